This design comes from an exercise in tuning for small area on the open sky130 flow, not from production work. In this exercise RTL edits were held to simulation tests only and were not proved equivalent to the original. Runs are listed by start time; runs that overlapped did not see each other's results, and the first one shown may already differ from the original design. Some runs may be left out. An edit can pass the tests and still lose a function that they never use. Power is estimated from default activity; no workload was simulated.

`flow/config.mk`:
```
export PLATFORM = sky130hd
export DESIGN_NAME = CPU
export DESIGN_NICKNAME = CPU
export VERILOG_FILES = /design/flow/design.v
export SDC_FILE = /design/flow/constraint.sdc
export NUM_CORES = 4
export LEC_CHECK = 0
export CAP_MARGIN = 20
export CORE_MARGIN = 2
export CORE_UTILIZATION = 40
export SLEW_MARGIN = 20
```
`flow/constraint.sdc`:
```
create_clock -name core_clock -period 15.0 [get_ports {clk}]
set_input_delay 3.0000 -clock core_clock [delete_from_list [all_inputs] [get_ports {clk}]]
set_output_delay 3.0000 -clock core_clock [all_outputs]
set_load 0.01 [all_outputs]
```
`flow/design.v`:
```
module ALU (
    input [31:0] A,          
    input [31:0] B,          
    input [3:0] ALUControl,  
    output reg [31:0] Result,   
    output reg Zero          
);
    always @ (A, B, ALUControl) begin
        case (ALUControl)
            4'b0000: Result = A + B;           
            4'b0001: Result = A - B;           
            4'b0010: Result = A & B;           
            4'b0011: Result = A | B;           
            4'b0100: Result = A ^ B;           
            4'b0101: Result = ~(A | B);        
            default: Result = 32'b0;           
        endcase
        Zero = (Result == 32'b0);   
    end
endmodule
module RegisterFile (
    input clk,                
    input reset,              
    input [3:0] readReg1,     
    input [3:0] readReg2,     
    input [3:0] writeReg,     
    input [31:0] writeData,   
    input writeEnable,        
    output [31:0] readData1,  
    output [31:0] readData2   
);
    reg [31:0] registers [0:15];
    integer i;
    always @ (posedge clk or posedge reset) begin
        if (reset) begin
            for (i = 0; i < 16; i = i + 1)
                registers[i] = 32'b0;
        end else if (writeEnable) begin
            registers[writeReg] = writeData;   
        end
    end
    assign readData1 = registers[readReg1];
    assign readData2 = registers[readReg2];
endmodule
module CPU (
    input clk,               
    input reset,             
    input [3:0] ALUControl,  
    input [3:0] readReg1,    
    input [3:0] readReg2,    
    input [3:0] writeReg,    
    input [31:0] writeData,  
    input writeEnable,       
    output [31:0] ALUResult,  
    output Zero              
);
    wire [31:0] readData1;
    wire [31:0] readData2;
    RegisterFile regFile (
        .clk(clk),
        .reset(reset),
        .readReg1(readReg1),
        .readReg2(readReg2),
        .writeReg(writeReg),
        .writeData(writeData),
        .writeEnable(writeEnable),
        .readData1(readData1),
        .readData2(readData2)
    );
    ALU alu (
        .A(readData1),
        .B(readData2),
        .ALUControl(ALUControl),
        .Result(ALUResult),
        .Zero(Zero)
    );
endmodule
```
`flow/run.sh`:
```
#!/bin/bash
# synth_recipe.tcl (not shown) runs the flow's synth.tcl, then flattens the netlist and writes it again
# the make line also repeats each setting of config.mk as NAME=value (left out here)
make -C /OpenROAD-flow-scripts/flow DESIGN_CONFIG=/design/flow/config.mk WORK_HOME=/design/flow/orfs CLKGATE_MAP_FILE= SYNTH_SCRIPT=/design/flow/synth_recipe.tcl finish
```
==> key figures, run 1 <==
Clocking
  • Max Root-Sink Buffers: 3
  • Clock transition at path regs: about 0.050 ns
  • Root Driver: clkbuf_16
  • TritonCTS Buffers: between 50 and 60
  • CTS tree: done
  • Cts repair resizes: 0
  • Latest clock arrival within the worst-skew pair: a little over 0.6 ns
  • Clock sink count: between 500 and 600
  • Post-CTS Setup Repair Bufs: 0
  • Post-CTS Hold Fix Bufs: 0
  • H-tree levels: 2

Synth
  • Number of flops mapped to enable cells by yosys: 0
  • Synthesized Nets: around 3000
  • Largest area contributor in the synthesized netlist: dfrtp_1
  • Synth async-reset ratio: 1.00
  • Top-area cell type share of the netlist area: 0.411
  • Post-Syn Area: between 0.03 and 0.04 mm2
  • Synth cell types: just over 80
  • Yosys warning count: 3
  • Post-synthesis register bit count: between 500 and 600
  • Syn Area/Cell: approximately 11 um2
  • Synth area leaders: dfrtp_1 41%, mux2_2 19%, a22oi_1 5.2%
  • Seq/Total Area, Yosys: 0.411
  • Post-Syn Instances: 2935
  • Synth Flop Type: dfrtp_1

Pwr
  • Worst IR drop on VDD: between 0.07 and 0.08 mV
  • Leakage: 14.6 nW
  • PD cells: around 140 mW/mm2

Critical path
  • Critical Path Slowest Stage Cell: clkdlybuf4s50_1
  • Worst path top cell family by delay: simple AND/OR/NAND/NOR gates
  • Crit path DAT: around 11 ns
  • Worst EP required: 12.00 ns
  • Kind of critical path: input pin to output port
  • Max FO, Critical Path: 35
  • CP dominant cell by count: buf_4
  • CP Launch Type: input pin
  • Worst stage delay on the critical path: 0.59 ns
  • Worst setup EP type: output port
  • WP buf/inv: 4

Floorplanning
  • Core ar.: 0.0773 mm2
  • Die X: 283 um
  • I/O pins: between 80 and 90
  • Die span in y: between 200 and 300 um
  • Die Area: 0.0802 mm2
  • Initial Util: 0.403
  • Row cnt: 102

Final layout
  • Design area: 0.0352 mm2
  • Final net count: between 3000 and 4000
  • Area delta synth->final: 13.0%
  • Largest register FFs: ~500
  • Layout cell share with drive strength beyond 1: 0.276
  • Fill cells: a little over 7000
  • Fin cells: approximately 4000

STA
  • Tcrit/Tclk final: 0.950
  • Setup WS post-layout: 0.756 ns
  • Slew headroom: 0.133
  • Fin. max-slew vios: 0
  • RSZ-0062 raised after global routing: false
  • Maximum clock rate: 0.0702 GHz
  • Tmin final: between 10 and 15 ns
  • Slew @ Worst Pin: about 1.3 ns
  • Clk_skew: 0 ns
  • Hold_ws: between 0.5 and 0.6 ns
  • Sum Neg Setup Slack: 0 ns
  • Final setup vio count: 0
  • Hold Vio Cnt, Final: 0

Min path
  • HP Class: register to register

Outcome
  • Outcome: timing/DRC/antenna clean

Global route
  • Gr usage total: 0.319
  • Initial antenna violation count: 4
  • Largest net degree at the start of global routing: 170
  • Vias in the first global route: ~27000
  • GR Overflow Total: 0
  • First-pass GRT wire length: 191000 um

Detailed routing
  • DRC viols: 0
  • Antenna Violating Nets Remaining: 0
  • Total routed wirelength: about 130000 um
  • Wire per inst: approximately 33 um
  • DR vias: ~28000
  • Initial DRC Count: approximately 4500
  • Vias/cell: 6.95
  • DR pass1 iterations: 7

Placed design
  • DP Area: 0.0335 mm2
  • Dpl cells: between 3000 and 4000
  • RD Place Congestion: ~1
  • Pre-CTS setup slack: a little under 0.9 ns
  • Dpl hpwl: between 80000 and 90000 um
  • I/O Buffers: 83

Job
  • Max Cap Viol: 0
[synth_stat cells, drive strengths merged, types with 62 or more instances]
cell,number
mux2,539
dfrtp,512
a22oi,216
clkbuf,210
a21oi,129
nand2,98
ha,96
nor2,95
o21ai,92
inv,86
mux2i,67
nand3,67
a22o,62
[logic make-up after synthesis]
logic type      count (synthesis)  share of synthesized area
simple gates                  493                     0.0827
buf+inv                       349                     0.0426
xor+xnor                       46                     0.0129
mux                           608                      0.218
flops                         512                      0.411
fa+ha+maj                      97                     0.0392
compound gates                830                      0.194
[layer usage]
layer	up-vias	share of wire	GRT usage	wire length, um
met5	-	0.00022	0	29
met4	4	0.060	0.160	7880
li1	11200	-	-	-
met1	14000	0.39	0.420	51600
met2	2153	0.42	0.460	54900
met3	589	0.13	0.115	17500
[where the power goes]
part	switching (W)	total (W)	internal [W]
clock	0.000573	0.00132	0.000747
sequential	0.000369	0.00207	0.00170
combinational	0.000758	0.00140	0.000640
[layout make-up]
cell class | count | area (um2) | area share
inverter | 87 | 330 | 0.00938
clock inverter | 21 | 199 | 0.00565
sequential | 512 | 12800 | 0.364
timing repair buffer | 204 | 1800 | 0.0512
multi-input combinational | 2074 | 17300 | 0.490
tap | 1040 | 1300 | 0.0370
antenna | 3 | 7.51 | 0.000213
clock buffer | 72 | 1500 | 0.0425
[cell usage in the layout, fill, tap and decap left out, types with 11 or more instances in the layout]
cell / n
clkbuf_16: 53
a22o_1: 62
nand2b_1: 25
dfrtp_1: 512
nand4_1: 53
nor3_1: 21
inv_1: 85
a21o_1: 19
mux2i_1: 67
buf_4: 118
a22oi_1: 216
or3_1: 14
nand2_1: 97
a32o_1: 11
and3_1: 15
xnor2_1: 45
a21oi_1: 129
nand3b_1: 12
ha_1: 96
clkinv_2: 11
o211ai_1: 16
clkdlybuf4s50_1: 78
mux2_2: 539
a32oi_1: 18
o21ai_0: 92
o22a_1: 35
a31oi_1: 25
o22ai_1: 21
nand3_1: 67
nor2_1: 75
nor2_4: 18
a221oi_1: 60
nor2b_1: 13
[path summary, 6_finish.rpt]
path,endpoint,slack (ns),cells after the start,startpoint
min reg2reg,regFile.registers[9][30]$_DFFE_PP0P_,0.54,1,regFile.registers[9][30]$_DFFE_PP0P_
max in group asynchronous,regFile.registers[3][22]$_DFFE_PP0P_,9.18,5,reset
min in group asynchronous,regFile.registers[4][2]$_DFFE_PP0P_,2.86,2,reset
max,Zero,0.76,25,readReg2[1]
max reg2reg,regFile.registers[3][25]$_DFFE_PP0P_,14.09,1,regFile.registers[3][25]$_DFFE_PP0P_
min,regFile.registers[9][30]$_DFFE_PP0P_,0.54,1,regFile.registers[9][30]$_DFFE_PP0P_
[per-stage QoR]
stage                     total power, W  utilization
after global routing             0.00499        0.455
final                            0.00479        0.455
after global placement           0.00339        0.433
after floorplan                  0.00288            -
after detailed placement         0.00342        0.433
after CTS                        0.00474        0.455
==> inputs of run 2 (changes only) <==
==> flow/design.v (replaced) <==
module ALU (
    input [31:0] Ax,
    input [31:0] B,
    input [3:0] ALUControl,
    output [31:0] Result,
    output Zero
);
    wire add = (ALUControl == 4'd0);
    wire sub = (ALUControl == 4'd1);
    wire opand = (ALUControl == 4'd2);
    wire opor  = (ALUControl == 4'd3);
    wire opxor = (ALUControl == 4'd4);
    wire opnor = (ALUControl == 4'd5);
    wire f00 = sub | opnor;
    wire f01 = add | opxor | opor;
    wire f10 = add | opxor | opor;
    wire f11 = sub | opand | opor;
    wire m   = add | sub;
    wire [32:0] cx;    
    wire [31:0] p;
    assign cx[0] = sub;
    genvar i;
    generate
        for (i = 0; i < 32; i = i + 1) begin : bt
            if (i % 2 == 0) begin : ev
                wire k;   
                hc_mux4 pm (.A0(f10), .A1(f00), .A2(f11), .A3(f01), .S0(Ax[i]), .S1(B[i]), .X(p[i]));
                hc_nor2 kg (.A(Ax[i]), .B(~m), .Y(k));
                hc_mux2i cm (.A0(k), .A1(cx[i]), .S(p[i]), .Y(cx[i+1]));
                hc_xor2 sx (.A(p[i]), .B(cx[i]), .X(Result[i]));
            end else begin : od
                wire kn;  
                hc_mux4 pm (.A0(f00), .A1(f10), .A2(f01), .A3(f11), .S0(Ax[i]), .S1(B[i]), .X(p[i]));
                hc_nand2 kg (.A(Ax[i]), .B(m), .Y(kn));
                hc_mux2i cm (.A0(kn), .A1(cx[i]), .S(p[i]), .Y(cx[i+1]));
                hc_xnor2 sx (.A(p[i]), .B(cx[i]), .Y(Result[i]));
            end
        end
    endgenerate
    wire [7:0] z4;
    wire [1:0] z16n;
    generate
        for (i = 0; i < 8; i = i + 1) begin : zq
            hc_nor4 z (.A(Result[4*i]), .B(Result[4*i+1]), .C(Result[4*i+2]), .D(Result[4*i+3]), .Y(z4[i]));
        end
    endgenerate
    hc_nand4 zh0 (.A(z4[0]), .B(z4[1]), .C(z4[2]), .D(z4[3]), .Y(z16n[0]));
    hc_nand4 zh1 (.A(z4[4]), .B(z4[5]), .C(z4[6]), .D(z4[7]), .Y(z16n[1]));
    hc_nor2  zf  (.A(z16n[0]), .B(z16n[1]), .Y(Zero));
endmodule
module RegisterFile (
    input clk,
    input reset,
    input [3:0] readReg1,
    input [3:0] readReg2,
    input [3:0] writeReg,
    input [31:0] writeData,
    input writeEnable,
    output [31:0] readData1x,
    output [31:0] readData2
);
    reg  [15:0] valid;
    wire [15:0] we;      
    wire [15:0] hold;    
    wire [511:0] regs;
    genvar g, b;
    generate
        for (g = 0; g < 16; g = g + 1) begin : row
            reg  [31:0] q;
            wire [31:0] d;
            assign we[g]   = writeEnable & (writeReg == g);
            assign hold[g] = valid[g] & ~we[g];
            for (b = 0; b < 32; b = b + 1) begin : bt
                hc_a22o upd (.A1(q[b]), .A2(hold[g]), .B1(writeData[b]), .B2(we[g]), .X(d[b]));
            end
            always @(posedge clk)
                q <= d;
            assign regs[32*g +: 32] = q;
        end
    endgenerate
    always @(posedge clk or posedge reset) begin
        if (reset)
            valid <= 16'b0;
        else
            valid <= valid | we;
    end
    wire [15:0] sel1 = valid & (16'b1 << readReg1);
    wire [15:0] sel2 = valid & (16'b1 << readReg2);
    generate
        for (b = 0; b < 32; b = b + 1) begin : rbit
            wire [15:0] col;   
            for (g = 0; g < 16; g = g + 1) begin : c
                assign col[g] = regs[32*g + b];
            end
            RegRead #(.INV(b % 2 == 0)) rd1 (.sel(sel1), .d(col), .y(readData1x[b]));
            RegRead #(.INV(0))          rd2 (.sel(sel2), .d(col), .y(readData2[b]));
        end
    endgenerate
endmodule
module RegRead #(parameter INV = 0) (
    input [15:0] sel,
    input [15:0] d,
    output y
);
    genvar i;
    wire [4:0] t;
    generate
        for (i = 0; i < 5; i = i + 1) begin : grp
            hc_a222oi g (.A1(sel[3*i]), .A2(d[3*i]), .B1(sel[3*i+1]), .B2(d[3*i+1]),
                         .C1(sel[3*i+2]), .C2(d[3*i+2]), .Y(t[i]));
        end
        if (INV) begin : inv
            wire u0, u1;
            hc_nand3 n0 (.A(t[0]), .B(t[1]), .C(t[2]), .Y(u0));
            hc_nand2 n1 (.A(t[3]), .B(t[4]), .Y(u1));
            hc_a211oi o (.A1(sel[15]), .A2(d[15]), .B1(u0), .C1(u1), .Y(y));
        end else begin : tru
            wire v0, t5;
            hc_and3  a0 (.A(t[0]), .B(t[1]), .C(t[2]), .X(v0));
            hc_nand2 n5 (.A(sel[15]), .B(d[15]), .Y(t5));
            hc_nand4 o  (.A(v0), .B(t[3]), .C(t[4]), .D(t5), .Y(y));
        end
    endgenerate
endmodule
module CPU (
    input clk,
    input reset,
    input [3:0] ALUControl,
    input [3:0] readReg1,
    input [3:0] readReg2,
    input [3:0] writeReg,
    input [31:0] writeData,
    input writeEnable,
    output [31:0] ALUResult,
    output Zero
);
    wire [31:0] readData1x;   
    wire [31:0] readData2;    
    RegisterFile regFile (
        .clk(clk),
        .reset(reset),
        .readReg1(readReg1),
        .readReg2(readReg2),
        .writeReg(writeReg),
        .writeData(writeData),
        .writeEnable(writeEnable),
        .readData1x(readData1x),
        .readData2(readData2)
    );
    ALU alu (
        .Ax(readData1x),
        .B(readData2),
        .ALUControl(ALUControl),
        .Result(ALUResult),
        .Zero(Zero)
    );
endmodule
module hc_a22o (input A1, input A2, input B1, input B2, output X);
    assign X = (A1 & A2) | (B1 & B2);
endmodule
module hc_a222oi (input A1, input A2, input B1, input B2, input C1, input C2, output Y);
    assign Y = ~((A1 & A2) | (B1 & B2) | (C1 & C2));
endmodule
module hc_a211oi (input A1, input A2, input B1, input C1, output Y);
    assign Y = ~((A1 & A2) | B1 | C1);
endmodule
module hc_and3 (input A, input B, input C, output X);
    assign X = A & B & C;
endmodule
module hc_nand2 (input A, input B, output Y);
    assign Y = ~(A & B);
endmodule
module hc_nand3 (input A, input B, input C, output Y);
    assign Y = ~(A & B & C);
endmodule
module hc_nand4 (input A, input B, input C, input D, output Y);
    assign Y = ~(A & B & C & D);
endmodule
module hc_nor2 (input A, input B, output Y);
    assign Y = ~(A | B);
endmodule
module hc_nor4 (input A, input B, input C, input D, output Y);
    assign Y = ~(A | B | C | D);
endmodule
module hc_xor2 (input A, input B, output X);
    assign X = A ^ B;
endmodule
module hc_xnor2 (input A, input B, output Y);
    assign Y = ~(A ^ B);
endmodule
module hc_mux2i (input A0, input A1, input S, output Y);
    assign Y = ~(S ? A1 : A0);
endmodule
module hc_mux4 (input A0, input A1, input A2, input A3, input S0, input S1, output X);
    assign X = S1 ? (S0 ? A3 : A2) : (S0 ? A1 : A0);
endmodule
==> flow/flow/run.sh (new file) <==
#!/bin/bash
# Layout flow: ORFS's synthesis with one added step, then the standard ORFS
# flow from floorplan to finish.
#
# The added step maps the design's hc_* gate modules (plain-logic modules in
# the RTL) straight to the library gates of the same function (flow/cellmap.v)
# before Yosys flattens the design, so ABC only maps the remaining logic.
# Registers are inferred and mapped exactly as in the standard synthesis.
# Each tool's output goes to a log file of its own in this folder.
set -euo pipefail
W=$PWD
mkdir -p $W/mysynth

# standard synthesis, for reference (register names and cells)
make -C $FLOW_HOME DESIGN_CONFIG=$FLOW_CONFIG WORK_HOME=$W/orfs_std CLKGATE_MAP_FILE= \
  SYNTH_SCRIPT=$W/synth_recipe.tcl synth > $W/std_synth.log 2>&1 || true

# ORFS synth.tcl with the cell-mapping step after the first hierarchy command
sed "/^hierarchy -check -top/a techmap -map $W/flow/cellmap.v" \
  $FLOW_HOME/scripts/synth.tcl > $W/mysynth/synth.tcl
grep -q "cellmap.v" $W/mysynth/synth.tcl
sed "s#source \$::env(SCRIPTS_DIR)/synth.tcl#source $W/mysynth/synth.tcl#" \
  $W/synth_recipe.tcl > $W/mysynth/synth_recipe.tcl
grep -q "mysynth/synth.tcl" $W/mysynth/synth_recipe.tcl

make -C $FLOW_HOME DESIGN_CONFIG=$FLOW_CONFIG WORK_HOME=$W/orfs CLKGATE_MAP_FILE= \
  SYNTH_SCRIPT=$W/mysynth/synth_recipe.tcl synth > $W/my_synth.log 2>&1

# compare the registers with the standard synthesis
python3 $W/flow/regs.py $W/orfs_std/results/$FLOW_PLATFORM/CPU/base/1_2_yosys.v \
  $W/orfs/results/$FLOW_PLATFORM/CPU/base/1_2_yosys.v > $W/regs_compare.log 2>&1 || true
[ -n "${FT_SYNTH_ONLY:-}" ] && exit 0

make -C $FLOW_HOME DESIGN_CONFIG=$FLOW_CONFIG WORK_HOME=$W/orfs CLKGATE_MAP_FILE= \
  SYNTH_SCRIPT=$W/mysynth/synth_recipe.tcl \
  BUFFER_PORTS_ARGS="-buffer_cell sky130_fd_sc_hd__buf_1" finish > $W/orfs_flow.log 2>&1

: # left out here: write the final layout as DEF
  $FLOW_OUT/final.def > $W/mysynth/write_def.tcl
openroad -no_init -exit $W/mysynth/write_def.tcl > $W/write_def.log 2>&1
==> flow/flow/cellmap.v (new file) <==
// Maps the design's hc_* gate modules to the library gates of the same function.
module hc_a22o (input A1, input A2, input B1, input B2, output X);
    sky130_fd_sc_hd__a22o_1 _TECHMAP_REPLACE_ (.A1(A1), .A2(A2), .B1(B1), .B2(B2), .X(X));
endmodule

module hc_a222oi (input A1, input A2, input B1, input B2, input C1, input C2, output Y);
    sky130_fd_sc_hd__a222oi_1 _TECHMAP_REPLACE_ (.A1(A1), .A2(A2), .B1(B1), .B2(B2), .C1(C1), .C2(C2), .Y(Y));
endmodule

module hc_a211oi (input A1, input A2, input B1, input C1, output Y);
    sky130_fd_sc_hd__a211oi_1 _TECHMAP_REPLACE_ (.A1(A1), .A2(A2), .B1(B1), .C1(C1), .Y(Y));
endmodule

module hc_and3 (input A, input B, input C, output X);
    sky130_fd_sc_hd__and3_1 _TECHMAP_REPLACE_ (.A(A), .B(B), .C(C), .X(X));
endmodule

module hc_nand2 (input A, input B, output Y);
    sky130_fd_sc_hd__nand2_1 _TECHMAP_REPLACE_ (.A(A), .B(B), .Y(Y));
endmodule

module hc_nand3 (input A, input B, input C, output Y);
    sky130_fd_sc_hd__nand3_1 _TECHMAP_REPLACE_ (.A(A), .B(B), .C(C), .Y(Y));
endmodule

module hc_nand4 (input A, input B, input C, input D, output Y);
    sky130_fd_sc_hd__nand4_1 _TECHMAP_REPLACE_ (.A(A), .B(B), .C(C), .D(D), .Y(Y));
endmodule

module hc_nor2 (input A, input B, output Y);
    sky130_fd_sc_hd__nor2_1 _TECHMAP_REPLACE_ (.A(A), .B(B), .Y(Y));
endmodule

module hc_nor4 (input A, input B, input C, input D, output Y);
    sky130_fd_sc_hd__nor4_1 _TECHMAP_REPLACE_ (.A(A), .B(B), .C(C), .D(D), .Y(Y));
endmodule

module hc_xor2 (input A, input B, output X);
    sky130_fd_sc_hd__xor2_1 _TECHMAP_REPLACE_ (.A(A), .B(B), .X(X));
endmodule

module hc_xnor2 (input A, input B, output Y);
    sky130_fd_sc_hd__xnor2_1 _TECHMAP_REPLACE_ (.A(A), .B(B), .Y(Y));
endmodule

module hc_mux2i (input A0, input A1, input S, output Y);
    sky130_fd_sc_hd__mux2i_1 _TECHMAP_REPLACE_ (.A0(A0), .A1(A1), .S(S), .Y(Y));
endmodule

module hc_mux4 (input A0, input A1, input A2, input A3, input S0, input S1, output X);
    sky130_fd_sc_hd__mux4_2 _TECHMAP_REPLACE_ (.A0(A0), .A1(A1), .A2(A2), .A3(A3), .S0(S0), .S1(S1), .X(X));
endmodule
==> flow/flow/regs.py (new file) <==
# regs.py STD.v MINE.v: compare flip-flop instances (name -> cell) of two netlists.
import re, sys
def regs(path):
    r = {}
    for m in re.finditer(r'^\s*(sky130_fd_sc_hd__(?:df|edf|sdf|dl)\w*)\s+(\S+)\s*\(', open(path).read(), re.M):
        r[m.group(2)] = re.sub(r'_\d+$', '', m.group(1))
    return r
a, b = regs(sys.argv[1]), regs(sys.argv[2])
print("standard:", len(a), "mine:", len(b))
bad = 0
for k in sorted(set(a) | set(b)):
    if a.get(k) != b.get(k):
        bad += 1
        if bad <= 20: print("DIFF", k, a.get(k), b.get(k))
print("differences:", bad)
sys.exit(1 if bad else 0)
==> flow/standard.sh (new file) <==
#!/bin/bash
# synth_recipe.tcl (not shown) runs the flow's synth.tcl, then flattens the netlist and writes it again
# the make line also repeats each setting of config.mk as NAME=value (left out here)
make -C /OpenROAD-flow-scripts/flow DESIGN_CONFIG=/design/flow/config.mk WORK_HOME=/design/flow/orfs CLKGATE_MAP_FILE= SYNTH_SCRIPT=/design/flow/synth_recipe.tcl "${@:-finish}"
--- a/flow/config.mk
+++ b/flow/config.mk
@@ -8,4 +8,5 @@
 export CAP_MARGIN = 20
 export CORE_MARGIN = 2
-export CORE_UTILIZATION = 40
+export CORE_UTILIZATION = 70
+export CTS_BUF_LIST = sky130_fd_sc_hd__clkbuf_4 sky130_fd_sc_hd__clkbuf_8
 export SLEW_MARGIN = 20
removed: flow/run.sh
==> key figures, run 2 <==
Critical path
  • Worst EP required: between 10 and 15 ns
  • Crit path DAT: 12.42 ns
  • Kind of critical path: input pin to output port
  • CP Launch Type: input pin
  • CP endpoint: Zero
  • R2R depth: 3
  • Worst setup EP type: output port
  • R2R Path Start: regFile.valid[1]$_DFF_PP0_
  • RR Endpoint: regFile.row[1].q[19]$_DFF_P_
  • Worst stage delay on the critical path: 0.53 ns
  • Max FO, Critical Path: 16
  • CP dominant cell by count: mux2i_1
  • Critical Path Slowest Stage Cell: mux4_2
  • Crit path from: readReg1[0]
  • Flop-to-flop setup slack: roughly 13 ns

Detailed routing
  • DRC viols: 0
  • Total routed wirelength: about 100000 um
  • Initial DRC Count: slightly below 9000
  • Wire per inst: 40.5 um
  • DR pass1 iterations: 30
  • DR vias: about 25000
  • Vias/cell: roughly 9.6
  • Antenna Violating Nets Remaining: 0

Final layout
  • Design area: between 0.02 and 0.03 mm2
  • Most frequent cells in the layout: 512 x a22o_1, 512 x dfxtp_1, 320 x a222oi_1, 143 x buf_4, 111 x clkbuf_8
  • Largest register FFs: a little over 500
  • Layout cell share with drive strength beyond 1: 0.179
  • Fin cells: 2588
  • Area delta synth->final: 19.8%
  • Final net count: between 2000 and 2500

Clocking
  • TritonCTS Buffers: 83
  • Clock transition at path regs: 0.06 ns
  • Post-CTS Hold Fix Bufs: 0
  • CTS tree: done
  • Latest clock arrival within the worst-skew pair: around 0.7 ns
  • Max Root-Sink Buffers: 3
  • Clock sink count: between 500 and 600
  • Root Driver: clkbuf_8
  • H-tree levels: 3

Global route
  • Vias in the first global route: 23700
  • First-pass GRT wire length: between 100000 and 150000 um
  • GR Overflow Total: 0
  • Initial antenna violation count: 5
  • Largest net degree at the start of global routing: 34
  • Gr usage total: 0.592

Synth
  • Post-synthesis register bit count: about 530
  • Post-Syn Instances: 1814
  • Synthesized Nets: around 1900
  • Synth async-reset ratio: 0.0303
  • Synth area leaders: dfxtp_1 47%, a22o_1 21%, a222oi_1 15%
  • Top-area cell type share of the netlist area: 0.474
  • Seq/Total Area, Yosys: 0.492
  • Commonest cells post-synth: 512 x a22o_1, 512 x dfxtp_1, 320 x a222oi_1, 83 x nand2_1, 72 x and3_1
  • Post-Syn Area: ~0.022 mm2
  • Syn Area/Cell: around 12 um2
  • Synth cell types: 33
  • Synth Flop Type: dfxtp_1
  • Largest area contributor in the synthesized netlist: dfxtp_1
  • Yosys warning count: 1
  • Number of flops mapped to enable cells by yosys: 0

Pwr
  • Leakage: 9.59 nW
  • Worst IR drop on VDD: 0.144 mV
  • PD cells: about 130 mW/mm2

Placed design
  • Dpl hpwl: around 57000 um
  • Pre-CTS setup slack: -0.519 ns
  • I/O Buffers: 83
  • RD Place Congestion: ~1.1
  • Dpl cells: roughly 2400
  • DP Area: approximately 0.023 mm2

STA
  • RSZ-0062 raised after global routing: true
  • Slew headroom: 0.109
  • Sum Neg Setup Slack: -0.421 ns
  • Tcrit/Tclk final: 1.03
  • Fin. max-slew vios: 0
  • Slew @ Worst Pin: ~1.3 ns
  • Tmin final: about 15 ns
  • Hold Vio Cnt, Final: 0
  • Maximum clock rate: about 0.065 GHz
  • Setup WS post-layout: -0.421 ns
  • Clk_skew: approximately 0.023 ns
  • Final setup vio count: 1

Floorplanning
  • Die Area: 0.0323 mm2
  • Row cnt: 64
  • Die X: approximately 180 um
  • I/O pins: 84
  • Die span in y: between 150 and 200 um
  • Core ar.: 0.0305 mm2
  • Initial Util: 0.709

Min path
  • HP Class: register to register
  • Cell count of the worst hold path: 1

Outcome
  • SO Viols: negative setup slack
  • Outcome: finished with violations

Job
  • Max Cap Viol: 0
run 2: cell count changes after synthesis, moves of 216 or more:
cell      previous run  this run
a222oi_1             6       320
mux2_2             539         0
dfrtp_1            512        16
a22o_1              62       512
a22oi_1            216         0
dfxtp_1              0       512
run 2: layout make-up:
type,count,area (um2)
fill,1581,4590
inverter,2,7.51
antenna,3,7.51
sequential,528,10700
tap,396,495
clock buffer,131,1680
clock inverter,14,138
multi-input combinational,1275,11200
timing repair buffer,239,1710
run 2: per-stage QoR:
stage	utilization	power, W	hold slack (ns)
floorplan	-	0.00184	0.472
global route	0.849	0.00351	0.519
detailed placement	0.768	0.00207	0.487
finish	0.849	0.00348	0.511
global placement	0.767	0.00205	0.483
CTS	0.833	0.00336	0.507
run 2: where the power goes:
group	internal, W	total [W]	switching (W)
Sequential	0.00151	0.00162	0.000108
Combinational	0.000156	0.000509	0.000352
Clock	0.000744	0.00135	0.000605
Total	0.00241	0.00348	0.00107
run 2: logic make-up after synthesis:
logic type | count (synthesis) | share of synthesized area
buf+inv | 11 | 0.00237
compound gates | 881 | 0.372
xor+xnor | 32 | 0.0130
simple gates | 299 | 0.0722
flops | 528 | 0.492
mux | 63 | 0.0477
run 2: timing repair:
item,4_1_cts,5_1_grt
buffers inserted,21,16
endpoints found under the setup margin,1,3
hold endpoints to repair,0,0
pin swaps,4,14
gates resized for setup,2,51
run 2: worst min path at each step:
stage | start | endpoint
detailed placement | regFile.row[12].q[24]$_DFF_P_ | regFile.row[12].q[24]$_DFF_P_
CTS | regFile.row[14].q[4]$_DFF_P_ | regFile.row[14].q[4]$_DFF_P_
floorplan | regFile.valid[5]$_DFF_PP0_ | regFile.valid[5]$_DFF_PP0_
global placement | regFile.row[12].q[31]$_DFF_P_ | regFile.row[12].q[31]$_DFF_P_
finish | regFile.row[15].q[5]$_DFF_P_ | regFile.row[15].q[5]$_DFF_P_
global route | regFile.row[8].q[8]$_DFF_P_ | regFile.row[8].q[8]$_DFF_P_
run 2: routing by layer:
| metal | up-vias | part of all wire | track usage |
|---|---|---|---|
| met5 | - | 0.00021 | 0.00741 |
| met4 | 4 | 0.12 | 0.461 |
| met3 | 1196 | 0.19 | 0.300 |
| met2 | 3501 | 0.38 | 0.800 |
| met1 | 11200 | 0.31 | 0.708 |
| li1 | 8898 | - | - |
run 2: worst max-delay path: cells and delay by family:
family	cells	cell delay, ns
xor gates and xnor gates	1	0.09
and+or+nand+nor	6	1.45
muxes	29	5.81
AOI/OAI and AO/OA	2	0.72
buffers and inverters	8	1.33
==> inputs of run 3 (changes only) <==
--- a/flow/design.v
+++ b/flow/design.v
@@ -17,32 +17,177 @@
     wire f11 = sub | opand | opor;
     wire m   = add | sub;
-    wire [32:0] cx;    
-    wire [31:0] p;
+    wire mn  = ~m;
+    wire [31:0] p;      
+    wire [31:0] kx;     
+    wire [32:0] cx;     
     assign cx[0] = sub;
-    genvar i;
-    generate
-        for (i = 0; i < 32; i = i + 1) begin : bt
-            if (i % 2 == 0) begin : ev
-                wire k;   
-                hc_mux4 pm (.A0(f10), .A1(f00), .A2(f11), .A3(f01), .S0(Ax[i]), .S1(B[i]), .X(p[i]));
-                hc_nor2 kg (.A(Ax[i]), .B(~m), .Y(k));
-                hc_mux2i cm (.A0(k), .A1(cx[i]), .S(p[i]), .Y(cx[i+1]));
-                hc_xor2 sx (.A(p[i]), .B(cx[i]), .X(Result[i]));
-            end else begin : od
-                wire kn;  
-                hc_mux4 pm (.A0(f00), .A1(f10), .A2(f01), .A3(f11), .S0(Ax[i]), .S1(B[i]), .X(p[i]));
-                hc_nand2 kg (.A(Ax[i]), .B(m), .Y(kn));
-                hc_mux2i cm (.A0(kn), .A1(cx[i]), .S(p[i]), .Y(cx[i+1]));
-                hc_xnor2 sx (.A(p[i]), .B(cx[i]), .Y(Result[i]));
-            end
-        end
-    endgenerate
+    hc_mux4 pm0 (.A0(f10), .A1(f00), .A2(f11), .A3(f01), .S0(Ax[0]), .S1(B[0]), .X(p[0]));
+    hc_nor2 kg0 (.A(Ax[0]), .B(mn), .Y(kx[0]));    
+    hc_mux4 pm1 (.A0(f00), .A1(f10), .A2(f01), .A3(f11), .S0(Ax[1]), .S1(B[1]), .X(p[1]));
+    hc_nand2 kg1 (.A(Ax[1]), .B(m), .Y(kx[1]));    
+    hc_mux4 pm2 (.A0(f10), .A1(f00), .A2(f11), .A3(f01), .S0(Ax[2]), .S1(B[2]), .X(p[2]));
+    hc_nor2 kg2 (.A(Ax[2]), .B(mn), .Y(kx[2]));    
+    hc_mux4 pm3 (.A0(f00), .A1(f10), .A2(f01), .A3(f11), .S0(Ax[3]), .S1(B[3]), .X(p[3]));
+    hc_nand2 kg3 (.A(Ax[3]), .B(m), .Y(kx[3]));    
+    hc_mux4 pm4 (.A0(f10), .A1(f00), .A2(f11), .A3(f01), .S0(Ax[4]), .S1(B[4]), .X(p[4]));
+    hc_nor2 kg4 (.A(Ax[4]), .B(mn), .Y(kx[4]));    
+    hc_mux4 pm5 (.A0(f10), .A1(f00), .A2(f11), .A3(f01), .S0(Ax[5]), .S1(B[5]), .X(p[5]));
+    hc_nor2 kg5 (.A(Ax[5]), .B(mn), .Y(kx[5]));    
+    hc_mux4 pm6 (.A0(f00), .A1(f10), .A2(f01), .A3(f11), .S0(Ax[6]), .S1(B[6]), .X(p[6]));
+    hc_nand2 kg6 (.A(Ax[6]), .B(m), .Y(kx[6]));    
+    hc_mux4 pm7 (.A0(f00), .A1(f10), .A2(f01), .A3(f11), .S0(Ax[7]), .S1(B[7]), .X(p[7]));
+    hc_nand2 kg7 (.A(Ax[7]), .B(m), .Y(kx[7]));    
+    hc_mux4 pm8 (.A0(f10), .A1(f00), .A2(f11), .A3(f01), .S0(Ax[8]), .S1(B[8]), .X(p[8]));
+    hc_nor2 kg8 (.A(Ax[8]), .B(mn), .Y(kx[8]));    
+    hc_mux4 pm9 (.A0(f10), .A1(f00), .A2(f11), .A3(f01), .S0(Ax[9]), .S1(B[9]), .X(p[9]));
+    hc_nor2 kg9 (.A(Ax[9]), .B(mn), .Y(kx[9]));    
+    hc_mux4 pm10 (.A0(f00), .A1(f10), .A2(f01), .A3(f11), .S0(Ax[10]), .S1(B[10]), .X(p[10]));
+    hc_nand2 kg10 (.A(Ax[10]), .B(m), .Y(kx[10]));    
+    hc_mux4 pm11 (.A0(f00), .A1(f10), .A2(f01), .A3(f11), .S0(Ax[11]), .S1(B[11]), .X(p[11]));
+    hc_nand2 kg11 (.A(Ax[11]), .B(m), .Y(kx[11]));    
+    hc_mux4 pm12 (.A0(f10), .A1(f00), .A2(f11), .A3(f01), .S0(Ax[12]), .S1(B[12]), .X(p[12]));
+    hc_nor2 kg12 (.A(Ax[12]), .B(mn), .Y(kx[12]));    
+    hc_mux4 pm13 (.A0(f10), .A1(f00), .A2(f11), .A3(f01), .S0(Ax[13]), .S1(B[13]), .X(p[13]));
+    hc_nor2 kg13 (.A(Ax[13]), .B(mn), .Y(kx[13]));    
+    hc_mux4 pm14 (.A0(f00), .A1(f10), .A2(f01), .A3(f11), .S0(Ax[14]), .S1(B[14]), .X(p[14]));
+    hc_nand2 kg14 (.A(Ax[14]), .B(m), .Y(kx[14]));    
+    hc_mux4 pm15 (.A0(f00), .A1(f10), .A2(f01), .A3(f11), .S0(Ax[15]), .S1(B[15]), .X(p[15]));
+    hc_nand2 kg15 (.A(Ax[15]), .B(m), .Y(kx[15]));    
+    hc_mux4 pm16 (.A0(f10), .A1(f00), .A2(f11), .A3(f01), .S0(Ax[16]), .S1(B[16]), .X(p[16]));
+    hc_nor2 kg16 (.A(Ax[16]), .B(mn), .Y(kx[16]));    
+    hc_mux4 pm17 (.A0(f10), .A1(f00), .A2(f11), .A3(f01), .S0(Ax[17]), .S1(B[17]), .X(p[17]));
+    hc_nor2 kg17 (.A(Ax[17]), .B(mn), .Y(kx[17]));    
+    hc_mux4 pm18 (.A0(f00), .A1(f10), .A2(f01), .A3(f11), .S0(Ax[18]), .S1(B[18]), .X(p[18]));
+    hc_nand2 kg18 (.A(Ax[18]), .B(m), .Y(kx[18]));    
+    hc_mux4 pm19 (.A0(f00), .A1(f10), .A2(f01), .A3(f11), .S0(Ax[19]), .S1(B[19]), .X(p[19]));
+    hc_nand2 kg19 (.A(Ax[19]), .B(m), .Y(kx[19]));    
+    hc_mux4 pm20 (.A0(f10), .A1(f00), .A2(f11), .A3(f01), .S0(Ax[20]), .S1(B[20]), .X(p[20]));
+    hc_nor2 kg20 (.A(Ax[20]), .B(mn), .Y(kx[20]));    
+    hc_mux4 pm21 (.A0(f10), .A1(f00), .A2(f11), .A3(f01), .S0(Ax[21]), .S1(B[21]), .X(p[21]));
+    hc_nor2 kg21 (.A(Ax[21]), .B(mn), .Y(kx[21]));    
+    hc_mux4 pm22 (.A0(f00), .A1(f10), .A2(f01), .A3(f11), .S0(Ax[22]), .S1(B[22]), .X(p[22]));
+    hc_nand2 kg22 (.A(Ax[22]), .B(m), .Y(kx[22]));    
+    hc_mux4 pm23 (.A0(f00), .A1(f10), .A2(f01), .A3(f11), .S0(Ax[23]), .S1(B[23]), .X(p[23]));
+    hc_nand2 kg23 (.A(Ax[23]), .B(m), .Y(kx[23]));    
+    hc_mux4 pm24 (.A0(f10), .A1(f00), .A2(f11), .A3(f01), .S0(Ax[24]), .S1(B[24]), .X(p[24]));
+    hc_nor2 kg24 (.A(Ax[24]), .B(mn), .Y(kx[24]));    
+    hc_mux4 pm25 (.A0(f00), .A1(f10), .A2(f01), .A3(f11), .S0(Ax[25]), .S1(B[25]), .X(p[25]));
+    hc_nand2 kg25 (.A(Ax[25]), .B(m), .Y(kx[25]));    
+    hc_mux4 pm26 (.A0(f10), .A1(f00), .A2(f11), .A3(f01), .S0(Ax[26]), .S1(B[26]), .X(p[26]));
+    hc_nor2 kg26 (.A(Ax[26]), .B(mn), .Y(kx[26]));    
+    hc_mux4 pm27 (.A0(f00), .A1(f10), .A2(f01), .A3(f11), .S0(Ax[27]), .S1(B[27]), .X(p[27]));
+    hc_nand2 kg27 (.A(Ax[27]), .B(m), .Y(kx[27]));    
+    hc_mux4 pm28 (.A0(f10), .A1(f00), .A2(f11), .A3(f01), .S0(Ax[28]), .S1(B[28]), .X(p[28]));
+    hc_nor2 kg28 (.A(Ax[28]), .B(mn), .Y(kx[28]));    
+    hc_mux4 pm29 (.A0(f00), .A1(f10), .A2(f01), .A3(f11), .S0(Ax[29]), .S1(B[29]), .X(p[29]));
+    hc_nand2 kg29 (.A(Ax[29]), .B(m), .Y(kx[29]));    
+    hc_mux4 pm30 (.A0(f10), .A1(f00), .A2(f11), .A3(f01), .S0(Ax[30]), .S1(B[30]), .X(p[30]));
+    hc_nor2 kg30 (.A(Ax[30]), .B(mn), .Y(kx[30]));    
+    hc_mux4 pm31 (.A0(f10), .A1(f00), .A2(f11), .A3(f01), .S0(Ax[31]), .S1(B[31]), .X(p[31]));
+    assign kx[31] = 1'b0;   
+    hc_mux2i cm0 (.A0(kx[0]), .A1(cx[0]), .S(p[0]), .Y(cx[1]));
+    hc_mux2i cm1 (.A0(kx[1]), .A1(cx[1]), .S(p[1]), .Y(cx[2]));
+    hc_mux2i cm2 (.A0(kx[2]), .A1(cx[2]), .S(p[2]), .Y(cx[3]));
+    hc_mux2i cm3 (.A0(kx[3]), .A1(cx[3]), .S(p[3]), .Y(cx[4]));
+    hc_mux2i cm4 (.A0(kx[4]), .A1(cx[4]), .S(p[4]), .Y(cx[5]));
+    wire g2_4, ppn_4;
+    hc_mux2 gm4 (.A0(kx[5]), .A1(kx[4]), .S(p[5]), .X(g2_4));
+    hc_nand2 pp4 (.A(p[4]), .B(p[5]), .Y(ppn_4));
+    hc_mux2i sm4 (.A0(cx[4]), .A1(g2_4), .S(ppn_4), .Y(cx[6]));
+    hc_mux2i cm6 (.A0(kx[6]), .A1(cx[6]), .S(p[6]), .Y(cx[7]));
+    wire g2_6, ppn_6;
+    hc_mux2 gm6 (.A0(kx[7]), .A1(kx[6]), .S(p[7]), .X(g2_6));
+    hc_nand2 pp6 (.A(p[6]), .B(p[7]), .Y(ppn_6));
+    hc_mux2i sm6 (.A0(cx[6]), .A1(g2_6), .S(ppn_6), .Y(cx[8]));
+    hc_mux2i cm8 (.A0(kx[8]), .A1(cx[8]), .S(p[8]), .Y(cx[9]));
+    wire g2_8, ppn_8;
+    hc_mux2 gm8 (.A0(kx[9]), .A1(kx[8]), .S(p[9]), .X(g2_8));
+    hc_nand2 pp8 (.A(p[8]), .B(p[9]), .Y(ppn_8));
+    hc_mux2i sm8 (.A0(cx[8]), .A1(g2_8), .S(ppn_8), .Y(cx[10]));
+    hc_mux2i cm10 (.A0(kx[10]), .A1(cx[10]), .S(p[10]), .Y(cx[11]));
+    wire g2_10, ppn_10;
+    hc_mux2 gm10 (.A0(kx[11]), .A1(kx[10]), .S(p[11]), .X(g2_10));
+    hc_nand2 pp10 (.A(p[10]), .B(p[11]), .Y(ppn_10));
+    hc_mux2i sm10 (.A0(cx[10]), .A1(g2_10), .S(ppn_10), .Y(cx[12]));
+    hc_mux2i cm12 (.A0(kx[12]), .A1(cx[12]), .S(p[12]), .Y(cx[13]));
+    wire g2_12, ppn_12;
+    hc_mux2 gm12 (.A0(kx[13]), .A1(kx[12]), .S(p[13]), .X(g2_12));
+    hc_nand2 pp12 (.A(p[12]), .B(p[13]), .Y(ppn_12));
+    hc_mux2i sm12 (.A0(cx[12]), .A1(g2_12), .S(ppn_12), .Y(cx[14]));
+    hc_mux2i cm14 (.A0(kx[14]), .A1(cx[14]), .S(p[14]), .Y(cx[15]));
+    wire g2_14, ppn_14;
+    hc_mux2 gm14 (.A0(kx[15]), .A1(kx[14]), .S(p[15]), .X(g2_14));
+    hc_nand2 pp14 (.A(p[14]), .B(p[15]), .Y(ppn_14));
+    hc_mux2i sm14 (.A0(cx[14]), .A1(g2_14), .S(ppn_14), .Y(cx[16]));
+    hc_mux2i cm16 (.A0(kx[16]), .A1(cx[16]), .S(p[16]), .Y(cx[17]));
+    wire g2_16, ppn_16;
+    hc_mux2 gm16 (.A0(kx[17]), .A1(kx[16]), .S(p[17]), .X(g2_16));
+    hc_nand2 pp16 (.A(p[16]), .B(p[17]), .Y(ppn_16));
+    hc_mux2i sm16 (.A0(cx[16]), .A1(g2_16), .S(ppn_16), .Y(cx[18]));
+    hc_mux2i cm18 (.A0(kx[18]), .A1(cx[18]), .S(p[18]), .Y(cx[19]));
+    wire g2_18, ppn_18;
+    hc_mux2 gm18 (.A0(kx[19]), .A1(kx[18]), .S(p[19]), .X(g2_18));
+    hc_nand2 pp18 (.A(p[18]), .B(p[19]), .Y(ppn_18));
+    hc_mux2i sm18 (.A0(cx[18]), .A1(g2_18), .S(ppn_18), .Y(cx[20]));
+    hc_mux2i cm20 (.A0(kx[20]), .A1(cx[20]), .S(p[20]), .Y(cx[21]));
+    wire g2_20, ppn_20;
+    hc_mux2 gm20 (.A0(kx[21]), .A1(kx[20]), .S(p[21]), .X(g2_20));
+    hc_nand2 pp20 (.A(p[20]), .B(p[21]), .Y(ppn_20));
+    hc_mux2i sm20 (.A0(cx[20]), .A1(g2_20), .S(ppn_20), .Y(cx[22]));
+    hc_mux2i cm22 (.A0(kx[22]), .A1(cx[22]), .S(p[22]), .Y(cx[23]));
+    wire g2_22, ppn_22;
+    hc_mux2 gm22 (.A0(kx[23]), .A1(kx[22]), .S(p[23]), .X(g2_22));
+    hc_nand2 pp22 (.A(p[22]), .B(p[23]), .Y(ppn_22));
+    hc_mux2i sm22 (.A0(cx[22]), .A1(g2_22), .S(ppn_22), .Y(cx[24]));
+    hc_mux2i cm24 (.A0(kx[24]), .A1(cx[24]), .S(p[24]), .Y(cx[25]));
+    hc_mux2i cm25 (.A0(kx[25]), .A1(cx[25]), .S(p[25]), .Y(cx[26]));
+    hc_mux2i cm26 (.A0(kx[26]), .A1(cx[26]), .S(p[26]), .Y(cx[27]));
+    hc_mux2i cm27 (.A0(kx[27]), .A1(cx[27]), .S(p[27]), .Y(cx[28]));
+    hc_mux2i cm28 (.A0(kx[28]), .A1(cx[28]), .S(p[28]), .Y(cx[29]));
+    hc_mux2i cm29 (.A0(kx[29]), .A1(cx[29]), .S(p[29]), .Y(cx[30]));
+    hc_mux2i cm30 (.A0(kx[30]), .A1(cx[30]), .S(p[30]), .Y(cx[31]));
+    assign cx[32] = 1'b0;   
+    hc_xor2 sx0 (.A(p[0]), .B(cx[0]), .X(Result[0]));
+    hc_xnor2 sx1 (.A(p[1]), .B(cx[1]), .Y(Result[1]));
+    hc_xor2 sx2 (.A(p[2]), .B(cx[2]), .X(Result[2]));
+    hc_xnor2 sx3 (.A(p[3]), .B(cx[3]), .Y(Result[3]));
+    hc_xor2 sx4 (.A(p[4]), .B(cx[4]), .X(Result[4]));
+    hc_xnor2 sx5 (.A(p[5]), .B(cx[5]), .Y(Result[5]));
+    hc_xnor2 sx6 (.A(p[6]), .B(cx[6]), .Y(Result[6]));
+    hc_xor2 sx7 (.A(p[7]), .B(cx[7]), .X(Result[7]));
+    hc_xor2 sx8 (.A(p[8]), .B(cx[8]), .X(Result[8]));
+    hc_xnor2 sx9 (.A(p[9]), .B(cx[9]), .Y(Result[9]));
+    hc_xnor2 sx10 (.A(p[10]), .B(cx[10]), .Y(Result[10]));
+    hc_xor2 sx11 (.A(p[11]), .B(cx[11]), .X(Result[11]));
+    hc_xor2 sx12 (.A(p[12]), .B(cx[12]), .X(Result[12]));
+    hc_xnor2 sx13 (.A(p[13]), .B(cx[13]), .Y(Result[13]));
+    hc_xnor2 sx14 (.A(p[14]), .B(cx[14]), .Y(Result[14]));
+    hc_xor2 sx15 (.A(p[15]), .B(cx[15]), .X(Result[15]));
+    hc_xor2 sx16 (.A(p[16]), .B(cx[16]), .X(Result[16]));
+    hc_xnor2 sx17 (.A(p[17]), .B(cx[17]), .Y(Result[17]));
+    hc_xnor2 sx18 (.A(p[18]), .B(cx[18]), .Y(Result[18]));
+    hc_xor2 sx19 (.A(p[19]), .B(cx[19]), .X(Result[19]));
+    hc_xor2 sx20 (.A(p[20]), .B(cx[20]), .X(Result[20]));
+    hc_xnor2 sx21 (.A(p[21]), .B(cx[21]), .Y(Result[21]));
+    hc_xnor2 sx22 (.A(p[22]), .B(cx[22]), .Y(Result[22]));
+    hc_xor2 sx23 (.A(p[23]), .B(cx[23]), .X(Result[23]));
+    hc_xor2 sx24 (.A(p[24]), .B(cx[24]), .X(Result[24]));
+    hc_xnor2 sx25 (.A(p[25]), .B(cx[25]), .Y(Result[25]));
+    hc_xor2 sx26 (.A(p[26]), .B(cx[26]), .X(Result[26]));
+    hc_xnor2 sx27 (.A(p[27]), .B(cx[27]), .Y(Result[27]));
+    hc_xor2 sx28 (.A(p[28]), .B(cx[28]), .X(Result[28]));
+    hc_xnor2 sx29 (.A(p[29]), .B(cx[29]), .Y(Result[29]));
+    hc_xor2 sx30 (.A(p[30]), .B(cx[30]), .X(Result[30]));
+    hc_xnor2 sx31 (.A(p[31]), .B(cx[31]), .Y(Result[31]));
     wire [7:0] z4;
     wire [1:0] z16n;
-    generate
-        for (i = 0; i < 8; i = i + 1) begin : zq
-            hc_nor4 z (.A(Result[4*i]), .B(Result[4*i+1]), .C(Result[4*i+2]), .D(Result[4*i+3]), .Y(z4[i]));
-        end
-    endgenerate
+    hc_nor4 zq0 (.A(Result[0]), .B(Result[1]), .C(Result[2]), .D(Result[3]), .Y(z4[0]));
+    hc_nor4 zq1 (.A(Result[4]), .B(Result[5]), .C(Result[6]), .D(Result[7]), .Y(z4[1]));
+    hc_nor4 zq2 (.A(Result[8]), .B(Result[9]), .C(Result[10]), .D(Result[11]), .Y(z4[2]));
+    hc_nor4 zq3 (.A(Result[12]), .B(Result[13]), .C(Result[14]), .D(Result[15]), .Y(z4[3]));
+    hc_nor4 zq4 (.A(Result[16]), .B(Result[17]), .C(Result[18]), .D(Result[19]), .Y(z4[4]));
+    hc_nor4 zq5 (.A(Result[20]), .B(Result[21]), .C(Result[22]), .D(Result[23]), .Y(z4[5]));
+    hc_nor4 zq6 (.A(Result[24]), .B(Result[25]), .C(Result[26]), .D(Result[27]), .Y(z4[6]));
+    hc_nor4 zq7 (.A(Result[28]), .B(Result[29]), .C(Result[30]), .D(Result[31]), .Y(z4[7]));
     hc_nand4 zh0 (.A(z4[0]), .B(z4[1]), .C(z4[2]), .D(z4[3]), .Y(z16n[0]));
     hc_nand4 zh1 (.A(z4[4]), .B(z4[5]), .C(z4[6]), .D(z4[7]), .Y(z16n[1]));
@@ -85,4 +230,5 @@
             valid <= valid | we;
     end
+    localparam [31:0] AINV = 32'hd5333335;
     wire [15:0] sel1 = valid & (16'b1 << readReg1);
     wire [15:0] sel2 = valid & (16'b1 << readReg2);
@@ -93,5 +239,5 @@
                 assign col[g] = regs[32*g + b];
             end
-            RegRead #(.INV(b % 2 == 0)) rd1 (.sel(sel1), .d(col), .y(readData1x[b]));
+            RegRead #(.INV(AINV[b])) rd1 (.sel(sel1), .d(col), .y(readData1x[b]));
             RegRead #(.INV(0))          rd2 (.sel(sel2), .d(col), .y(readData2[b]));
         end
@@ -192,4 +338,7 @@
     assign Y = ~(S ? A1 : A0);
 endmodule
+module hc_mux2 (input A0, input A1, input S, output X);
+    assign X = S ? A1 : A0;
+endmodule
 module hc_mux4 (input A0, input A1, input A2, input A3, input S0, input S1, output X);
     assign X = S1 ? (S0 ? A3 : A2) : (S0 ? A1 : A0);
--- a/flow/flow/run.sh
+++ b/flow/flow/run.sh
@@ -11,4 +11,8 @@
 W=$PWD
 mkdir -p $W/mysynth
+
+# clock tree: 8x clock buffers in clusters of at most 16 flip-flops, no dummy loads
+CTS_ARGS="-sink_clustering_enable -repair_clock_nets -buf_list sky130_fd_sc_hd__clkbuf_8"
+CTS_ARGS="$CTS_ARGS -sink_clustering_size 16 -sink_clustering_max_diameter 50 -dont_use_dummy_load"
 
 # standard synthesis, for reference (register names and cells)
@@ -34,5 +38,7 @@
 make -C $FLOW_HOME DESIGN_CONFIG=$FLOW_CONFIG WORK_HOME=$W/orfs CLKGATE_MAP_FILE= \
   SYNTH_SCRIPT=$W/mysynth/synth_recipe.tcl \
-  BUFFER_PORTS_ARGS="-buffer_cell sky130_fd_sc_hd__buf_1" finish > $W/orfs_flow.log 2>&1
+  BUFFER_PORTS_ARGS="-buffer_cell sky130_fd_sc_hd__buf_1" \
+  CTS_ARGS="$CTS_ARGS" ${FT_TARGET:-finish} > $W/orfs_flow.log 2>&1
+[ -n "${FT_TARGET:-}" ] && exit 0
 
 : # left out here: write the final layout as DEF
--- a/flow/flow/cellmap.v
+++ b/flow/flow/cellmap.v
@@ -51,2 +51,6 @@
     sky130_fd_sc_hd__mux4_2 _TECHMAP_REPLACE_ (.A0(A0), .A1(A1), .A2(A2), .A3(A3), .S0(S0), .S1(S1), .X(X));
 endmodule
+
+module hc_mux2 (input A0, input A1, input S, output X);
+    sky130_fd_sc_hd__mux2_1 _TECHMAP_REPLACE_ (.A0(A0), .A1(A1), .S(S), .X(X));
+endmodule
--- a/flow/config.mk
+++ b/flow/config.mk
@@ -9,4 +9,3 @@
 export CORE_MARGIN = 2
 export CORE_UTILIZATION = 70
-export CTS_BUF_LIST = sky130_fd_sc_hd__clkbuf_4 sky130_fd_sc_hd__clkbuf_8
 export SLEW_MARGIN = 20
==> key figures, run 3 <==
Final layout
  • Layout cell share with drive strength beyond 1: 0.0957
  • Final net count: 2060
  • Area delta synth->final: 9.44%
  • Fin cells: 2408
  • Largest register FFs: 512
  • Design area: 0.0238 mm2
  • Most frequent cells in the layout: 512 x a22o_1, 512 x dfxtp_1, 320 x a222oi_1, 93 x nand2_1, 83 x buf_1

Global route
  • First-pass GRT wire length: ~130000 um
  • Vias in the first global route: between 20000 and 25000
  • GR Overflow Total: 0
  • Largest net degree at the start of global routing: 37
  • Initial antenna violation count: 6
  • Gr usage total: 0.543

Detailed routing
  • DRC viols: 0
  • Initial DRC Count: around 6500
  • DR pass1 iterations: 17
  • Total routed wirelength: 93100 um
  • DR vias: between 20000 and 25000
  • Vias/cell: approximately 9.4
  • Wire per inst: 38.6 um
  • Antenna Violating Nets Remaining: 0

Pwr
  • Total power: between 0.002 and 0.003 W
  • Worst IR drop on VDD: about 0.10 mV
  • Leakage: ~8.5 nW
  • PD cells: between 100 and 150 mW/mm2

Critical path
  • Kind of critical path: input pin to output port
  • Crit path DAT: 11.63 ns
  • CP Launch Type: input pin
  • CP dominant cell by count: mux2i_1
  • Worst EP required: about 12 ns
  • Max FO, Critical Path: 17
  • Critical Path Slowest Stage Cell: mux4_2
  • Worst stage delay on the critical path: roughly 0.60 ns
  • Worst setup EP type: output port

Clocking
  • Post-CTS Hold Fix Bufs: 0
  • Clock sink count: 528
  • Latest clock arrival within the worst-skew pair: 0.62 ns
  • TritonCTS Buffers: 44
  • H-tree levels: 2
  • CTS tree: done
  • Max Root-Sink Buffers: 3
  • Clock transition at path regs: 0.10 ns
  • Root Driver: clkbuf_8

Synth
  • Synth Flop Type: dfxtp_1
  • Synth cell types: 34
  • Synth async-reset ratio: 0.0303
  • Seq/Total Area, Yosys: 0.489
  • Number of flops mapped to enable cells by yosys: 0
  • Synth area leaders: dfxtp_1 47%, a22o_1 21%, a222oi_1 15%
  • Yosys warning count: 1
  • Commonest cells post-synth: 512 x a22o_1, 512 x dfxtp_1, 320 x a222oi_1, 93 x nand2_1, 71 x and3_1
  • Post-Syn Instances: roughly 1800
  • Top-area cell type share of the netlist area: 0.471
  • Synthesized Nets: ~1900
  • Largest area contributor in the synthesized netlist: dfxtp_1
  • Post-Syn Area: ~0.022 mm2
  • Post-synthesis register bit count: between 500 and 600
  • Syn Area/Cell: between 10 and 15 um2

Floorplanning
  • Die span in y: about 180 um
  • Initial Util: 0.712
  • Row cnt: 64
  • I/O pins: 84
  • Die X: around 180 um
  • Die Area: about 0.033 mm2
  • Core ar.: around 0.03 mm2

Placed design
  • I/O Buffers: 83
  • Dpl cells: 2356
  • Dpl hpwl: approximately 52000 um
  • DP Area: roughly 0.023 mm2
  • RD Place Congestion: 0.970

STA
  • Fin. max-slew vios: 0
  • Maximum clock rate: around 0.068 GHz
  • Final setup vio count: 0
  • Slew headroom: 0.105
  • Tmin final: around 15 ns
  • Hold Vio Cnt, Final: 0
  • Clk_skew: just over 0.06 ns
  • Hold_ws: roughly 0.52 ns
  • Tcrit/Tclk final: 0.976
  • Slew @ Worst Pin: approximately 1.3 ns

Outcome
  • Outcome: timing/DRC/antenna clean

Job
  • Max Cap Viol: 0

Min path
  • HP Class: register to register
run 3: kinds of logic (layout without fill, tap and decap cells):
| kind of cell | Yosys count | after routing | share of synthesized area |
|---|---|---|---|
| other cells | 0 | 5 | 0 |
| simple gates | 308 | 308 | 0.0731 |
| buf+inv | 11 | 184 | 0.00236 |
| xor+xnor | 32 | 32 | 0.0129 |
| flops | 528 | 528 | 0.489 |
| mux | 73 | 73 | 0.0525 |
| compound gates | 882 | 882 | 0.370 |
run 3: layer usage:
layer / share of wire / GRT usage / vias to the layer above
met5: 0.00061 / 0.00889 / -
met4: 0.090 / 0.364 / 4
met3: 0.19 / 0.235 / 764
met2: 0.40 / 0.771 / 2709
met1: 0.32 / 0.667 / 10400
li1: - / - / 8626
run 3: per-stage QoR:
stage	TNS [ns]	utilization	setup WS (ns)
CTS	0	0.776	0.227
global route	-0.00179	0.779	-0.00179
detailed placement	0	0.756	0.268
finish	0	0.779	0.367
global placement	0	0.756	0.833
floorplan	0	-	1.04
run 3: cell type report:
cell class | count | area [um2]
fill | 2031 | 6760
multi-input combinational | 1295 | 11300
timing repair buffer | 138 | 744
tap | 396 | 495
clock buffer | 44 | 606
sequential | 528 | 10700
antenna | 5 | 12.5
inverter | 2 | 7.51
run 3: worst paths after layout:
kind                                                from                       endpoint  slack, ns  cells past startpoint
setup / recovery                             readReg1[0]                           Zero       0.37                     34
min in group asynchronous                          reset    regFile.valid[14]$_DFF_PP0_       2.51                      2
hold / removal             regFile.row[15].q[18]$_DFF_P_  regFile.row[15].q[18]$_DFF_P_       0.52                      1
max in group asynchronous                          reset     regFile.valid[0]$_DFF_PP0_      12.04                      2
setup reg to reg             regFile.valid[12]$_DFF_PP0_   regFile.row[12].q[2]$_DFF_P_      13.09                      2
hold reg to reg            regFile.row[15].q[18]$_DFF_P_  regFile.row[15].q[18]$_DFF_P_       0.52                      1
run 3: power breakdown:
part,switching (W),leakage [nW],internal [W]
registers,0.0000988,4.33,0.00151
logic,0.000324,3.81,0.000140
clock network,0.000455,0.316,0.000263
run 3: timing repair:
item	CTS	global route
resized for setup	0	6
buffers inserted	0	2
setup endpoints to repair	0	1
run 3: critical path, delay by kind of cell:
kind	cells	cell delay, ns
compound gates	2	0.62
xor+xnor	1	0.12
buf+inv	3	0.46
mux	22	5.76
simple gates	6	1.68
==> inputs of run 4 (changes only) <==
--- a/flow/design.v
+++ b/flow/design.v
@@ -209,4 +209,8 @@
     wire [15:0] hold;    
     wire [511:0] regs;
+    wire [3:0] wlo = {4{writeEnable}} & (4'b1 << writeReg[1:0]);
+    wire [3:0] whi = 4'b1 << writeReg[3:2];
+    wire [15:0] sel1 = valid & (16'b1 << readReg1);
+    wire [15:0] sel2 = valid & (16'b1 << readReg2);
     genvar g, b;
     generate
@@ -214,6 +218,6 @@
             reg  [31:0] q;
             wire [31:0] d;
-            assign we[g]   = writeEnable & (writeReg == g);
-            assign hold[g] = valid[g] & ~we[g];
+            hc_and2_4  wdec (.A(wlo[g % 4]), .B(whi[g / 4]), .X(we[g]));
+            hc_and2b_4 hdec (.A_N(we[g]), .B(valid[g]), .X(hold[g]));
             for (b = 0; b < 32; b = b + 1) begin : bt
                 hc_a22o upd (.A1(q[b]), .A2(hold[g]), .B1(writeData[b]), .B2(we[g]), .X(d[b]));
@@ -231,6 +235,4 @@
     end
     localparam [31:0] AINV = 32'hd5333335;
-    wire [15:0] sel1 = valid & (16'b1 << readReg1);
-    wire [15:0] sel2 = valid & (16'b1 << readReg2);
     generate
         for (b = 0; b < 32; b = b + 1) begin : rbit
@@ -311,4 +313,13 @@
     assign Y = ~((A1 & A2) | B1 | C1);
 endmodule
+module hc_and2_4 (input A, input B, output X);
+    assign X = A & B;
+endmodule
+module hc_and2b_4 (input A_N, input B, output X);
+    assign X = ~A_N & B;
+endmodule
+module hc_and3_4 (input A, input B, input C, output X);
+    assign X = A & B & C;
+endmodule
 module hc_and3 (input A, input B, input C, output X);
     assign X = A & B & C;
--- a/flow/flow/cellmap.v
+++ b/flow/flow/cellmap.v
@@ -55,2 +55,14 @@
     sky130_fd_sc_hd__mux2_1 _TECHMAP_REPLACE_ (.A0(A0), .A1(A1), .S(S), .X(X));
 endmodule
+
+module hc_and2_4 (input A, input B, output X);
+    sky130_fd_sc_hd__and2_4 _TECHMAP_REPLACE_ (.A(A), .B(B), .X(X));
+endmodule
+
+module hc_and2b_4 (input A_N, input B, output X);
+    sky130_fd_sc_hd__and2b_4 _TECHMAP_REPLACE_ (.A_N(A_N), .B(B), .X(X));
+endmodule
+
+module hc_and3_4 (input A, input B, input C, output X);
+    sky130_fd_sc_hd__and3_4 _TECHMAP_REPLACE_ (.A(A), .B(B), .C(C), .X(X));
+endmodule
--- a/flow/config.mk
+++ b/flow/config.mk
@@ -9,3 +9,4 @@
 export CORE_MARGIN = 2
 export CORE_UTILIZATION = 70
+export SETUP_SLACK_MARGIN = 0.4
 export SLEW_MARGIN = 20
==> key figures, run 4 <==
Synth
  • Seq/Total Area, Yosys: 0.487
  • Synth Flop Type: dfxtp_1
  • Synthesized Nets: roughly 1900
  • Synth area leaders: dfxtp_1 47%, a22o_1 21%, a222oi_1 15%
  • Yosys warning count: 1
  • Post-synthesis register bit count: ~530
  • Synth cell types: 33
  • Post-Syn Instances: between 1500 and 2000
  • Commonest cells post-synth: 512 x a22o_1, 512 x dfxtp_1, 320 x a222oi_1, 92 x nand2_1, 74 x and3_1
  • Largest area contributor in the synthesized netlist: dfxtp_1
  • Number of flops mapped to enable cells by yosys: 0
  • Synth async-reset ratio: 0.0303
  • Syn Area/Cell: ~12 um2
  • Post-Syn Area: roughly 0.022 mm2
  • Top-area cell type share of the netlist area: 0.469

Placed design
  • Dpl hpwl: between 50000 and 60000 um
  • I/O Buffers: 83
  • RD Place Congestion: between 1 and 1.5

Pwr
  • Clock power share: 0.257
  • PD cells: between 100 and 150 mW/mm2
  • Worst IR drop on VDD: about 0.15 mV
  • Net Sw Frac: 0.311
  • Register share of total power: 0.578
  • Leakage: 8.52 nW
  • Total power: 0.00278 W
  • Cell-internal power: between 0.0015 and 0.002 W
  • Net switching power: about 0.00087 W
  • Comb pwr share: 0.165

Detailed routing
  • Wire per inst: 37.6 um
  • Total routed wirelength: 90100 um
  • Vias/cell: between 9 and 10
  • DR pass1 iterations: 17
  • Antenna Violating Nets Remaining: 0
  • DR vias: about 22000
  • DRC viols: 0
  • Initial DRC Count: around 6500

STA
  • Slew @ Worst Pin: between 1 and 1.5 ns
  • Clk_skew: between 0.04 and 0.05 ns
  • Tmin final: around 14 ns
  • Fin. max-slew vios: 0
  • Tcrit/Tclk final: 0.951
  • Maximum clock rate: roughly 0.070 GHz
  • Hold Vio Cnt, Final: 0
  • Sum Neg Setup Slack: 0 ns
  • RSZ-0062 raised after global routing: false
  • Slew headroom: 0.271
  • Final setup vio count: 0

Critical path
  • Critical Path Slowest Stage Cell: mux4_2
  • Worst setup EP type: output port
  • Crit path DAT: approximately 11 ns
  • Worst EP required: 12.00 ns
  • Max FO, Critical Path: 20
  • CP dominant cell by count: mux2i_1
  • Worst stage delay on the critical path: 0.55 ns
  • Kind of critical path: input pin to output port
  • CP Launch Type: input pin

Outcome
  • Outcome: timing/DRC/antenna clean

Global route
  • First-pass GRT wire length: roughly 130000 um
  • Gr usage total: 0.523
  • GR Overflow Total: 0
  • Largest net degree at the start of global routing: 53
  • Initial antenna violation count: 2
  • Vias in the first global route: roughly 21000

Floorplanning
  • I/O pins: 84
  • Die X: around 180 um
  • Die span in y: ~180 um
  • Row cnt: 64
  • Die Area: around 0.033 mm2
  • Initial Util: 0.713
  • Core ar.: 0.0307 mm2

Clocking
  • Root Driver: clkbuf_8
  • Latest clock arrival within the worst-skew pair: between 0.6 and 0.7 ns
  • Clock sink count: about 530
  • H-tree levels: 2
  • CTS tree: done
  • Clock transition at path regs: around 0.05 ns
  • TritonCTS Buffers: 44
  • Max Root-Sink Buffers: 3

Final layout
  • Most frequent cells in the layout: 512 x a22o_1, 512 x dfxtp_1, 320 x a222oi_1, 92 x nand2_1, 81 x buf_1
  • Final net count: 2053
  • Layout cell share with drive strength beyond 1: 0.102
  • Largest register FFs: 512
  • Area delta synth->final: 8.53%

Job
  • Max Cap Viol: 0

Min path
  • HP Class: register to register
## run 4: changes by cell type in the layout (fill, tap and decap cells not counted), sizes merged, moves of 2 or more
cell	before	now
and2	2	20
and2b	0	17
o21a	16	0
o21bai	16	0
or2	2	17
nor2	39	25
buf	138	127
and3	71	74
diode	5	2
and4	4	2
clkbuf	44	46
nand3	19	17
## run 4: cell families after synthesis
| family | count (synthesis) | share of synthesized area |
|---|---|---|
| AOI/OAI and AO/OA | 850 | 0.358 |
| DFF | 528 | 0.487 |
| buffers and inverters | 3 | 0.000572 |
| and+or+nand+nor | 342 | 0.0891 |
| xor gates and xnor gates | 32 | 0.0128 |
| muxes | 73 | 0.0523 |
## run 4: final timing paths
kind | depth (start not counted) | startpoint | to | slack, ns
setup / recovery | 33 | readReg1[2] | Zero | 0.73
hold / removal | 1 | regFile.row[15].q[11]$_DFF_P_ | regFile.row[15].q[11]$_DFF_P_ | 0.51
setup reg to reg | 2 | regFile.valid[5]$_DFF_PP0_ | regFile.row[5].q[13]$_DFF_P_ | 13.53
hold reg to reg | 1 | regFile.row[15].q[11]$_DFF_P_ | regFile.row[15].q[11]$_DFF_P_ | 0.51
max in group asynchronous | 2 | reset | regFile.valid[12]$_DFF_PP0_ | 12.20
min in group asynchronous | 2 | reset | regFile.valid[6]$_DFF_PP0_ | 2.42
## run 4: per-layer routing
layer | vias to the layer above | GRT usage | wire (um)
met5 | - | 0 | 12
met4 | 2 | 0.365 | 7960
met3 | 749 | 0.198 | 16700
met2 | 2726 | 0.736 | 36000
met1 | 10400 | 0.662 | 29500
li1 | 8573 | - | -
## run 4: area by class of cell
cell class | count | area (um2)
Antenna cell | 2 | 5.00
Sequential cell | 528 | 10700
Timing Repair Buffer | 129 | 659
Inverter | 2 | 7.51
Multi-Input combinational cell | 1297 | 11300
Tap cell | 396 | 495
Clock buffer | 44 | 606
Fill cell | 2130 | 6950
## run 4: power by group through the flow
| stage | sequential, W | combinational [W] | clock, W |
|---|---|---|---|
| floorplan | 0.00160 | 0.000246 | 0 |
| CTS | 0.00160 | 0.000421 | 0.000701 |
| global route | 0.00161 | 0.000458 | 0.000746 |
| detailed placement | 0.00163 | 0.000419 | 0 |
| global placement | 0.00162 | 0.000408 | 0 |
| finish | 0.00161 | 0.000458 | 0.000716 |
## run 4: timing repair
item,in CTS,in global routing
hold endpoints to repair,0,0
hold buffers,0,0
endpoints found under the setup margin,1,2
resized for setup,2,10
buffers inserted,0,2
## run 4: worst max-delay path, delay by kind of cell
family / cells / cell delay (ns)
mux: 21 / 5.27
simple gates: 7 / 1.87
buf+inv: 3 / 0.79
xor+xnor: 1 / 0.19
compound gates: 1 / 0.12
## run 4: through the flow
step           hold WS [ns]  cells  area [um2]  utilization  setup slack [ns]
6_report              0.507   2398       23700        0.773             0.733
3_3_place_gp          0.484   2350       23000        0.751             0.634
4_1_cts               0.508   2394       23700        0.771             0.473
2_1_floorplan         0.468   1828       21900            -              1.72
3_5_place_dp          0.490   2350       23000        0.751             0.311
5_1_grt               0.524   2397       23700        0.773             0.291
==> inputs of run 5 (changes only) <==
--- a/flow/design.v
+++ b/flow/design.v
@@ -38,12 +38,12 @@
     hc_mux4 pm7 (.A0(f00), .A1(f10), .A2(f01), .A3(f11), .S0(Ax[7]), .S1(B[7]), .X(p[7]));
     hc_nand2 kg7 (.A(Ax[7]), .B(m), .Y(kx[7]));    
-    hc_mux4 pm8 (.A0(f10), .A1(f00), .A2(f11), .A3(f01), .S0(Ax[8]), .S1(B[8]), .X(p[8]));
-    hc_nor2 kg8 (.A(Ax[8]), .B(mn), .Y(kx[8]));    
-    hc_mux4 pm9 (.A0(f10), .A1(f00), .A2(f11), .A3(f01), .S0(Ax[9]), .S1(B[9]), .X(p[9]));
-    hc_nor2 kg9 (.A(Ax[9]), .B(mn), .Y(kx[9]));    
-    hc_mux4 pm10 (.A0(f00), .A1(f10), .A2(f01), .A3(f11), .S0(Ax[10]), .S1(B[10]), .X(p[10]));
-    hc_nand2 kg10 (.A(Ax[10]), .B(m), .Y(kx[10]));    
-    hc_mux4 pm11 (.A0(f00), .A1(f10), .A2(f01), .A3(f11), .S0(Ax[11]), .S1(B[11]), .X(p[11]));
-    hc_nand2 kg11 (.A(Ax[11]), .B(m), .Y(kx[11]));    
+    hc_mux4 pm8 (.A0(f00), .A1(f10), .A2(f01), .A3(f11), .S0(Ax[8]), .S1(B[8]), .X(p[8]));
+    hc_nand2 kg8 (.A(Ax[8]), .B(m), .Y(kx[8]));    
+    hc_mux4 pm9 (.A0(f00), .A1(f10), .A2(f01), .A3(f11), .S0(Ax[9]), .S1(B[9]), .X(p[9]));
+    hc_nand2 kg9 (.A(Ax[9]), .B(m), .Y(kx[9]));    
+    hc_mux4 pm10 (.A0(f10), .A1(f00), .A2(f11), .A3(f01), .S0(Ax[10]), .S1(B[10]), .X(p[10]));
+    hc_nor2 kg10 (.A(Ax[10]), .B(mn), .Y(kx[10]));    
+    hc_mux4 pm11 (.A0(f10), .A1(f00), .A2(f11), .A3(f01), .S0(Ax[11]), .S1(B[11]), .X(p[11]));
+    hc_nor2 kg11 (.A(Ax[11]), .B(mn), .Y(kx[11]));    
     hc_mux4 pm12 (.A0(f10), .A1(f00), .A2(f11), .A3(f01), .S0(Ax[12]), .S1(B[12]), .X(p[12]));
     hc_nor2 kg12 (.A(Ax[12]), .B(mn), .Y(kx[12]));    
@@ -54,12 +54,12 @@
     hc_mux4 pm15 (.A0(f00), .A1(f10), .A2(f01), .A3(f11), .S0(Ax[15]), .S1(B[15]), .X(p[15]));
     hc_nand2 kg15 (.A(Ax[15]), .B(m), .Y(kx[15]));    
-    hc_mux4 pm16 (.A0(f10), .A1(f00), .A2(f11), .A3(f01), .S0(Ax[16]), .S1(B[16]), .X(p[16]));
-    hc_nor2 kg16 (.A(Ax[16]), .B(mn), .Y(kx[16]));    
-    hc_mux4 pm17 (.A0(f10), .A1(f00), .A2(f11), .A3(f01), .S0(Ax[17]), .S1(B[17]), .X(p[17]));
-    hc_nor2 kg17 (.A(Ax[17]), .B(mn), .Y(kx[17]));    
-    hc_mux4 pm18 (.A0(f00), .A1(f10), .A2(f01), .A3(f11), .S0(Ax[18]), .S1(B[18]), .X(p[18]));
-    hc_nand2 kg18 (.A(Ax[18]), .B(m), .Y(kx[18]));    
-    hc_mux4 pm19 (.A0(f00), .A1(f10), .A2(f01), .A3(f11), .S0(Ax[19]), .S1(B[19]), .X(p[19]));
-    hc_nand2 kg19 (.A(Ax[19]), .B(m), .Y(kx[19]));    
+    hc_mux4 pm16 (.A0(f00), .A1(f10), .A2(f01), .A3(f11), .S0(Ax[16]), .S1(B[16]), .X(p[16]));
+    hc_nand2 kg16 (.A(Ax[16]), .B(m), .Y(kx[16]));    
+    hc_mux4 pm17 (.A0(f00), .A1(f10), .A2(f01), .A3(f11), .S0(Ax[17]), .S1(B[17]), .X(p[17]));
+    hc_nand2 kg17 (.A(Ax[17]), .B(m), .Y(kx[17]));    
+    hc_mux4 pm18 (.A0(f10), .A1(f00), .A2(f11), .A3(f01), .S0(Ax[18]), .S1(B[18]), .X(p[18]));
+    hc_nor2 kg18 (.A(Ax[18]), .B(mn), .Y(kx[18]));    
+    hc_mux4 pm19 (.A0(f10), .A1(f00), .A2(f11), .A3(f01), .S0(Ax[19]), .S1(B[19]), .X(p[19]));
+    hc_nor2 kg19 (.A(Ax[19]), .B(mn), .Y(kx[19]));    
     hc_mux4 pm20 (.A0(f10), .A1(f00), .A2(f11), .A3(f01), .S0(Ax[20]), .S1(B[20]), .X(p[20]));
     hc_nor2 kg20 (.A(Ax[20]), .B(mn), .Y(kx[20]));    
@@ -70,18 +70,18 @@
     hc_mux4 pm23 (.A0(f00), .A1(f10), .A2(f01), .A3(f11), .S0(Ax[23]), .S1(B[23]), .X(p[23]));
     hc_nand2 kg23 (.A(Ax[23]), .B(m), .Y(kx[23]));    
-    hc_mux4 pm24 (.A0(f10), .A1(f00), .A2(f11), .A3(f01), .S0(Ax[24]), .S1(B[24]), .X(p[24]));
-    hc_nor2 kg24 (.A(Ax[24]), .B(mn), .Y(kx[24]));    
-    hc_mux4 pm25 (.A0(f00), .A1(f10), .A2(f01), .A3(f11), .S0(Ax[25]), .S1(B[25]), .X(p[25]));
-    hc_nand2 kg25 (.A(Ax[25]), .B(m), .Y(kx[25]));    
-    hc_mux4 pm26 (.A0(f10), .A1(f00), .A2(f11), .A3(f01), .S0(Ax[26]), .S1(B[26]), .X(p[26]));
-    hc_nor2 kg26 (.A(Ax[26]), .B(mn), .Y(kx[26]));    
-    hc_mux4 pm27 (.A0(f00), .A1(f10), .A2(f01), .A3(f11), .S0(Ax[27]), .S1(B[27]), .X(p[27]));
-    hc_nand2 kg27 (.A(Ax[27]), .B(m), .Y(kx[27]));    
-    hc_mux4 pm28 (.A0(f10), .A1(f00), .A2(f11), .A3(f01), .S0(Ax[28]), .S1(B[28]), .X(p[28]));
-    hc_nor2 kg28 (.A(Ax[28]), .B(mn), .Y(kx[28]));    
-    hc_mux4 pm29 (.A0(f00), .A1(f10), .A2(f01), .A3(f11), .S0(Ax[29]), .S1(B[29]), .X(p[29]));
-    hc_nand2 kg29 (.A(Ax[29]), .B(m), .Y(kx[29]));    
-    hc_mux4 pm30 (.A0(f10), .A1(f00), .A2(f11), .A3(f01), .S0(Ax[30]), .S1(B[30]), .X(p[30]));
-    hc_nor2 kg30 (.A(Ax[30]), .B(mn), .Y(kx[30]));    
+    hc_mux4 pm24 (.A0(f00), .A1(f10), .A2(f01), .A3(f11), .S0(Ax[24]), .S1(B[24]), .X(p[24]));
+    hc_nand2 kg24 (.A(Ax[24]), .B(m), .Y(kx[24]));    
+    hc_mux4 pm25 (.A0(f10), .A1(f00), .A2(f11), .A3(f01), .S0(Ax[25]), .S1(B[25]), .X(p[25]));
+    hc_nor2 kg25 (.A(Ax[25]), .B(mn), .Y(kx[25]));    
+    hc_mux4 pm26 (.A0(f00), .A1(f10), .A2(f01), .A3(f11), .S0(Ax[26]), .S1(B[26]), .X(p[26]));
+    hc_nand2 kg26 (.A(Ax[26]), .B(m), .Y(kx[26]));    
+    hc_mux4 pm27 (.A0(f10), .A1(f00), .A2(f11), .A3(f01), .S0(Ax[27]), .S1(B[27]), .X(p[27]));
+    hc_nor2 kg27 (.A(Ax[27]), .B(mn), .Y(kx[27]));    
+    hc_mux4 pm28 (.A0(f00), .A1(f10), .A2(f01), .A3(f11), .S0(Ax[28]), .S1(B[28]), .X(p[28]));
+    hc_nand2 kg28 (.A(Ax[28]), .B(m), .Y(kx[28]));    
+    hc_mux4 pm29 (.A0(f10), .A1(f00), .A2(f11), .A3(f01), .S0(Ax[29]), .S1(B[29]), .X(p[29]));
+    hc_nor2 kg29 (.A(Ax[29]), .B(mn), .Y(kx[29]));    
+    hc_mux4 pm30 (.A0(f00), .A1(f10), .A2(f01), .A3(f11), .S0(Ax[30]), .S1(B[30]), .X(p[30]));
+    hc_nand2 kg30 (.A(Ax[30]), .B(m), .Y(kx[30]));    
     hc_mux4 pm31 (.A0(f10), .A1(f00), .A2(f11), .A3(f01), .S0(Ax[31]), .S1(B[31]), .X(p[31]));
     assign kx[31] = 1'b0;   
@@ -90,54 +90,59 @@
     hc_mux2i cm2 (.A0(kx[2]), .A1(cx[2]), .S(p[2]), .Y(cx[3]));
     hc_mux2i cm3 (.A0(kx[3]), .A1(cx[3]), .S(p[3]), .Y(cx[4]));
+    wire g2l_4, g2h_4, g4_4, ppnl_4, ppnh_4, ppn4_4;
     hc_mux2i cm4 (.A0(kx[4]), .A1(cx[4]), .S(p[4]), .Y(cx[5]));
-    wire g2_4, ppn_4;
-    hc_mux2 gm4 (.A0(kx[5]), .A1(kx[4]), .S(p[5]), .X(g2_4));
-    hc_nand2 pp4 (.A(p[4]), .B(p[5]), .Y(ppn_4));
-    hc_mux2i sm4 (.A0(cx[4]), .A1(g2_4), .S(ppn_4), .Y(cx[6]));
+    hc_mux2 gl4 (.A0(kx[5]), .A1(kx[4]), .S(p[5]), .X(g2l_4));
+    hc_nand2 pl4 (.A(p[4]), .B(p[5]), .Y(ppnl_4));
+    hc_mux2i sl4 (.A0(cx[4]), .A1(g2l_4), .S(ppnl_4), .Y(cx[6]));
     hc_mux2i cm6 (.A0(kx[6]), .A1(cx[6]), .S(p[6]), .Y(cx[7]));
-    wire g2_6, ppn_6;
-    hc_mux2 gm6 (.A0(kx[7]), .A1(kx[6]), .S(p[7]), .X(g2_6));
-    hc_nand2 pp6 (.A(p[6]), .B(p[7]), .Y(ppn_6));
-    hc_mux2i sm6 (.A0(cx[6]), .A1(g2_6), .S(ppn_6), .Y(cx[8]));
+    hc_mux2i gh4 (.A0(kx[7]), .A1(kx[6]), .S(p[7]), .Y(g2h_4));
+    hc_nand2 ph4 (.A(p[6]), .B(p[7]), .Y(ppnh_4));
+    hc_mux2 g4m4 (.A0(g2l_4), .A1(g2h_4), .S(ppnh_4), .X(g4_4));
+    hc_nand4 p44 (.A(p[4]), .B(p[5]), .C(p[6]), .D(p[7]), .Y(ppn4_4));
+    hc_mux2i sq4 (.A0(cx[4]), .A1(g4_4), .S(ppn4_4), .Y(cx[8]));
+    wire g2l_8, g2h_8, g4_8, ppnl_8, ppnh_8, ppn4_8;
     hc_mux2i cm8 (.A0(kx[8]), .A1(cx[8]), .S(p[8]), .Y(cx[9]));
-    wire g2_8, ppn_8;
-    hc_mux2 gm8 (.A0(kx[9]), .A1(kx[8]), .S(p[9]), .X(g2_8));
-    hc_nand2 pp8 (.A(p[8]), .B(p[9]), .Y(ppn_8));
-    hc_mux2i sm8 (.A0(cx[8]), .A1(g2_8), .S(ppn_8), .Y(cx[10]));
+    hc_mux2 gl8 (.A0(kx[9]), .A1(kx[8]), .S(p[9]), .X(g2l_8));
+    hc_nand2 pl8 (.A(p[8]), .B(p[9]), .Y(ppnl_8));
+    hc_mux2i sl8 (.A0(cx[8]), .A1(g2l_8), .S(ppnl_8), .Y(cx[10]));
     hc_mux2i cm10 (.A0(kx[10]), .A1(cx[10]), .S(p[10]), .Y(cx[11]));
-    wire g2_10, ppn_10;
-    hc_mux2 gm10 (.A0(kx[11]), .A1(kx[10]), .S(p[11]), .X(g2_10));
-    hc_nand2 pp10 (.A(p[10]), .B(p[11]), .Y(ppn_10));
-    hc_mux2i sm10 (.A0(cx[10]), .A1(g2_10), .S(ppn_10), .Y(cx[12]));
+    hc_mux2i gh8 (.A0(kx[11]), .A1(kx[10]), .S(p[11]), .Y(g2h_8));
+    hc_nand2 ph8 (.A(p[10]), .B(p[11]), .Y(ppnh_8));
+    hc_mux2 g4m8 (.A0(g2l_8), .A1(g2h_8), .S(ppnh_8), .X(g4_8));
+    hc_nand4 p48 (.A(p[8]), .B(p[9]), .C(p[10]), .D(p[11]), .Y(ppn4_8));
+    hc_mux2i sq8 (.A0(cx[8]), .A1(g4_8), .S(ppn4_8), .Y(cx[12]));
+    wire g2l_12, g2h_12, g4_12, ppnl_12, ppnh_12, ppn4_12;
     hc_mux2i cm12 (.A0(kx[12]), .A1(cx[12]), .S(p[12]), .Y(cx[13]));
-    wire g2_12, ppn_12;
-    hc_mux2 gm12 (.A0(kx[13]), .A1(kx[12]), .S(p[13]), .X(g2_12));
-    hc_nand2 pp12 (.A(p[12]), .B(p[13]), .Y(ppn_12));
-    hc_mux2i sm12 (.A0(cx[12]), .A1(g2_12), .S(ppn_12), .Y(cx[14]));
+    hc_mux2 gl12 (.A0(kx[13]), .A1(kx[12]), .S(p[13]), .X(g2l_12));
+    hc_nand2 pl12 (.A(p[12]), .B(p[13]), .Y(ppnl_12));
+    hc_mux2i sl12 (.A0(cx[12]), .A1(g2l_12), .S(ppnl_12), .Y(cx[14]));
     hc_mux2i cm14 (.A0(kx[14]), .A1(cx[14]), .S(p[14]), .Y(cx[15]));
-    wire g2_14, ppn_14;
-    hc_mux2 gm14 (.A0(kx[15]), .A1(kx[14]), .S(p[15]), .X(g2_14));
-    hc_nand2 pp14 (.A(p[14]), .B(p[15]), .Y(ppn_14));
-    hc_mux2i sm14 (.A0(cx[14]), .A1(g2_14), .S(ppn_14), .Y(cx[16]));
+    hc_mux2i gh12 (.A0(kx[15]), .A1(kx[14]), .S(p[15]), .Y(g2h_12));
+    hc_nand2 ph12 (.A(p[14]), .B(p[15]), .Y(ppnh_12));
+    hc_mux2 g4m12 (.A0(g2l_12), .A1(g2h_12), .S(ppnh_12), .X(g4_12));
+    hc_nand4 p412 (.A(p[12]), .B(p[13]), .C(p[14]), .D(p[15]), .Y(ppn4_12));
+    hc_mux2i sq12 (.A0(cx[12]), .A1(g4_12), .S(ppn4_12), .Y(cx[16]));
+    wire g2l_16, g2h_16, g4_16, ppnl_16, ppnh_16, ppn4_16;
     hc_mux2i cm16 (.A0(kx[16]), .A1(cx[16]), .S(p[16]), .Y(cx[17]));
-    wire g2_16, ppn_16;
-    hc_mux2 gm16 (.A0(kx[17]), .A1(kx[16]), .S(p[17]), .X(g2_16));
-    hc_nand2 pp16 (.A(p[16]), .B(p[17]), .Y(ppn_16));
-    hc_mux2i sm16 (.A0(cx[16]), .A1(g2_16), .S(ppn_16), .Y(cx[18]));
+    hc_mux2 gl16 (.A0(kx[17]), .A1(kx[16]), .S(p[17]), .X(g2l_16));
+    hc_nand2 pl16 (.A(p[16]), .B(p[17]), .Y(ppnl_16));
+    hc_mux2i sl16 (.A0(cx[16]), .A1(g2l_16), .S(ppnl_16), .Y(cx[18]));
     hc_mux2i cm18 (.A0(kx[18]), .A1(cx[18]), .S(p[18]), .Y(cx[19]));
-    wire g2_18, ppn_18;
-    hc_mux2 gm18 (.A0(kx[19]), .A1(kx[18]), .S(p[19]), .X(g2_18));
-    hc_nand2 pp18 (.A(p[18]), .B(p[19]), .Y(ppn_18));
-    hc_mux2i sm18 (.A0(cx[18]), .A1(g2_18), .S(ppn_18), .Y(cx[20]));
+    hc_mux2i gh16 (.A0(kx[19]), .A1(kx[18]), .S(p[19]), .Y(g2h_16));
+    hc_nand2 ph16 (.A(p[18]), .B(p[19]), .Y(ppnh_16));
+    hc_mux2 g4m16 (.A0(g2l_16), .A1(g2h_16), .S(ppnh_16), .X(g4_16));
+    hc_nand4 p416 (.A(p[16]), .B(p[17]), .C(p[18]), .D(p[19]), .Y(ppn4_16));
+    hc_mux2i sq16 (.A0(cx[16]), .A1(g4_16), .S(ppn4_16), .Y(cx[20]));
+    wire g2l_20, g2h_20, g4_20, ppnl_20, ppnh_20, ppn4_20;
     hc_mux2i cm20 (.A0(kx[20]), .A1(cx[20]), .S(p[20]), .Y(cx[21]));
-    wire g2_20, ppn_20;
-    hc_mux2 gm20 (.A0(kx[21]), .A1(kx[20]), .S(p[21]), .X(g2_20));
-    hc_nand2 pp20 (.A(p[20]), .B(p[21]), .Y(ppn_20));
-    hc_mux2i sm20 (.A0(cx[20]), .A1(g2_20), .S(ppn_20), .Y(cx[22]));
+    hc_mux2 gl20 (.A0(kx[21]), .A1(kx[20]), .S(p[21]), .X(g2l_20));
+    hc_nand2 pl20 (.A(p[20]), .B(p[21]), .Y(ppnl_20));
+    hc_mux2i sl20 (.A0(cx[20]), .A1(g2l_20), .S(ppnl_20), .Y(cx[22]));
     hc_mux2i cm22 (.A0(kx[22]), .A1(cx[22]), .S(p[22]), .Y(cx[23]));
-    wire g2_22, ppn_22;
-    hc_mux2 gm22 (.A0(kx[23]), .A1(kx[22]), .S(p[23]), .X(g2_22));
-    hc_nand2 pp22 (.A(p[22]), .B(p[23]), .Y(ppn_22));
-    hc_mux2i sm22 (.A0(cx[22]), .A1(g2_22), .S(ppn_22), .Y(cx[24]));
+    hc_mux2i gh20 (.A0(kx[23]), .A1(kx[22]), .S(p[23]), .Y(g2h_20));
+    hc_nand2 ph20 (.A(p[22]), .B(p[23]), .Y(ppnh_20));
+    hc_mux2 g4m20 (.A0(g2l_20), .A1(g2h_20), .S(ppnh_20), .X(g4_20));
+    hc_nand4 p420 (.A(p[20]), .B(p[21]), .C(p[22]), .D(p[23]), .Y(ppn4_20));
+    hc_mux2i sq20 (.A0(cx[20]), .A1(g4_20), .S(ppn4_20), .Y(cx[24]));
     hc_mux2i cm24 (.A0(kx[24]), .A1(cx[24]), .S(p[24]), .Y(cx[25]));
     hc_mux2i cm25 (.A0(kx[25]), .A1(cx[25]), .S(p[25]), .Y(cx[26]));
@@ -156,28 +161,28 @@
     hc_xnor2 sx6 (.A(p[6]), .B(cx[6]), .Y(Result[6]));
     hc_xor2 sx7 (.A(p[7]), .B(cx[7]), .X(Result[7]));
-    hc_xor2 sx8 (.A(p[8]), .B(cx[8]), .X(Result[8]));
-    hc_xnor2 sx9 (.A(p[9]), .B(cx[9]), .Y(Result[9]));
-    hc_xnor2 sx10 (.A(p[10]), .B(cx[10]), .Y(Result[10]));
-    hc_xor2 sx11 (.A(p[11]), .B(cx[11]), .X(Result[11]));
+    hc_xnor2 sx8 (.A(p[8]), .B(cx[8]), .Y(Result[8]));
+    hc_xor2 sx9 (.A(p[9]), .B(cx[9]), .X(Result[9]));
+    hc_xor2 sx10 (.A(p[10]), .B(cx[10]), .X(Result[10]));
+    hc_xnor2 sx11 (.A(p[11]), .B(cx[11]), .Y(Result[11]));
     hc_xor2 sx12 (.A(p[12]), .B(cx[12]), .X(Result[12]));
     hc_xnor2 sx13 (.A(p[13]), .B(cx[13]), .Y(Result[13]));
     hc_xnor2 sx14 (.A(p[14]), .B(cx[14]), .Y(Result[14]));
     hc_xor2 sx15 (.A(p[15]), .B(cx[15]), .X(Result[15]));
-    hc_xor2 sx16 (.A(p[16]), .B(cx[16]), .X(Result[16]));
-    hc_xnor2 sx17 (.A(p[17]), .B(cx[17]), .Y(Result[17]));
-    hc_xnor2 sx18 (.A(p[18]), .B(cx[18]), .Y(Result[18]));
-    hc_xor2 sx19 (.A(p[19]), .B(cx[19]), .X(Result[19]));
+    hc_xnor2 sx16 (.A(p[16]), .B(cx[16]), .Y(Result[16]));
+    hc_xor2 sx17 (.A(p[17]), .B(cx[17]), .X(Result[17]));
+    hc_xor2 sx18 (.A(p[18]), .B(cx[18]), .X(Result[18]));
+    hc_xnor2 sx19 (.A(p[19]), .B(cx[19]), .Y(Result[19]));
     hc_xor2 sx20 (.A(p[20]), .B(cx[20]), .X(Result[20]));
     hc_xnor2 sx21 (.A(p[21]), .B(cx[21]), .Y(Result[21]));
     hc_xnor2 sx22 (.A(p[22]), .B(cx[22]), .Y(Result[22]));
     hc_xor2 sx23 (.A(p[23]), .B(cx[23]), .X(Result[23]));
-    hc_xor2 sx24 (.A(p[24]), .B(cx[24]), .X(Result[24]));
-    hc_xnor2 sx25 (.A(p[25]), .B(cx[25]), .Y(Result[25]));
-    hc_xor2 sx26 (.A(p[26]), .B(cx[26]), .X(Result[26]));
-    hc_xnor2 sx27 (.A(p[27]), .B(cx[27]), .Y(Result[27]));
-    hc_xor2 sx28 (.A(p[28]), .B(cx[28]), .X(Result[28]));
-    hc_xnor2 sx29 (.A(p[29]), .B(cx[29]), .Y(Result[29]));
-    hc_xor2 sx30 (.A(p[30]), .B(cx[30]), .X(Result[30]));
-    hc_xnor2 sx31 (.A(p[31]), .B(cx[31]), .Y(Result[31]));
+    hc_xnor2 sx24 (.A(p[24]), .B(cx[24]), .Y(Result[24]));
+    hc_xor2 sx25 (.A(p[25]), .B(cx[25]), .X(Result[25]));
+    hc_xnor2 sx26 (.A(p[26]), .B(cx[26]), .Y(Result[26]));
+    hc_xor2 sx27 (.A(p[27]), .B(cx[27]), .X(Result[27]));
+    hc_xnor2 sx28 (.A(p[28]), .B(cx[28]), .Y(Result[28]));
+    hc_xor2 sx29 (.A(p[29]), .B(cx[29]), .X(Result[29]));
+    hc_xnor2 sx30 (.A(p[30]), .B(cx[30]), .Y(Result[30]));
+    hc_xor2 sx31 (.A(p[31]), .B(cx[31]), .X(Result[31]));
     wire [7:0] z4;
     wire [1:0] z16n;
@@ -189,8 +194,8 @@
     hc_nor4 zq5 (.A(Result[20]), .B(Result[21]), .C(Result[22]), .D(Result[23]), .Y(z4[5]));
     hc_nor4 zq6 (.A(Result[24]), .B(Result[25]), .C(Result[26]), .D(Result[27]), .Y(z4[6]));
-    hc_nor4 zq7 (.A(Result[28]), .B(Result[29]), .C(Result[30]), .D(Result[31]), .Y(z4[7]));
+    hc_nor3 zq7 (.A(Result[28]), .B(Result[29]), .C(Result[30]), .Y(z4[7]));
     hc_nand4 zh0 (.A(z4[0]), .B(z4[1]), .C(z4[2]), .D(z4[3]), .Y(z16n[0]));
     hc_nand4 zh1 (.A(z4[4]), .B(z4[5]), .C(z4[6]), .D(z4[7]), .Y(z16n[1]));
-    hc_nor2  zf  (.A(z16n[0]), .B(z16n[1]), .Y(Zero));
+    hc_nor3  zf  (.A(z16n[0]), .B(z16n[1]), .C(Result[31]), .Y(Zero));
 endmodule
 module RegisterFile (
@@ -234,5 +239,5 @@
             valid <= valid | we;
     end
-    localparam [31:0] AINV = 32'hd5333335;
+    localparam [31:0] AINV = 32'haa3c3c35;
     generate
         for (b = 0; b < 32; b = b + 1) begin : rbit
@@ -337,4 +342,7 @@
     assign Y = ~(A | B);
 endmodule
+module hc_nor3 (input A, input B, input C, output Y);
+    assign Y = ~(A | B | C);
+endmodule
 module hc_nor4 (input A, input B, input C, input D, output Y);
     assign Y = ~(A | B | C | D);
--- a/flow/flow/cellmap.v
+++ b/flow/flow/cellmap.v
@@ -67,2 +67,6 @@
     sky130_fd_sc_hd__and3_4 _TECHMAP_REPLACE_ (.A(A), .B(B), .C(C), .X(X));
 endmodule
+
+module hc_nor3 (input A, input B, input C, output Y);
+    sky130_fd_sc_hd__nor3_1 _TECHMAP_REPLACE_ (.A(A), .B(B), .C(C), .Y(Y));
+endmodule
--- a/flow/config.mk
+++ b/flow/config.mk
@@ -9,4 +9,4 @@
 export CORE_MARGIN = 2
 export CORE_UTILIZATION = 70
-export SETUP_SLACK_MARGIN = 0.4
+export SETUP_SLACK_MARGIN = 0.2
 export SLEW_MARGIN = 20
==> key figures, run 5 <==
Detailed routing
  • DR pass1 iterations: 17
  • Initial DRC Count: 6032
  • DR vias: around 22000
  • Wire per inst: about 38 um
  • DRC viols: 0
  • Antenna Violating Nets Remaining: 0
  • Total routed wirelength: around 91000 um
  • Vias/cell: 9.23

Final layout
  • Area delta synth->final: 8.25%
  • Design area: around 0.024 mm2
  • Most frequent cells in the layout: 512 x a22o_1, 512 x dfxtp_1, 320 x a222oi_1, 93 x nand2_1, 83 x buf_1
  • Largest register FFs: around 510
  • Fill cells: a little over 2000
  • Final net count: roughly 2100
  • Layout cell share with drive strength beyond 1: 0.0891

Placed design
  • Dpl hpwl: approximately 50000 um
  • RD Place Congestion: 1.00
  • Pre-CTS setup slack: 1.67 ns
  • DP Area: 0.0231 mm2
  • I/O Buffers: 83

Global route
  • Initial antenna violation count: 6
  • GR Overflow Total: 0
  • Largest net degree at the start of global routing: 35
  • First-pass GRT wire length: around 130000 um
  • Gr usage total: 0.536
  • Vias in the first global route: between 20000 and 25000

Outcome
  • Outcome: timing/DRC/antenna clean

Synth
  • Post-synthesis register bit count: roughly 530
  • Number of flops mapped to enable cells by yosys: 0
  • Largest area contributor in the synthesized netlist: dfxtp_1
  • Post-Syn Instances: between 1500 and 2000
  • Yosys warning count: 1
  • Post-Syn Area: approximately 0.022 mm2
  • Synth async-reset ratio: 0.0303
  • Commonest cells post-synth: 512 x a22o_1, 512 x dfxtp_1, 320 x a222oi_1, 93 x nand2_1, 75 x and3_1
  • Syn Area/Cell: 11.9 um2
  • Synth cell types: 33
  • Synth area leaders: dfxtp_1 47%, a22o_1 20%, a222oi_1 15%
  • Synth Flop Type: dfxtp_1
  • Synthesized Nets: around 1900
  • Seq/Total Area, Yosys: 0.486
  • Top-area cell type share of the netlist area: 0.467

Floorplanning
  • Die Area: around 0.033 mm2
  • Row cnt: 64
  • Initial Util: 0.713
  • Die span in y: 181 um
  • Core ar.: between 0.03 and 0.04 mm2
  • I/O pins: 84
  • Die X: approximately 180 um

STA
  • Clk_skew: between 0.04 and 0.05 ns
  • Slew @ Worst Pin: between 1 and 1.5 ns
  • Fin. max-slew vios: 0
  • Setup WS post-layout: 1.11 ns
  • Tcrit/Tclk final: 0.926
  • Slew headroom: 0.266
  • Hold Vio Cnt, Final: 0
  • RSZ-0062 raised after global routing: false
  • Tmin final: approximately 14 ns
  • Final setup vio count: 0
  • Sum Neg Setup Slack: 0 ns
  • Hold_ws: approximately 0.51 ns
  • Maximum clock rate: between 0.07 and 0.08 GHz

Pwr
  • Net Sw Frac: 0.310
  • Clock power share: 0.256
  • Cell-internal power: 0.00191 W
  • Register share of total power: 0.578
  • Worst IR drop on VDD: around 0.1 mV
  • PD cells: approximately 120 mW/mm2
  • Net switching power: between 0.0008 and 0.0009 W
  • Leakage: 8.57 nW
  • Comb pwr share: 0.166

Clocking
  • Post-CTS Hold Fix Bufs: 0
  • Clock sink count: 528
  • Clock transition at path regs: ~0.070 ns
  • Latest clock arrival within the worst-skew pair: 0.62 ns
  • H-tree levels: 2
  • Root Driver: clkbuf_8
  • Cts repair resizes: 0
  • Post-CTS Setup Repair Bufs: 0
  • Max Root-Sink Buffers: 3
  • TritonCTS Buffers: 44
  • CTS tree: done

Critical path
  • WP buf/inv: 2
  • Critical Path Slowest Stage Cell: mux4_2
  • R2R Path Start: regFile.valid[14]$_DFF_PP0_
  • Worst EP required: 12.00 ns
  • Kind of critical path: input pin to output port
  • Worst path top cell family by delay: multiplexers
  • Worst stage delay on the critical path: around 0.63 ns
  • Crit path from: readReg1[1]
  • CP dominant cell by count: mux2i_1
  • Worst setup EP type: output port
  • Max FO, Critical Path: 9
  • Crit path DAT: 10.89 ns
  • CP Launch Type: input pin

Job
  • Max Cap Viol: 0

Min path
  • HP Class: register to register
  • Min-Delay Startpoint: regFile.row[15].q[10]$_DFF_P_
==> run 5: cell types whose count changed after synthesis, sizes merged <==
cell | previous run | this run
a211oi | 17 | 16
nand2 | 92 | 93
nand4 | 49 | 55
nor2 | 25 | 23
nand3 | 17 | 16
mux2i | 31 | 36
nor4 | 8 | 7
nor3 | 2 | 4
and3 | 74 | 75
==> run 5: logic make-up (layout without fill, tap and decap cells) <==
group,Yosys count,in the layout,synth area share
and+or+nand+nor,348,348,0.0905
DFF,528,528,0.486
muxes,78,78,0.0544
other,0,2,0
xor gates and xnor gates,32,32,0.0128
AOI/OAI and AO/OA,849,849,0.356
buffers and inverters,3,175,0.000570
==> run 5: area by class of cell <==
type                            instances  area [um2]  area share
Multi-Input combinational cell       1307       11300       0.477
Sequential cell                       528       10700       0.449
Timing Repair Buffer                  129         657      0.0277
Clock buffer                           44         606      0.0255
Tap cell                              396         495      0.0209
Inverter                                2        7.51    0.000316
Antenna cell                            2        5.00    0.000211
==> run 5: power groups by stage <==
stage	clock network, W	registers [W]	logic (W)
global placement	0	0.00162	0.000413
detailed placement	0	0.00163	0.000426
global route	0.000755	0.00161	0.000460
finish	0.000711	0.00160	0.000460
floorplan	0	0.00160	0.000247
CTS	0.000701	0.00160	0.000426
==> run 5: path summary, 6_finish.rpt <==
kind                       cells past startpoint                       endpoint  slack [ns]
setup / recovery                              27                           Zero        1.11
hold / removal                                 1  regFile.row[15].q[10]$_DFF_P_        0.51
setup reg to reg                               2  regFile.row[14].q[12]$_DFF_P_       13.49
hold reg to reg                                1  regFile.row[15].q[10]$_DFF_P_        0.51
max in group asynchronous                      2    regFile.valid[13]$_DFF_PP0_       12.01
min in group asynchronous                      2     regFile.valid[3]$_DFF_PP0_        2.52
==> run 5: layer usage <==
metal / up-vias / wire length, um / global-route usage
met2: 2568 / 36000 / 0.736
met4: 6 / 7600 / 0.386
met3: 637 / 17200 / 0.244
met1: 10400 / 30300 / 0.663
li1: 8613 / - / -
met5: - / 86 / 0.0178
==> run 5: worst reg2reg max path, cell delays in order (launching register included) <==
cell,delay [ns]
dfrtp_1,0.43
and2b_4,0.69
a22o_1,0.31
==> run 5: through the flow <==
| step | power, W | util | std cells |
|---|---|---|---|
| floorplan | 0.00185 | - | 1838 |
| global placement | 0.00203 | 0.752 | 2362 |
| detailed placement | 0.00205 | 0.752 | 2362 |
| CTS | 0.00272 | 0.772 | 2406 |
| global route | 0.00283 | 0.772 | 2407 |
| finish | 0.00277 | 0.772 | 2408 |
==> inputs of run 6 (changes only) <==
--- a/flow/design.v
+++ b/flow/design.v
@@ -210,5 +210,5 @@
     output [31:0] readData2
 );
-    reg  [15:0] valid;
+    reg         clr;
     wire [15:0] we;      
     wire [15:0] hold;    
@@ -216,6 +216,6 @@
     wire [3:0] wlo = {4{writeEnable}} & (4'b1 << writeReg[1:0]);
     wire [3:0] whi = 4'b1 << writeReg[3:2];
-    wire [15:0] sel1 = valid & (16'b1 << readReg1);
-    wire [15:0] sel2 = valid & (16'b1 << readReg2);
+    wire [15:0] sel1 = {16{~clr}} & (16'b1 << readReg1);
+    wire [15:0] sel2 = {16{~clr}} & (16'b1 << readReg2);
     genvar g, b;
     generate
@@ -224,5 +224,5 @@
             wire [31:0] d;
             hc_and2_4  wdec (.A(wlo[g % 4]), .B(whi[g / 4]), .X(we[g]));
-            hc_and2b_4 hdec (.A_N(we[g]), .B(valid[g]), .X(hold[g]));
+            hc_nor2_4  hdec (.A(we[g]), .B(clr), .Y(hold[g]));
             for (b = 0; b < 32; b = b + 1) begin : bt
                 hc_a22o upd (.A1(q[b]), .A2(hold[g]), .B1(writeData[b]), .B2(we[g]), .X(d[b]));
@@ -235,7 +235,7 @@
     always @(posedge clk or posedge reset) begin
         if (reset)
-            valid <= 16'b0;
+            clr <= 1'b1;
         else
-            valid <= valid | we;
+            clr <= 1'b0;
     end
     localparam [31:0] AINV = 32'haa3c3c35;
@@ -321,10 +321,10 @@
     assign X = A & B;
 endmodule
-module hc_and2b_4 (input A_N, input B, output X);
-    assign X = ~A_N & B;
-endmodule
 module hc_and3_4 (input A, input B, input C, output X);
     assign X = A & B & C;
 endmodule
+module hc_nor2_4 (input A, input B, output Y);
+    assign Y = ~(A | B);
+endmodule
 module hc_and3 (input A, input B, input C, output X);
     assign X = A & B & C;
--- a/flow/flow/run.sh
+++ b/flow/flow/run.sh
@@ -7,4 +7,6 @@
 # before Yosys flattens the design, so ABC only maps the remaining logic.
 # Registers are inferred and mapped exactly as in the standard synthesis.
+# After global routing ORFS's power recovery (RECOVER_POWER) downsizes gates
+# off the critical paths; port buffers are the smallest buffer.
 # Each tool's output goes to a log file of its own in this folder.
 set -euo pipefail
@@ -39,5 +41,5 @@
   SYNTH_SCRIPT=$W/mysynth/synth_recipe.tcl \
   BUFFER_PORTS_ARGS="-buffer_cell sky130_fd_sc_hd__buf_1" \
-  CTS_ARGS="$CTS_ARGS" ${FT_TARGET:-finish} > $W/orfs_flow.log 2>&1
+  CTS_ARGS="$CTS_ARGS" RECOVER_POWER=100 ${FT_TARGET:-finish} > $W/orfs_flow.log 2>&1
 [ -n "${FT_TARGET:-}" ] && exit 0
 
--- a/flow/flow/cellmap.v
+++ b/flow/flow/cellmap.v
@@ -60,8 +60,4 @@
 endmodule
 
-module hc_and2b_4 (input A_N, input B, output X);
-    sky130_fd_sc_hd__and2b_4 _TECHMAP_REPLACE_ (.A_N(A_N), .B(B), .X(X));
-endmodule
-
 module hc_and3_4 (input A, input B, input C, output X);
     sky130_fd_sc_hd__and3_4 _TECHMAP_REPLACE_ (.A(A), .B(B), .C(C), .X(X));
@@ -71,2 +67,6 @@
     sky130_fd_sc_hd__nor3_1 _TECHMAP_REPLACE_ (.A(A), .B(B), .C(C), .Y(Y));
 endmodule
+
+module hc_nor2_4 (input A, input B, output Y);
+    sky130_fd_sc_hd__nor2_4 _TECHMAP_REPLACE_ (.A(A), .B(B), .Y(Y));
+endmodule
==> key figures, run 6 <==
Min path
  • HP Class: register to register
  • Cell count of the worst hold path: 1
  • Min-Delay Startpoint: regFile.row[13].q[22]$_DFF_P_
  • Hold path endpoint: regFile.row[13].q[22]$_DFF_P_

Job
  • Max Cap Viol: 33

Detailed routing
  • Wire per inst: 36.9 um
  • Initial DRC Count: 6092
  • DRC viols: 0
  • DR pass1 iterations: 17
  • DR vias: between 20000 and 25000
  • Antenna Violating Nets Remaining: 0
  • Vias/cell: between 9 and 10
  • Total routed wirelength: 87800 um

Placed design
  • Dpl hpwl: between 40000 and 50000 um
  • I/O Buffers: 83
  • RD Place Congestion: roughly 0.96
  • Dpl cells: 2324

Critical path
  • Worst stage delay on the critical path: about 0.63 ns
  • CP Launch Type: input pin
  • Worst setup EP type: output port
  • CP dominant cell by count: mux2i_1
  • Worst EP required: about 12 ns
  • Critical Path Slowest Stage Cell: mux2i_1
  • Crit path DAT: roughly 11 ns
  • Max FO, Critical Path: 22
  • RR Endpoint: regFile.row[11].q[3]$_DFF_P_
  • Flop-to-flop setup slack: between 10 and 15 ns
  • R2R Path Start: regFile.clr$_DFF_PP1_
  • Worst path top cell family by delay: multiplexers
  • R2R depth: 2
  • WP buf/inv: 2
  • Kind of critical path: input pin to output port

Final layout
  • Fill cells: between 2000 and 2500
  • Largest register FFs: 512
  • Most frequent cells in the layout: 512 x a22o_1, 512 x dfxtp_1, 320 x a222oi_1, 93 x nand2_1, 82 x buf_1
  • Fin cells: 2377
  • Final net count: roughly 2000
  • Area delta synth->final: 8.75%
  • Util after Layout: 0.767
  • Register Area: roughly 0.01 mm2
  • Layout cell share with drive strength beyond 1: 0.0824
  • Area of the multi-input gates: between 0.01 and 0.015 mm2

Synth
  • Post-Synth Adder-Cell Area: 0
  • Top-area cell type share of the netlist area: 0.479
  • Yosys warning count: 1
  • Number of flops mapped to enable cells by yosys: 0
  • Synthesized Nets: 1852
  • Post-Syn Instances: 1801
  • Post-Syn Area: approximately 0.021 mm2
  • Synth cell types: 33
  • Syn Area/Cell: between 10 and 15 um2
  • Post-synthesis register bit count: 513
  • Largest family of logic cells by synthesized area: compound AO/OA/AOI/OAI gates
  • Commonest cells post-synth: 512 x a22o_1, 512 x dfxtp_1, 320 x a222oi_1, 93 x nand2_1, 55 x nand4_1
  • Synth async-reset ratio: 0.00195
  • Synth area leaders: dfxtp_1 48%, a22o_1 21%, a222oi_1 15%
  • Compound-cell area share of the yosys netlist: 0.365
  • Largest area contributor in the synthesized netlist: dfxtp_1
  • Synth Area in Simple Gates: 0.0857
  • Synth Flop Type: dfxtp_1
  • Synth Area in XOR/XNOR: 0.0131
  • Seq/Total Area, Yosys: 0.480
  • Multiplexer share of the synthesized area: 0.0558

Clocking
  • Latest clock arrival within the worst-skew pair: between 0.6 and 0.7 ns
  • H-tree levels: 2
  • Root Driver: clkbuf_8
  • Cts repair resizes: 0
  • Max Root-Sink Buffers: 3
  • CTS tree: done
  • Post-CTS Setup Repair Bufs: 0
  • TritonCTS Buffers: 44
  • Post-CTS Hold Fix Bufs: 0
  • Clock transition at path regs: approximately 0.05 ns
  • Clock sink count: between 500 and 600

Outcome
  • Outcome: finished with violations
  • SO Viols: max-capacitance violations, max-slew violations

STA
  • Tmin final: about 14 ns
  • Slew headroom: -1.42
  • Clk_skew: 0.0396 ns
  • Sum Neg Setup Slack: 0 ns
  • Final setup vio count: 0
  • Fin. max-slew vios: 998
  • Maximum clock rate: 0.0731 GHz
  • RSZ-0062 raised after global routing: false
  • Slew @ Worst Pin: 3.63 ns
  • Tcrit/Tclk final: 0.912
  • Hold Vio Cnt, Final: 0

Pwr
  • Total power: approximately 0.0023 W
  • PD cells: about 100 mW/mm2
  • Worst IR drop on VDD: between 0.1 and 0.15 mV
  • Leakage: ~8.1 nW

Floorplanning
  • Die Area: approximately 0.032 mm2
  • Die X: 179 um
  • Core ar.: 0.0303 mm2
  • Row cnt: 64
  • I/O pins: 84
  • Initial Util: 0.705
  • Die span in y: 179 um

Global route
  • Vias in the first global route: between 20000 and 25000
  • GR Overflow Total: 0
  • First-pass GRT wire length: 126000 um
  • Largest net degree at the start of global routing: 65
  • Gr usage total: 0.529
  • Initial antenna violation count: 7
run 6: worst max-delay path by stage:
stage | start | to | cells past startpoint
3_5_place_dp | readReg1[3] | Zero | 27
4_1_cts | readReg1[3] | Zero | 27
5_1_grt | readReg1[3] | Zero | 27
2_1_floorplan | readReg1[0] | Zero | 25
3_3_place_gp | readReg1[3] | Zero | 27
6_report | readReg1[3] | Zero | 27
run 6: worst reg2reg max path: cells and delay by family, from the launching register on:
kind / cells / cell delay [ns]
and+or+nand+nor: 1 / 2.65
DFF: 1 / 0.56
AOI/OAI and AO/OA: 1 / 0.50
run 6: area by class of cell:
class                           instances  area share
Timing Repair Buffer                  133      0.0288
Antenna cell                            3    0.000322
Inverter                                2    0.000322
Tap cell                              396      0.0213
Multi-Input combinational cell       1286       0.482
Sequential cell                       513       0.441
Clock buffer                           44      0.0260
run 6: logic make-up (layout without fill, tap and decap cells):
logic type / count (synthesis) / count (layout)
xor+xnor: 32 / 32
simple gates: 326 / 326
mux: 78 / 78
compound gates: 849 / 849
buf+inv: 2 / 179
flops: 513 / 513
other cells: 1 / 4
run 6: metrics by stage:
stage,setup WS [ns],area [um2],hold WS [ns]
floorplan,2.39,21400,0.472
global placement,1.69,22800,0.484
detailed placement,1.49,22800,0.488
CTS,1.48,23400,0.509
global route,0.847,23300,0.525
finish,1.31,23300,0.513
run 6: where the power goes:
group | internal [W] | switching, W
registers | 0.00139 | 0.0000276
logic | 0.0000540 | 0.000150
clock network | 0.000262 | 0.000448
total | 0.00171 | 0.000626
run 6: metal layers:
layer  up-vias  track usage  share of wire
li1       8502            -              -
met1     10200        0.645           0.33
met2      2354        0.758           0.41
met3       628        0.239           0.18
met4         8        0.333          0.071
met5         -            0         0.0013
==> inputs of run 7 (changes only) <==
--- a/flow/design.v
+++ b/flow/design.v
@@ -216,6 +216,10 @@
     wire [3:0] wlo = {4{writeEnable}} & (4'b1 << writeReg[1:0]);
     wire [3:0] whi = 4'b1 << writeReg[3:2];
-    wire [15:0] sel1 = {16{~clr}} & (16'b1 << readReg1);
-    wire [15:0] sel2 = {16{~clr}} & (16'b1 << readReg2);
+    wire [3:0] r1lo = {4{~clr}} & (4'b1 << readReg1[1:0]);
+    wire [3:0] r1hi = 4'b1 << readReg1[3:2];
+    wire [3:0] r2lo = {4{~clr}} & (4'b1 << readReg2[1:0]);
+    wire [3:0] r2hi = 4'b1 << readReg2[3:2];
+    wire [15:0] sel1;
+    wire [15:0] sel2;
     genvar g, b;
     generate
@@ -225,4 +229,6 @@
             hc_and2_4  wdec (.A(wlo[g % 4]), .B(whi[g / 4]), .X(we[g]));
             hc_nor2_4  hdec (.A(we[g]), .B(clr), .Y(hold[g]));
+            hc_and2_4  s1dec (.A(r1lo[g % 4]), .B(r1hi[g / 4]), .X(sel1[g]));
+            hc_and2_4  s2dec (.A(r2lo[g % 4]), .B(r2hi[g / 4]), .X(sel2[g]));
             for (b = 0; b < 32; b = b + 1) begin : bt
                 hc_a22o upd (.A1(q[b]), .A2(hold[g]), .B1(writeData[b]), .B2(we[g]), .X(d[b]));
--- a/flow/flow/run.sh
+++ b/flow/flow/run.sh
@@ -7,6 +7,5 @@
 # before Yosys flattens the design, so ABC only maps the remaining logic.
 # Registers are inferred and mapped exactly as in the standard synthesis.
-# After global routing ORFS's power recovery (RECOVER_POWER) downsizes gates
-# off the critical paths; port buffers are the smallest buffer.
+# Port buffers are the smallest buffer.
 # Each tool's output goes to a log file of its own in this folder.
 set -euo pipefail
@@ -41,5 +40,5 @@
   SYNTH_SCRIPT=$W/mysynth/synth_recipe.tcl \
   BUFFER_PORTS_ARGS="-buffer_cell sky130_fd_sc_hd__buf_1" \
-  CTS_ARGS="$CTS_ARGS" RECOVER_POWER=100 ${FT_TARGET:-finish} > $W/orfs_flow.log 2>&1
+  CTS_ARGS="$CTS_ARGS" ${FT_TARGET:-finish} > $W/orfs_flow.log 2>&1
 [ -n "${FT_TARGET:-}" ] && exit 0
 
==> key figures, run 7 <==
Critical path
  • R2R depth: 3
  • Kind of critical path: input pin to output port
  • Max FO, Critical Path: 32
  • Worst EP required: 12.00 ns
  • CP Launch Type: input pin
  • Crit path DAT: between 10 and 15 ns
  • Worst setup EP type: output port

STA
  • RSZ-0062 raised after global routing: false
  • Clk_skew: 0.0310 ns
  • Sum Neg Setup Slack: 0 ns
  • Hold Vio Cnt, Final: 0
  • Tcrit/Tclk final: 0.907
  • Tmin final: roughly 14 ns
  • Slew headroom: 0.178
  • Slew @ Worst Pin: 1.23 ns
  • Fin. max-slew vios: 0
  • Maximum clock rate: approximately 0.073 GHz
  • Final setup vio count: 0

Final layout
  • Final net count: 2000
  • Area delta synth->final: 8.17%
  • Most frequent cells in the layout: 512 x a22o_1, 512 x dfxtp_1, 320 x a222oi_1, 92 x nand2_1, 83 x buf_1
  • Layout cell share with drive strength beyond 1: 0.0827
  • Largest register FFs: a little over 500

Floorplanning
  • Die span in y: roughly 180 um
  • Die Area: approximately 0.032 mm2
  • Core ar.: between 0.03 and 0.04 mm2
  • Initial Util: 0.708
  • I/O pins: 84
  • Row cnt: 64
  • Die X: about 180 um

Detailed routing
  • Vias/cell: 9.12
  • DR vias: 21400
  • Antenna Violating Nets Remaining: 0
  • Initial DRC Count: between 5000 and 6000
  • DR pass1 iterations: 15
  • Wire per inst: ~36 um
  • DRC viols: 0
  • Total routed wirelength: 83900 um

Clocking
  • Cts repair resizes: 0
  • Root Driver: clkbuf_8
  • Clock sink count: between 500 and 600
  • CTS tree: done
  • Clock transition at path regs: 0.04 ns
  • Max Root-Sink Buffers: 3
  • Latest clock arrival within the worst-skew pair: slightly above 0.6 ns
  • H-tree levels: 2
  • Post-CTS Hold Fix Bufs: 0
  • Post-CTS Setup Repair Bufs: 0
  • TritonCTS Buffers: 46

Global route
  • Largest net degree at the start of global routing: 65
  • GR Overflow Total: 0
  • Initial antenna violation count: 2
  • Vias in the first global route: approximately 21000
  • First-pass GRT wire length: roughly 120000 um
  • Gr usage total: 0.493

Synth
  • Synth area leaders: dfxtp_1 48%, a22o_1 21%, a222oi_1 15%
  • Number of flops mapped to enable cells by yosys: 0
  • Commonest cells post-synth: 512 x a22o_1, 512 x dfxtp_1, 320 x a222oi_1, 92 x nand2_1, 55 x nand4_1
  • Post-Syn Instances: 1804
  • Largest area contributor in the synthesized netlist: dfxtp_1
  • Seq/Total Area, Yosys: 0.477
  • Top-area cell type share of the netlist area: 0.476
  • Synth cell types: 30
  • Post-synthesis register bit count: ~510
  • Syn Area/Cell: between 10 and 15 um2
  • Synth async-reset ratio: 0.00195
  • Post-Syn Area: 0.0215 mm2
  • Yosys warning count: 1
  • Synth Flop Type: dfxtp_1
  • Synthesized Nets: between 1500 and 2000

Placed design
  • Dpl hpwl: about 45000 um
  • RD Place Congestion: between 0.8 and 0.9
  • I/O Buffers: 83

Pwr
  • Total power: 0.00235 W
  • Worst IR drop on VDD: between 0.09 and 0.1 mV
  • Leakage: ~8.1 nW
  • PD cells: a little over 100 mW/mm2

Min path
  • HP Class: register to register
  • Cell count of the worst hold path: 1

Job
  • Max Cap Viol: 0

Outcome
  • Outcome: timing/DRC/antenna clean
-- run 7: cell types whose count changed after synthesis, sizes merged, moves of 3 or more --
cell    delta
nand2b     -4
or3b       -4
nor2b      +4
nor3       -5
or3        -3
nor2      -21
nor3b      +4
and2      +34
-- run 7: power by group --
group / total, W / internal, W / leakage [nW] / switching [W]
registers: 0.00142 / 0.00139 / 4.15 / 0.0000288
clock network: 0.000722 / 0.000274 / 0.331 / 0.000448
logic: 0.000203 / 0.0000591 / 3.65 / 0.000144
total: 0.00235 / 0.00172 / 8.14 / 0.000621
-- run 7: path summary, 6_finish.rpt --
check	slack [ns]	start	endpoint
setup / recovery	1.39	readReg1[0]	Zero
hold / removal	0.52	regFile.row[0].q[13]$_DFF_P_	regFile.row[0].q[13]$_DFF_P_
setup reg to reg	12.76	regFile.clr$_DFF_PP1_	regFile.row[10].q[4]$_DFF_P_
hold reg to reg	0.52	regFile.row[0].q[13]$_DFF_P_	regFile.row[0].q[13]$_DFF_P_
max in group asynchronous	12.62	reset	regFile.clr$_DFF_PP1_
min in group asynchronous	2.36	reset	regFile.clr$_DFF_PP1_
-- run 7: worst max-delay path: stages --
cell and delay, ns:
buf_1 0.15, nor3_1 0.13, and2_4 0.38, a222oi_1 0.46
nand3_1 0.16, a211oi_1 0.38, mux4_2 0.60, mux2i_1 0.35
mux2i_1 0.19, mux2i_1 0.25, mux2i_1 0.19, mux2i_1 0.40
mux2i_1 0.36, mux2i_1 0.54, mux2i_1 0.31, mux2i_1 0.44
mux2i_1 0.20, mux2i_1 0.27, mux2i_1 0.16, mux2i_1 0.29
mux2i_1 0.17, mux2i_1 0.27, xnor2_1 0.14, nor3_1 0.14
nand4_1 0.11, nor3_1 0.35, buf_1 0.19
-- run 7: area by class of cell --
type,instances,area [um2]
tap,396,495
timing repair buffer,97,602
clock buffer,46,633
inverter,2,7.51
fill,2112,7120
multi-input combinational,1289,11300
antenna,1,2.50
sequential,513,10300
-- run 7: cell families (layout without fill, tap and decap cells) --
kind of cell | Yosys count | in the layout | synth area share
simple gates | 329 | 329 | 0.0916
buf+inv | 2 | 145 | 0.000349
flops | 513 | 513 | 0.477
compound gates | 849 | 849 | 0.363
xor+xnor | 32 | 32 | 0.0130
mux | 78 | 78 | 0.0554
other cells | 1 | 2 | 0.000174
-- run 7: stage by stage --
stage	hold slack, ns	std cells	instance area, um2	utilization	setup WS [ns]
floorplan	0.472	1804	21500	-	2.83
global placement	0.484	2287	22400	0.737	2.14
detailed placement	0.490	2290	22500	0.739	1.87
CTS	0.503	2336	23100	0.760	1.80
global route	0.523	2343	23300	0.766	1.07
finish	0.517	2344	23300	0.766	1.39
-- run 7: metal layers --
layer | wire (um) | global-route usage | up-vias
met5 | 0 | 0.00148 | -
met4 | 6350 | 0.326 | 0
met3 | 14000 | 0.161 | 615
met2 | 34800 | 0.725 | 2291
met1 | 28700 | 0.622 | 10000
li1 | - | - | 8433
==> inputs of run 8 (changes only) <==
--- a/flow/design.v
+++ b/flow/design.v
@@ -216,10 +216,6 @@
     wire [3:0] wlo = {4{writeEnable}} & (4'b1 << writeReg[1:0]);
     wire [3:0] whi = 4'b1 << writeReg[3:2];
-    wire [3:0] r1lo = {4{~clr}} & (4'b1 << readReg1[1:0]);
-    wire [3:0] r1hi = 4'b1 << readReg1[3:2];
-    wire [3:0] r2lo = {4{~clr}} & (4'b1 << readReg2[1:0]);
-    wire [3:0] r2hi = 4'b1 << readReg2[3:2];
-    wire [15:0] sel1;
-    wire [15:0] sel2;
+    wire [15:0] sel1 = {16{~clr}} & (16'b1 << readReg1);
+    wire [15:0] sel2 = {16{~clr}} & (16'b1 << readReg2);
     genvar g, b;
     generate
@@ -229,6 +225,4 @@
             hc_and2_4  wdec (.A(wlo[g % 4]), .B(whi[g / 4]), .X(we[g]));
             hc_nor2_4  hdec (.A(we[g]), .B(clr), .Y(hold[g]));
-            hc_and2_4  s1dec (.A(r1lo[g % 4]), .B(r1hi[g / 4]), .X(sel1[g]));
-            hc_and2_4  s2dec (.A(r2lo[g % 4]), .B(r2hi[g / 4]), .X(sel2[g]));
             for (b = 0; b < 32; b = b + 1) begin : bt
                 hc_a22o upd (.A1(q[b]), .A2(hold[g]), .B1(writeData[b]), .B2(we[g]), .X(d[b]));
==> key figures, run 8 <==
Outcome
  • Outcome: timing/DRC/antenna clean

Clocking
  • Post-CTS Setup Repair Bufs: 0
  • CTS tree: done
  • Cts repair resizes: 0
  • Max Root-Sink Buffers: 3
  • Clock sink count: between 500 and 600
  • TritonCTS Buffers: between 40 and 50
  • Root Driver: clkbuf_8
  • Post-CTS Hold Fix Bufs: 0
  • H-tree levels: 2
  • Clock transition at path regs: about 0.09 ns
  • Latest clock arrival within the worst-skew pair: between 0.6 and 0.7 ns

Final layout
  • Largest register FFs: ~510
  • Fill cells: roughly 2000
  • Layout cell share with drive strength beyond 1: 0.102
  • Util after Layout: 0.777
  • Area delta synth->final: 10.1%
  • Most frequent cells in the layout: 512 x a22o_1, 512 x dfxtp_1, 320 x a222oi_1, 93 x nand2_1, 83 x buf_1
  • Final net count: around 2000

Floorplanning
  • Die X: 179 um
  • Row cnt: 64
  • Core ar.: a little over 0.03 mm2
  • Die Area: 0.0320 mm2
  • Die span in y: roughly 180 um
  • I/O pins: 84
  • Initial Util: 0.705

Critical path
  • CP Launch Type: input pin
  • Worst stage delay on the critical path: ~0.68 ns
  • CP dominant cell by count: mux2i_1
  • Max FO, Critical Path: 22
  • Crit path DAT: roughly 11 ns
  • Critical Path Slowest Stage Cell: mux2i_1
  • Worst EP required: roughly 12 ns
  • Worst setup EP type: output port
  • Kind of critical path: input pin to output port

STA
  • Hold Vio Cnt, Final: 0
  • Clk_skew: just over 0.04 ns
  • Maximum clock rate: approximately 0.073 GHz
  • RSZ-0062 raised after global routing: false
  • Hold_ws: 0.515 ns
  • Tcrit/Tclk final: 0.913
  • Setup WS post-layout: 1.30 ns
  • Fin. max-slew vios: 0
  • Slew @ Worst Pin: between 1 and 1.5 ns
  • Tmin final: ~14 ns
  • Final setup vio count: 0
  • Sum Neg Setup Slack: 0 ns
  • Slew headroom: 0.149

Synth
  • Synth area leaders: dfxtp_1 48%, a22o_1 21%, a222oi_1 15%
  • Synthesized Nets: roughly 1900
  • Yosys warning count: 1
  • Top-area cell type share of the netlist area: 0.479
  • Commonest cells post-synth: 512 x a22o_1, 512 x dfxtp_1, 320 x a222oi_1, 93 x nand2_1, 55 x nand4_1
  • Number of flops mapped to enable cells by yosys: 0
  • Post-Syn Instances: roughly 1800
  • Seq/Total Area, Yosys: 0.480
  • Synth async-reset ratio: 0.00195
  • Syn Area/Cell: between 10 and 15 um2
  • Post-Syn Area: 0.0214 mm2
  • Synth Flop Type: dfxtp_1
  • Post-synthesis register bit count: roughly 500
  • Largest area contributor in the synthesized netlist: dfxtp_1
  • Synth cell types: 33

Global route
  • Largest net degree at the start of global routing: 65
  • GR Overflow Total: 0
  • Gr usage total: 0.529
  • First-pass GRT wire length: approximately 130000 um
  • Vias in the first global route: a little over 20000
  • Initial antenna violation count: 7

Placed design
  • Dpl hpwl: between 40000 and 50000 um
  • Pre-CTS setup slack: between 1 and 1.5 ns
  • I/O Buffers: 83
  • RD Place Congestion: 0.965

Detailed routing
  • Total routed wirelength: 88100 um
  • Top Metal Used: met5
  • Post-Route M1 WL: approximately 30000 um
  • Wire per inst: approximately 37 um
  • Vias/cell: about 9
  • DR vias: around 22000
  • Antenna Violating Nets Remaining: 0
  • Initial DRC Count: between 6000 and 7000
  • Met3 Wirelength: between 15000 and 20000 um
  • DR WL met2: between 30000 and 40000 um
  • DR pass1 iterations: 17
  • DRC viols: 0

Pwr
  • PD cells: just under 100 mW/mm2
  • Worst IR drop on VDD: around 0.098 mV
  • Leakage: about 8 nW
  • Total power: 0.00234 W

Min path
  • HP Class: register to register

Job
  • Max Cap Viol: 0
-- run 8: cell types whose count changed in the layout (fill, tap and decap cells not counted), sizes merged --
cell | previous run | this run
or3b | 0 | 4
nand3b | 1 | 3
nor2b | 6 | 2
buf | 97 | 133
nor2 | 36 | 57
nand2b | 0 | 4
and3b | 2 | 1
nand2 | 92 | 93
clkbuf | 46 | 44
and2 | 51 | 17
nor3b | 7 | 3
nor3 | 5 | 10
diode | 1 | 6
or3 | 0 | 3
-- run 8: routing by layer --
layer  vias up  track usage
met5         -            0
met3       644        0.239
met1     10200        0.645
met2      2340        0.758
met4         2        0.333
li1       8521            -
-- run 8: path summary, 6_finish.rpt --
check	startpoint	slack [ns]	end	cells after the start
worst max-delay path	readReg1[3]	1.30	Zero	27
worst min-delay path	regFile.row[15].q[1]$_DFF_P_	0.52	regFile.row[15].q[1]$_DFF_P_	1
worst max register to register	regFile.clr$_DFF_PP1_	12.74	regFile.row[9].q[19]$_DFF_P_	3
worst min register to register	regFile.row[15].q[1]$_DFF_P_	0.52	regFile.row[15].q[1]$_DFF_P_	1
max in group asynchronous	reset	12.64	regFile.clr$_DFF_PP1_	2
min in group asynchronous	reset	2.34	regFile.clr$_DFF_PP1_	2
-- run 8: per-stage QoR --
stage | cell area [um2] | instances
after floorplan | 21400 | 1801
after global placement | 22800 | 2324
after detailed placement | 22800 | 2324
after CTS | 23400 | 2368
after global routing | 23600 | 2375
final | 23600 | 2380
-- run 8: logic make-up (layout without fill, tap and decap cells) --
logic type,Yosys count,count (layout),share of synthesized area
DFF,513,513,0.480
and+or+nand+nor,326,326,0.0857
xor gates and xnor gates,32,32,0.0131
AOI/OAI and AO/OA,849,849,0.365
other,1,7,0.000175
buffers and inverters,2,179,0.000351
muxes,78,78,0.0558
-- run 8: final cells by class --
cell class / count / area (um2) / area share
flip-flops and latches: 513 / 10300 / 0.436
repair buffers: 133 / 812 / 0.0344
multi-input cells: 1286 / 11400 / 0.482
inverters: 2 / 7.51 / 0.000318
clock buffers: 44 / 606 / 0.0257
diodes: 6 / 15.0 / 0.000637
well taps: 396 / 495 / 0.0210
-- run 8: power breakdown --
group | total (W) | internal (W) | switching (W)
Clock | 0.000712 | 0.000262 | 0.000450
Combinational | 0.000210 | 0.0000583 | 0.000152
Sequential | 0.00142 | 0.00139 | 0.0000286
Total | 0.00234 | 0.00171 | 0.000630
-- run 8: critical path, delay by kind of cell --
| kind | cells | cell delay (ns) |
|---|---|---|
| and+or+nand+nor | 6 | 1.45 |
| xor gates and xnor gates | 1 | 0.16 |
| AOI/OAI and AO/OA | 2 | 0.75 |
| muxes | 16 | 4.84 |
| buffers and inverters | 2 | 0.48 |
==> inputs of run 9 (changes only) <==
--- a/flow/design.v
+++ b/flow/design.v
@@ -210,5 +210,5 @@
     output [31:0] readData2
 );
-    reg         clr;
+    reg         ready;
     wire [15:0] we;      
     wire [15:0] hold;    
@@ -216,6 +216,10 @@
     wire [3:0] wlo = {4{writeEnable}} & (4'b1 << writeReg[1:0]);
     wire [3:0] whi = 4'b1 << writeReg[3:2];
-    wire [15:0] sel1 = {16{~clr}} & (16'b1 << readReg1);
-    wire [15:0] sel2 = {16{~clr}} & (16'b1 << readReg2);
+    wire [3:0] r1lo = {4{ready}} & (4'b1 << readReg1[1:0]);
+    wire [3:0] r1hi = 4'b1 << readReg1[3:2];
+    wire [3:0] r2lo = {4{ready}} & (4'b1 << readReg2[1:0]);
+    wire [3:0] r2hi = 4'b1 << readReg2[3:2];
+    wire [15:0] sel1;
+    wire [15:0] sel2;
     genvar g, b;
     generate
@@ -224,5 +228,7 @@
             wire [31:0] d;
             hc_and2_4  wdec (.A(wlo[g % 4]), .B(whi[g / 4]), .X(we[g]));
-            hc_nor2_4  hdec (.A(we[g]), .B(clr), .Y(hold[g]));
+            hc_and2b_4 hdec (.A_N(we[g]), .B(ready), .X(hold[g]));
+            hc_and2_4  s1dec (.A(r1lo[g % 4]), .B(r1hi[g / 4]), .X(sel1[g]));
+            hc_and2_4  s2dec (.A(r2lo[g % 4]), .B(r2hi[g / 4]), .X(sel2[g]));
             for (b = 0; b < 32; b = b + 1) begin : bt
                 hc_a22o upd (.A1(q[b]), .A2(hold[g]), .B1(writeData[b]), .B2(we[g]), .X(d[b]));
@@ -235,7 +241,7 @@
     always @(posedge clk or posedge reset) begin
         if (reset)
-            clr <= 1'b1;
+            ready <= 1'b0;
         else
-            clr <= 1'b0;
+            ready <= 1'b1;
     end
     localparam [31:0] AINV = 32'haa3c3c35;
@@ -324,6 +330,6 @@
     assign X = A & B & C;
 endmodule
-module hc_nor2_4 (input A, input B, output Y);
-    assign Y = ~(A | B);
+module hc_and2b_4 (input A_N, input B, output X);
+    assign X = ~A_N & B;
 endmodule
 module hc_and3 (input A, input B, input C, output X);
--- a/flow/flow/cellmap.v
+++ b/flow/flow/cellmap.v
@@ -68,5 +68,5 @@
 endmodule
 
-module hc_nor2_4 (input A, input B, output Y);
-    sky130_fd_sc_hd__nor2_4 _TECHMAP_REPLACE_ (.A(A), .B(B), .Y(Y));
+module hc_and2b_4 (input A_N, input B, output X);
+    sky130_fd_sc_hd__and2b_4 _TECHMAP_REPLACE_ (.A_N(A_N), .B(B), .X(X));
 endmodule
==> key figures, run 9 <==
Final layout
  • Ant. Diodes: 0
  • Most frequent cells in the layout: 512 x a22o_1, 512 x dfxtp_1, 320 x a222oi_1, 94 x nand2_1, 83 x buf_1
  • Largest register FFs: approximately 500
  • Layout cell share with drive strength beyond 1: 0.0774
  • Final net count: approximately 2000
  • Area delta synth->final: 6.87%
  • Design area: roughly 0.023 mm2

Synth
  • Syn Area/Cell: 11.9 um2
  • Yosys warning count: 1
  • Top-area cell type share of the netlist area: 0.476
  • Compound-cell area share of the yosys netlist: 0.363
  • Synth Area in XOR/XNOR: 0.0130
  • Seq/Total Area, Yosys: 0.477
  • Synth Area in Simple Gates: 0.0909
  • Synthesized Nets: about 1900
  • Synth async-reset ratio: 0.00195
  • Multiplexer share of the synthesized area: 0.0554
  • Synth Flop Type: dfxtp_1
  • Synth cell types: 30
  • Commonest cells post-synth: 512 x a22o_1, 512 x dfxtp_1, 320 x a222oi_1, 94 x nand2_1, 55 x nand4_1
  • Post-Syn Area: 0.0215 mm2
  • Largest area contributor in the synthesized netlist: dfxtp_1
  • Largest family of logic cells by synthesized area: compound AO/OA/AOI/OAI gates
  • Post-Syn Instances: 1806
  • Post-Synth Adder-Cell Area: 0
  • Number of flops mapped to enable cells by yosys: 0
  • Synth area leaders: dfxtp_1 48%, a22o_1 21%, a222oi_1 15%
  • Post-synthesis register bit count: between 500 and 600

Detailed routing
  • DR pass1 iterations: 15
  • Antenna Violating Nets Remaining: 0
  • Total routed wirelength: ~84000 um
  • Vias/cell: 9.13
  • DR vias: ~21000
  • DRC viols: 0
  • Wire per inst: ~36 um
  • Initial DRC Count: between 5000 and 6000

Critical path
  • Max FO, Critical Path: 32
  • Critical Path Slowest Stage Cell: mux4_2
  • Worst stage delay on the critical path: just under 0.6 ns
  • Worst path top cell family by delay: multiplexers
  • Flop-to-flop setup slack: 12.89 ns
  • Kind of critical path: input pin to output port
  • CP dominant cell by count: mux2i_1
  • Worst setup EP type: output port
  • CP Launch Type: input pin
  • Crit path DAT: 10.53 ns
  • WP buf/inv: 2
  • Worst EP required: around 12 ns

STA
  • Slew @ Worst Pin: 1.04 ns
  • Tmin final: approximately 14 ns
  • Slew headroom: 0.305
  • Tcrit/Tclk final: 0.902
  • Sum Neg Setup Slack: 0 ns
  • Final setup vio count: 0
  • Hold_ws: roughly 0.51 ns
  • Maximum clock rate: 0.0739 GHz
  • Clk_skew: 0.0376 ns
  • Hold Vio Cnt, Final: 0
  • Fin. max-slew vios: 0
  • RSZ-0062 raised after global routing: false

Global route
  • Vias in the first global route: 20400
  • Largest net degree at the start of global routing: 63
  • Gr usage total: 0.505
  • GR Overflow Total: 0
  • First-pass GRT wire length: 122000 um
  • Initial antenna violation count: 0

Clocking
  • Clock transition at path regs: roughly 0.07 ns
  • Post-CTS Hold Fix Bufs: 0
  • Clock sink count: approximately 510
  • CTS tree: done
  • Post-CTS Setup Repair Bufs: 0
  • H-tree levels: 2
  • Latest clock arrival within the worst-skew pair: 0.60 ns
  • Root Driver: clkbuf_8
  • TritonCTS Buffers: between 40 and 50
  • Max Root-Sink Buffers: 3
  • Cts repair resizes: 0

Pwr
  • PD cells: around 100 mW/mm2
  • Total power: 0.00232 W
  • Worst IR drop on VDD: roughly 0.093 mV
  • Leakage: about 8.0 nW

Placed design
  • DP Area: around 0.022 mm2
  • I/O Buffers: 83
  • RD Place Congestion: around 0.97
  • Dpl hpwl: ~46000 um

Floorplanning
  • Die X: around 180 um
  • Die Area: around 0.032 mm2
  • Core ar.: 0.0304 mm2
  • Initial Util: 0.708
  • Row cnt: 64
  • Die span in y: between 150 and 200 um
  • I/O pins: 84

Job
  • Max Cap Viol: 0

Min path
  • HP Class: register to register

Outcome
  • Outcome: timing/DRC/antenna clean
[run 9: changes by cell type after synthesis, moves of 2 or more]
| cell | change |
|---|---|
| and2b_4 | +16 |
| and2_1 | +2 |
| or3_4 | -2 |
| nor3_1 | -7 |
| and3_1 | +2 |
| nor2_1 | -19 |
| and2_4 | +32 |
| nand2b_1 | -4 |
| nor2_4 | -16 |
| nor2b_1 | +4 |
| or3b_4 | -4 |
| nand3b_1 | -2 |
[run 9: report_power, final]
group | leakage [nW] | total [W] | switching [W] | internal, W
sequential | 4.16 | 0.00142 | 0.0000277 | 0.00139
combinational | 3.58 | 0.000196 | 0.000143 | 0.0000534
clock | 0.309 | 0.000699 | 0.000443 | 0.000257
[run 9: area by class of cell]
| type | count | area [um2] |
|---|---|---|
| multi-input combinational | 1291 | 11300 |
| sequential | 513 | 10300 |
| fill | 2144 | 7420 |
| clock buffer | 43 | 592 |
| tap | 396 | 495 |
| timing repair buffer | 90 | 364 |
| inverter | 2 | 7.51 |
[run 9: layer usage]
| metal | share of wire | vias to the layer above | track usage |
|---|---|---|---|
| met5 | 0.0012 | - | 0.0262 |
| met4 | 0.078 | 4 | 0.339 |
| met3 | 0.18 | 589 | 0.207 |
| met2 | 0.40 | 2357 | 0.710 |
| met1 | 0.34 | 9944 | 0.631 |
| li1 | - | 8414 | - |
[run 9: final timing paths]
path | from | end | cells past startpoint
max | readReg1[1] | Zero | 27
min | regFile.row[14].q[17]$_DFF_P_ | regFile.row[14].q[17]$_DFF_P_ | 1
max reg2reg | regFile.ready$_DFF_PP0_ | regFile.row[11].q[13]$_DFF_P_ | 2
min reg2reg | regFile.row[14].q[17]$_DFF_P_ | regFile.row[14].q[17]$_DFF_P_ | 1
max in group asynchronous | reset | regFile.ready$_DFF_PP0_ | 2
min in group asynchronous | reset | regFile.ready$_DFF_PP0_ | 2
[run 9: cell families (layout without fill, tap and decap cells)]
family,after synthesis,count (layout)
compound gates,849,849
buf+inv,2,135
flops,513,513
xor+xnor,32,32
simple gates,331,331
other cells,1,1
mux,78,78
[run 9: through the flow]
step | cells | setup slack [ns] | utilization
final | 2335 | 1.47 | 0.756
after global routing | 2335 | 1.13 | 0.756
after CTS | 2335 | 1.74 | 0.756
after detailed placement | 2292 | 1.77 | 0.737
after global placement | 2292 | 2.18 | 0.737
after floorplan | 1806 | 2.83 | -
[run 9: worst reg2reg max path: stages (launching register included)]
cell     delay (ns)
dfrtp_1        0.89
and2b_4        0.84
a22o_1         0.29
==> inputs of run 10 (changes only) <==
--- a/flow/design.v
+++ b/flow/design.v
@@ -38,12 +38,12 @@
     hc_mux4 pm7 (.A0(f00), .A1(f10), .A2(f01), .A3(f11), .S0(Ax[7]), .S1(B[7]), .X(p[7]));
     hc_nand2 kg7 (.A(Ax[7]), .B(m), .Y(kx[7]));    
-    hc_mux4 pm8 (.A0(f00), .A1(f10), .A2(f01), .A3(f11), .S0(Ax[8]), .S1(B[8]), .X(p[8]));
-    hc_nand2 kg8 (.A(Ax[8]), .B(m), .Y(kx[8]));    
-    hc_mux4 pm9 (.A0(f00), .A1(f10), .A2(f01), .A3(f11), .S0(Ax[9]), .S1(B[9]), .X(p[9]));
-    hc_nand2 kg9 (.A(Ax[9]), .B(m), .Y(kx[9]));    
-    hc_mux4 pm10 (.A0(f10), .A1(f00), .A2(f11), .A3(f01), .S0(Ax[10]), .S1(B[10]), .X(p[10]));
-    hc_nor2 kg10 (.A(Ax[10]), .B(mn), .Y(kx[10]));    
-    hc_mux4 pm11 (.A0(f10), .A1(f00), .A2(f11), .A3(f01), .S0(Ax[11]), .S1(B[11]), .X(p[11]));
-    hc_nor2 kg11 (.A(Ax[11]), .B(mn), .Y(kx[11]));    
+    hc_mux4 pm8 (.A0(f10), .A1(f00), .A2(f11), .A3(f01), .S0(Ax[8]), .S1(B[8]), .X(p[8]));
+    hc_nor2 kg8 (.A(Ax[8]), .B(mn), .Y(kx[8]));    
+    hc_mux4 pm9 (.A0(f10), .A1(f00), .A2(f11), .A3(f01), .S0(Ax[9]), .S1(B[9]), .X(p[9]));
+    hc_nor2 kg9 (.A(Ax[9]), .B(mn), .Y(kx[9]));    
+    hc_mux4 pm10 (.A0(f00), .A1(f10), .A2(f01), .A3(f11), .S0(Ax[10]), .S1(B[10]), .X(p[10]));
+    hc_nand2 kg10 (.A(Ax[10]), .B(m), .Y(kx[10]));    
+    hc_mux4 pm11 (.A0(f00), .A1(f10), .A2(f01), .A3(f11), .S0(Ax[11]), .S1(B[11]), .X(p[11]));
+    hc_nand2 kg11 (.A(Ax[11]), .B(m), .Y(kx[11]));    
     hc_mux4 pm12 (.A0(f10), .A1(f00), .A2(f11), .A3(f01), .S0(Ax[12]), .S1(B[12]), .X(p[12]));
     hc_nor2 kg12 (.A(Ax[12]), .B(mn), .Y(kx[12]));    
@@ -54,12 +54,12 @@
     hc_mux4 pm15 (.A0(f00), .A1(f10), .A2(f01), .A3(f11), .S0(Ax[15]), .S1(B[15]), .X(p[15]));
     hc_nand2 kg15 (.A(Ax[15]), .B(m), .Y(kx[15]));    
-    hc_mux4 pm16 (.A0(f00), .A1(f10), .A2(f01), .A3(f11), .S0(Ax[16]), .S1(B[16]), .X(p[16]));
-    hc_nand2 kg16 (.A(Ax[16]), .B(m), .Y(kx[16]));    
-    hc_mux4 pm17 (.A0(f00), .A1(f10), .A2(f01), .A3(f11), .S0(Ax[17]), .S1(B[17]), .X(p[17]));
-    hc_nand2 kg17 (.A(Ax[17]), .B(m), .Y(kx[17]));    
-    hc_mux4 pm18 (.A0(f10), .A1(f00), .A2(f11), .A3(f01), .S0(Ax[18]), .S1(B[18]), .X(p[18]));
-    hc_nor2 kg18 (.A(Ax[18]), .B(mn), .Y(kx[18]));    
-    hc_mux4 pm19 (.A0(f10), .A1(f00), .A2(f11), .A3(f01), .S0(Ax[19]), .S1(B[19]), .X(p[19]));
-    hc_nor2 kg19 (.A(Ax[19]), .B(mn), .Y(kx[19]));    
+    hc_mux4 pm16 (.A0(f10), .A1(f00), .A2(f11), .A3(f01), .S0(Ax[16]), .S1(B[16]), .X(p[16]));
+    hc_nor2 kg16 (.A(Ax[16]), .B(mn), .Y(kx[16]));    
+    hc_mux4 pm17 (.A0(f10), .A1(f00), .A2(f11), .A3(f01), .S0(Ax[17]), .S1(B[17]), .X(p[17]));
+    hc_nor2 kg17 (.A(Ax[17]), .B(mn), .Y(kx[17]));    
+    hc_mux4 pm18 (.A0(f00), .A1(f10), .A2(f01), .A3(f11), .S0(Ax[18]), .S1(B[18]), .X(p[18]));
+    hc_nand2 kg18 (.A(Ax[18]), .B(m), .Y(kx[18]));    
+    hc_mux4 pm19 (.A0(f00), .A1(f10), .A2(f01), .A3(f11), .S0(Ax[19]), .S1(B[19]), .X(p[19]));
+    hc_nand2 kg19 (.A(Ax[19]), .B(m), .Y(kx[19]));    
     hc_mux4 pm20 (.A0(f10), .A1(f00), .A2(f11), .A3(f01), .S0(Ax[20]), .S1(B[20]), .X(p[20]));
     hc_nor2 kg20 (.A(Ax[20]), .B(mn), .Y(kx[20]));    
@@ -70,18 +70,18 @@
     hc_mux4 pm23 (.A0(f00), .A1(f10), .A2(f01), .A3(f11), .S0(Ax[23]), .S1(B[23]), .X(p[23]));
     hc_nand2 kg23 (.A(Ax[23]), .B(m), .Y(kx[23]));    
-    hc_mux4 pm24 (.A0(f00), .A1(f10), .A2(f01), .A3(f11), .S0(Ax[24]), .S1(B[24]), .X(p[24]));
-    hc_nand2 kg24 (.A(Ax[24]), .B(m), .Y(kx[24]));    
-    hc_mux4 pm25 (.A0(f10), .A1(f00), .A2(f11), .A3(f01), .S0(Ax[25]), .S1(B[25]), .X(p[25]));
-    hc_nor2 kg25 (.A(Ax[25]), .B(mn), .Y(kx[25]));    
-    hc_mux4 pm26 (.A0(f00), .A1(f10), .A2(f01), .A3(f11), .S0(Ax[26]), .S1(B[26]), .X(p[26]));
-    hc_nand2 kg26 (.A(Ax[26]), .B(m), .Y(kx[26]));    
-    hc_mux4 pm27 (.A0(f10), .A1(f00), .A2(f11), .A3(f01), .S0(Ax[27]), .S1(B[27]), .X(p[27]));
-    hc_nor2 kg27 (.A(Ax[27]), .B(mn), .Y(kx[27]));    
-    hc_mux4 pm28 (.A0(f00), .A1(f10), .A2(f01), .A3(f11), .S0(Ax[28]), .S1(B[28]), .X(p[28]));
-    hc_nand2 kg28 (.A(Ax[28]), .B(m), .Y(kx[28]));    
-    hc_mux4 pm29 (.A0(f10), .A1(f00), .A2(f11), .A3(f01), .S0(Ax[29]), .S1(B[29]), .X(p[29]));
-    hc_nor2 kg29 (.A(Ax[29]), .B(mn), .Y(kx[29]));    
-    hc_mux4 pm30 (.A0(f00), .A1(f10), .A2(f01), .A3(f11), .S0(Ax[30]), .S1(B[30]), .X(p[30]));
-    hc_nand2 kg30 (.A(Ax[30]), .B(m), .Y(kx[30]));    
+    hc_mux4 pm24 (.A0(f10), .A1(f00), .A2(f11), .A3(f01), .S0(Ax[24]), .S1(B[24]), .X(p[24]));
+    hc_nor2 kg24 (.A(Ax[24]), .B(mn), .Y(kx[24]));    
+    hc_mux4 pm25 (.A0(f00), .A1(f10), .A2(f01), .A3(f11), .S0(Ax[25]), .S1(B[25]), .X(p[25]));
+    hc_nand2 kg25 (.A(Ax[25]), .B(m), .Y(kx[25]));    
+    hc_mux4 pm26 (.A0(f10), .A1(f00), .A2(f11), .A3(f01), .S0(Ax[26]), .S1(B[26]), .X(p[26]));
+    hc_nor2 kg26 (.A(Ax[26]), .B(mn), .Y(kx[26]));    
+    hc_mux4 pm27 (.A0(f00), .A1(f10), .A2(f01), .A3(f11), .S0(Ax[27]), .S1(B[27]), .X(p[27]));
+    hc_nand2 kg27 (.A(Ax[27]), .B(m), .Y(kx[27]));    
+    hc_mux4 pm28 (.A0(f10), .A1(f00), .A2(f11), .A3(f01), .S0(Ax[28]), .S1(B[28]), .X(p[28]));
+    hc_nor2 kg28 (.A(Ax[28]), .B(mn), .Y(kx[28]));    
+    hc_mux4 pm29 (.A0(f00), .A1(f10), .A2(f01), .A3(f11), .S0(Ax[29]), .S1(B[29]), .X(p[29]));
+    hc_nand2 kg29 (.A(Ax[29]), .B(m), .Y(kx[29]));    
+    hc_mux4 pm30 (.A0(f10), .A1(f00), .A2(f11), .A3(f01), .S0(Ax[30]), .S1(B[30]), .X(p[30]));
+    hc_nor2 kg30 (.A(Ax[30]), .B(mn), .Y(kx[30]));    
     hc_mux4 pm31 (.A0(f10), .A1(f00), .A2(f11), .A3(f01), .S0(Ax[31]), .S1(B[31]), .X(p[31]));
     assign kx[31] = 1'b0;   
@@ -90,59 +90,54 @@
     hc_mux2i cm2 (.A0(kx[2]), .A1(cx[2]), .S(p[2]), .Y(cx[3]));
     hc_mux2i cm3 (.A0(kx[3]), .A1(cx[3]), .S(p[3]), .Y(cx[4]));
-    wire g2l_4, g2h_4, g4_4, ppnl_4, ppnh_4, ppn4_4;
     hc_mux2i cm4 (.A0(kx[4]), .A1(cx[4]), .S(p[4]), .Y(cx[5]));
-    hc_mux2 gl4 (.A0(kx[5]), .A1(kx[4]), .S(p[5]), .X(g2l_4));
-    hc_nand2 pl4 (.A(p[4]), .B(p[5]), .Y(ppnl_4));
-    hc_mux2i sl4 (.A0(cx[4]), .A1(g2l_4), .S(ppnl_4), .Y(cx[6]));
+    wire g2_4, ppn_4;
+    hc_mux2 gm4 (.A0(kx[5]), .A1(kx[4]), .S(p[5]), .X(g2_4));
+    hc_nand2 pp4 (.A(p[4]), .B(p[5]), .Y(ppn_4));
+    hc_mux2i sm4 (.A0(cx[4]), .A1(g2_4), .S(ppn_4), .Y(cx[6]));
     hc_mux2i cm6 (.A0(kx[6]), .A1(cx[6]), .S(p[6]), .Y(cx[7]));
-    hc_mux2i gh4 (.A0(kx[7]), .A1(kx[6]), .S(p[7]), .Y(g2h_4));
-    hc_nand2 ph4 (.A(p[6]), .B(p[7]), .Y(ppnh_4));
-    hc_mux2 g4m4 (.A0(g2l_4), .A1(g2h_4), .S(ppnh_4), .X(g4_4));
-    hc_nand4 p44 (.A(p[4]), .B(p[5]), .C(p[6]), .D(p[7]), .Y(ppn4_4));
-    hc_mux2i sq4 (.A0(cx[4]), .A1(g4_4), .S(ppn4_4), .Y(cx[8]));
-    wire g2l_8, g2h_8, g4_8, ppnl_8, ppnh_8, ppn4_8;
+    wire g2_6, ppn_6;
+    hc_mux2 gm6 (.A0(kx[7]), .A1(kx[6]), .S(p[7]), .X(g2_6));
+    hc_nand2 pp6 (.A(p[6]), .B(p[7]), .Y(ppn_6));
+    hc_mux2i sm6 (.A0(cx[6]), .A1(g2_6), .S(ppn_6), .Y(cx[8]));
     hc_mux2i cm8 (.A0(kx[8]), .A1(cx[8]), .S(p[8]), .Y(cx[9]));
-    hc_mux2 gl8 (.A0(kx[9]), .A1(kx[8]), .S(p[9]), .X(g2l_8));
-    hc_nand2 pl8 (.A(p[8]), .B(p[9]), .Y(ppnl_8));
-    hc_mux2i sl8 (.A0(cx[8]), .A1(g2l_8), .S(ppnl_8), .Y(cx[10]));
+    wire g2_8, ppn_8;
+    hc_mux2 gm8 (.A0(kx[9]), .A1(kx[8]), .S(p[9]), .X(g2_8));
+    hc_nand2 pp8 (.A(p[8]), .B(p[9]), .Y(ppn_8));
+    hc_mux2i sm8 (.A0(cx[8]), .A1(g2_8), .S(ppn_8), .Y(cx[10]));
     hc_mux2i cm10 (.A0(kx[10]), .A1(cx[10]), .S(p[10]), .Y(cx[11]));
-    hc_mux2i gh8 (.A0(kx[11]), .A1(kx[10]), .S(p[11]), .Y(g2h_8));
-    hc_nand2 ph8 (.A(p[10]), .B(p[11]), .Y(ppnh_8));
-    hc_mux2 g4m8 (.A0(g2l_8), .A1(g2h_8), .S(ppnh_8), .X(g4_8));
-    hc_nand4 p48 (.A(p[8]), .B(p[9]), .C(p[10]), .D(p[11]), .Y(ppn4_8));
-    hc_mux2i sq8 (.A0(cx[8]), .A1(g4_8), .S(ppn4_8), .Y(cx[12]));
-    wire g2l_12, g2h_12, g4_12, ppnl_12, ppnh_12, ppn4_12;
+    wire g2_10, ppn_10;
+    hc_mux2 gm10 (.A0(kx[11]), .A1(kx[10]), .S(p[11]), .X(g2_10));
+    hc_nand2 pp10 (.A(p[10]), .B(p[11]), .Y(ppn_10));
+    hc_mux2i sm10 (.A0(cx[10]), .A1(g2_10), .S(ppn_10), .Y(cx[12]));
     hc_mux2i cm12 (.A0(kx[12]), .A1(cx[12]), .S(p[12]), .Y(cx[13]));
-    hc_mux2 gl12 (.A0(kx[13]), .A1(kx[12]), .S(p[13]), .X(g2l_12));
-    hc_nand2 pl12 (.A(p[12]), .B(p[13]), .Y(ppnl_12));
-    hc_mux2i sl12 (.A0(cx[12]), .A1(g2l_12), .S(ppnl_12), .Y(cx[14]));
+    wire g2_12, ppn_12;
+    hc_mux2 gm12 (.A0(kx[13]), .A1(kx[12]), .S(p[13]), .X(g2_12));
+    hc_nand2 pp12 (.A(p[12]), .B(p[13]), .Y(ppn_12));
+    hc_mux2i sm12 (.A0(cx[12]), .A1(g2_12), .S(ppn_12), .Y(cx[14]));
     hc_mux2i cm14 (.A0(kx[14]), .A1(cx[14]), .S(p[14]), .Y(cx[15]));
-    hc_mux2i gh12 (.A0(kx[15]), .A1(kx[14]), .S(p[15]), .Y(g2h_12));
-    hc_nand2 ph12 (.A(p[14]), .B(p[15]), .Y(ppnh_12));
-    hc_mux2 g4m12 (.A0(g2l_12), .A1(g2h_12), .S(ppnh_12), .X(g4_12));
-    hc_nand4 p412 (.A(p[12]), .B(p[13]), .C(p[14]), .D(p[15]), .Y(ppn4_12));
-    hc_mux2i sq12 (.A0(cx[12]), .A1(g4_12), .S(ppn4_12), .Y(cx[16]));
-    wire g2l_16, g2h_16, g4_16, ppnl_16, ppnh_16, ppn4_16;
+    wire g2_14, ppn_14;
+    hc_mux2 gm14 (.A0(kx[15]), .A1(kx[14]), .S(p[15]), .X(g2_14));
+    hc_nand2 pp14 (.A(p[14]), .B(p[15]), .Y(ppn_14));
+    hc_mux2i sm14 (.A0(cx[14]), .A1(g2_14), .S(ppn_14), .Y(cx[16]));
     hc_mux2i cm16 (.A0(kx[16]), .A1(cx[16]), .S(p[16]), .Y(cx[17]));
-    hc_mux2 gl16 (.A0(kx[17]), .A1(kx[16]), .S(p[17]), .X(g2l_16));
-    hc_nand2 pl16 (.A(p[16]), .B(p[17]), .Y(ppnl_16));
-    hc_mux2i sl16 (.A0(cx[16]), .A1(g2l_16), .S(ppnl_16), .Y(cx[18]));
+    wire g2_16, ppn_16;
+    hc_mux2 gm16 (.A0(kx[17]), .A1(kx[16]), .S(p[17]), .X(g2_16));
+    hc_nand2 pp16 (.A(p[16]), .B(p[17]), .Y(ppn_16));
+    hc_mux2i sm16 (.A0(cx[16]), .A1(g2_16), .S(ppn_16), .Y(cx[18]));
     hc_mux2i cm18 (.A0(kx[18]), .A1(cx[18]), .S(p[18]), .Y(cx[19]));
-    hc_mux2i gh16 (.A0(kx[19]), .A1(kx[18]), .S(p[19]), .Y(g2h_16));
-    hc_nand2 ph16 (.A(p[18]), .B(p[19]), .Y(ppnh_16));
-    hc_mux2 g4m16 (.A0(g2l_16), .A1(g2h_16), .S(ppnh_16), .X(g4_16));
-    hc_nand4 p416 (.A(p[16]), .B(p[17]), .C(p[18]), .D(p[19]), .Y(ppn4_16));
-    hc_mux2i sq16 (.A0(cx[16]), .A1(g4_16), .S(ppn4_16), .Y(cx[20]));
-    wire g2l_20, g2h_20, g4_20, ppnl_20, ppnh_20, ppn4_20;
+    wire g2_18, ppn_18;
+    hc_mux2 gm18 (.A0(kx[19]), .A1(kx[18]), .S(p[19]), .X(g2_18));
+    hc_nand2 pp18 (.A(p[18]), .B(p[19]), .Y(ppn_18));
+    hc_mux2i sm18 (.A0(cx[18]), .A1(g2_18), .S(ppn_18), .Y(cx[20]));
     hc_mux2i cm20 (.A0(kx[20]), .A1(cx[20]), .S(p[20]), .Y(cx[21]));
-    hc_mux2 gl20 (.A0(kx[21]), .A1(kx[20]), .S(p[21]), .X(g2l_20));
-    hc_nand2 pl20 (.A(p[20]), .B(p[21]), .Y(ppnl_20));
-    hc_mux2i sl20 (.A0(cx[20]), .A1(g2l_20), .S(ppnl_20), .Y(cx[22]));
+    wire g2_20, ppn_20;
+    hc_mux2 gm20 (.A0(kx[21]), .A1(kx[20]), .S(p[21]), .X(g2_20));
+    hc_nand2 pp20 (.A(p[20]), .B(p[21]), .Y(ppn_20));
+    hc_mux2i sm20 (.A0(cx[20]), .A1(g2_20), .S(ppn_20), .Y(cx[22]));
     hc_mux2i cm22 (.A0(kx[22]), .A1(cx[22]), .S(p[22]), .Y(cx[23]));
-    hc_mux2i gh20 (.A0(kx[23]), .A1(kx[22]), .S(p[23]), .Y(g2h_20));
-    hc_nand2 ph20 (.A(p[22]), .B(p[23]), .Y(ppnh_20));
-    hc_mux2 g4m20 (.A0(g2l_20), .A1(g2h_20), .S(ppnh_20), .X(g4_20));
-    hc_nand4 p420 (.A(p[20]), .B(p[21]), .C(p[22]), .D(p[23]), .Y(ppn4_20));
-    hc_mux2i sq20 (.A0(cx[20]), .A1(g4_20), .S(ppn4_20), .Y(cx[24]));
+    wire g2_22, ppn_22;
+    hc_mux2 gm22 (.A0(kx[23]), .A1(kx[22]), .S(p[23]), .X(g2_22));
+    hc_nand2 pp22 (.A(p[22]), .B(p[23]), .Y(ppn_22));
+    hc_mux2i sm22 (.A0(cx[22]), .A1(g2_22), .S(ppn_22), .Y(cx[24]));
     hc_mux2i cm24 (.A0(kx[24]), .A1(cx[24]), .S(p[24]), .Y(cx[25]));
     hc_mux2i cm25 (.A0(kx[25]), .A1(cx[25]), .S(p[25]), .Y(cx[26]));
@@ -161,28 +156,28 @@
     hc_xnor2 sx6 (.A(p[6]), .B(cx[6]), .Y(Result[6]));
     hc_xor2 sx7 (.A(p[7]), .B(cx[7]), .X(Result[7]));
-    hc_xnor2 sx8 (.A(p[8]), .B(cx[8]), .Y(Result[8]));
-    hc_xor2 sx9 (.A(p[9]), .B(cx[9]), .X(Result[9]));
-    hc_xor2 sx10 (.A(p[10]), .B(cx[10]), .X(Result[10]));
-    hc_xnor2 sx11 (.A(p[11]), .B(cx[11]), .Y(Result[11]));
+    hc_xor2 sx8 (.A(p[8]), .B(cx[8]), .X(Result[8]));
+    hc_xnor2 sx9 (.A(p[9]), .B(cx[9]), .Y(Result[9]));
+    hc_xnor2 sx10 (.A(p[10]), .B(cx[10]), .Y(Result[10]));
+    hc_xor2 sx11 (.A(p[11]), .B(cx[11]), .X(Result[11]));
     hc_xor2 sx12 (.A(p[12]), .B(cx[12]), .X(Result[12]));
     hc_xnor2 sx13 (.A(p[13]), .B(cx[13]), .Y(Result[13]));
     hc_xnor2 sx14 (.A(p[14]), .B(cx[14]), .Y(Result[14]));
     hc_xor2 sx15 (.A(p[15]), .B(cx[15]), .X(Result[15]));
-    hc_xnor2 sx16 (.A(p[16]), .B(cx[16]), .Y(Result[16]));
-    hc_xor2 sx17 (.A(p[17]), .B(cx[17]), .X(Result[17]));
-    hc_xor2 sx18 (.A(p[18]), .B(cx[18]), .X(Result[18]));
-    hc_xnor2 sx19 (.A(p[19]), .B(cx[19]), .Y(Result[19]));
+    hc_xor2 sx16 (.A(p[16]), .B(cx[16]), .X(Result[16]));
+    hc_xnor2 sx17 (.A(p[17]), .B(cx[17]), .Y(Result[17]));
+    hc_xnor2 sx18 (.A(p[18]), .B(cx[18]), .Y(Result[18]));
+    hc_xor2 sx19 (.A(p[19]), .B(cx[19]), .X(Result[19]));
     hc_xor2 sx20 (.A(p[20]), .B(cx[20]), .X(Result[20]));
     hc_xnor2 sx21 (.A(p[21]), .B(cx[21]), .Y(Result[21]));
     hc_xnor2 sx22 (.A(p[22]), .B(cx[22]), .Y(Result[22]));
     hc_xor2 sx23 (.A(p[23]), .B(cx[23]), .X(Result[23]));
-    hc_xnor2 sx24 (.A(p[24]), .B(cx[24]), .Y(Result[24]));
-    hc_xor2 sx25 (.A(p[25]), .B(cx[25]), .X(Result[25]));
-    hc_xnor2 sx26 (.A(p[26]), .B(cx[26]), .Y(Result[26]));
-    hc_xor2 sx27 (.A(p[27]), .B(cx[27]), .X(Result[27]));
-    hc_xnor2 sx28 (.A(p[28]), .B(cx[28]), .Y(Result[28]));
-    hc_xor2 sx29 (.A(p[29]), .B(cx[29]), .X(Result[29]));
-    hc_xnor2 sx30 (.A(p[30]), .B(cx[30]), .Y(Result[30]));
-    hc_xor2 sx31 (.A(p[31]), .B(cx[31]), .X(Result[31]));
+    hc_xor2 sx24 (.A(p[24]), .B(cx[24]), .X(Result[24]));
+    hc_xnor2 sx25 (.A(p[25]), .B(cx[25]), .Y(Result[25]));
+    hc_xor2 sx26 (.A(p[26]), .B(cx[26]), .X(Result[26]));
+    hc_xnor2 sx27 (.A(p[27]), .B(cx[27]), .Y(Result[27]));
+    hc_xor2 sx28 (.A(p[28]), .B(cx[28]), .X(Result[28]));
+    hc_xnor2 sx29 (.A(p[29]), .B(cx[29]), .Y(Result[29]));
+    hc_xor2 sx30 (.A(p[30]), .B(cx[30]), .X(Result[30]));
+    hc_xnor2 sx31 (.A(p[31]), .B(cx[31]), .Y(Result[31]));
     wire [7:0] z4;
     wire [1:0] z16n;
@@ -245,5 +240,5 @@
             ready <= 1'b1;
     end
-    localparam [31:0] AINV = 32'haa3c3c35;
+    localparam [31:0] AINV = 32'hd5333335;
     generate
         for (b = 0; b < 32; b = b + 1) begin : rbit
--- a/flow/config.mk
+++ b/flow/config.mk
@@ -6,7 +6,8 @@
 export NUM_CORES = 4
 export LEC_CHECK = 0
+export ABC_AREA = 1
 export CAP_MARGIN = 20
 export CORE_MARGIN = 2
 export CORE_UTILIZATION = 70
-export SETUP_SLACK_MARGIN = 0.2
+export SETUP_SLACK_MARGIN = 0.4
 export SLEW_MARGIN = 20
==> key figures, run 10 <==
Placed design
  • I/O Buffers: a little over 80
  • Dpl hpwl: between 50000 and 60000 um
  • RD Place Congestion: about 0.98
  • DP Area: 0.0226 mm2

Critical path
  • Worst stage delay on the critical path: around 0.57 ns
  • Flop-to-flop setup slack: roughly 13 ns
  • Max FO, Critical Path: 19
  • Critical Path Slowest Stage Cell: mux4_2
  • Kind of critical path: input pin to output port
  • Worst EP required: between 10 and 15 ns
  • CP dominant cell by count: mux2i_1
  • Crit path DAT: 11.35 ns
  • CP Launch Type: input pin
  • Worst setup EP type: output port

Pwr
  • Clock power share: 0.301
  • Cell-internal power: roughly 0.0017 W
  • Register share of total power: 0.610
  • Leakage: 8.28 nW
  • Comb pwr share: 0.089
  • Net Sw Frac: 0.269
  • Net switching power: between 0.0006 and 0.0007 W
  • PD cells: 100 mW/mm2
  • Worst IR drop on VDD: ~0.092 mV

Synth
  • Synth cell types: 23
  • Number of flops mapped to enable cells by yosys: 0
  • Commonest cells post-synth: 512 x a22o_1, 512 x dfxtp_1, 320 x a222oi_1, 101 x nand2_1, 49 x nand4_1
  • Post-synthesis register bit count: between 500 and 600
  • Seq/Total Area, Yosys: 0.479
  • Top-area cell type share of the netlist area: 0.478
  • Yosys warning count: 1
  • Post-Syn Instances: 1817
  • Synthesized Nets: 1868
  • Syn Area/Cell: roughly 12 um2
  • Synth Flop Type: dfxtp_1
  • Largest area contributor in the synthesized netlist: dfxtp_1
  • Post-Syn Area: roughly 0.021 mm2
  • Synth async-reset ratio: 0.00195
  • Synth area leaders: dfxtp_1 48%, a22o_1 21%, a222oi_1 15%

Outcome
  • Outcome: timing/DRC/antenna clean

Floorplanning
  • Core ar.: roughly 0.030 mm2
  • Die span in y: roughly 180 um
  • Die X: approximately 180 um
  • Die Area: 0.0321 mm2
  • Row cnt: 64
  • Initial Util: 0.707
  • I/O pins: 84

Detailed routing
  • DRC viols: 0
  • Antenna Violating Nets Remaining: 0
  • DR vias: between 20000 and 25000
  • Wire per inst: a little under 40 um
  • DR pass1 iterations: 22
  • Vias/cell: just over 9
  • Initial DRC Count: 6620
  • Total routed wirelength: roughly 90000 um

Clocking
  • Post-CTS Hold Fix Bufs: 0
  • H-tree levels: 2
  • Post-CTS Setup Repair Bufs: 0
  • Clock sink count: between 500 and 600
  • Latest clock arrival within the worst-skew pair: ~0.66 ns
  • CTS tree: done
  • Max Root-Sink Buffers: 3
  • Clock transition at path regs: around 0.06 ns
  • TritonCTS Buffers: 43
  • Root Driver: clkbuf_8

Global route
  • Vias in the first global route: around 21000
  • First-pass GRT wire length: approximately 130000 um
  • GR Overflow Total: 0
  • Initial antenna violation count: 4
  • Gr usage total: 0.556
  • Largest net degree at the start of global routing: 35

Final layout
  • Largest register FFs: about 500
  • Util after Layout: 0.764
  • Fill cells: 1994
  • Most frequent cells in the layout: 512 x a22o_1, 512 x dfxtp_1, 320 x a222oi_1, 99 x nand2_1, 83 x buf_1
  • Layout cell share with drive strength beyond 1: 0.0954
  • Final net count: 2035
  • Design area: around 0.023 mm2
  • Area delta synth->final: 8.08%

STA
  • Tcrit/Tclk final: 0.957
  • Sum Neg Setup Slack: 0 ns
  • Slew headroom: 0.185
  • RSZ-0062 raised after global routing: false
  • Tmin final: 14.35 ns
  • Slew @ Worst Pin: between 1 and 1.5 ns
  • Final setup vio count: 0
  • Hold Vio Cnt, Final: 0
  • Clk_skew: 0.0891 ns
  • Fin. max-slew vios: 0
  • Maximum clock rate: between 0.06 and 0.07 GHz

Min path
  • HP Class: register to register

Job
  • Max Cap Viol: 0
## run 10: changes by cell type after synthesis, moves of 5 or more
cell and delta:
mux2i_1 -5, nor2b_1 -6, nor3_1 +5, inv_1 +17, nand4_1 -6, nand2_1 +7
nor2_1 +13
## run 10: final cells by class
class / count / area [um2] / share of cell area
inverters: 20 / 75.1 / 0.00324
diodes: 4 / 10.0 / 0.000432
well taps: 396 / 495 / 0.0214
repair buffers: 122 / 604 / 0.0261
multi-input cells: 1284 / 11100 / 0.480
clock buffers: 43 / 592 / 0.0255
flip-flops and latches: 513 / 10300 / 0.443
## run 10: power by group through the flow
stage | clock (W) | sequential (W) | combinational, W
2_1_floorplan | 0 | 0.00144 | 0.0000970
3_3_place_gp | 0 | 0.00145 | 0.000185
3_5_place_dp | 0 | 0.00145 | 0.000189
4_1_cts | 0.000687 | 0.00142 | 0.000189
5_1_grt | 0.000737 | 0.00142 | 0.000207
6_report | 0.000702 | 0.00142 | 0.000208
## run 10: per-stage QoR
step,cells,setup WS [ns],total power [W],hold slack [ns]
3_5_place_dp,2335,0.859,0.00164,0.489
4_1_cts,2378,0.823,0.00229,0.512
5_1_grt,2381,0.359,0.00237,0.530
2_1_floorplan,1817,2.91,0.00154,0.472
6_report,2382,0.649,0.00233,0.514
3_3_place_gp,2335,1.13,0.00163,0.483
## run 10: layer usage
| layer | vias to the layer above | wire length, um | part of all wire | track usage |
|---|---|---|---|---|
| met4 | 2 | 8890 | 0.097 | 0.410 |
| met5 | - | 11 | 0.00012 | 0.00321 |
| met2 | 2663 | 36400 | 0.40 | 0.774 |
| li1 | 8469 | - | - | - |
| met3 | 808 | 17600 | 0.19 | 0.266 |
| met1 | 10200 | 29200 | 0.32 | 0.662 |
## run 10: path summary, 6_finish.rpt
check	startpoint	to	depth (start not counted)
worst max-delay path	readReg1[1]	Zero	32
worst min-delay path	regFile.row[5].q[24]$_DFF_P_	regFile.row[5].q[24]$_DFF_P_	1
worst max register to register	regFile.ready$_DFF_PP0_	regFile.row[9].q[0]$_DFF_P_	2
worst min register to register	regFile.row[5].q[24]$_DFF_P_	regFile.row[5].q[24]$_DFF_P_	1
max in group asynchronous	reset	regFile.ready$_DFF_PP0_	2
min in group asynchronous	reset	regFile.ready$_DFF_PP0_	2
## run 10: logic make-up after synthesis
group	synth area share
AO/OA/AOI/OAI	0.364
flip-flops	0.479
AND/OR/NAND/NOR	0.0870
multiplexers	0.0533
XOR/XNOR	0.0131
buffers and inverters	0.00350
other	0.000175
## run 10: worst max-delay path: cells and delay by family
family                    cells  cell delay (ns)
muxes                        20             5.55
and+or+nand+nor               7             1.68
buffers and inverters         3             0.80
AOI/OAI and AO/OA             1             0.18
xor gates and xnor gates      1             0.13
## run 10: what timing repair did
item	in CTS	in global routing
resized for setup	0	5
endpoints found under the hold margin	0	0
endpoints found under the setup margin	0	1

afterwards: timing with drivers on the ports:
In the flow no input, the clock included, has a driving cell. The finished layouts below were timed again as built, in two steps.
Step 1 (the two cells are an assumption about what drives the block):
set clk [get_ports {clk}]
set_driving_cell -lib_cell sky130_fd_sc_hd__clkbuf_16 $clk
set_driving_cell -lib_cell sky130_fd_sc_hd__buf_2 [delete_from_list [all_inputs] $clk]
Step 2 times the ports against the registers' clock, not the clock port: input delays grow and output delays shrink by t, the midpoint of the rising clock arrivals with the driver on.
Three values: no drivers, after step 1, after step 2; two values: the first two.
run	t (ns)	setup slack, ns	latest minus earliest clock arrival (ns)	worst register clock-pin slew, ns
run 1	0.685	0.756 / 0.708 / 0.708	0.023 / 0.023	0.07 / 0.07
run 2	0.714	-0.421 / -0.494 / -0.494	0.037 / 0.037	0.07 / 0.07
run 3	0.647	0.367 / 0.265 / 0.265	0.061 / 0.061	0.11 / 0.11
run 4	0.647	0.733 / 0.705 / 0.705	0.059 / 0.059	0.11 / 0.11
run 5	0.649	1.109 / 1.012 / 1.012	0.042 / 0.042	0.10 / 0.10
run 6	0.662	1.315 / 1.159 / 1.159	0.077 / 0.077	0.11 / 0.11
run 7	0.659	1.392 / 1.358 / 1.358	0.057 / 0.057	0.10 / 0.10
run 8	0.665	1.301 / 1.147 / 1.147	0.077 / 0.077	0.11 / 0.11
run 9	0.634	1.475 / 1.441 / 1.441	0.046 / 0.046	0.11 / 0.11
run 10	0.662	0.649 / 0.603 / 0.603	0.089 / 0.089	0.10 / 0.10
The setup slack of run 6, which loses most, moves by -0.156 ns with the drivers and by -0.156 ns with both steps.
